Context: an optimization exercise on an open-source flow, tuned for small area. The choices shown serve that exercise and are no tape-out recipe. At most, simulation tests tie the RTL to the original design; equivalence was not proved. The runs stand in the order in which they began. Some may have run side by side, so a run need not build on the results above it, and the first need not be the original design. Some runs may be left out. An edit can pass the tests and still lose a function that they never use. No functional check of the RTL was part of runs 1, 10, 11 and 14. In runs 14 to 17 the design's own scripts or RTL, not TritonCTS, make the clock network. The flow treats the clock pin as an ideal source. Dropping or thinning the clock tree relies on that and would not hold on a real chip. Power is estimated from default activity; no workload was simulated.

==> design.v <==
`timescale 1ns / 1ps
module Decoder_7_segment(
    input [3:0] in,          
    output reg [6:0] seg         
    );
    always@(in)
    begin
    case(in)
    0:seg=7'b0000001;
    1:seg=7'b1001111;
    2:seg=7'b0010010;
    3:seg=7'b0000110;
    4:seg=7'b1001100;
    5:seg=7'b0100100;
    6:seg=7'b0100000;
    7:seg=7'b0001111;
    8:seg=7'b0000000;
    9:seg=7'b0000100;
    default:seg=7'b1111111;
    endcase
    end
endmodule
`timescale 1ns / 1ps
module binarytoBCD(
    input [11:0] binary,  
    output reg [3:0] thos,   
    output reg [3:0] huns,   
    output reg [3:0] tens,   
    output reg [3:0] ones    
    );
    reg[11:0] bcd_data;
    always@(binary)          
    begin
    bcd_data=binary;     
    thos=bcd_data/1000;  
    bcd_data=bcd_data%1000;  
    huns=bcd_data/100;   
    bcd_data=bcd_data%100;  
    tens=bcd_data/10;    
    ones=bcd_data%10;    
    end
endmodule
`timescale 1ns / 1ps
module D_FF(
    input clk,
    input rst,
    input en,    
    input D,
    output reg Q,
    output reg Qbar
    );
    always@(posedge clk)
    begin
    if(rst)
    begin
    Q<=1'b0;
    Qbar<=1'b1;
    end
    else if(en)
    begin
    Q<=D;
    Qbar<=!Q;
    end
    end
endmodule
`timescale 1ns / 1ps
module Slow_Clock_4Hz(
    input clk_in,
    input rst,
    output reg clk_out,
    output clk_rise      
    );
    reg [25:0] count;     
    assign clk_rise = (count==1_249) && !clk_out;
    always@(posedge clk_in)
    begin
    if(rst)
    begin
    count<=0;
    clk_out<=1'b0;
    end
    else
    begin
    count<=count+1;
    if(count==1_249)
    begin
    count<=0;
    clk_out<=~clk_out;  
    end
    end
    end
endmodule
`timescale 1ns / 1ps
module debounce(
    input clk_in,rst,pb,
    output led 
    );
    wire clk_out, clk_rise;
    wire Q1,Q2,Q2_bar;
    Slow_Clock_4Hz u1(clk_in, rst, clk_out, clk_rise);
    D_FF D1 (clk_in, rst, clk_rise, pb, Q1);
    D_FF D2 (clk_in, rst, clk_rise, Q1, Q2);
    assign Q2_bar = ~Q2;
    assign led= Q1 & Q2_bar;
 endmodule
`timescale 1ns / 1ps
module sevenseg_driver(
    input clk,
    input clr,
    input [3:0] in1,
    input [3:0] in2,
    input [3:0] in3,
    input [3:0] in4,
    output reg [3:0] an,
    output reg [6:0] seg
    );
    wire [6:0] seg1,seg2,seg3,seg4;
    reg [3:0] segclk;  
    localparam LEFT=2'b00, MIDLEFT = 2'b01, MIDRIGHT = 2'b10, RIGHT =2'b11;
    reg [1:0] state;  
    always@(posedge clk)
    if(clr==1)
    segclk<=4'd0;
    else
    segclk<=segclk+1'b1;  
    always@(posedge clk)
    begin 
    if(clr==1)
    begin
    seg<=7'b0000000;  
    an<=4'b0000;
    state<=LEFT;
    end
    else if(segclk==4'b0111)     
    begin                        
    case(state)                  
    LEFT: begin                  
        seg<=seg1;
        an<=4'b0111;                
        state<=MIDLEFT;
        end
    MIDLEFT: begin               
         seg<=seg2;
        an<=4'b1011;
        state<=MIDRIGHT;
        end
    MIDRIGHT: begin
         seg<=seg3;
        an<=4'b1101;
        state<=RIGHT;
        end
    RIGHT: begin
        seg<=seg4;
        an<=4'b1110;
        state<=LEFT;
        end
    endcase 
    end
    end
    Decoder_7_segment disp1(in1,seg1);
    Decoder_7_segment disp2(in2,seg2);
    Decoder_7_segment disp3(in3,seg3);
    Decoder_7_segment disp4(in4,seg4) ;
endmodule
`timescale 1ns / 1ps
module digital_clock(
    input clk,
    input sysrst,  
    input en,
    input rst,
    input hrup,
    input minup,
    output [3:0] s1, 
    output [3:0] s2,
    output [3:0] m1,
    output [3:0] m2,
    output [3:0] h1,
    output [3:0] h2
    );
    reg[5:0] hour, min, sec;  
    integer clkc;     
    localparam onesec=9_999;  
    always@(posedge clk)
    begin
    if(sysrst==1'b1)
     begin
     {hour,min,sec}<=0;
     clkc<=0;
     end
    else if(rst==1'b1)            
     {hour,min,sec}<=0;      
    else if (minup==1'b1)  
    if(min==6'd59)
    min<=0;
    else min<=min+1'd1;
    else if (hrup==1'b1)
    if(hour==23)
    hour<=0;
    else hour<=hour+1'd1;
    else if(en==1'b1)
        if(clkc==onesec)  
            begin
             clkc<=0;
                if(sec==6'd59)
                  begin
                     sec<=0;
                        if (min==6'd59)
                          begin min<=0;
                             if (hour==6'd23)
                                 hour<=0;
                             else
                                hour<=hour+1'd1;
                         end  
                       else
                         min<=min+1'd1;
                  end
                else
                  sec<=sec+1'd1;
             end 
        else    
          clkc<=clkc+1;  
    end
    binarytoBCD secs(.binary(sec), .thos(), .huns(), .tens(s2), .ones(s1));
    binarytoBCD mins(.binary(min), .thos(), .huns(), .tens(m2), .ones(m1));
    binarytoBCD hours(.binary(hour), .thos(), .huns(), .tens(h2), .ones(h1));
endmodule
`timescale 1ns / 1ps
module Top_Module(
    input clk,
    input rst,   
    input sw,    
    input btnC,  
    input btnU,  
    input btnR,  
    output [6:0] seg,
    output [3:0] an,
    output [7:0] led  
    );
    wire [3:0] s1,s2,m1,m2,h1,h2;
    reg hrup, minup;
    wire btnCclr, btnUclr, btnRclr;
    reg btnCclr_prev, btnUclr_prev, btnRclr_prev;  
    debounce dbC (clk,rst,btnC,btnCclr);
    debounce dbU (clk,rst,btnU,btnUclr);     
    debounce dbR (clk,rst,btnR,btnRclr);     
    sevenseg_driver seg7 (clk, rst, h2,h1,m2,m1,an,seg);  
    digital_clock clock(clk,rst,sw,btnCclr,hrup,minup,s1,s2,m1,m2,h1,h2);  
    always@(posedge clk)
    begin
    if (rst)
    begin
    btnUclr_prev <= 1'b0;
    btnRclr_prev <= 1'b0;
    hrup <= 1'b0;
    minup <= 1'b0;
    end
    else
    begin
    btnUclr_prev <= btnUclr;
    btnRclr_prev <= btnRclr;
    if (btnUclr_prev == 1'b0 && btnUclr ==1'b1)
        hrup<=1'b1;
     else hrup<=0;
    if (btnRclr_prev == 1'b0 && btnRclr ==1'b1)
        minup<=1'b1;
     else minup<=0;
    end
    end
    assign led [7:0] = {s2,s1};
endmodule
==> run.sh <==
#!/bin/bash
# synth_recipe.tcl (not shown) runs the flow's synth.tcl, then flattens the netlist and writes it again
# the make line also repeats each setting of config.mk as NAME=value (left out here)
make -C /OpenROAD-flow-scripts/flow DESIGN_CONFIG=/design/flow/config.mk WORK_HOME=/design/flow/orfs CLKGATE_MAP_FILE= SYNTH_SCRIPT=/design/flow/synth_recipe.tcl finish
==> config.mk <==
export PLATFORM = sky130hd
export DESIGN_NAME = Top_Module
export DESIGN_NICKNAME = Top_Module
export VERILOG_FILES = /design/flow/design.v
export SDC_FILE = /design/flow/constraint.sdc
export NUM_CORES = 4
export LEC_CHECK = 0
export CAP_MARGIN = 20
export CORE_MARGIN = 2
export CORE_UTILIZATION = 40
export PLACE_DENSITY = 0.6
export SLEW_MARGIN = 20
==> constraint.sdc <==
create_clock -name core_clock -period 10.0 [get_ports {clk}]
set_input_delay 2.0000 -clock core_clock [delete_from_list [all_inputs] [get_ports {clk}]]
set_output_delay 2.0000 -clock core_clock [all_outputs]
set_load 0.01 [all_outputs]
==> results_dict.tcl, run 1 <==
set metrics [dict create \
    area_added_between_synthesis_and_finish_pct 11.2 \
    routed-via-count 7108 \
    hold_violations 0 \
    place_worst_setup_slack_ns 4.52 \
    grt_first_pass_wirelength_mm 30.5 \
    ys_warn_count 10 \
    cell_family_with_most_cp_delay "compound AO/OA/AOI/OAI gates" \
    routed_wire_length_per_instance_um 12.6 \
    boundaryPins 25 \
    maxClockFrequency_mhz 169 \
    cts_root_buffer "sky130_fd_sc_hd__clkbuf_16" \
    cts_repair_resize_count 0 \
    synth-async-reset-ratio 0 \
    die_width_um 153 \
    rows 54 \
    cp.required_ns 8.00 \
    cp_data_arrival_time_ns 3.92 \
    grt.total_usage 0.152 \
    hold_ws_ns 0.391 \
    rr_worst_depth 15 \
    layout_min_cycle_time_ns 5.92 \
    antenna_violations_before_repair 0 \
    max_stage_delay_ns 0.62 \
    synth_enable_flop_cells 0 \
    ir_drop_v 0.0000971 \
    run_status "finished clean" \
    finalWeightedCongestion 0.795 \
    layout_common_cells "sky130_fd_sc_hd__nor2_1 (174), sky130_fd_sc_hd__dfxtp_1 (158), sky130_fd_sc_hd__nand2_1 (84)" \
    final_util 0.454 \
    power_mw 1.32 \
    antennaDiodeCount 0 \
    crit_fanout 15 \
    yosys.cell_types.count 78 \
    core_area_um2 21800 \
    hpwlAfterDp_mm 12.2 \
    synth-seq-cells 158 \
    clkSlewWorstSetupHoldPaths_ns 0.07 \
    grt_setup_unrepaired "false" \
    ys_top_cells_by_area "sky130_fd_sc_hd__dfxtp_1 (36%), sky130_fd_sc_hd__ha_1 (8.3%), sky130_fd_sc_hd__nor2_1 (7.3%), sky130_fd_sc_hd__xnor2_1 (6.1%), sky130_fd_sc_hd__xor2_1 (4.7%)" \
    slew_viol_final 0 \
    cts_tree "built" \
    grt_overflow 0 \
    cts-buffers-inserted 17 \
    crit_chain "inv_1 > ha_1 > inv_1 > ha_1 > nor4_1 > o21ai_0 > a2111oi_2 > nor2_1 > xnor2_1 > clkdlybuf4s50_1" \
    cts.sinks 158 \
    synth.cell_area_um2 8910 \
    commonest_non_fill_non_tap_cell_in_the_layout "sky130_fd_sc_hd__nor2_1" \
    max_slew_margin 0.338 \
    postSynthAreaPerCell_um2 8.23 \
    detail_route.wirelength_mm 17.3 \
    timing.setup.critical_path_class "reg -> out" \
    worst_setup_path_end_kind "output port" \
    routed-wl-met2_mm 7.67 \
    synthDominantCellAreaShare 0.355 \
    drt.antenna.violating_nets 0 \
    grt_max_degree 36 \
    min_period_over_period 0.592 \
    number_of_buffers_inserted_for_hold_repair_after_clock_tree_synthesis 0 \
    slowest_stage "sky130_fd_sc_hd__a2111oi_2" \
    max_cap_violations 0 \
    synthesis.instances 1083 \
    postLayoutSetupSlackWorst_ns 4.08 \
    leakage_nw 3.55 \
    cts-htree-levels 4 \
    timing_worst_slew_pin_value_ns 0.993 \
    drtIter0Drc 311 \
    firstDrtPassIters 4 \
    dominantRegCellSynth "sky130_fd_sc_hd__dfxtp_1" \
    timing.critical_path.buf_inv 3 \
    postSynthNetCount 1148 \
    route.detailed.drc 0 \
    whs_path_depth 1 \
    maxUsedRoutingLayer "met4" \
    post_cts.repair.setup_buffers 0 \
    drive_above_1_share 0.0591 \
    worstHoldPathType "reg -> reg" \
    clock_latency_ns 0.43 \
    setup-tns-final_ns 0 \
    floorplan.die.height_um 153 \
    buffer_ports.inserted 23 \
    design.die.area_um2 23500 \
    first_global_vias 6605 \
    route.met3.wl_um 471 \
    average_via_count_per_standard_cell 5.15 \
    crit_cells 10 \
    timing.critical_path.from_type "register" \
    finalSetupViolations 0 \
    ctsLongestPathBuffers 2 \
    met1_length_mm 9.03 \
    power.density_nw_per_um2 133 \
    proportion_of_synthesized_chip_area_in_sequential_cells 0.355 \
    floorplan.initialDensity 0.408 \
    num-nets-final 1151 \
    synthDominantAreaCellType "sky130_fd_sc_hd__dfxtp_1" \
    worst_clock_skew_ns 0.0129 \
]
## per-layer routing
layer,vias to the layer above,GRT usage
met5,-,0
met4,0,0.0406
met3,17,0.0295
met2,77,0.244
met1,3280,0.210
li1,3734,-
## Yosys cell counts, drive strengths merged, types with 20 or more instances
cell	instances
ha	59
and3	27
xor2	48
nand4	22
clkbuf	27
dfxtp	158
inv	49
nor4	20
nand3	38
a21oi	43
nand2	84
nor2	175
xnor2	62
or3	22
o21ai	47
nor3	25
## report_power, final
group	leakage, nW	switching [mW]	internal (mW)
logic	1.99	0.0178	0.0106
registers	1.27	0.00556	0.635
clock network	0.282	0.267	0.384
total	3.55	0.291	1.03
## worst register-to-register path, cell delays in order, from the launching register on
cell and delay [ns]:
sky130_fd_sc_hd__dfxtp_1 0.45, sky130_fd_sc_hd__nor2_2 0.29, sky130_fd_sc_hd__inv_1 0.09, sky130_fd_sc_hd__ha_1 0.30, sky130_fd_sc_hd__nand2b_1 0.17, sky130_fd_sc_hd__o21ai_1 0.16, sky130_fd_sc_hd__nand2_1 0.27, sky130_fd_sc_hd__inv_2 0.12
sky130_fd_sc_hd__maj3_1 0.34, sky130_fd_sc_hd__a211oi_1 0.80, sky130_fd_sc_hd__xnor2_1 0.29, sky130_fd_sc_hd__ha_1 0.25, sky130_fd_sc_hd__nand2_1 0.07, sky130_fd_sc_hd__a21boi_1 0.10, sky130_fd_sc_hd__a2111oi_2 0.46, sky130_fd_sc_hd__a2111oi_2 0.13
## per-stage QoR
stage / instances / cell area (µm²)
2_1_floorplan: 1083 / 8910
3_3_place_gp: 1347 / 9320
3_5_place_dp: 1347 / 9320
4_1_cts: 1379 / 9910
5_1_grt: 1379 / 9910
6_report: 1379 / 9910
## state kept, by name (all words and copies together) (netlist names)
| register | cells |
|---|---|
| btnRclr_prev | 1 |
| btnUclr_prev | 1 |
| clock.clkc | 32 |
| clock.hour | 6 |
| clock.min | 6 |
| clock.sec | 6 |
| dbC.D1.Q | 1 |
| dbC.D2.Q | 1 |
| dbC.u1.clk_out | 1 |
| dbC.u1.count | 26 |
| dbR.D1.Q | 1 |
| dbR.D2.Q | 1 |
| dbR.u1.clk_out | 1 |
| dbR.u1.count | 26 |
| dbU.D1.Q | 1 |
| dbU.D2.Q | 1 |
| dbU.u1.clk_out | 1 |
| dbU.u1.count | 26 |
| hrup | 1 |
| minup | 1 |
| seg7.an | 4 |
| seg7.seg | 7 |
| seg7.segclk | 4 |
| seg7.state | 2 |
## logic make-up (layout without fill, tap and decap cells)
logic type                 count (synthesis)  count (layout)  share of synthesized area
adders and majority gates                 61              61                     0.0851
muxes                                     18              18                     0.0209
AOI/OAI and AO/OA                        168             168                      0.128
buffers and inverters                     89             105                     0.0411
xor gates and xnor gates                 110             110                      0.108
and+or+nand+nor                          478             478                      0.261
DFF                                      158             158                      0.355
other                                      1               1                   0.000421
## worst paths after layout
check                                 start  slack, ns                        to
setup / recovery  clock.sec[3]$_SDFFE_PP0P_       4.08                    led[3]
hold / removal      btnUclr_prev$_SDFF_PP0_       0.39           hrup$_SDFF_PP0_
hold reg to reg     btnUclr_prev$_SDFF_PP0_       0.39           hrup$_SDFF_PP0_
setup reg to reg  clock.min[4]$_SDFFE_PP0P_       5.59  seg7.seg[0]$_SDFFE_PP0N_
## area by class of cell
cell class                      count  area, µm²
Fill cell                        2147      11900
Multi-Input combinational cell    836       5380
Sequential cell                   158       3160
Clock buffer                       21        460
Tap cell                          280        350
Timing Repair Buffer               24        238
Inverter                           49        184
Clock inverter                     11        134
==> run 2, diff against run 1 <==
==> design.v (replaced) <==
module Decoder_7_segment(
    input [3:0] in,
    output [6:0] seg
    );
    wire d3 = in[3], d2 = in[2], d1 = in[1], d0 = in[0];
    assign seg[0] = (d2 & d1 & d0) | (~d3 & ~d2 & ~d1);
    assign seg[1] = (~d2 & d1) | (d1 & d0) | (~d3 & ~d2 & d0);
    assign seg[2] = d0 | (d2 & ~d1);
    assign seg[3] = (d2 & ~d1 & ~d0) | (d2 & d1 & d0) | (~d3 & ~d2 & ~d1 & d0);
    assign seg[4] = ~d2 & d1 & ~d0;
    assign seg[5] = (~d3 & d2 & d1 & ~d0) | (d2 & ~d1 & d0);
    assign seg[6] = (d2 & ~d1 & ~d0) | (~d3 & ~d2 & ~d1 & d0);
endmodule
module Top_Module(
    input clk,
    input rst,   
    input sw,    
    input btnC,  
    input btnU,  
    input btnR,  
    output [6:0] seg,
    output [3:0] an,
    output [7:0] led
    );
    reg [5:0] z;
    reg [9:0] y;
    wire y_last  = (y == 10'b0100111101);    
    wire y_first = (y == 10'b0000000001);    
    wire rise = y_last  & (z[1:0] == 2'b01);
    wire pulse = y_first & (z[1:0] == 2'b11);
    always @(posedge clk)
        if (rst) begin
            z <= 6'd56;
            y <= 10'd0;
        end else begin
            z <= z + 1'b1;
            y <= y_last ? 10'd0 : {y[8:0], ~(y[9] ^ y[6])};
        end
    reg qc, dc, qu, du, qr, dr;
    always @(posedge clk)
        if (rst) begin
            {qc, dc, qu, du, qr, dr} <= 6'b0;
        end else if (rise) begin
            qc <= btnC; dc <= btnC & ~qc;
            qu <= btnU; du <= btnU & ~qu;
            qr <= btnR; dr <= btnR & ~qr;
        end
    wire clr   = dc;
    wire minup = pulse & dr;
    wire hrup  = pulse & du;
    reg [13:0] c;
    wire c_last = (c == 14'b00110000100101);    
    wire run  = sw & ~clr & ~minup & ~hrup;
    wire tick = run & c_last;
    always @(posedge clk)
        if (rst)
            c <= 14'd0;
        else if (run)
            c <= c_last ? 14'd0 : {c[12:0], ~(c[13] ^ c[12])};
    reg [3:0] s1, m1, h1;
    reg [2:0] s2, m2;
    reg [1:0] h2;
    wire s1_9 = (s1 == 4'd9);
    wire s59  = s1_9 & (s2 == 3'd5);
    wire m1_9 = (m1 == 4'd9);
    wire m59  = m1_9 & (m2 == 3'd5);
    wire h23  = (h2 == 2'd2) & (h1 == 4'd3);
    wire minc = minup | (tick & s59);
    wire hinc = (hrup & ~minup) | (tick & s59 & m59);
    always @(posedge clk)
        if (rst | clr) begin
            s1 <= 4'd0; s2 <= 3'd0;
            m1 <= 4'd0; m2 <= 3'd0;
            h1 <= 4'd0; h2 <= 2'd0;
        end else begin
            if (tick) begin
                s1 <= s1_9 ? 4'd0 : s1 + 1'b1;
                if (s1_9) s2 <= (s2 == 3'd5) ? 3'd0 : s2 + 1'b1;
            end
            if (minc) begin
                m1 <= m1_9 ? 4'd0 : m1 + 1'b1;
                if (m1_9) m2 <= (m2 == 3'd5) ? 3'd0 : m2 + 1'b1;
            end
            if (hinc) begin
                if (h23) begin
                    h1 <= 4'd0; h2 <= 2'd0;
                end else if (h1 == 4'd9) begin
                    h1 <= 4'd0; h2 <= h2 + 1'b1;
                end else
                    h1 <= h1 + 1'b1;
            end
        end
    assign led = {1'b0, s2, s1};
    reg [3:0] d;
    always @(posedge clk)
        if (rst)
            d <= 4'd14;
        else if (z[3:0] == 4'hf)
            case (z[5:4])
            2'd3: d <= {2'b00, h2};
            2'd0: d <= h1;
            2'd1: d <= {1'b0, m2};
            2'd2: d <= m1;
            endcase
    wire blank = d[3] & d[2];
    assign an = blank ? 4'b0000 : ~(4'b1000 >> z[5:4]);
    Decoder_7_segment dec (.in(d), .seg(seg));
endmodule
--- a/config.mk
+++ b/config.mk
@@ -7,2 +7,3 @@
 export LEC_CHECK = 0
+export ABC_AREA = 1
 export CAP_MARGIN = 20
==> run 2 against run 1 <==
Still clean. Area after synthesis down 67%. Final cell count down 61%. Clock power down 67%. Flip-flop and latch count down 98. Global-route usage up 0.69 points. Combinational power down 8.1%. Count of clock-buffer cells in the layout down 12. Critical path depth down 4. Core utilization up 2.6 points. Critical endpoint is now m2[1]$_SDFFE_PP0P_.
==> results_dict.tcl, run 2 <==
set metrics [dict create \
    run_status "finished clean" \
    die_width_um 89.8 \
    firstDrtPassIters 4 \
    max_slew_margin 0.397 \
    synthesis.instances 403 \
    ys_top_cells_by_area "sky130_fd_sc_hd__dfxtp_1 (41%), sky130_fd_sc_hd__nand2_1 (8.3%), sky130_fd_sc_hd__nor2_1 (7.0%), sky130_fd_sc_hd__inv_1 (6.4%), sky130_fd_sc_hd__a21oi_1 (5.8%)" \
    largest_reg_flops 14 \
    leakage_nw 1.39 \
    average_via_count_per_standard_cell 4.77 \
    routed-via-count 2540 \
    timing.critical_path.from_type "primary input" \
    timing.setup.critical_path_class "in -> reg" \
    timing_worst_slew_pin_value_ns 0.901 \
    max_cap_violations 0 \
    cts.sinks 60 \
    switchingPower_mw 0.122 \
    post_cts.repair.setup_buffers 0 \
    grt_overflow 0 \
    finalSetupViolations 0 \
    synthAdderAreaFrac 0.0127 \
    worstHoldPathType "reg -> reg" \
    synthMostInstantiatedCell "sky130_fd_sc_hd__nand2_1" \
    rows 31 \
    cp_data_arrival_time_ns 4.60 \
    slew_viol_final 0 \
    clkSlewWorstSetupHoldPaths_ns 0.08 \
    maxClockFrequency_mhz 232 \
    first_global_vias 2366 \
    cp.required_ns 10.28 \
    postSynthNetCount 412 \
    worst_clock_skew_ns 0.00923 \
    n_fill_cell 755 \
    hold_violations 0 \
    ir_drop_v 0.0000948 \
    proportion_of_synthesized_chip_area_in_sequential_cells 0.408 \
    clockPowerShare 0.443 \
    synthMuxAreaShare 0 \
    synthTopCellsByCount "sky130_fd_sc_hd__nand2_1 (65), sky130_fd_sc_hd__dfxtp_1 (60), sky130_fd_sc_hd__nor2_1 (55)" \
    antenna_violations_before_repair 0 \
    boundaryPins 25 \
    commonest_non_fill_non_tap_cell_in_the_layout "sky130_fd_sc_hd__nand2_1" \
    cts-buffers-inserted 9 \
    placedInstanceArea_um2 3250 \
    p_sw_frac 0.248 \
    pwr-share-seq 0.504 \
    post_synthesis_xor_xnor_area_fraction 0.00595 \
    routed_wire_length_per_instance_um 11.1 \
    grt_max_degree 19 \
    number_of_buffers_inserted_for_hold_repair_after_clock_tree_synthesis 0 \
    clock_latency_ns 0.34 \
    area_added_between_synthesis_and_finish_pct 17.1 \
    buffer_ports.inserted 23 \
    internal_power_mw 0.370 \
    post-route-cell-area_um2 3450 \
    ctsLongestPathBuffers 2 \
    synth-compound-area-share 0.147 \
    route.detailed.drc 0 \
    cts-htree-levels 3 \
    grt_setup_unrepaired "false" \
    synthDominantAreaCellType "sky130_fd_sc_hd__dfxtp_1" \
    design.die.area_um2 8070 \
    ys_warn_count 1 \
    layout_common_cells "sky130_fd_sc_hd__nand2_1 (65), sky130_fd_sc_hd__dfxtp_1 (60), sky130_fd_sc_hd__nor2_1 (55)" \
    power.combinational.fraction 0.053 \
    synth-seq-cells 60 \
    synth.cell_area_um2 2950 \
    antennaDiodeCount 0 \
    layout_min_cycle_time_ns 4.32 \
    postSynthAreaPerCell_um2 7.31 \
    hold_ws_ns 0.430 \
    drtIter0Drc 103 \
    cts_root_buffer "sky130_fd_sc_hd__clkbuf_8" \
    grt_first_pass_wirelength_mm 10.5 \
    power_mw 0.493 \
    drt.antenna.violating_nets 0 \
    core_area_um2 7180 \
    grt.total_usage 0.159 \
    detail_route.wirelength_mm 5.93 \
    floorplan.die.height_um 89.8 \
    postLayoutSetupSlackWorst_ns 5.68 \
    cts_repair_resize_count 0 \
    synth-async-reset-ratio 0 \
    num-nets-final 438 \
    simple_gate_fraction_of_synth_area 0.333 \
    place_worst_setup_slack_ns 5.29 \
    largest_register "c" \
    setup-tns-final_ns 0 \
    power.density_nw_per_um2 143 \
    yosys.cell_types.count 43 \
    dominantRegCellSynth "sky130_fd_sc_hd__dfxtp_1" \
    drive_above_1_share 0.122 \
    crit_fanout 17 \
    combinational_family_with_the_most_area_after_synthesis "simple AND/OR/NAND/NOR gates" \
    worst_setup_path_end_kind "register" \
    hpwlAfterDp_mm 4.36 \
    synthDominantCellAreaShare 0.408 \
    layout_top_registers "c (14), y (10), z (6)" \
    floorplan.initialDensity 0.410 \
    synth_enable_flop_cells 0 \
    finalWeightedCongestion 0.845 \
    min_period_over_period 0.432 \
    cts_tree "built" \
]
## run 2: worst paths after layout
check / start / end / slack [ns] / depth (start not counted)
worst max-delay path: rst / m2[1]$_SDFFE_PP0P_ / 5.68 / 6
worst min-delay path: y[0]$_SDFF_PP0_ / y[1]$_SDFF_PP0_ / 0.43 / 2
worst max register to register: dc$_SDFFE_PP0P_ / m2[1]$_SDFFE_PP0P_ / 7.89 / 5
worst min register to register: y[0]$_SDFF_PP0_ / y[1]$_SDFF_PP0_ / 0.43 / 2
## run 2: cell families after synthesis
| family | Yosys count |
|---|---|
| other | 1 |
| xor gates and xnor gates | 2 |
| adders and majority gates | 3 |
| and+or+nand+nor | 193 |
| buffers and inverters | 66 |
| AOI/OAI and AO/OA | 78 |
| DFF | 60 |
## run 2: layout make-up
type                            instances  area, µm²  area share
Multi-Input combinational cell        277       1470       0.427
Sequential cell                        60       1200       0.348
Timing Repair Buffer                   23        230      0.0668
Inverter                               58        220      0.0639
Clock buffer                            9        124      0.0359
Tap cell                               99        124      0.0359
Clock inverter                          7       76.3      0.0221
## run 2: metal layers
metal | GRT usage | vias up | routed length (µm)
li1 | - | 1365 | -
met1 | 0.209 | 1118 | 3080
met2 | 0.243 | 45 | 2500
met3 | 0.0310 | 12 | 186
met4 | 0.0936 | 0 | 159
met5 | 0 | - | 0
## run 2: metrics by stage
stage,std cells,util
3_3_place_gp,517,0.453
6_report,533,0.481
4_1_cts,533,0.481
3_5_place_dp,517,0.453
2_1_floorplan,403,-
5_1_grt,533,0.481
## run 2: power by group through the flow
stage | Clock [mW] | Sequential [mW] | Combinational [mW]
floorplan | 0 | 0.253 | 0.0209
global placement | 0 | 0.254 | 0.0258
detailed placement | 0 | 0.254 | 0.0263
CTS | 0.225 | 0.248 | 0.0264
global route | 0.235 | 0.249 | 0.0301
finish | 0.218 | 0.248 | 0.0261
## run 2: critical path, stage by stage
cell	delay, ns
sky130_fd_sc_hd__clkdlybuf4s50_1	0.72
sky130_fd_sc_hd__nor2_1	0.83
sky130_fd_sc_hd__clkinv_1	0.52
sky130_fd_sc_hd__nor4_1	0.38
sky130_fd_sc_hd__nand2_1	0.08
sky130_fd_sc_hd__nand2_1	0.06
==> run 3, diff against run 2 <==
==> flow/run.sh (new file) <==
#!/bin/bash
# Own layout flow: ORFS's standard flow (standard.sh), with
#  - synthesis using a stronger ABC area script (flow/synth.tcl),
#  - port buffers of the smallest buffer cell.
set -euo pipefail
W=$(pwd)
export MY_ABC_SCRIPT=$W/flow/abc_area_strong.script
SYN="SYNTH_SCRIPT=$W/flow/synth.tcl"
bash standard.sh "$SYN" synth > "$W/run_synth.log" 2>&1
bash standard.sh "$SYN" "BUFFER_PORTS_ARGS=-buffer_cell sky130_fd_sc_hd__buf_1" finish > "$W/run_finish.log" 2>&1
==> flow/abc_area_strong.script (new file) <==
strash
balance -l
resub -K 6 -l
rewrite -l
resub -K 6 -N 2 -l
refactor -l
resub -K 8 -l
balance -l
resub -K 8 -N 2 -l
rewrite -l
resub -K 10 -l
rewrite -z -l
resub -K 10 -N 2 -l
balance -l
resub -K 12 -l
refactor -z -l
resub -K 12 -N 2 -l
rewrite -z -l
balance -l
dch -f
map -a
mfs2
strash
balance -l
resub -K 6 -l
rewrite -l
resub -K 6 -N 2 -l
refactor -l
resub -K 8 -l
balance -l
resub -K 8 -N 2 -l
rewrite -l
resub -K 10 -l
rewrite -z -l
resub -K 10 -N 2 -l
balance -l
resub -K 12 -l
refactor -z -l
resub -K 12 -N 2 -l
rewrite -z -l
balance -l
dch -f
map -a
topo
==> flow/synth.tcl (new file) <==
# The standard synthesis script (synth_recipe.tcl), with one change: the
# combinational mapping runs abc_area_strong.script instead of ORFS's abc_area.script.
# Flip-flops are mapped before ABC runs, so the registers are the standard synthesis's.
proc synth {args} { yosys synth -nofsm -noshare {*}$args }
proc abc {args} {
  set i [lsearch -exact $args -script]
  if { $i >= 0 } {
    lset args [expr {$i + 1}] $::env(MY_ABC_SCRIPT)
  }
  yosys abc {*}$args
}
source $::env(SCRIPTS_DIR)/synth.tcl
# left out here: clear keep_hierarchy, flatten, clean up, hide names made inside functions, write 1_2_yosys.v
==> standard.sh (new file) <==
#!/bin/bash
# synth_recipe.tcl (not shown) runs the flow's synth.tcl, then flattens the netlist and writes it again
# the make line also repeats each setting of config.mk as NAME=value (left out here)
make -C /OpenROAD-flow-scripts/flow DESIGN_CONFIG=/design/flow/config.mk WORK_HOME=/design/flow/orfs CLKGATE_MAP_FILE= SYNTH_SCRIPT=/design/flow/synth_recipe.tcl "${@:-finish}"
removed: run.sh
==> run 3 against run 2 <==
Largest power group unchanged. Synthesized cell count down 17%. Die area down 15%. Still clean. Hold slack worse by 0.011 ns. Core utilization down 0.43 points. Largest cell class is now flip-flops and latches. Register-to-register slack worse by 1.4 ns. Flip-flop and latch count unchanged. Non-clock buffer count up 1. Critical path type unchanged. Total power down 7.7%.
==> results_dict.tcl, run 3 <==
set metrics [dict create \
    cts-htree-levels 3 \
    num-nets-final 379 \
    die_width_um 82.8 \
    synth.cell_area_um2 2480 \
    grt_max_degree 25 \
    layout_top_registers "c (14), y (10), z (6)" \
    slew_viol_final 0 \
    cts.sinks 60 \
    max_stage_delay_ns 0.37 \
    clkSlewWorstSetupHoldPaths_ns 0.06 \
    timing.critical_path.from_type "primary input" \
    synthTopCellsByCount "sky130_fd_sc_hd__nor2_1 (62), sky130_fd_sc_hd__clkinv_1 (61), sky130_fd_sc_hd__dfxtp_1 (60)" \
    postSynthAreaPerCell_um2 7.38 \
    placedInstanceArea_um2 2660 \
    design.die.area_um2 6850 \
    floorplan.initialDensity 0.417 \
    commonest_non_fill_non_tap_cell_in_the_layout "sky130_fd_sc_hd__nor2_1" \
    floorplan.die.height_um 82.8 \
    antenna_violations_before_repair 0 \
    grt_first_pass_wirelength_mm 8.42 \
    layout_common_cells "sky130_fd_sc_hd__nor2_1 (62), sky130_fd_sc_hd__clkinv_1 (61), sky130_fd_sc_hd__dfxtp_1 (60)" \
    cp_data_arrival_time_ns 4.48 \
    average_via_count_per_standard_cell 4.93 \
    post-place-cells 434 \
    synth-seq-cells 60 \
    hpwlAfterDp_mm 3.65 \
    cts_root_buffer "sky130_fd_sc_hd__clkbuf_8" \
    grt_setup_unrepaired "false" \
    rows 28 \
    synth_enable_flop_cells 0 \
    place_worst_setup_slack_ns 5.42 \
    timing.setup.critical_path_class "in -> reg" \
    slowest_stage "sky130_fd_sc_hd__nand3_1" \
    post_layout_nonfiller_instances 448 \
    buffer_ports.inserted 23 \
    leakage_nw 0.993 \
    run_status "finished clean" \
    yosys.cell_types.count 25 \
    ir_drop_v 0.0000684 \
    worst_clock_skew_ns 0.00602 \
    route.met3.wl_um 176 \
    n_fill_cell 643 \
    synthesis.instances 336 \
    drt.antenna.violating_nets 0 \
    routed_wire_length_per_instance_um 10.9 \
    clock_latency_ns 0.33 \
    maxUsedRoutingLayer "met4" \
    synth-async-reset-ratio 0 \
    post_cts.repair.setup_buffers 0 \
    core_area_um2 5960 \
    first_global_vias 2034 \
    min_period_over_period 0.423 \
    maxClockFrequency_mhz 236 \
    worstHoldPathType "reg -> reg" \
    pwr-share-seq 0.539 \
    clockPowerShare 0.427 \
    postLayoutSetupSlackWorst_ns 5.77 \
    met1_length_mm 2.47 \
    postSynthNetCount 345 \
    power.density_nw_per_um2 160 \
    ys_top_cells_by_area "sky130_fd_sc_hd__dfxtp_1 (48%), sky130_fd_sc_hd__nor2_1 (9.4%), sky130_fd_sc_hd__clkinv_1 (9.2%), sky130_fd_sc_hd__a21oi_1 (6.1%), sky130_fd_sc_hd__nand2_1 (6.1%)" \
    hold_violations 0 \
    route.detailed.drc 0 \
    detail_route.wirelength_mm 4.87 \
    cts_repair_resize_count 0 \
    cts_tree "built" \
    routed-via-count 2210 \
    crit_chain "buf_1 > nand3_1 > clkinv_1 > nand2_1 > nor2_1 > clkinv_1 > nor2_1 > nand2_1 > nor3_1 > nand4_1 > a21oi_1 > nand2_1 > nor2_1 > nor2_1 > nor3_1" \
    routed-wl-met2_mm 2.10 \
    ys_warn_count 1 \
    final_util 0.476 \
    firstDrtPassIters 4 \
    synthDominantCellAreaShare 0.484 \
    drive_above_1_share 0.0402 \
    grt.total_usage 0.161 \
    dominantRegCellSynth "sky130_fd_sc_hd__dfxtp_1" \
    post-route-cell-area_um2 2840 \
    worst_setup_path_end_kind "register" \
    max_slew_margin 0.280 \
    timing_worst_slew_pin_value_ns 1.07 \
    power.combinational.fraction 0.033 \
    drtIter0Drc 86 \
    finalWeightedCongestion 0.782 \
    proportion_of_synthesized_chip_area_in_sequential_cells 0.484 \
    cell_family_with_most_cp_delay "simple AND/OR/NAND/NOR gates" \
    internal_power_mw 0.354 \
    synthMostInstantiatedCell "sky130_fd_sc_hd__nor2_1" \
    largest_reg_flops 14 \
    cp.required_ns 10.25 \
    boundaryPins 25 \
    cts-buffers-inserted 9 \
    layout_min_cycle_time_ns 4.23 \
    p_sw_frac 0.222 \
    setup-tns-final_ns 0 \
    finalSetupViolations 0 \
    number_of_buffers_inserted_for_hold_repair_after_clock_tree_synthesis 0 \
    area_added_between_synthesis_and_finish_pct 14.3 \
    crit_fanout 14 \
    ctsLongestPathBuffers 2 \
    max_cap_violations 0 \
    timing.critical_path.buf_inv 3 \
    switchingPower_mw 0.101 \
    antennaDiodeCount 0 \
    crit_path_frequent_cell "sky130_fd_sc_hd__nor2_1" \
    synthDominantAreaCellType "sky130_fd_sc_hd__dfxtp_1" \
    largest_register "c" \
    grt_overflow 0 \
]
[run 3: stage by stage]
| stage | hold slack [ns] | total power, mW |
|---|---|---|
| after floorplan | 0.402 | 0.260 |
| after CTS | 0.429 | 0.461 |
| final | 0.419 | 0.455 |
| after global placement | 0.414 | 0.266 |
| after detailed placement | 0.419 | 0.266 |
| after global routing | 0.460 | 0.472 |
[run 3: worst paths after layout]
path,startpoint,end,slack (ns),cells after the start
max,sw,h1[3]$_SDFFE_PP0P_,5.77,15
min,y[1]$_SDFF_PP0_,y[2]$_SDFF_PP0_,0.42,2
max reg2reg,z[0]$_SDFF_PP0_,h1[3]$_SDFFE_PP0P_,6.52,20
min reg2reg,y[1]$_SDFF_PP0_,y[2]$_SDFF_PP0_,0.42,2
[run 3: power groups by stage]
stage | combinational, mW | clock [mW] | sequential (mW)
2_1_floorplan | 0.0104 | 0 | 0.250
3_5_place_dp | 0.0153 | 0 | 0.251
6_report | 0.0152 | 0.194 | 0.245
3_3_place_gp | 0.0151 | 0 | 0.251
4_1_cts | 0.0154 | 0.200 | 0.245
5_1_grt | 0.0178 | 0.209 | 0.246
[run 3: metal layers]
metal,track usage,vias up
met5,0,-
met4,0.0885,0
met3,0.0380,13
met2,0.256,31
met1,0.201,984
li1,-,1182
[run 3: area by class of cell]
| type | count | area (µm²) | share of cell area |
|---|---|---|---|
| timing repair buffer | 24 | 93.8 | 0.0331 |
| sequential | 60 | 1200 | 0.423 |
| clock buffer | 12 | 165 | 0.0582 |
| clock inverter | 2 | 10.0 | 0.00353 |
| inverter | 61 | 229 | 0.0807 |
| multi-input combinational | 214 | 1040 | 0.368 |
| tap | 75 | 93.8 | 0.0331 |
[run 3: logic make-up after synthesis]
family          share of synthesized area
flops                               0.484
compound gates                      0.158
simple gates                        0.243
fa+ha+maj                          0.0151
other cells                       0.00151
xor+xnor                          0.00353
buf+inv                            0.0953
[run 3: tightest hold or removal path: cells and delay by family (launching register included)]
family / cells / cell delay, ns
simple gates: 1 / 0.03
buf+inv: 1 / 0.04
flops: 1 / 0.31
==> run 4, diff against run 3 <==
--- a/config.mk
+++ b/config.mk
@@ -11,2 +11,5 @@
 export CORE_UTILIZATION = 40
+export CTS_BUF_LIST = sky130_fd_sc_hd__clkbuf_8
+export CTS_CLUSTER_DIAMETER = 500
+export CTS_CLUSTER_SIZE = 60
 export PLACE_DENSITY = 0.6
==> run 4 against run 3 <==
Fmax did not move. Sequential share of layout area stayed put. Largest power group unchanged. Global-route usage stayed put. Synthesized cell count did not move. Clock skew stayed put. Still clean on timing, DRC and antenna. Area after synthesis unchanged. Via count unchanged. Critical path depth unchanged.
==> results_dict.tcl, run 4 <==
set metrics [dict create \
    grt_overflow 0 \
    postSynthNetCount 345 \
    internal_power_mw 0.354 \
    switchingPower_mw 0.101 \
    number_of_buffers_inserted_for_hold_repair_after_clock_tree_synthesis 0 \
    worst_setup_path_end_kind "register" \
    rows 28 \
    cts-buffers-inserted 9 \
    met1_length_mm 2.47 \
    routed_wire_length_per_instance_um 10.9 \
    synthDominantAreaCellType "sky130_fd_sc_hd__dfxtp_1" \
    finalSetupViolations 0 \
    hpwlAfterDp_mm 3.65 \
    slowest_stage "sky130_fd_sc_hd__nand3_1" \
    routed-wl-met2_mm 2.10 \
    floorplan.initialDensity 0.417 \
    crit_cells 15 \
    grt_setup_unrepaired "false" \
    routed-via-count 2210 \
    route.met3.wl_um 176 \
    slew_viol_final 0 \
    crit_path_frequent_cell "sky130_fd_sc_hd__nor2_1" \
    ctsLongestPathBuffers 2 \
    firstDrtPassIters 4 \
    crit_fanout 14 \
    timing.critical_path.buf_inv 3 \
    synth-seq-cells 60 \
    timing_worst_slew_pin_value_ns 1.07 \
    floorplan.die.height_um 82.8 \
    largest_register "c" \
    cts_tree "built" \
    synthMostInstantiatedCell "sky130_fd_sc_hd__nor2_1" \
    power.density_nw_per_um2 160 \
    synthDominantCellAreaShare 0.484 \
    synth-async-reset-ratio 0 \
    pwr-share-seq 0.539 \
    hold_ws_ns 0.419 \
    timing.critical_path.from_type "primary input" \
    final_util 0.476 \
    worst_clock_skew_ns 0.00602 \
    core_area_um2 5960 \
    min_period_over_period 0.423 \
    worst_r2r_startpoint "z[0]$_SDFF_PP0_" \
    r2r_setup_slack_ns 6.52 \
    postSynthAreaPerCell_um2 7.38 \
    ys_top_cells_by_area "sky130_fd_sc_hd__dfxtp_1 (48%), sky130_fd_sc_hd__nor2_1 (9.4%), sky130_fd_sc_hd__clkinv_1 (9.2%), sky130_fd_sc_hd__a21oi_1 (6.1%), sky130_fd_sc_hd__nand2_1 (6.1%)" \
    p_sw_frac 0.222 \
    clkSlewWorstSetupHoldPaths_ns 0.06 \
    grt_first_pass_wirelength_mm 8.42 \
    area_added_between_synthesis_and_finish_pct 14.3 \
    cts_root_buffer "sky130_fd_sc_hd__clkbuf_8" \
    layout_top_registers "c (14), y (10), z (6)" \
    timing.setup.critical_path_class "in -> reg" \
    maxClockFrequency_mhz 236 \
    yosys.cell_types.count 25 \
    power_mw 0.455 \
    maxUsedRoutingLayer "met4" \
    clockPowerShare 0.427 \
    route.detailed.drc 0 \
    antennaDiodeCount 0 \
    max_slew_margin 0.280 \
    cts-htree-levels 3 \
    cp.required_ns 10.25 \
    post-place-cells 434 \
    post_cts.repair.setup_buffers 0 \
    layout_common_cells "sky130_fd_sc_hd__nor2_1 (62), sky130_fd_sc_hd__clkinv_1 (61), sky130_fd_sc_hd__dfxtp_1 (60)" \
    timing.hold.worst.start "y[1]$_SDFF_PP0_" \
    drive_above_1_share 0.0402 \
    max_stage_delay_ns 0.37 \
    crit_path_start "sw" \
    design.die.area_um2 6850 \
    die_width_um 82.8 \
    power.combinational.fraction 0.033 \
    proportion_of_synthesized_chip_area_in_sequential_cells 0.484 \
    largest_reg_flops 14 \
    worstHoldPathType "reg -> reg" \
    cts_repair_resize_count 0 \
    regToRegEndpoint "h1[3]$_SDFFE_PP0P_" \
    boundaryPins 25 \
    average_via_count_per_standard_cell 4.93 \
    hold_violations 0 \
    cell_family_with_most_cp_delay "simple AND/OR/NAND/NOR gates" \
    finalWeightedCongestion 0.782 \
    crit_chain "buf_1 > nand3_1 > clkinv_1 > nand2_1 > nor2_1 > clkinv_1 > nor2_1 > nand2_1 > nor3_1 > nand4_1 > a21oi_1 > nand2_1 > nor2_1 > nor2_1 > nor3_1" \
    dominantRegCellSynth "sky130_fd_sc_hd__dfxtp_1" \
    grt.total_usage 0.161 \
    synth_enable_flop_cells 0 \
    synthTopCellsByCount "sky130_fd_sc_hd__nor2_1 (62), sky130_fd_sc_hd__clkinv_1 (61), sky130_fd_sc_hd__dfxtp_1 (60)" \
    first_global_vias 2034 \
    leakage_nw 0.993 \
    grt_max_degree 25 \
    drtIter0Drc 86 \
    buffer_ports.inserted 23 \
    clock_latency_ns 0.33 \
    drt.antenna.violating_nets 0 \
    synthesis.instances 336 \
    crit_end "h1[3]$_SDFFE_PP0P_" \
    ys_warn_count 1 \
    layout_min_cycle_time_ns 4.23 \
    cp_data_arrival_time_ns 4.48 \
    synth.cell_area_um2 2480 \
    commonest_non_fill_non_tap_cell_in_the_layout "sky130_fd_sc_hd__nor2_1" \
    rr_worst_depth 20 \
    run_status "finished clean" \
    detail_route.wirelength_mm 4.87 \
    ir_drop_v 0.0000684 \
    antenna_violations_before_repair 0 \
    max_cap_violations 0 \
    num-nets-final 379 \
    post_layout_nonfiller_instances 448 \
    cts.sinks 60 \
    setup-tns-final_ns 0 \
]
run 4: cell counts in the layout (fill, tap and decap cells not counted):
Identical to the previous run, type by type.
run 4: worst min path at each step:
| stage | slack, ns | end | cells past startpoint |
|---|---|---|---|
| after floorplan | 0.40 | y[8]$_SDFF_PP0_ | 2 |
| after global placement | 0.41 | y[1]$_SDFF_PP0_ | 2 |
| after detailed placement | 0.42 | y[1]$_SDFF_PP0_ | 2 |
| after CTS | 0.43 | y[1]$_SDFF_PP0_ | 2 |
| after global routing | 0.46 | y[1]$_SDFF_PP0_ | 2 |
| final | 0.42 | y[2]$_SDFF_PP0_ | 2 |
run 4: cells by family after synthesis:
| kind of cell | after synthesis | share of synthesized area |
|---|---|---|
| adders and majority gates | 3 | 0.0151 |
| AOI/OAI and AO/OA | 68 | 0.158 |
| and+or+nand+nor | 141 | 0.243 |
| xor gates and xnor gates | 1 | 0.00353 |
| buffers and inverters | 62 | 0.0953 |
| DFF | 60 | 0.484 |
| other | 1 | 0.00151 |
run 4: routing by layer:
layer	up-vias	track usage
li1	1182	-
met1	984	0.201
met2	31	0.256
met3	13	0.0380
met4	0	0.0885
met5	-	0
run 4: metrics by stage:
| stage | instance area, µm² | worst slack (ns) |
|---|---|---|
| CTS | 2840 | 5.76 |
| detailed placement | 2660 | 5.42 |
| floorplan | 2480 | 6.00 |
| global route | 2840 | 5.28 |
| finish | 2840 | 5.77 |
| global placement | 2660 | 5.57 |
run 4: final cells by class:
class                      instances  area (µm²)
clock buffer                      12         165
clock inverter                     2        10.0
fill                             643        3120
inverter                          61         229
multi-input combinational        214        1040
sequential                        60        1200
tap                               75        93.8
timing repair buffer              24        93.8
run 4: power groups by stage:
stage	combinational [mW]	sequential [mW]	clock [mW]
global route	0.0178	0.246	0.209
finish	0.0152	0.245	0.194
CTS	0.0154	0.245	0.200
global placement	0.0151	0.251	0
detailed placement	0.0153	0.251	0
floorplan	0.0104	0.250	0
run 4: worst min-delay path, cell delays in order, from the launching register on:
cell	delay, ns
sky130_fd_sc_hd__dfxtp_1	0.31
sky130_fd_sc_hd__clkinv_1	0.04
sky130_fd_sc_hd__nor2_1	0.03
==> run 5, diff against run 4 <==
--- a/config.mk
+++ b/config.mk
@@ -11,5 +11,5 @@
 export CORE_UTILIZATION = 40
-export CTS_BUF_LIST = sky130_fd_sc_hd__clkbuf_8
+export CTS_BUF_LIST = sky130_fd_sc_hd__clkbuf_4
 export CTS_CLUSTER_DIAMETER = 500
-export CTS_CLUSTER_SIZE = 60
+export CTS_CLUSTER_SIZE = 100
 export PLACE_DENSITY = 0.6
==> run 5 against run 4 <==
Critical endpoint unchanged. Critical path depth did not move. Global-route usage up 0.088 points. Total power shrank 15%. Setup slack improved by 0.062 ns. Hold slack better by 0.0060 ns. First-iteration DRC count is 13% lower. Clock skew rose by 0.0051 ns. Sequential power barely moved. Area after synthesis is the same. Still clean.
==> results_dict.tcl, run 5 <==
set metrics [dict create \
    floorplan.initialDensity 0.417 \
    grt_setup_unrepaired "false" \
    average_via_count_per_standard_cell 4.94 \
    crit_path_frequent_cell "sky130_fd_sc_hd__nor2_1" \
    crit_chain "buf_1 > nand3_1 > clkinv_1 > nand2_1 > nor2_1 > clkinv_1 > nor2_1 > nand2_1 > nor3_1 > nand4_1 > a21oi_1 > nand2_1 > nor2_1 > nor2_1 > nor3_1" \
    clock_latency_ns 0.40 \
    synthDominantCellAreaShare 0.484 \
    timing.critical_path.from_type "primary input" \
    pwr-share-seq 0.633 \
    layout_common_cells "sky130_fd_sc_hd__clkinv_1 (64), sky130_fd_sc_hd__nor2_1 (62), sky130_fd_sc_hd__dfxtp_1 (60)" \
    detail_route.wirelength_mm 4.87 \
    rows 28 \
    finalWeightedCongestion 0.782 \
    leakage_nw 0.952 \
    power.density_nw_per_um2 141 \
    postLayoutSetupSlackWorst_ns 5.83 \
    final_util 0.462 \
    timing_worst_slew_pin_value_ns 1.07 \
    worst_setup_path_end_kind "register" \
    commonest_non_fill_non_tap_cell_in_the_layout "sky130_fd_sc_hd__clkinv_1" \
    antenna_violations_before_repair 0 \
    maxClockFrequency_mhz 240 \
    grt_first_pass_wirelength_mm 8.44 \
    ys_warn_count 1 \
    buffer_ports.inserted 23 \
    setup-tns-final_ns 0 \
    internal_power_mw 0.292 \
    first_global_vias 2026 \
    floorplan.die.height_um 82.8 \
    synth-seq-cells 60 \
    synthTopCellsByCount "sky130_fd_sc_hd__nor2_1 (62), sky130_fd_sc_hd__clkinv_1 (61), sky130_fd_sc_hd__dfxtp_1 (60)" \
    max_stage_delay_ns 0.37 \
    p_sw_frac 0.246 \
    cell_family_with_most_cp_delay "simple AND/OR/NAND/NOR gates" \
    cp.required_ns 10.32 \
    synth.cell_area_um2 2480 \
    worst_clock_skew_ns 0.0111 \
    hold_violations 0 \
    cts-htree-levels 3 \
    cts.sinks 60 \
    cts-buffers-inserted 9 \
    ctsLongestPathBuffers 2 \
    dominantRegCellSynth "sky130_fd_sc_hd__dfxtp_1" \
    timing.setup.critical_path_class "in -> reg" \
    clockPowerShare 0.328 \
    route.detailed.drc 0 \
    grt_overflow 0 \
    proportion_of_synthesized_chip_area_in_sequential_cells 0.484 \
    routed_wire_length_per_instance_um 10.9 \
    worstHoldPathType "reg -> reg" \
    drt.antenna.violating_nets 0 \
    drive_above_1_share 0.0322 \
    min_period_over_period 0.417 \
    drtIter0Drc 75 \
    switchingPower_mw 0.0950 \
    slew_viol_final 0 \
    synth-async-reset-ratio 0 \
    die_width_um 82.8 \
    run_status "finished clean" \
    largest_register "c" \
    max_slew_margin 0.281 \
    cp_data_arrival_time_ns 4.49 \
    cts_root_buffer "sky130_fd_sc_hd__clkbuf_4" \
    grt_max_degree 25 \
    place_worst_setup_slack_ns 5.42 \
    synthesis.instances 336 \
    layout_min_cycle_time_ns 4.17 \
    core_area_um2 5960 \
    cts_repair_resize_count 0 \
    synthMostInstantiatedCell "sky130_fd_sc_hd__nor2_1" \
    boundaryPins 25 \
    ir_drop_v 0.0000661 \
    crit_fanout 14 \
    cts_tree "built" \
    synth_enable_flop_cells 0 \
    grt.total_usage 0.162 \
    firstDrtPassIters 4 \
    num-nets-final 379 \
    slowest_stage "sky130_fd_sc_hd__nand3_1" \
    routed-via-count 2214 \
    postSynthNetCount 345 \
    post_cts.repair.setup_buffers 0 \
    area_added_between_synthesis_and_finish_pct 10.8 \
    design.die.area_um2 6850 \
    hpwlAfterDp_mm 3.65 \
    postSynthAreaPerCell_um2 7.38 \
    antennaDiodeCount 0 \
    synthDominantAreaCellType "sky130_fd_sc_hd__dfxtp_1" \
    finalSetupViolations 0 \
    largest_reg_flops 14 \
    yosys.cell_types.count 25 \
    power.combinational.fraction 0.039 \
    number_of_buffers_inserted_for_hold_repair_after_clock_tree_synthesis 0 \
    max_cap_violations 0 \
    clkSlewWorstSetupHoldPaths_ns 0.09 \
    ys_top_cells_by_area "sky130_fd_sc_hd__dfxtp_1 (48%), sky130_fd_sc_hd__nor2_1 (9.4%), sky130_fd_sc_hd__clkinv_1 (9.2%), sky130_fd_sc_hd__a21oi_1 (6.1%), sky130_fd_sc_hd__nand2_1 (6.1%)" \
    layout_top_registers "c (14), y (10), z (6)" \
    timing.critical_path.buf_inv 3 \
]
-- run 5: cells by family (layout without fill, tap and decap cells) --
kind of cell,Yosys count,in the layout,share of synthesized area
adders and majority gates,3,3,0.0151
buffers and inverters,62,99,0.0953
DFF,60,60,0.484
other,1,1,0.00151
and+or+nand+nor,141,141,0.243
xor gates and xnor gates,1,1,0.00353
AOI/OAI and AO/OA,68,68,0.158
-- run 5: power by group through the flow --
| stage | combinational, mW | sequential (mW) | clock [mW] |
|---|---|---|---|
| floorplan | 0.0104 | 0.250 | 0 |
| finish | 0.0152 | 0.245 | 0.127 |
| detailed placement | 0.0153 | 0.251 | 0 |
| CTS | 0.0154 | 0.245 | 0.134 |
| global route | 0.0178 | 0.246 | 0.143 |
| global placement | 0.0151 | 0.251 | 0 |
-- run 5: final cells by class --
class,instances,area (µm²)
Clock inverter,5,21.3
Timing Repair Buffer,24,93.8
Clock buffer,9,67.6
Sequential cell,60,1200
Fill cell,652,3210
Inverter,61,229
Multi-Input combinational cell,214,1040
Tap cell,75,93.8
-- run 5: worst reg2reg max path: cells and delay by family (launching register included) --
family / cells / cell delay, ns
flip-flops: 1 / 0.36
buffers and inverters: 3 / 0.52
AO/OA/AOI/OAI: 1 / 0.25
AND/OR/NAND/NOR: 15 / 2.04
adder cells (fa/ha/maj): 1 / 0.23
-- run 5: worst paths after layout --
| path | slack (ns) | start | to | cells after the start |
|---|---|---|---|---|
| min reg2reg | 0.42 | y[1]$_SDFF_PP0_ | y[2]$_SDFF_PP0_ | 2 |
| min | 0.42 | y[1]$_SDFF_PP0_ | y[2]$_SDFF_PP0_ | 2 |
| max | 5.83 | sw | h1[3]$_SDFFE_PP0P_ | 15 |
| max reg2reg | 6.52 | z[0]$_SDFF_PP0_ | h1[3]$_SDFFE_PP0P_ | 20 |
-- run 5: metrics by stage --
stage / std cells / area (µm²) / hold slack, ns / power, mW
after detailed placement: 434 / 2660 / 0.419 / 0.266
after global routing: 448 / 2750 / 0.465 / 0.406
after floorplan: 336 / 2480 / 0.402 / 0.260
final: 448 / 2750 / 0.425 / 0.387
after CTS: 448 / 2750 / 0.434 / 0.394
after global placement: 434 / 2660 / 0.414 / 0.266
-- run 5: metal layers --
metal	vias to the layer above	share of wire	global-route usage
li1	1186	-	-
met1	990	0.51	0.204
met2	29	0.43	0.253
met3	9	0.042	0.0576
met4	0	0.019	0.0639
met5	-	0	0
==> run 6, diff against run 5 <==
==> flow/run.sh (replaced) <==
#!/bin/bash
set -euo pipefail
W=$(pwd)
export MY_ABC_SCRIPT=$W/flow/abc_area_strong.script
SYN="SYNTH_SCRIPT=$W/flow/synth.tcl"
bash standard.sh "$SYN" synth > "$W/run_synth.log" 2>&1
bash standard.sh "$SYN" "BUFFER_PORTS_ARGS=-buffer_cell sky130_fd_sc_hd__buf_1" \
  "CTS_ARGS=-buf_list sky130_fd_sc_hd__clkbuf_16 -root_buf sky130_fd_sc_hd__clkbuf_16 -distance_between_buffers 1000 -dont_use_dummy_load -repair_clock_nets" \
  finish > "$W/run_finish.log" 2>&1
--- a/config.mk
+++ b/config.mk
@@ -11,5 +11,2 @@
 export CORE_UTILIZATION = 40
-export CTS_BUF_LIST = sky130_fd_sc_hd__clkbuf_4
-export CTS_CLUSTER_DIAMETER = 500
-export CTS_CLUSTER_SIZE = 100
 export PLACE_DENSITY = 0.6
==> run 6 against run 5 <==
Critical path depth is the same. Core utilization grew 2.3 points. First-iteration DRC count decreased by 16%. Largest cell class unchanged. Sequential share of layout area decreased by 2.1 points. Clock skew decreased by 0.0023 ns. Register-to-register slack barely moved. Non-clock buffer count unchanged. Wire length rose by 0.74%. Still clean. Hold slack lost 0.0042 ns. Area after synthesis is the same. Largest power group unchanged. Final cell count decreased by 1.1%.
==> results_dict.tcl, run 6 <==
set metrics [dict create \
    run_status "finished clean" \
    maxClockFrequency_mhz 236 \
    grt_setup_unrepaired "false" \
    ctsLongestPathBuffers 2 \
    cts_tree "built" \
    synth-seq-cells 60 \
    slew_viol_final 0 \
    crit_path_start "sw" \
    finalSetupViolations 0 \
    worst_r2r_startpoint "z[0]$_SDFF_PP0_" \
    firstDrtPassIters 4 \
    timing_worst_slew_pin_value_ns 0.738 \
    drive_above_1_share 0.0272 \
    cts_repair_resize_count 0 \
    synth.cell_area_um2 2480 \
    r2r_setup_slack_ns 6.53 \
    layout_top_registers "c (14), y (10), z (6)" \
    grt.total_usage 0.163 \
    commonest_non_fill_non_tap_cell_in_the_layout "sky130_fd_sc_hd__nor2_1" \
    detail_route.wirelength_mm 4.90 \
    ys_top_cells_by_area "sky130_fd_sc_hd__dfxtp_1 (48%), sky130_fd_sc_hd__nor2_1 (9.4%), sky130_fd_sc_hd__clkinv_1 (9.2%), sky130_fd_sc_hd__a21oi_1 (6.1%), sky130_fd_sc_hd__nand2_1 (6.1%)" \
    synthAdderAreaFrac 0.0151 \
    crit_end "h1[3]$_SDFFE_PP0P_" \
    num-nets-final 379 \
    layout_min_cycle_time_ns 4.24 \
    route.detailed.drc 0 \
    average_via_count_per_standard_cell 4.96 \
    synthDominantAreaCellType "sky130_fd_sc_hd__dfxtp_1" \
    cts-buffers-inserted 9 \
    buffer_ports.inserted 23 \
    timing.critical_path.from_type "primary input" \
    max_cap_violations 0 \
    largest_register "c" \
    synthesis.instances 336 \
    number_of_buffers_inserted_for_hold_repair_after_clock_tree_synthesis 0 \
    worst_clock_skew_ns 0.00880 \
    core_area_um2 5960 \
    design.die.area_um2 6850 \
    layout_common_cells "sky130_fd_sc_hd__nor2_1 (62), sky130_fd_sc_hd__clkinv_1 (61), sky130_fd_sc_hd__dfxtp_1 (60)" \
    synth-async-reset-ratio 0 \
    switchingPower_mw 0.103 \
    synthDominantCellAreaShare 0.484 \
    post_cts.repair.setup_buffers 0 \
    largest_reg_flops 14 \
    cp_data_arrival_time_ns 4.48 \
    first_global_vias 2036 \
    postSynthAreaPerCell_um2 7.38 \
    cts.sinks 60 \
    power.density_nw_per_um2 176 \
    die_width_um 82.8 \
    ys_warn_count 1 \
    clockPowerShare 0.485 \
    worst_setup_path_end_kind "register" \
    cp.required_ns 10.24 \
    dominantRegCellSynth "sky130_fd_sc_hd__dfxtp_1" \
    synthMuxAreaShare 0 \
    synth-compound-area-share 0.158 \
    finalWeightedCongestion 0.782 \
    yosys.cell_types.count 25 \
    drt.antenna.violating_nets 0 \
    power.combinational.fraction 0.030 \
    proportion_of_synthesized_chip_area_in_sequential_cells 0.484 \
    boundaryPins 25 \
    max_slew_margin 0.506 \
    postSynthNetCount 345 \
    crit_fanout 14 \
    pwr-share-seq 0.485 \
    routed_wire_length_per_instance_um 11.1 \
    combinational_family_with_the_most_area_after_synthesis "simple AND/OR/NAND/NOR gates" \
    rows 28 \
    clkSlewWorstSetupHoldPaths_ns 0.05 \
    drtIter0Drc 63 \
    grt_overflow 0 \
    internal_power_mw 0.404 \
    cts-htree-levels 3 \
    synthMostInstantiatedCell "sky130_fd_sc_hd__nor2_1" \
    hold_violations 0 \
    grt_max_degree 25 \
    antennaDiodeCount 0 \
    antenna_violations_before_repair 0 \
    min_period_over_period 0.424 \
    cts_root_buffer "sky130_fd_sc_hd__clkbuf_16" \
    simple_gate_fraction_of_synth_area 0.243 \
    ir_drop_v 0.000113 \
    regToRegEndpoint "h1[3]$_SDFFE_PP0P_" \
    p_sw_frac 0.203 \
    leakage_nw 1.01 \
    timing.setup.critical_path_class "in -> reg" \
    routed-via-count 2198 \
    area_added_between_synthesis_and_finish_pct 16.3 \
    setup-tns-final_ns 0 \
    post_synthesis_xor_xnor_area_fraction 0.00353 \
    hold_ws_ns 0.421 \
    rr_worst_depth 20 \
    hpwlAfterDp_mm 3.65 \
    clock_latency_ns 0.32 \
    synth_enable_flop_cells 0 \
    floorplan.die.height_um 82.8 \
    grt_first_pass_wirelength_mm 8.45 \
    worstHoldPathType "reg -> reg" \
    synthTopCellsByCount "sky130_fd_sc_hd__nor2_1 (62), sky130_fd_sc_hd__clkinv_1 (61), sky130_fd_sc_hd__dfxtp_1 (60)" \
    floorplan.initialDensity 0.417 \
]
[run 6: cell counts after synthesis]
Identical to the previous run, type by type.
[run 6: critical path: stages]
cell and delay (ns):
sky130_fd_sc_hd__buf_1 0.07, sky130_fd_sc_hd__nand3_1 0.37, sky130_fd_sc_hd__clkinv_1 0.31, sky130_fd_sc_hd__nand2_1 0.10, sky130_fd_sc_hd__nor2_1 0.16, sky130_fd_sc_hd__clkinv_1 0.13
sky130_fd_sc_hd__nor2_1 0.13, sky130_fd_sc_hd__nand2_1 0.10, sky130_fd_sc_hd__nor3_1 0.23, sky130_fd_sc_hd__nand4_1 0.16, sky130_fd_sc_hd__a21oi_1 0.25, sky130_fd_sc_hd__nand2_1 0.13
sky130_fd_sc_hd__nor2_1 0.14, sky130_fd_sc_hd__nor2_1 0.06, sky130_fd_sc_hd__nor3_1 0.12
[run 6: how the worst min path moves through the flow]
stage	start	to	depth (start not counted)
final	y[1]$_SDFF_PP0_	y[2]$_SDFF_PP0_	2
after global routing	y[0]$_SDFF_PP0_	y[1]$_SDFF_PP0_	2
after CTS	y[0]$_SDFF_PP0_	y[1]$_SDFF_PP0_	2
after detailed placement	y[0]$_SDFF_PP0_	y[1]$_SDFF_PP0_	2
after global placement	y[0]$_SDFF_PP0_	y[1]$_SDFF_PP0_	2
after floorplan	y[7]$_SDFF_PP0_	y[8]$_SDFF_PP0_	2
[run 6: stage by stage]
| step | area [µm²] | total power, mW | setup WS (ns) | utilization | instances |
|---|---|---|---|---|---|
| after floorplan | 2480 | 0.260 | 6.00 | - | 336 |
| after global placement | 2660 | 0.266 | 5.57 | 0.447 | 434 |
| after detailed placement | 2660 | 0.266 | 5.42 | 0.447 | 434 |
| after CTS | 2890 | 0.514 | 5.74 | 0.485 | 443 |
| after global routing | 2890 | 0.525 | 5.27 | 0.485 | 443 |
| final | 2890 | 0.507 | 5.76 | 0.485 | 443 |
[run 6: kinds of logic after synthesis]
family | Yosys count
simple gates | 141
compound gates | 68
buf+inv | 62
flops | 60
fa+ha+maj | 3
xor+xnor | 1
other cells | 1
[run 6: routing by layer]
metal  up-vias  routed length (µm)  GRT usage
li1       1186                   -          -
met1       971                2490      0.201
met2        29                2120      0.259
met3        12                 171     0.0413
met4         0                 120     0.0885
met5         -                   0          0
[run 6: power by group through the flow]
stage | logic [mW] | clock network (mW) | registers, mW
floorplan | 0.0104 | 0 | 0.250
detailed placement | 0.0153 | 0 | 0.251
global route | 0.0178 | 0.261 | 0.246
finish | 0.0152 | 0.246 | 0.246
global placement | 0.0151 | 0 | 0.251
CTS | 0.0154 | 0.252 | 0.246
[run 6: final cells by class]
| cell class | count | area, µm² |
|---|---|---|
| inverter | 61 | 229 |
| clock buffer | 9 | 225 |
| multi-input combinational | 214 | 1040 |
| tap | 75 | 93.8 |
| fill | 635 | 3070 |
| sequential | 60 | 1200 |
| timing repair buffer | 24 | 93.8 |
==> run 7, diff against run 6 <==
==> flow/run.sh (replaced) <==
#!/bin/bash
set -euo pipefail
W=$(pwd)
export MY_ABC_SCRIPT=$W/flow/abc_area_strong.script
SYN="SYNTH_SCRIPT=$W/flow/synth.tcl"
bash standard.sh "$SYN" synth > "$W/run_synth.log" 2>&1
bash standard.sh "$SYN" "BUFFER_PORTS_ARGS=-buffer_cell sky130_fd_sc_hd__buf_1" \
  "CTS_ARGS=-sink_clustering_enable -sink_clustering_size 100 -sink_clustering_max_diameter 1000 -sink_clustering_levels 1 -buf_list sky130_fd_sc_hd__clkbuf_8 -root_buf sky130_fd_sc_hd__clkbuf_8 -dont_use_dummy_load -repair_clock_nets" \
  finish > "$W/run_finish.log" 2>&1
==> run 7 against run 6 <==
Still clean on timing, DRC and antenna. Core utilization is 1.7 points lower. Clock power decreased by 35%. Via count is essentially flat. Register-to-register slack about the same. Setup slack improved by 0.0067 ns. Non-clock buffer count unchanged. Clock skew is 0.0050 ns higher. Flip-flop and latch count did not move. Critical path type unchanged. Largest cell class unchanged.
==> results_dict.tcl, run 7 <==
set metrics [dict create \
    grt_setup_unrepaired "false" \
    firstDrtPassIters 4 \
    post-place-cells 434 \
    worst_clock_skew_ns 0.0138 \
    internal_power_mw 0.327 \
    synth-compound-area-share 0.158 \
    design.die.area_um2 6850 \
    timing.setup.critical_path_class "in -> reg" \
    commonest_non_fill_non_tap_cell_in_the_layout "sky130_fd_sc_hd__nor2_1" \
    buffer_ports.inserted 23 \
    route.detailed.drc 0 \
    synth-seq-cells 60 \
    routed_wire_length_per_instance_um 11.0 \
    run_status "finished clean" \
    maxClockFrequency_mhz 236 \
    p_sw_frac 0.220 \
    hpwlAfterDp_mm 3.65 \
    ir_drop_v 0.0000750 \
    die_width_um 82.8 \
    synth.cell_area_um2 2480 \
    grt_overflow 0 \
    detail_route.wirelength_mm 4.87 \
    slowest_stage "sky130_fd_sc_hd__nand3_1" \
    worstHoldPathType "reg -> reg" \
    drt.antenna.violating_nets 0 \
    hold_violations 0 \
    slew_viol_final 0 \
    clkSlewWorstSetupHoldPaths_ns 0.06 \
    power.density_nw_per_um2 151 \
    crit_chain "buf_1 > nand3_1 > clkinv_1 > nand2_1 > nor2_1 > clkinv_1 > nor2_1 > nand2_1 > nor3_1 > nand4_1 > a21oi_1 > nand2_1 > nor2_1 > nor2_1 > nor3_1" \
    layout_min_cycle_time_ns 4.24 \
    synthDominantAreaCellType "sky130_fd_sc_hd__dfxtp_1" \
    postSynthNetCount 345 \
    cts.sinks 60 \
    synthTopCellsByCount "sky130_fd_sc_hd__nor2_1 (62), sky130_fd_sc_hd__clkinv_1 (61), sky130_fd_sc_hd__dfxtp_1 (60)" \
    cp_data_arrival_time_ns 4.48 \
    largest_reg_flops 14 \
    cts_tree "built" \
    antenna_violations_before_repair 0 \
    synth_enable_flop_cells 0 \
    grt_first_pass_wirelength_mm 8.43 \
    cp.required_ns 10.24 \
    switchingPower_mw 0.0923 \
    boundaryPins 25 \
    dominantRegCellSynth "sky130_fd_sc_hd__dfxtp_1" \
    cts-buffers-inserted 9 \
    synthAdderAreaFrac 0.0151 \
    worst_setup_path_end_kind "register" \
    combinational_family_with_the_most_area_after_synthesis "simple AND/OR/NAND/NOR gates" \
    pwr-share-seq 0.585 \
    timing.critical_path.from_type "primary input" \
    max_slew_margin 0.279 \
    min_period_over_period 0.424 \
    core_area_um2 5960 \
    proportion_of_synthesized_chip_area_in_sequential_cells 0.484 \
    layout_top_registers "c (14), y (10), z (6)" \
    postSynthAreaPerCell_um2 7.38 \
    max_cap_violations 0 \
    synthesis.instances 336 \
    post_synthesis_xor_xnor_area_fraction 0.00353 \
    n_fill_cell 648 \
    cts-htree-levels 3 \
    post_cts.repair.setup_buffers 0 \
    finalWeightedCongestion 0.782 \
    floorplan.initialDensity 0.417 \
    floorplan.die.height_um 82.8 \
    max_stage_delay_ns 0.37 \
    grt_max_degree 25 \
    power_mw 0.419 \
    cts_repair_resize_count 0 \
    leakage_nw 0.963 \
    ys_warn_count 1 \
    timing.critical_path.buf_inv 3 \
    synth-async-reset-ratio 0 \
    rows 28 \
    crit_path_frequent_cell "sky130_fd_sc_hd__nor2_1" \
    final_util 0.468 \
    post-route-cell-area_um2 2790 \
    layout_common_cells "sky130_fd_sc_hd__nor2_1 (62), sky130_fd_sc_hd__clkinv_1 (61), sky130_fd_sc_hd__dfxtp_1 (60)" \
    average_via_count_per_standard_cell 4.96 \
    clock_latency_ns 0.33 \
    setup-tns-final_ns 0 \
    drive_above_1_share 0.0272 \
    number_of_buffers_inserted_for_hold_repair_after_clock_tree_synthesis 0 \
    synthMostInstantiatedCell "sky130_fd_sc_hd__nor2_1" \
    cts_root_buffer "sky130_fd_sc_hd__clkbuf_8" \
    synthMuxAreaShare 0 \
    ys_top_cells_by_area "sky130_fd_sc_hd__dfxtp_1 (48%), sky130_fd_sc_hd__nor2_1 (9.4%), sky130_fd_sc_hd__clkinv_1 (9.2%), sky130_fd_sc_hd__a21oi_1 (6.1%), sky130_fd_sc_hd__nand2_1 (6.1%)" \
    power.combinational.fraction 0.036 \
    drtIter0Drc 71 \
    yosys.cell_types.count 25 \
    finalSetupViolations 0 \
    first_global_vias 2034 \
    area_added_between_synthesis_and_finish_pct 12.3 \
    post_layout_nonfiller_instances 443 \
    grt.total_usage 0.162 \
    clockPowerShare 0.379 \
    num-nets-final 379 \
    routed-via-count 2197 \
    synthDominantCellAreaShare 0.484 \
    simple_gate_fraction_of_synth_area 0.243 \
    antennaDiodeCount 0 \
    placedInstanceArea_um2 2660 \
    ctsLongestPathBuffers 2 \
    timing_worst_slew_pin_value_ns 1.07 \
    largest_register "c" \
    crit_fanout 14 \
    cell_family_with_most_cp_delay "simple AND/OR/NAND/NOR gates" \
]
[run 7: cell types whose count changed in the layout (fill, tap and decap cells not counted)]
cell,change
sky130_fd_sc_hd__clkbuf_16,-9
sky130_fd_sc_hd__clkbuf_8,+9
sky130_fd_sc_hd__o21ai_0,+1
sky130_fd_sc_hd__o21ai_1,-1
[run 7: metal layers]
| layer | GRT usage | vias to the layer above | routed length [µm] |
|---|---|---|---|
| li1 | - | 1178 | - |
| met4 | 0.0885 | 0 | 121 |
| met5 | 0 | - | 0 |
| met3 | 0.0413 | 14 | 176 |
| met2 | 0.255 | 27 | 2090 |
| met1 | 0.202 | 978 | 2480 |
[run 7: cell families after synthesis]
group,count (synthesis)
adder cells (fa/ha/maj),3
AND/OR/NAND/NOR,141
flip-flops,60
XOR/XNOR,1
other,1
buffers and inverters,62
AO/OA/AOI/OAI,68
[run 7: power by group through the flow]
stage / Clock [mW] / Sequential, mW / Combinational (mW)
floorplan: 0 / 0.250 / 0.0104
global placement: 0 / 0.251 / 0.0151
detailed placement: 0 / 0.251 / 0.0153
CTS: 0.165 / 0.245 / 0.0154
global route: 0.173 / 0.246 / 0.0178
finish: 0.159 / 0.245 / 0.0152
[run 7: stage by stage]
step | hold slack, ns | worst slack, ns
after global placement | 0.414 | 5.57
after global routing | 0.460 | 5.27
after detailed placement | 0.419 | 5.42
after CTS | 0.429 | 5.75
after floorplan | 0.402 | 6.00
final | 0.418 | 5.76
[run 7: worst reg2reg max path, cell delays in order (launching register included)]
cell	delay (ns)
sky130_fd_sc_hd__dfxtp_1	0.35
sky130_fd_sc_hd__ha_1	0.23
sky130_fd_sc_hd__clkinv_1	0.07
sky130_fd_sc_hd__nor4_1	0.04
sky130_fd_sc_hd__nand3_1	0.11
sky130_fd_sc_hd__nor2_1	0.06
sky130_fd_sc_hd__nor2_1	0.12
sky130_fd_sc_hd__nand3_1	0.37
sky130_fd_sc_hd__clkinv_1	0.32
sky130_fd_sc_hd__nand2_1	0.10
sky130_fd_sc_hd__nor2_1	0.16
sky130_fd_sc_hd__clkinv_1	0.13
sky130_fd_sc_hd__nor2_1	0.13
sky130_fd_sc_hd__nand2_1	0.10
sky130_fd_sc_hd__nor3_1	0.24
sky130_fd_sc_hd__nand4_1	0.16
sky130_fd_sc_hd__a21oi_1	0.25
sky130_fd_sc_hd__nand2_1	0.13
sky130_fd_sc_hd__nor2_1	0.14
sky130_fd_sc_hd__nor2_1	0.06
sky130_fd_sc_hd__nor3_1	0.12
[run 7: worst paths after layout]
check | start | end | slack, ns | depth (start not counted)
max | sw | h1[3]$_SDFFE_PP0P_ | 5.76 | 15
min | y[1]$_SDFF_PP0_ | y[2]$_SDFF_PP0_ | 0.42 | 2
max reg2reg | z[0]$_SDFF_PP0_ | h1[3]$_SDFFE_PP0P_ | 6.52 | 20
min reg2reg | y[1]$_SDFF_PP0_ | y[2]$_SDFF_PP0_ | 0.42 | 2
[run 7: layout make-up]
type	instances	area, µm²	area share
multi-input combinational	214	1040	0.375
tap	75	93.8	0.0337
timing repair buffer	24	93.8	0.0337
sequential	60	1200	0.431
inverter	61	229	0.0822
clock buffer	9	124	0.0445
==> run 8, diff against run 7 <==
==> design.v (replaced) <==
module Decoder_7_segment(
    input [3:0] in,
    output [6:0] seg
    );
    wire d3 = in[3], d2 = in[2], d1 = in[1], d0 = in[0];
    assign seg[0] = (d2 & d1 & d0) | (~d3 & ~d2 & ~d1);
    assign seg[1] = (~d2 & d1) | (d1 & d0) | (~d3 & ~d2 & d0);
    assign seg[2] = d0 | (d2 & ~d1);
    assign seg[3] = (d2 & ~d1 & ~d0) | (d2 & d1 & d0) | (~d3 & ~d2 & ~d1 & d0);
    assign seg[4] = ~d2 & d1 & ~d0;
    assign seg[5] = (~d3 & d2 & d1 & ~d0) | (d2 & ~d1 & d0);
    assign seg[6] = (d2 & ~d1 & ~d0) | (~d3 & ~d2 & ~d1 & d0);
endmodule
module Top_Module(
    input clk,
    input rst,   
    input sw,    
    input btnC,  
    input btnU,  
    input btnR,  
    output [6:0] seg,
    output [3:0] an,
    output [7:0] led
    );
    localparam [5:0]  Z_INV = 6'b000000;
    localparam [9:0]  Y_INV = 10'b0000000000;
    localparam [5:0]  B_INV = 6'b000000;          
    localparam [13:0] C_INV = 14'b00000000000000;
    localparam [19:0] T_INV = 20'b00000000000000000000;  
    localparam [3:0]  D_INV = 4'b0000;
    reg [5:0] z_r;
    reg [9:0] y_r;
    wire [5:0] z = z_r ^ Z_INV;
    wire [9:0] y = y_r ^ Y_INV;
    localparam [9:0] Y_RESET = 10'b0101100000;    
    wire y_last  = (y == 10'b0010110000);         
    wire y_first = (y == 10'b1011000000);         
    wire rise = y_last  & (z[1:0] == 2'b01);
    wire pulse = y_first & (z[1:0] == 2'b11);
    always @(posedge clk)
        if (rst) begin
            z_r <= 6'd56 ^ Z_INV;
            y_r <= Y_RESET ^ Y_INV;
        end else begin
            z_r <= (z + 1'b1) ^ Z_INV;
            y_r <= {y[8:0], ~(y[9] ^ y[6] ^ y_last)} ^ Y_INV;
        end
    reg [5:0] b_r;
    wire [5:0] b = b_r ^ B_INV;
    wire qc = b[5], dc = b[4], qu = b[3], du = b[2], qr = b[1], dr = b[0];
    always @(posedge clk)
        if (rst)
            b_r <= B_INV;
        else if (rise)
            b_r <= {btnC, btnC & ~qc, btnU, btnU & ~qu, btnR, btnR & ~qr} ^ B_INV;
    wire clr   = dc;
    wire minup = pulse & dr;
    wire hrup  = pulse & du;
    reg [13:0] c_r;
    wire [13:0] c = c_r ^ C_INV;
    localparam [13:0] C_RESET = 14'b00010101000000;   
    wire c_last = (c == 14'b00001010100000);          
    wire run  = sw & ~clr & ~minup & ~hrup;
    wire tick = run & c_last;
    always @(posedge clk)
        if (rst)
            c_r <= C_RESET ^ C_INV;
        else if (run)
            c_r <= {c[12:0], ~(c[13] ^ c[12] ^ c_last)} ^ C_INV;
    reg [19:0] t_r;
    wire [19:0] t = t_r ^ T_INV;
    wire [1:0] h2 = t[19:18];
    wire [3:0] h1 = t[17:14];
    wire [2:0] m2 = t[13:11];
    wire [3:0] m1 = t[10:7];
    wire [2:0] s2 = t[6:4];
    wire [3:0] s1 = t[3:0];
    wire s1_9 = (s1 == 4'd9);
    wire s59  = s1_9 & (s2 == 3'd5);
    wire m1_9 = (m1 == 4'd9);
    wire m59  = m1_9 & (m2 == 3'd5);
    wire h23  = (h2 == 2'd2) & (h1 == 4'd3);
    wire minc = minup | (tick & s59);
    wire hinc = (hrup & ~minup) | (tick & s59 & m59);
    reg [3:0] s1_n, m1_n, h1_n;
    reg [2:0] s2_n, m2_n;
    reg [1:0] h2_n;
    always @(*) begin
        s1_n = s1; s2_n = s2; m1_n = m1; m2_n = m2; h1_n = h1; h2_n = h2;
        if (tick) begin
            s1_n = s1_9 ? 4'd0 : s1 + 1'b1;
            if (s1_9) s2_n = (s2 == 3'd5) ? 3'd0 : s2 + 1'b1;
        end
        if (minc) begin
            m1_n = m1_9 ? 4'd0 : m1 + 1'b1;
            if (m1_9) m2_n = (m2 == 3'd5) ? 3'd0 : m2 + 1'b1;
        end
        if (hinc) begin
            if (h23) begin
                h1_n = 4'd0; h2_n = 2'd0;
            end else if (h1 == 4'd9) begin
                h1_n = 4'd0; h2_n = h2 + 1'b1;
            end else
                h1_n = h1 + 1'b1;
        end
    end
    always @(posedge clk)
        if (rst | clr)
            t_r <= T_INV;
        else
            t_r <= {h2_n, h1_n, m2_n, m1_n, s2_n, s1_n} ^ T_INV;
    assign led = {1'b0, s2, s1};
    reg [3:0] d_r;
    wire [3:0] d = d_r ^ D_INV;
    reg [3:0] d_n;
    always @(*)
        case (z[5:4])
        2'd3: d_n = {2'b00, h2};
        2'd0: d_n = h1;
        2'd1: d_n = {1'b0, m2};
        default: d_n = m1;
        endcase
    always @(posedge clk)
        if (rst)
            d_r <= 4'd14 ^ D_INV;
        else if (z[3:0] == 4'hf)
            d_r <= d_n ^ D_INV;
    wire blank = d[3] & d[2];
    assign an = blank ? 4'b0000 : ~(4'b1000 >> z[5:4]);
    Decoder_7_segment dec (.in(d), .seg(seg));
endmodule
==> flow/run.sh (replaced) <==
#!/bin/bash
# Own layout flow: ORFS's standard flow (standard.sh), with
#  - synthesis using a stronger ABC area script (flow/synth.tcl),
#  - port buffers of the smallest buffer cell,
#  - a few clock buffers, each driving a cluster of registers, in place of ORFS's CTS (flow/cts.tcl).
set -euo pipefail
W=$(pwd)
export MY_ABC_SCRIPT=$W/flow/abc_area_strong.script
SYN="SYNTH_SCRIPT=$W/flow/synth.tcl"
PORTS="BUFFER_PORTS_ARGS=-buffer_cell sky130_fd_sc_hd__buf_1"
bash standard.sh "$SYN" synth > "$W/run_synth.log" 2>&1
bash standard.sh "$SYN" "$PORTS" place > "$W/run_place.log" 2>&1
export RES=$W/orfs/results/$FLOW_PLATFORM/Top_Module/base
export CLK_NET=clk CLK_BUF=${CLK_BUF:-sky130_fd_sc_hd__clkbuf_8} CLK_K=${CLK_K:-3}
openroad -no_init -exit "$W/flow/cts.tcl" > "$W/run_cts.log" 2>&1
bash standard.sh "$SYN" "$PORTS" finish > "$W/run_finish.log" 2>&1
==> flow/cts.tcl (new file) <==
# Clock distribution for a small design: the clock port drives CLK_K clock
# buffers directly; each drives one cluster of registers (k-means on the
# placed register positions) and is placed at its cluster's centre.
# Replaces ORFS's CTS step: reads 3_place.odb, writes 4_1_cts.odb and 4_cts.sdc.
set R $::env(RES)
set P $::env(FLOW_HOME)/platforms/$::env(FLOW_PLATFORM)
read_liberty $P/lib/sky130_fd_sc_hd__tt_025C_1v80.lib
read_db $R/3_place.odb
read_sdc $R/3_place.sdc
source $P/setRC.tcl

set block [ord::get_db_block]
set dbu [$block getDbUnitsPerMicron]
set K $::env(CLK_K)
set pins {}
foreach it [[$block findNet $::env(CLK_NET)] getITerms] {
  set inst [$it getInst]
  set bb [$inst getBBox]
  lappend pins [list "[$inst getName]/[[$it getMTerm] getName]" \
    [expr {([$bb xMin] + [$bb xMax]) / 2.0 / $dbu}] \
    [expr {([$bb yMin] + [$bb yMax]) / 2.0 / $dbu}]]
}
set n [llength $pins]
# k-means, seeded with sinks spread along x
set sorted [lsort -real -index 1 $pins]
set cents {}
for {set k 0} {$k < $K} {incr k} {
  set p [lindex $sorted [expr {int(($k + 0.5) * $n / $K)}]]
  lappend cents [list [lindex $p 1] [lindex $p 2]]
}
for {set iter 0} {$iter < 50} {incr iter} {
  set groups {}
  for {set k 0} {$k < $K} {incr k} { lappend groups {} }
  foreach p $pins {
    set best 0; set bd 1e30
    for {set k 0} {$k < $K} {incr k} {
      set c [lindex $cents $k]
      set d [expr {abs([lindex $p 1] - [lindex $c 0]) + abs([lindex $p 2] - [lindex $c 1])}]
      if {$d < $bd} { set bd $d; set best $k }
    }
    lset groups $best [concat [lindex $groups $best] [list $p]]
  }
  set cents {}
  foreach g $groups {
    set sx 0.0; set sy 0.0
    foreach p $g { set sx [expr {$sx + [lindex $p 1]}]; set sy [expr {$sy + [lindex $p 2]}] }
    set m [llength $g]
    if {$m == 0} { set m 1 }
    lappend cents [list [expr {$sx / $m}] [expr {$sy / $m}]]
  }
}
for {set k 0} {$k < $K} {incr k} {
  set g [lindex $groups $k]
  if {[llength $g] == 0} { continue }
  set loads {}
  foreach p $g { lappend loads [get_pins [lindex $p 0]] }
  set c [lindex $cents $k]
  puts "clock buffer $k: [llength $g] sinks at ($c)"
  insert_buffer -buffer_cell $::env(CLK_BUF) -net $::env(CLK_NET) -load_pins $loads \
    -location $c -buffer_name clkbuf_$k -net_name clknet_$k
}
detailed_placement
check_placement -verbose
set_propagated_clock [all_clocks]
estimate_parasitics -placement
report_clock_skew
report_checks -path_delay min
report_checks -path_delay max
write_db $R/4_1_cts.odb
unset_propagated_clock [all_clocks]
write_sdc -no_timestamp $R/4_cts.sdc
==> run 8 against run 7 <==
Largest power group unchanged. Highest routed layer unchanged. Hold slack gained 0.0051 ns. Combinational power grew 38%. Die area shrank 1.5%. Largest cell class unchanged.
==> results_dict.tcl, run 8 <==
set metrics [dict create \
    run_status "finished clean" \
    internal_power_mw 0.282 \
    core_area_um2 5920 \
    power.density_nw_per_um2 133 \
    post_layout_nonfiller_instances 427 \
    postLayoutSetupSlackWorst_ns 5.82 \
    area_added_between_synthesis_and_finish_pct 9.59 \
    drtIter0Drc 67 \
    finalWeightedCongestion 0.761 \
    ys_top_cells_by_area "sky130_fd_sc_hd__dfxtp_1 (49%), sky130_fd_sc_hd__clkinv_1 (9.4%), sky130_fd_sc_hd__nor2_1 (8.6%), sky130_fd_sc_hd__a21oi_1 (7.0%), sky130_fd_sc_hd__o21ai_0 (5.7%)" \
    synthDominantCellAreaShare 0.492 \
    first_global_vias 1833 \
    switchingPower_mw 0.0749 \
    floorplan.initialDensity 0.412 \
    antenna_violations_before_repair 0 \
    clkSlewWorstSetupHoldPaths_ns 0.12 \
    place_worst_setup_slack_ns 5.67 \
    boundaryPins 25 \
    firstDrtPassIters 5 \
    grt.total_usage 0.138 \
    synth.cell_area_um2 2440 \
    synth-async-reset-ratio 0 \
    layout_top_registers "t_r (20), c_r (14), y_r (10)" \
    postSynthAreaPerCell_um2 7.51 \
    synthesis.instances 325 \
    num-nets-final 363 \
    synthMostInstantiatedCell "sky130_fd_sc_hd__clkinv_1" \
    floorplan.die.height_um 82.1 \
    average_via_count_per_standard_cell 4.92 \
    layout_common_cells "sky130_fd_sc_hd__clkinv_1 (61), sky130_fd_sc_hd__dfxtp_1 (60), sky130_fd_sc_hd__nor2_1 (56)" \
    buffer_ports.inserted 23 \
    grt_setup_unrepaired "false" \
    worst_clock_skew_ns 0.0167 \
    final_util 0.452 \
    ys_warn_count 1 \
    post-route-cell-area_um2 2680 \
    clock_latency_ns 0.17 \
    drive_above_1_share 0.0227 \
    max_slew_margin 0.495 \
    ir_drop_v 0.0000931 \
    route.detailed.drc 0 \
    p_sw_frac 0.210 \
    cp.required_ns 10.09 \
    synthTopCellsByCount "sky130_fd_sc_hd__clkinv_1 (61), sky130_fd_sc_hd__dfxtp_1 (60), sky130_fd_sc_hd__nor2_1 (56)" \
    routed_wire_length_per_instance_um 10.6 \
    leakage_nw 0.954 \
    crit_fanout 29 \
    maxClockFrequency_mhz 239 \
    timing.setup.critical_path_class "in -> reg" \
    proportion_of_synthesized_chip_area_in_sequential_cells 0.492 \
    placedInstanceArea_um2 2630 \
    detail_route.wirelength_mm 4.51 \
    pwr-share-seq 0.702 \
    timing.critical_path.from_type "primary input" \
    largest_reg_flops 20 \
    setup-tns-final_ns 0 \
    max_cap_violations 0 \
    slew_viol_final 0 \
    layout_min_cycle_time_ns 4.18 \
    finalSetupViolations 0 \
    hpwlAfterDp_mm 3.34 \
    hold_violations 0 \
    power.combinational.fraction 0.059 \
    synthDominantAreaCellType "sky130_fd_sc_hd__dfxtp_1" \
    dominantRegCellSynth "sky130_fd_sc_hd__dfxtp_1" \
    timing_worst_slew_pin_value_ns 0.755 \
    cp_data_arrival_time_ns 4.27 \
    commonest_non_fill_non_tap_cell_in_the_layout "sky130_fd_sc_hd__clkinv_1" \
    grt_first_pass_wirelength_mm 7.81 \
    post-place-cells 424 \
    synth-seq-cells 60 \
    min_period_over_period 0.418 \
    postSynthNetCount 334 \
    antennaDiodeCount 0 \
    design.die.area_um2 6740 \
    worst_setup_path_end_kind "register" \
    rows 28 \
    die_width_um 82.1 \
    drt.antenna.violating_nets 0 \
    largest_register "t_r" \
    grt_overflow 0 \
    routed-via-count 2099 \
    yosys.cell_types.count 29 \
    grt_max_degree 30 \
    synth_enable_flop_cells 0 \
    clockPowerShare 0.239 \
    worstHoldPathType "reg -> reg" \
]
[run 8: cell types whose count changed after synthesis, sizes merged, moves of 2 or more]
cell and change:
a22oi -7, nor2 -6, nor4 -2, a21oi +4, nor3 -6, o21ai +10
o22ai +2, nand2 -11
[run 8: layer usage]
layer	track usage	vias to the layer above	part of all wire
li1	-	1122	-
met5	0	-	0
met2	0.241	44	0.44
met3	0.0109	5	0.040
met4	0.0133	0	0.010
met1	0.194	928	0.51
[run 8: worst max-delay path, cell delays in order]
cell                       delay (ns)
sky130_fd_sc_hd__buf_1           0.06
sky130_fd_sc_hd__nor3b_2         0.14
sky130_fd_sc_hd__buf_4           0.27
sky130_fd_sc_hd__nand2_1         0.11
sky130_fd_sc_hd__nor2_1          0.16
sky130_fd_sc_hd__clkinv_1        0.14
sky130_fd_sc_hd__nor2_1          0.16
sky130_fd_sc_hd__nand2_1         0.12
sky130_fd_sc_hd__o31ai_1         0.27
sky130_fd_sc_hd__clkinv_1        0.13
sky130_fd_sc_hd__nor2_1          0.15
sky130_fd_sc_hd__clkinv_1        0.10
sky130_fd_sc_hd__nor2_1          0.20
sky130_fd_sc_hd__nand2_1         0.10
sky130_fd_sc_hd__a22oi_1         0.15
[run 8: cell type report]
| cell class | count | area, µm² |
|---|---|---|
| Fill cell | 598 | 3250 |
| Inverter | 61 | 229 |
| Sequential cell | 60 | 1200 |
| Tap cell | 75 | 93.8 |
| Clock buffer | 3 | 41.3 |
| Multi-Input combinational cell | 203 | 1010 |
| Timing Repair Buffer | 25 | 101 |
[run 8: logic make-up after synthesis]
group	synth area share
flops	0.492
buf+inv	0.0969
simple gates	0.205
compound gates	0.186
fa+ha+maj	0.0154
xor+xnor	0.00359
other cells	0.00154
[run 8: path summary, 6_finish.rpt]
kind	from	endpoint	slack, ns	depth (start not counted)
hold / removal	y_r[0]$_SDFF_PP0_	y_r[1]$_SDFF_PP0_	0.42	2
setup reg to reg	z_r[0]$_SDFF_PP0_	t_r[13]$_SDFFE_PP0P_	6.76	19
setup / recovery	sw	t_r[13]$_SDFFE_PP0P_	5.82	15
hold reg to reg	y_r[0]$_SDFF_PP0_	y_r[1]$_SDFF_PP0_	0.42	2
[run 8: power by group through the flow]
stage	clock network, mW	logic, mW	registers (mW)
after floorplan	0	0.0151	0.255
after global placement	0	0.0209	0.256
after detailed placement	0	0.0214	0.256
after global routing	0.0979	0.0251	0.251
final	0.0851	0.0210	0.250
[run 8: per-stage QoR]
step           total power, mW  hold WS, ns
2_1_floorplan            0.270        0.397
3_5_place_dp             0.277        0.408
6_report                 0.357        0.423
5_1_grt                  0.374        0.442
3_3_place_gp             0.277        0.403
==> run 9, diff against run 8 <==
--- a/flow/run.sh
+++ b/flow/run.sh
@@ -13,3 +13,3 @@
 export RES=$W/orfs/results/$FLOW_PLATFORM/Top_Module/base
-export CLK_NET=clk CLK_BUF=${CLK_BUF:-sky130_fd_sc_hd__clkbuf_8} CLK_K=${CLK_K:-3}
+export CLK_NET=clk CLK_BUF=${CLK_BUF:-sky130_fd_sc_hd__clkbuf_16} CLK_K=${CLK_K:-2}
 openroad -no_init -exit "$W/flow/cts.tcl" > "$W/run_cts.log" 2>&1
==> run 9 against run 8 <==
Via count shrank 1.4%. Final cell count down 0.23%. First-iteration DRC count decreased by 1.5%. Clock skew down 0.0082 ns. Largest cell class unchanged.
==> results_dict.tcl, run 9 <==
set metrics [dict create \
    worst_clock_skew_ns 0.00853 \
    routed-via-count 2070 \
    largest_register "t_r" \
    post-place-cells 424 \
    cp.required_ns 10.08 \
    hpwlAfterDp_mm 3.34 \
    max_stage_delay_ns 0.27 \
    detail_route.wirelength_mm 4.52 \
    layout_top_registers "t_r (20), c_r (14), y_r (10)" \
    ir_drop_v 0.0000882 \
    die_width_um 82.1 \
    grt_first_pass_wirelength_mm 7.78 \
    proportion_of_synthesized_chip_area_in_sequential_cells 0.492 \
    area_added_between_synthesis_and_finish_pct 9.94 \
    ys_warn_count 1 \
    multiInputGateArea_um2 1010 \
    synthesis.instances 325 \
    crit_path_start "sw" \
    core_area_um2 5920 \
    timing.setup.critical_path_class "in -> reg" \
    synthDominantCellAreaShare 0.492 \
    post_layout_nonfiller_instances 426 \
    floorplan.initialDensity 0.412 \
    crit_fanout 29 \
    slew_viol_final 0 \
    post-route-cell-area_um2 2680 \
    synthMostInstantiatedCell "sky130_fd_sc_hd__clkinv_1" \
    largest_reg_flops 20 \
    power.combinational.fraction 0.058 \
    final_util 0.453 \
    postSynthAreaPerCell_um2 7.51 \
    grt_use_met2 0.248 \
    use_met1 0.190 \
    switchingPower_mw 0.0754 \
    firstDrtPassIters 5 \
    rows 28 \
    max_cap_violations 0 \
    grt_busiest_layer "met2" \
    power.density_nw_per_um2 136 \
    crit_path_frequent_cell "sky130_fd_sc_hd__nor2_1" \
    p_sw_frac 0.206 \
    timing.critical_path.buf_inv 5 \
    grt_max_degree 32 \
    grt_overflow 0 \
    crit_cells 16 \
    layout_common_cells "sky130_fd_sc_hd__clkinv_1 (61), sky130_fd_sc_hd__dfxtp_1 (60), sky130_fd_sc_hd__nor2_1 (56)" \
    regArea_um2 1200 \
    finalSetupViolations 0 \
    grt.total_usage 0.138 \
    synthTopCellsByCount "sky130_fd_sc_hd__clkinv_1 (61), sky130_fd_sc_hd__dfxtp_1 (60), sky130_fd_sc_hd__nor2_1 (56)" \
    drt.antenna.violating_nets 0 \
    ys_top_cells_by_area "sky130_fd_sc_hd__dfxtp_1 (49%), sky130_fd_sc_hd__clkinv_1 (9.4%), sky130_fd_sc_hd__nor2_1 (8.6%), sky130_fd_sc_hd__a21oi_1 (7.0%), sky130_fd_sc_hd__o21ai_0 (5.7%)" \
    worst_setup_path_end_kind "register" \
    boundaryPins 25 \
    worst_r2r_startpoint "z_r[0]$_SDFF_PP0_" \
    max_slew_margin 0.512 \
    cell_family_with_most_cp_delay "simple AND/OR/NAND/NOR gates" \
    synthDominantAreaCellType "sky130_fd_sc_hd__dfxtp_1" \
    maxClockFrequency_mhz 241 \
    commonest_non_fill_non_tap_cell_in_the_layout "sky130_fd_sc_hd__clkinv_1" \
    internal_power_mw 0.291 \
    antenna_violations_before_repair 0 \
    clock_latency_ns 0.17 \
    clkSlewWorstSetupHoldPaths_ns 0.11 \
    routed_wire_length_per_instance_um 10.6 \
    global_route.usage.met3 0.00761 \
    yosys.cell_types.count 29 \
    hold_violations 0 \
    r2r_setup_slack_ns 6.81 \
    run_status "finished clean" \
    cp_data_arrival_time_ns 4.22 \
    synth_enable_flop_cells 0 \
    rr_worst_depth 20 \
    antennaDiodeCount 0 \
    finalWeightedCongestion 0.761 \
    synth.cell_area_um2 2440 \
    regToRegEndpoint "t_r[12]$_SDFFE_PP0P_" \
    synth-seq-cells 60 \
    clockPowerShare 0.258 \
    grt_setup_unrepaired "false" \
    n_fill_cell 592 \
    postSynthNetCount 334 \
    dominantRegCellSynth "sky130_fd_sc_hd__dfxtp_1" \
    leakage_nw 0.957 \
    design.die.area_um2 6740 \
    slowest_stage "sky130_fd_sc_hd__buf_4" \
    first_global_vias 1822 \
    min_period_over_period 0.414 \
    average_via_count_per_standard_cell 4.86 \
    drtIter0Drc 66 \
    num-nets-final 362 \
    synth-async-reset-ratio 0 \
    floorplan.die.height_um 82.1 \
    placedInstanceArea_um2 2630 \
    power_mw 0.366 \
    pwr-share-seq 0.684 \
    worstHoldPathType "reg -> reg" \
    buffer_ports.inserted 23 \
    timing_worst_slew_pin_value_ns 0.729 \
    crit_chain "buf_1 > nor3b_2 > buf_4 > nand2_1 > nor2_1 > clkinv_1 > nor2_1 > nand2_1 > o31ai_1 > clkinv_1 > nor2_1 > clkinv_1 > nor2_1 > nand2_1 > nand2_1 > nor2_1" \
    route.detailed.drc 0 \
    drive_above_1_share 0.0199 \
    layout_min_cycle_time_ns 4.14 \
    setup-tns-final_ns 0 \
    timing.critical_path.from_type "primary input" \
    crit_end "t_r[12]$_SDFFE_PP0P_" \
]
[run 9: layout make-up]
class | count | area share
Sequential cell | 60 | 0.448
Timing Repair Buffer | 25 | 0.0378
Tap cell | 75 | 0.0350
Clock buffer | 2 | 0.0186
Multi-Input combinational cell | 203 | 0.376
Inverter | 61 | 0.0853
[run 9: power groups by stage]
stage          registers (mW)  logic [mW]  clock network, mW
3_5_place_dp            0.256      0.0214                  0
5_1_grt                 0.251      0.0252              0.107
6_report                0.250      0.0211             0.0945
3_3_place_gp            0.256      0.0209                  0
2_1_floorplan           0.255      0.0151                  0
[run 9: per-layer routing]
metal / up-vias / share of wire
li1: 1120 / -
met1: 915 / 0.51
met2: 31 / 0.45
met3: 4 / 0.032
met4: 0 / 0.010
met5: - / 0
[run 9: worst min path at each step]
stage | startpoint | to | slack, ns | cells past startpoint
floorplan | y_r[2]$_SDFF_PP0_ | y_r[3]$_SDFF_PP0_ | 0.40 | 2
global placement | y_r[1]$_SDFF_PP0_ | y_r[2]$_SDFF_PP0_ | 0.40 | 2
detailed placement | y_r[2]$_SDFF_PP0_ | y_r[3]$_SDFF_PP0_ | 0.41 | 2
global route | y_r[2]$_SDFF_PP0_ | y_r[3]$_SDFF_PP0_ | 0.44 | 2
finish | y_r[0]$_SDFF_PP0_ | y_r[1]$_SDFF_PP0_ | 0.42 | 2
[run 9: logic make-up (layout without fill, tap and decap cells)]
family | Yosys count | in the layout | share of synthesized area
simple gates | 117 | 117 | 0.205
compound gates | 81 | 81 | 0.186
buf+inv | 62 | 88 | 0.0969
flops | 60 | 60 | 0.492
fa+ha+maj | 3 | 3 | 0.0154
other cells | 1 | 1 | 0.00154
xor+xnor | 1 | 1 | 0.00359
[run 9: worst min-delay path, stage by stage (launching register included)]
cell and delay [ns]:
sky130_fd_sc_hd__dfxtp_1 0.32, sky130_fd_sc_hd__clkinv_1 0.05, sky130_fd_sc_hd__nor2_1 0.03
[run 9: stage by stage]
step / hold WS, ns / setup slack [ns]
final: 0.421 / 5.86
after detailed placement: 0.408 / 5.67
after global routing: 0.440 / 5.49
after floorplan: 0.397 / 4.90
after global placement: 0.403 / 5.81
==> run 10, diff against run 9 <==
--- a/design.v
+++ b/design.v
@@ -77,31 +77,26 @@
     wire [3:0] s1 = t[3:0];
-    wire s1_9 = (s1 == 4'd9);
-    wire s59  = s1_9 & (s2 == 3'd5);
-    wire m1_9 = (m1 == 4'd9);
-    wire m59  = m1_9 & (m2 == 3'd5);
-    wire h23  = (h2 == 2'd2) & (h1 == 4'd3);
+    wire s1_9 = s1[3] & s1[0];
+    wire s59  = s1_9 & s2[2] & s2[0];
+    wire m1_9 = m1[3] & m1[0];
+    wire m59  = m1_9 & m2[2] & m2[0];
+    wire h1_9 = h1[3] & h1[0];
+    wire h23  = h2[1] & h1[1] & h1[0];
     wire minc = minup | (tick & s59);
     wire hinc = (hrup & ~minup) | (tick & s59 & m59);
-    reg [3:0] s1_n, m1_n, h1_n;
-    reg [2:0] s2_n, m2_n;
-    reg [1:0] h2_n;
-    always @(*) begin
-        s1_n = s1; s2_n = s2; m1_n = m1; m2_n = m2; h1_n = h1; h2_n = h2;
-        if (tick) begin
-            s1_n = s1_9 ? 4'd0 : s1 + 1'b1;
-            if (s1_9) s2_n = (s2 == 3'd5) ? 3'd0 : s2 + 1'b1;
-        end
-        if (minc) begin
-            m1_n = m1_9 ? 4'd0 : m1 + 1'b1;
-            if (m1_9) m2_n = (m2 == 3'd5) ? 3'd0 : m2 + 1'b1;
-        end
-        if (hinc) begin
-            if (h23) begin
-                h1_n = 4'd0; h2_n = 2'd0;
-            end else if (h1 == 4'd9) begin
-                h1_n = 4'd0; h2_n = h2 + 1'b1;
-            end else
-                h1_n = h1 + 1'b1;
-        end
-    end
+    function [3:0] bcd10_t(input [3:0] q);
+        bcd10_t = {q[0] & (q[3] | (q[2] & q[1])), q[0] & q[1], q[0] & ~q[3], 1'b1};
+    endfunction
+    function [2:0] bcd6_t(input [2:0] q);
+        bcd6_t = {q[0] & (q[1] | q[2]), q[0] & ~q[2], 1'b1};
+    endfunction
+    wire e_s2 = tick & s1_9;
+    wire e_m2 = minc & m1_9;
+    wire [3:0] s1_n = s1 ^ ({4{tick}} & bcd10_t(s1));
+    wire [2:0] s2_n = s2 ^ ({3{e_s2}} & bcd6_t(s2));
+    wire [3:0] m1_n = m1 ^ ({4{minc}} & bcd10_t(m1));
+    wire [2:0] m2_n = m2 ^ ({3{e_m2}} & bcd6_t(m2));
+    wire [3:0] h1_t = bcd10_t(h1) & {2'b11, ~h2[1], 1'b1};
+    wire [3:0] h1_n = h1 ^ ({4{hinc}} & h1_t);
+    wire [1:0] h2_n = {(h2[1] & ~(hinc & h23)) | (hinc & h1_9 & h2[0]),
+                       h2[0] ^ (hinc & h1_9)};
     always @(posedge clk)
--- a/flow/run.sh
+++ b/flow/run.sh
@@ -2,8 +2,9 @@
 # Own layout flow: ORFS's standard flow (standard.sh), with
-#  - synthesis using a stronger ABC area script (flow/synth.tcl),
+#  - synthesis keeping the smallest of several ABC area mappings (flow/synth.tcl),
 #  - port buffers of the smallest buffer cell,
-#  - a few clock buffers, each driving a cluster of registers, in place of ORFS's CTS (flow/cts.tcl).
+#  - a few clock buffers, each driving a cluster of registers, in place of
+#    ORFS's CTS (flow/cts.tcl).
 set -euo pipefail
 W=$(pwd)
-export MY_ABC_SCRIPT=$W/flow/abc_area_strong.script
+export MY_ABC_DIR=$W/flow
 SYN="SYNTH_SCRIPT=$W/flow/synth.tcl"
==> flow/abc07.script (new file) <==
strash
&get -n
&st
&synch2
&if -m -a -K 6
&mfs
&st
&dch
&nf -R 1000
&put
topo
==> flow/abc09.script (new file) <==
strash
balance -l
resub -K 6 -l
rewrite -l
resub -K 6 -N 2 -l
refactor -l
resub -K 8 -l
balance -l
resub -K 8 -N 2 -l
rewrite -l
resub -K 10 -l
rewrite -z -l
resub -K 10 -N 2 -l
balance -l
resub -K 12 -l
refactor -z -l
resub -K 12 -N 2 -l
rewrite -z -l
balance -l
balance -l
resub -K 6 -l
rewrite -l
resub -K 6 -N 2 -l
refactor -l
resub -K 8 -l
balance -l
resub -K 8 -N 2 -l
rewrite -l
resub -K 10 -l
rewrite -z -l
resub -K 10 -N 2 -l
balance -l
resub -K 12 -l
refactor -z -l
resub -K 12 -N 2 -l
rewrite -z -l
balance -l
dch -f
amap
mfs2
strash
dch -f
map -a
mfs2
strash
dch -f
amap
topo
==> flow/abc1.script (new file) <==
strash
&get -n
&fraig -x
&put
dch -f
map -a
mfs2
strash
dch -f
map -a
topo
==> flow/abc10.script (new file) <==
strash
dc2
dch -f
map -a
mfs2
strash
dc2
dch -f
map -a
topo
==> flow/abc11.script (new file) <==
strash
&get -n
&st
&dc2
&dch -f
&put
map -a
mfs2 -a
strash
dch -f
map -a
topo
==> flow/abc12.script (new file) <==
strash
balance
rewrite
refactor
balance
rewrite
rewrite -z
balance
refactor -z
rewrite -z
balance
balance -l
resub -K 6 -l
rewrite -l
resub -K 6 -N 2 -l
refactor -l
resub -K 8 -l
balance -l
resub -K 8 -N 2 -l
rewrite -l
resub -K 10 -l
rewrite -z -l
resub -K 10 -N 2 -l
balance -l
resub -K 12 -l
refactor -z -l
resub -K 12 -N 2 -l
rewrite -z -l
balance -l
dch -f
map -a
strash
balance -l
resub -K 6 -l
rewrite -l
resub -K 6 -N 2 -l
refactor -l
resub -K 8 -l
balance -l
resub -K 8 -N 2 -l
rewrite -l
resub -K 10 -l
rewrite -z -l
resub -K 10 -N 2 -l
balance -l
resub -K 12 -l
refactor -z -l
resub -K 12 -N 2 -l
rewrite -z -l
balance -l
dch -f
map -a
mfs2
strash
dch -f
map -a
topo
==> flow/abc13.script (new file) <==
strash
ifraig
balance -l
resub -K 6 -l
rewrite -l
resub -K 6 -N 2 -l
refactor -l
resub -K 8 -l
balance -l
resub -K 8 -N 2 -l
rewrite -l
resub -K 10 -l
rewrite -z -l
resub -K 10 -N 2 -l
balance -l
resub -K 12 -l
refactor -z -l
resub -K 12 -N 2 -l
rewrite -z -l
balance -l
dch -f
map -a
mfs2
strash
balance -l
resub -K 6 -l
rewrite -l
resub -K 6 -N 2 -l
refactor -l
resub -K 8 -l
balance -l
resub -K 8 -N 2 -l
rewrite -l
resub -K 10 -l
rewrite -z -l
resub -K 10 -N 2 -l
balance -l
resub -K 12 -l
refactor -z -l
resub -K 12 -N 2 -l
rewrite -z -l
balance -l
dch -f
map -a
topo
==> flow/abc14.script (new file) <==
strash
&get -n
&st
&syn2
&dch
&put
amap
mfs2
strash
&get -n
&st
&syn3
&dch -f
&put
map -a
topo
==> flow/abc15.script (new file) <==
strash
&get -n
&st
&dch
&nf -p -a
&put
mfs2
strash
dch -f
map -a
topo
==> flow/abc16.script (new file) <==
strash
balance
rewrite
refactor
balance
rewrite
rewrite -z
balance
refactor -z
rewrite -z
balance
balance
rewrite
refactor
balance
rewrite
rewrite -z
balance
refactor -z
rewrite -z
balance
dch -f
map -a
mfs2
strash
dch -f
map -a
mfs2
strash
dch -f
map -a
topo
==> flow/abc2.script (new file) <==
strash
balance
rewrite
refactor
balance
rewrite
rewrite -z
balance
refactor -z
rewrite -z
balance
dch -f
map -a
mfs2
strash
dch -f
map -a
topo
==> flow/abc3.script (new file) <==
strash
balance -l
resub -K 6 -l
rewrite -l
resub -K 6 -N 2 -l
refactor -l
resub -K 8 -l
balance -l
resub -K 8 -N 2 -l
rewrite -l
resub -K 10 -l
rewrite -z -l
resub -K 10 -N 2 -l
balance -l
resub -K 12 -l
refactor -z -l
resub -K 12 -N 2 -l
rewrite -z -l
balance -l
dch -f
map -a
mfs2
strash
balance -l
resub -K 6 -l
rewrite -l
resub -K 6 -N 2 -l
refactor -l
resub -K 8 -l
balance -l
resub -K 8 -N 2 -l
rewrite -l
resub -K 10 -l
rewrite -z -l
resub -K 10 -N 2 -l
balance -l
resub -K 12 -l
refactor -z -l
resub -K 12 -N 2 -l
rewrite -z -l
balance -l
dch -f
map -a
topo
==> flow/abc4.script (new file) <==
strash
&get -n
&fraig -x
&put
balance -l
resub -K 6 -l
rewrite -l
resub -K 6 -N 2 -l
refactor -l
resub -K 8 -l
balance -l
resub -K 8 -N 2 -l
rewrite -l
resub -K 10 -l
rewrite -z -l
resub -K 10 -N 2 -l
balance -l
resub -K 12 -l
refactor -z -l
resub -K 12 -N 2 -l
rewrite -z -l
balance -l
balance -l
resub -K 6 -l
rewrite -l
resub -K 6 -N 2 -l
refactor -l
resub -K 8 -l
balance -l
resub -K 8 -N 2 -l
rewrite -l
resub -K 10 -l
rewrite -z -l
resub -K 10 -N 2 -l
balance -l
resub -K 12 -l
refactor -z -l
resub -K 12 -N 2 -l
rewrite -z -l
balance -l
dch -f
map -a
mfs2
strash
dch -f
map -a
mfs2
strash
dch -f
map -a
topo
==> flow/abc5.script (new file) <==
strash
balance -l
resub -K 6 -l
rewrite -l
resub -K 6 -N 2 -l
refactor -l
resub -K 8 -l
balance -l
resub -K 8 -N 2 -l
rewrite -l
resub -K 10 -l
rewrite -z -l
resub -K 10 -N 2 -l
balance -l
resub -K 12 -l
refactor -z -l
resub -K 12 -N 2 -l
rewrite -z -l
balance -l
dch -f
amap
mfs2
strash
dch -f
map -a
topo
==> flow/abc6.script (new file) <==
strash
dch -f
amap
topo
==> flow/synth.tcl (replaced) <==
# The standard synthesis script (synth_recipe.tcl), with one change: the
# combinational mapping (ABC) runs each of the area scripts flow/abc*.script
# and keeps the smallest result. Flip-flops are mapped before ABC runs, so the
# registers are the standard synthesis's.
proc synth {args} { yosys synth -nofsm -noshare {*}$args }
proc design_area {lib_args} {
  set s [tee -q -s result.string stat {*}$lib_args]
  if {[regexp {Chip area for module '[^']*': ([0-9.]+)} $s -> a]} { return $a }
  return 1e30
}
proc abc {args} {
  set i [lsearch -exact $args -script]
  if { $i < 0 } { yosys abc {*}$args; return }
  set lib_args {}
  foreach {k v} $args { if {$k eq "-liberty"} { lappend lib_args -liberty $v } }
  set scripts [lsort [glob $::env(MY_ABC_DIR)/abc*.script]]
  design -save before_abc
  set best ""; set best_area 1e30
  foreach s $scripts {
    design -load before_abc
    lset args [expr {$i + 1}] $s
    yosys abc {*}$args
    yosys opt_clean
    # a result with unmapped cells is not usable
    set unmapped [tee -q -s result.string select -count t:\$*]
    if {[regexp {([0-9]+) objects} $unmapped -> nu] && $nu > 0} {
      puts "ABC script $s: $nu unmapped cells, skipped"
      continue
    }
    set a [design_area $lib_args]
    puts "ABC script $s: area $a"
    if {$a < $best_area} { set best_area $a; set best $s }
  }
  puts "ABC: using $best (area $best_area)"
  design -load before_abc
  lset args [expr {$i + 1}] $best
  yosys abc {*}$args
}
source $::env(SCRIPTS_DIR)/synth.tcl
# left out here: clear keep_hierarchy, flatten, clean up, hide names made inside functions, write 1_2_yosys.v
removed: flow/abc_area_strong.script
==> run 10 against run 9 <==
Sequential share of layout area increased by 2.3 points. Total power is 0.60% lower. Synthesized cell count is 15% lower. Sequential power about the same. Non-clock buffer count is 1 lower. Core utilization increased by 0.42 points. Flip-flop and latch count is the same.
==> results_dict.tcl, run 10 <==
set metrics [dict create \
    cp_data_arrival_time_ns 5.07 \
    detail_route.wirelength_mm 4.22 \
    hpwlAfterDp_mm 3.13 \
    rows 27 \
    area_added_between_synthesis_and_finish_pct 9.75 \
    r2r_setup_slack_ns 5.95 \
    slew_viol_final 0 \
    layout_top_registers "t_r (20), c_r (14), y_r (10)" \
    worstHoldPathType "reg -> reg" \
    multiInputGateArea_um2 972 \
    final_util 0.457 \
    setup-tns-final_ns 0 \
    layout_min_cycle_time_ns 5.00 \
    grt_first_pass_wirelength_mm 7.18 \
    rr_worst_depth 19 \
    timing.critical_path.from_type "primary input" \
    maxClockFrequency_mhz 200 \
    timing.setup.critical_path_class "in -> reg" \
    routed_wire_length_per_instance_um 11.3 \
    postLayoutSetupSlackWorst_ns 5.00 \
    synth_enable_flop_cells 0 \
    ir_drop_v 0.0000914 \
    power_mw 0.364 \
    timing.hold.worst.start "y_r[2]$_SDFF_PP0_" \
    worst_clock_skew_ns 0.00572 \
    worst_setup_path_end_kind "register" \
    synthMostInstantiatedCell "sky130_fd_sc_hd__dfxtp_1" \
    crit_path_frequent_cell "sky130_fd_sc_hd__nand2_1" \
    ys_warn_count 1 \
    clock_latency_ns 0.17 \
    buffer_ports.inserted 23 \
    power.density_nw_per_um2 143 \
    synthDominantCellAreaShare 0.517 \
    boundaryPins 25 \
    commonest_non_fill_non_tap_cell_in_the_layout "sky130_fd_sc_hd__dfxtp_1" \
    timing.hold.worst_endpoint "y_r[3]$_SDFF_PP0_" \
    grt_max_degree 32 \
    proportion_of_synthesized_chip_area_in_sequential_cells 0.517 \
    placedInstanceArea_um2 2500 \
    n_fill_cell 562 \
    first_global_vias 1610 \
    average_via_count_per_standard_cell 5.10 \
    hold_violations 0 \
    core_area_um2 5570 \
    synth-async-reset-ratio 0 \
    postSynthNetCount 287 \
    post-place-cells 372 \
    drive_above_1_share 0.00993 \
    grt_overflow 0 \
    post-route-cell-area_um2 2550 \
    ys_top_cells_by_area "sky130_fd_sc_hd__dfxtp_1 (52%), sky130_fd_sc_hd__nor2_1 (8.2%), sky130_fd_sc_hd__clkinv_1 (6.1%), sky130_fd_sc_hd__nor3_1 (4.3%), sky130_fd_sc_hd__a21oi_1 (3.4%)" \
    postSynthAreaPerCell_um2 8.39 \
    drtIter0Drc 63 \
    grt.total_usage 0.131 \
    synth.cell_area_um2 2320 \
    crit_chain "buf_1 > nand3_1 > nor2_1 > nand2_1 > nor2b_1 > nand2_1 > clkinv_1 > nand2_1 > nand2_1 > nand2_1 > nor2_1 > clkinv_1 > o41ai_1 > and3_1 > ha_1 > and3_1" \
    synthDominantAreaCellType "sky130_fd_sc_hd__dfxtp_1" \
    floorplan.initialDensity 0.417 \
    min_period_over_period 0.500 \
    antenna_violations_before_repair 0 \
    run_status "finished clean" \
    layout_common_cells "sky130_fd_sc_hd__dfxtp_1 (60), sky130_fd_sc_hd__nor2_1 (51), sky130_fd_sc_hd__clkinv_1 (38)" \
    synthTopCellsByCount "sky130_fd_sc_hd__dfxtp_1 (60), sky130_fd_sc_hd__nor2_1 (51), sky130_fd_sc_hd__clkinv_1 (38)" \
    timing_worst_slew_pin_value_ns 0.781 \
    worst_r2r_startpoint "z_r[0]$_SDFF_PP0_" \
    max_cap_violations 0 \
    hold_ws_ns 0.424 \
    whs_path_depth 2 \
    finalSetupViolations 0 \
    slowest_stage "sky130_fd_sc_hd__o41ai_1" \
    place_worst_setup_slack_ns 4.81 \
    leakage_nw 0.924 \
    num-nets-final 314 \
    clkSlewWorstSetupHoldPaths_ns 0.11 \
    firstDrtPassIters 4 \
    dominantRegCellSynth "sky130_fd_sc_hd__dfxtp_1" \
    route.detailed.drc 0 \
    die_width_um 80.2 \
    regToRegEndpoint "t_r[18]$_SDFF_PP0_" \
    synthesis.instances 277 \
    largest_register "t_r" \
    drt.antenna.violating_nets 0 \
    largest_reg_flops 20 \
    routed-via-count 1907 \
    synth-seq-cells 60 \
    finalWeightedCongestion 0.813 \
    antennaDiodeCount 0 \
    design.die.area_um2 6430 \
    post_layout_nonfiller_instances 374 \
    grt_setup_unrepaired "false" \
    regArea_um2 1200 \
    crit_fanout 17 \
    yosys.cell_types.count 31 \
    floorplan.die.height_um 80.2 \
    cp.required_ns 10.07 \
    max_stage_delay_ns 0.65 \
    max_slew_margin 0.472 \
]
==> run 10: cell count changes after synthesis, moves of 7 or more <==
cell,change
sky130_fd_sc_hd__nor3_1,+7
sky130_fd_sc_hd__a21oi_1,-18
sky130_fd_sc_hd__a22oi_1,+9
sky130_fd_sc_hd__clkinv_1,-23
sky130_fd_sc_hd__nand2_1,-15
sky130_fd_sc_hd__and3_1,+7
sky130_fd_sc_hd__o21ai_0,-20
==> run 10: layout make-up <==
type | instances | share of cell area
flip-flops and latches | 60 | 0.471
multi-input cells | 178 | 0.381
well taps | 72 | 0.0353
inverters | 38 | 0.0559
clock buffers | 2 | 0.0196
repair buffers | 24 | 0.0368
==> run 10: logic make-up after synthesis <==
family          count (synthesis)  synth area share
fa+ha+maj                       4            0.0215
simple gates                  111             0.215
flops                          60             0.517
buf+inv                        39            0.0646
other cells                     1           0.00161
compound gates                 61             0.176
xor+xnor                        1           0.00377
==> run 10: how the worst max path moves through the flow <==
stage,start,endpoint,slack (ns)
3_3_place_gp,sw,t_r[18]$_SDFF_PP0_,4.88
6_report,sw,t_r[18]$_SDFF_PP0_,5.00
5_1_grt,sw,t_r[18]$_SDFF_PP0_,4.62
3_5_place_dp,sw,t_r[18]$_SDFF_PP0_,4.81
2_1_floorplan,sw,t_r[18]$_SDFF_PP0_,5.35
==> run 10: per-layer routing <==
metal  up-vias  track usage  wire length (µm)
li1       1023            -                 -
met4         0      0.00847                30
met5         -            0                 0
met2        29        0.232              1990
met3         2      0.00787               128
met1       853        0.183              2070
==> run 10: power breakdown <==
group | internal (mW) | switching [mW]
sequential | 0.245 | 0.00407
combinational | 0.00676 | 0.0121
clock | 0.0372 | 0.0584
==> run 10: worst max-delay path, delay by kind of cell <==
family | cells | cell delay [ns]
simple gates | 11 | 1.91
fa+ha+maj | 1 | 0.22
compound gates | 1 | 0.65
buf+inv | 3 | 0.27
==> run 11, diff against run 10 <==
--- a/config.mk
+++ b/config.mk
@@ -8,6 +8,6 @@
 export ABC_AREA = 1
-export CAP_MARGIN = 20
+export CAP_MARGIN = 0
 export CORE_MARGIN = 2
-export CORE_UTILIZATION = 40
-export PLACE_DENSITY = 0.6
-export SLEW_MARGIN = 20
+export CORE_UTILIZATION = 65
+export PLACE_DENSITY = 0.75
+export SLEW_MARGIN = 0
==> run 11 against run 10 <==
Still clean on timing, DRC and antenna. Core utilization rose by 29 points. Final cell count shrank 7.0%. Fmax fell by 1.1%. Critical path depth unchanged. Sequential share of layout area up 0.61 points. Non-clock buffer count unchanged. Count of clock-buffer cells in the layout stayed put. Total power fell by 0.69%. Critical endpoint unchanged. Largest cell class unchanged.
==> results_dict.tcl, run 11 <==
set metrics [dict create \
    finalSetupViolations 0 \
    hold_violations 0 \
    layout_top_registers "t_r (20), c_r (14), y_r (10)" \
    worst_setup_path_end_kind "register" \
    routed-via-count 1915 \
    grt_setup_unrepaired "false" \
    slew_viol_final 0 \
    worst_r2r_startpoint "z_r[0]$_SDFF_PP0_" \
    power.density_nw_per_um2 144 \
    proportion_of_synthesized_chip_area_in_sequential_cells 0.517 \
    timing_worst_slew_pin_value_ns 0.777 \
    grt_first_pass_wirelength_mm 7.38 \
    buffer_ports.inserted 23 \
    rows 21 \
    slowest_stage "sky130_fd_sc_hd__o41ai_1" \
    routed_wire_length_per_instance_um 11.7 \
    postLayoutSetupSlackWorst_ns 4.94 \
    boundaryPins 25 \
    ir_drop_v 0.000176 \
    largest_reg_flops 20 \
    cell_family_with_most_cp_delay "simple AND/OR/NAND/NOR gates" \
    detail_route.wirelength_mm 4.06 \
    regArea_um2 1200 \
    design.die.area_um2 4070 \
    setup-tns-final_ns 0 \
    timing.critical_path.buf_inv 3 \
    place_worst_setup_slack_ns 4.75 \
    drive_above_1_share 0.00993 \
    n_fill_cell 257 \
    run_status "finished clean" \
    synth.cell_area_um2 2320 \
    postSynthNetCount 287 \
    finalWeightedCongestion 0.798 \
    dominantRegCellSynth "sky130_fd_sc_hd__dfxtp_1" \
    maxUsedRoutingLayer "met4" \
    synthDominantCellAreaShare 0.517 \
    layout_min_cycle_time_ns 5.06 \
    firstDrtPassIters 4 \
    rr_worst_depth 19 \
    min_period_over_period 0.506 \
    postSynthAreaPerCell_um2 8.39 \
    regToRegEndpoint "t_r[18]$_SDFF_PP0_" \
    clkSlewWorstSetupHoldPaths_ns 0.10 \
    synth-seq-cells 60 \
    grt_overflow 0 \
    average_via_count_per_standard_cell 5.50 \
    num-nets-final 314 \
    max_cap_violations 0 \
    cp.required_ns 10.07 \
    drtIter0Drc 117 \
    synthMostInstantiatedCell "sky130_fd_sc_hd__dfxtp_1" \
    floorplan.initialDensity 0.685 \
    ys_warn_count 1 \
    synthTopCellsByCount "sky130_fd_sc_hd__dfxtp_1 (60), sky130_fd_sc_hd__nor2_1 (51), sky130_fd_sc_hd__clkinv_1 (38)" \
    max_stage_delay_ns 0.64 \
    synth_enable_flop_cells 0 \
    antennaDiodeCount 0 \
    die_width_um 63.8 \
    largest_register "t_r" \
    ys_top_cells_by_area "sky130_fd_sc_hd__dfxtp_1 (52%), sky130_fd_sc_hd__nor2_1 (8.2%), sky130_fd_sc_hd__clkinv_1 (6.1%), sky130_fd_sc_hd__nor3_1 (4.3%), sky130_fd_sc_hd__a21oi_1 (3.4%)" \
    routed-wl-met2_mm 1.89 \
    commonest_non_fill_non_tap_cell_in_the_layout "sky130_fd_sc_hd__dfxtp_1" \
    met1_length_mm 2.01 \
    crit_path_frequent_cell "sky130_fd_sc_hd__nand2_1" \
    max_slew_margin 0.475 \
    multiInputGateArea_um2 972 \
    timing.setup.critical_path_class "in -> reg" \
    hpwlAfterDp_mm 3.03 \
    first_global_vias 1765 \
    drt.antenna.violating_nets 0 \
    leakage_nw 0.924 \
    worst_clock_skew_ns 0.00481 \
    r2r_setup_slack_ns 5.95 \
    post-route-cell-area_um2 2520 \
    layout_common_cells "sky130_fd_sc_hd__dfxtp_1 (60), sky130_fd_sc_hd__nor2_1 (51), sky130_fd_sc_hd__clkinv_1 (38)" \
    crit_fanout 17 \
    worstHoldPathType "reg -> reg" \
    synthDominantAreaCellType "sky130_fd_sc_hd__dfxtp_1" \
    area_added_between_synthesis_and_finish_pct 8.35 \
    placedInstanceArea_um2 2470 \
    timing.critical_path.from_type "primary input" \
    timing.hold.worst_endpoint "y_r[4]$_SDFF_PP0_" \
    core_area_um2 3390 \
    maxClockFrequency_mhz 198 \
    clock_latency_ns 0.16 \
    timing.hold.worst.start "y_r[3]$_SDFF_PP0_" \
    synth-async-reset-ratio 0 \
    floorplan.die.height_um 63.8 \
    synthesis.instances 277 \
    crit_chain "buf_1 > nand3_1 > nor2_1 > nand2_1 > nor2b_1 > nand2_1 > clkinv_1 > nand2_1 > nand2_1 > nand2_1 > nor2_1 > clkinv_1 > o41ai_1 > and3_1 > ha_1 > and3_1" \
    route.met3.wl_um 134 \
    grt.total_usage 0.213 \
    route.detailed.drc 0 \
    whs_path_depth 2 \
    cp_data_arrival_time_ns 5.13 \
    yosys.cell_types.count 31 \
    antenna_violations_before_repair 0 \
    grt_max_degree 32 \
]
[run 11: cell counts after synthesis]
No cell type changed its count.
[run 11: final cells by class]
type                            instances  share of cell area
Sequential cell                        60               0.477
Multi-Input combinational cell        178               0.386
Inverter                               38              0.0567
Timing Repair Buffer                   24              0.0373
Tap cell                               46              0.0229
Clock buffer                            2              0.0199
[run 11: cell families (layout without fill, tap and decap cells)]
family                   Yosys count  in the layout  synth area share
AND/OR/NAND/NOR                  111            111             0.215
adder cells (fa/ha/maj)            4              4            0.0215
flip-flops                        60             60             0.517
AO/OA/AOI/OAI                     61             61             0.176
buffers and inverters             39             64            0.0646
XOR/XNOR                           1              1           0.00377
other                              1              1           0.00161
[run 11: per-stage QoR]
stage,util,hold WS [ns],power [mW],std cells
3_5_place_dp,0.728,0.418,0.274,346
2_1_floorplan,-,0.400,0.267,277
6_report,0.743,0.432,0.361,348
3_3_place_gp,0.728,0.409,0.273,346
5_1_grt,0.743,0.457,0.375,348
[run 11: report_power, final]
group | switching [mW] | total (mW) | internal, mW
sequential | 0.00415 | 0.249 | 0.245
clock | 0.0557 | 0.0928 | 0.0371
combinational | 0.0123 | 0.0191 | 0.00686
[run 11: how the worst max path moves through the flow]
stage | startpoint | to | slack, ns | cells past startpoint
5_1_grt | sw | t_r[15]$_SDFF_PP0_ | 4.46 | 17
2_1_floorplan | sw | t_r[18]$_SDFF_PP0_ | 5.35 | 15
6_report | sw | t_r[18]$_SDFF_PP0_ | 4.94 | 16
3_3_place_gp | sw | t_r[18]$_SDFF_PP0_ | 4.92 | 16
3_5_place_dp | sw | t_r[18]$_SDFF_PP0_ | 4.75 | 16
[run 11: worst min-delay path, stage by stage (launching register included)]
cell and delay (ns):
sky130_fd_sc_hd__dfxtp_1 0.32, sky130_fd_sc_hd__clkinv_1 0.05, sky130_fd_sc_hd__nor2_1 0.04
[run 11: metal layers]
metal,global-route usage,vias to the layer above
li1,-,1018
met4,0.0163,0
met1,0.292,863
met5,0,-
met3,0.0106,2
met2,0.387,32
==> run 12, diff against run 11 <==
--- a/design.v
+++ b/design.v
@@ -97,3 +97,3 @@
     wire [2:0] m2_n = m2 ^ ({3{e_m2}} & bcd6_t(m2));
-    wire [3:0] h1_t = bcd10_t(h1) & {2'b11, ~h2[1], 1'b1};
+    wire [3:0] h1_t = bcd10_t(h1) & {1'b1, ~h2[1], 2'b11};
     wire [3:0] h1_n = h1 ^ ({4{hinc}} & h1_t);
--- a/config.mk
+++ b/config.mk
@@ -8,6 +8,6 @@
 export ABC_AREA = 1
-export CAP_MARGIN = 0
+export CAP_MARGIN = 20
 export CORE_MARGIN = 2
-export CORE_UTILIZATION = 65
-export PLACE_DENSITY = 0.75
-export SLEW_MARGIN = 0
+export CORE_UTILIZATION = 40
+export PLACE_DENSITY = 0.6
+export SLEW_MARGIN = 20
==> run 12 against run 11 <==
Critical path type unchanged. Setup slack improved by 1.2 ns. First-iteration DRC count fell by 41%. Final area rose by 4.0%. Highest routed layer unchanged.
==> results_dict.tcl, run 12 <==
set metrics [dict create \
    routed_wire_length_per_instance_um 11.6 \
    timing.critical_path.from_type "primary input" \
    postLayoutSetupSlackWorst_ns 6.10 \
    min_period_over_period 0.390 \
    largest_register "t_r" \
    worstHoldPathType "reg -> reg" \
    synthMostInstantiatedCell "sky130_fd_sc_hd__dfxtp_1" \
    layout_common_cells "sky130_fd_sc_hd__dfxtp_1 (60), sky130_fd_sc_hd__nor2_1 (51), sky130_fd_sc_hd__a21oi_1 (29)" \
    ir_drop_v 0.0000853 \
    route.detailed.drc 0 \
    timing_worst_slew_pin_value_ns 0.770 \
    floorplan.die.height_um 81.1 \
    crit_fanout 16 \
    internal_power_mw 0.292 \
    synthDominantAreaCellType "sky130_fd_sc_hd__dfxtp_1" \
    power.density_nw_per_um2 141 \
    commonest_non_fill_non_tap_cell_in_the_layout "sky130_fd_sc_hd__dfxtp_1" \
    drive_above_1_share 0.0130 \
    max_slew_margin 0.479 \
    maxClockFrequency_mhz 256 \
    power_mw 0.369 \
    finalWeightedCongestion 0.771 \
    clkSlewWorstSetupHoldPaths_ns 0.11 \
    antenna_violations_before_repair 0 \
    firstDrtPassIters 4 \
    ys_warn_count 1 \
    floorplan.initialDensity 0.407 \
    timing.hold.worst_endpoint "y_r[8]$_SDFF_PP1_" \
    power.combinational.fraction 0.056 \
    detail_route.wirelength_mm 4.43 \
    design.die.area_um2 6580 \
    clock_latency_ns 0.17 \
    antennaDiodeCount 0 \
    hold_violations 0 \
    synthesis.instances 281 \
    postSynthAreaPerCell_um2 8.47 \
    grt_first_pass_wirelength_mm 7.58 \
    num-nets-final 319 \
    n_fill_cell 604 \
    buffer_ports.inserted 23 \
    area_added_between_synthesis_and_finish_pct 9.99 \
    pwr-share-seq 0.683 \
    dominantRegCellSynth "sky130_fd_sc_hd__dfxtp_1" \
    leakage_nw 0.923 \
    proportion_of_synthesized_chip_area_in_sequential_cells 0.505 \
    switchingPower_mw 0.0769 \
    grt_setup_unrepaired "false" \
    max_cap_violations 0 \
    clockPowerShare 0.261 \
    hpwlAfterDp_mm 3.12 \
    run_status "finished clean" \
    synth.cell_area_um2 2380 \
    worst_r2r_startpoint "y_r[1]$_SDFF_PP0_" \
    layout_min_cycle_time_ns 3.90 \
    setup-tns-final_ns 0 \
    synth_enable_flop_cells 0 \
    multiInputGateArea_um2 1150 \
    largest_reg_flops 20 \
    final_util 0.447 \
    core_area_um2 5850 \
    cp_data_arrival_time_ns 3.99 \
    first_global_vias 1723 \
    timing.hold.worst.start "y_r[7]$_SDFF_PP0_" \
    synthDominantCellAreaShare 0.505 \
    r2r_setup_slack_ns 7.15 \
    drt.antenna.violating_nets 0 \
    boundaryPins 25 \
    postSynthNetCount 291 \
    synthTopCellsByCount "sky130_fd_sc_hd__dfxtp_1 (60), sky130_fd_sc_hd__nor2_1 (51), sky130_fd_sc_hd__a21oi_1 (29)" \
    yosys.cell_types.count 34 \
    regToRegEndpoint "t_r[18]$_SDFF_PP0_" \
    worst_clock_skew_ns 0.00653 \
    p_sw_frac 0.208 \
    timing.setup.critical_path_class "in -> reg" \
    routed-via-count 1969 \
    average_via_count_per_standard_cell 5.15 \
    cp.required_ns 10.09 \
    slew_viol_final 0 \
    drtIter0Drc 69 \
    synth-async-reset-ratio 0 \
    place_worst_setup_slack_ns 5.90 \
    regArea_um2 1200 \
    rr_worst_depth 11 \
    grt_overflow 0 \
    whs_path_depth 1 \
    worst_setup_path_end_kind "register" \
    die_width_um 81.1 \
    grt_max_degree 42 \
    ys_top_cells_by_area "sky130_fd_sc_hd__dfxtp_1 (50%), sky130_fd_sc_hd__nor2_1 (8.0%), sky130_fd_sc_hd__a21oi_1 (6.1%), sky130_fd_sc_hd__nor3_1 (4.2%), sky130_fd_sc_hd__nand2_1 (4.1%)" \
    layout_top_registers "t_r (20), c_r (14), y_r (10)" \
    rows 28 \
    grt.total_usage 0.136 \
    synth-seq-cells 60 \
    finalSetupViolations 0 \
]
## run 12: worst max-delay path by stage
stage | start | end | cells after the start | slack (ns)
floorplan | sw | t_r[18]$_SDFF_PP0_ | 9 | 6.28
global placement | sw | t_r[18]$_SDFF_PP0_ | 10 | 5.97
detailed placement | sw | t_r[8]$_SDFF_PP0_ | 9 | 5.90
global route | sw | t_r[8]$_SDFF_PP0_ | 9 | 5.80
finish | sw | t_r[10]$_SDFF_PP0_ | 9 | 6.10
## run 12: critical path, stage by stage
cell and delay, ns:
sky130_fd_sc_hd__buf_1 0.06, sky130_fd_sc_hd__nor2b_1 0.15, sky130_fd_sc_hd__o21a_1 0.46, sky130_fd_sc_hd__nand3_1 0.21, sky130_fd_sc_hd__o21ai_0 0.34, sky130_fd_sc_hd__and2_0 0.32, sky130_fd_sc_hd__and3_1 0.22, sky130_fd_sc_hd__nor2_1 0.04
sky130_fd_sc_hd__nor3b_1 0.18
## run 12: cell families (layout without fill, tap and decap cells)
logic type	Yosys count	after routing	share of synthesized area
AO/OA/AOI/OAI	57	57	0.140
AND/OR/NAND/NOR	147	147	0.301
XOR/XNOR	4	4	0.0147
buffers and inverters	7	33	0.0126
flip-flops	60	60	0.505
other	1	1	0.00158
multiplexers	1	1	0.00421
adder cells (fa/ha/maj)	4	4	0.0210
## run 12: routing by layer
| layer | global-route usage | vias up | wire length, µm |
|---|---|---|---|
| li1 | - | 1035 | - |
| met1 | 0.193 | 910 | 2260 |
| met2 | 0.240 | 21 | 2020 |
| met3 | 0.00778 | 3 | 111 |
| met4 | 0.00847 | 0 | 32 |
| met5 | 0 | - | 0 |
## run 12: area by class of cell
type,instances,share of cell area
flip-flops and latches,60,0.459
multi-input cells,214,0.439
well taps,75,0.0359
clock buffers,2,0.0191
repair buffers,25,0.0387
inverters,6,0.00860
## run 12: through the flow
step | cells | area (µm²) | hold WS [ns]
2_1_floorplan | 281 | 2380 | 0.409
3_3_place_gp | 380 | 2570 | 0.426
3_5_place_dp | 380 | 2570 | 0.430
5_1_grt | 382 | 2620 | 0.476
6_report | 382 | 2620 | 0.452
## run 12: power groups by stage
stage / combinational, mW / clock [mW] / sequential (mW)
6_report: 0.0208 / 0.0962 / 0.252
3_3_place_gp: 0.0207 / 0 / 0.257
5_1_grt: 0.0244 / 0.109 / 0.253
2_1_floorplan: 0.0147 / 0 / 0.256
3_5_place_dp: 0.0211 / 0 / 0.257
==> run 13, diff against run 12 <==
--- a/flow/run.sh
+++ b/flow/run.sh
@@ -14,3 +14,3 @@
 export RES=$W/orfs/results/$FLOW_PLATFORM/Top_Module/base
-export CLK_NET=clk CLK_BUF=${CLK_BUF:-sky130_fd_sc_hd__clkbuf_16} CLK_K=${CLK_K:-2}
+export CLK_NET=clk CLK_BUF=${CLK_BUF:-sky130_fd_sc_hd__clkbuf_8} CLK_K=${CLK_K:-3}
 openroad -no_init -exit "$W/flow/cts.tcl" > "$W/run_cts.log" 2>&1
--- a/config.mk
+++ b/config.mk
@@ -10,4 +10,4 @@
 export CORE_MARGIN = 2
-export CORE_UTILIZATION = 40
-export PLACE_DENSITY = 0.6
+export CORE_UTILIZATION = 65
+export PLACE_DENSITY = 0.75
 export SLEW_MARGIN = 20
==> run 13 against run 12 <==
Final area is 1.7% lower. Combinational power hardly changed. Synthesized cell count did not move. Still clean. Non-clock buffer count unchanged. Clock power is 12% lower. Final cell count fell by 7.3%. Critical path depth unchanged. Sequential share of layout area grew 0.80 points. Global-route usage is 7.4 points higher. Critical endpoint unchanged. Area after synthesis stayed put. Setup slack improved by 0.024 ns. Flip-flop and latch count unchanged. Highest routed layer unchanged.
==> results_dict.tcl, run 13 <==
set metrics [dict create \
    r2r_setup_slack_ns 7.14 \
    buffer_ports.inserted 23 \
    finalWeightedCongestion 0.786 \
    grt_busiest_layer "met2" \
    clock_latency_ns 0.17 \
    firstDrtPassIters 4 \
    average_via_count_per_standard_cell 5.51 \
    maxClockFrequency_mhz 258 \
    die_width_um 64.5 \
    synthDominantCellAreaShare 0.505 \
    core_area_um2 3420 \
    postSynthNetCount 291 \
    slew_viol_final 0 \
    design.die.area_um2 4160 \
    ir_drop_v 0.000143 \
    ys_top_cells_by_area "sky130_fd_sc_hd__dfxtp_1 (50%), sky130_fd_sc_hd__nor2_1 (8.0%), sky130_fd_sc_hd__a21oi_1 (6.1%), sky130_fd_sc_hd__nor3_1 (4.2%), sky130_fd_sc_hd__nand2_1 (4.1%)" \
    proportion_of_synthesized_chip_area_in_sequential_cells 0.505 \
    global_route.usage.met3 0.0139 \
    worst_r2r_startpoint "y_r[1]$_SDFF_PP0_" \
    largest_reg_flops 20 \
    synth-async-reset-ratio 0 \
    grt_setup_unrepaired "false" \
    dominantRegCellSynth "sky130_fd_sc_hd__dfxtp_1" \
    synth.cell_area_um2 2380 \
    finalSetupViolations 0 \
    largest_register "t_r" \
    antenna_violations_before_repair 0 \
    postSynthAreaPerCell_um2 8.47 \
    timing_worst_slew_pin_value_ns 0.773 \
    min_period_over_period 0.388 \
    cp_data_arrival_time_ns 3.96 \
    layout_common_cells "sky130_fd_sc_hd__dfxtp_1 (60), sky130_fd_sc_hd__nor2_1 (51), sky130_fd_sc_hd__a21oi_1 (29)" \
    grt.total_usage 0.210 \
    run_status "finished clean" \
    place_worst_setup_slack_ns 5.91 \
    detail_route.wirelength_mm 4.04 \
    max_cap_violations 0 \
    floorplan.die.height_um 64.5 \
    crit_fanout 16 \
    route.detailed.drc 0 \
    first_global_vias 1776 \
    area_added_between_synthesis_and_finish_pct 8.10 \
    rows 21 \
    boundaryPins 25 \
    drtIter0Drc 116 \
    regArea_um2 1200 \
    setup-tns-final_ns 0 \
    power.density_nw_per_um2 139 \
    synthDominantAreaCellType "sky130_fd_sc_hd__dfxtp_1" \
    use_met1 0.289 \
    synthAdderAreaFrac 0.0210 \
    layout_min_cycle_time_ns 3.88 \
    cp.required_ns 10.08 \
    max_slew_margin 0.477 \
    grt_use_met2 0.382 \
    hpwlAfterDp_mm 2.85 \
    drive_above_1_share 0.0162 \
    worstHoldPathType "reg -> reg" \
    synthesis.instances 281 \
    crit_path_start "sw" \
    worst_setup_path_end_kind "register" \
    routed_wire_length_per_instance_um 11.4 \
    drt.antenna.violating_nets 0 \
    combinational_family_with_the_most_area_after_synthesis "simple AND/OR/NAND/NOR gates" \
    synth-seq-cells 60 \
    clkSlewWorstSetupHoldPaths_ns 0.11 \
    rr_worst_depth 11 \
    synth_enable_flop_cells 0 \
    grt_first_pass_wirelength_mm 7.48 \
    n_fill_cell 272 \
    layout_top_registers "t_r (20), c_r (14), y_r (10)" \
    yosys.cell_types.count 34 \
    ys_warn_count 1 \
    leakage_nw 0.920 \
    grt_max_degree 42 \
    regToRegEndpoint "t_r[18]$_SDFF_PP0_" \
    hold_violations 0 \
    num-nets-final 320 \
    grt_overflow 0 \
    synthMuxAreaShare 0.00421 \
    simple_gate_fraction_of_synth_area 0.301 \
    commonest_non_fill_non_tap_cell_in_the_layout "sky130_fd_sc_hd__dfxtp_1" \
    floorplan.initialDensity 0.697 \
    post_synthesis_xor_xnor_area_fraction 0.0147 \
    synth-compound-area-share 0.140 \
    antennaDiodeCount 0 \
    power_mw 0.357 \
    synthTopCellsByCount "sky130_fd_sc_hd__dfxtp_1 (60), sky130_fd_sc_hd__nor2_1 (51), sky130_fd_sc_hd__a21oi_1 (29)" \
    postLayoutSetupSlackWorst_ns 6.12 \
    timing.critical_path.from_type "primary input" \
    synthMostInstantiatedCell "sky130_fd_sc_hd__dfxtp_1" \
    crit_end "t_r[10]$_SDFF_PP0_" \
    multiInputGateArea_um2 1150 \
    timing.setup.critical_path_class "in -> reg" \
    routed-via-count 1949 \
    worst_clock_skew_ns 0.0210 \
]
-- run 13: cell counts after synthesis --
No cell type changed its count.
-- run 13: kinds of logic (layout without fill, tap and decap cells) --
group | count (synthesis) | after routing
buf+inv | 7 | 34
xor+xnor | 4 | 4
compound gates | 57 | 57
fa+ha+maj | 4 | 4
flops | 60 | 60
other cells | 1 | 1
simple gates | 147 | 147
mux | 1 | 1
-- run 13: through the flow --
step	hold WS, ns	instances	util	area [µm²]
floorplan	0.409	281	-	2380
global placement	0.420	351	0.741	2530
detailed placement	0.438	351	0.741	2530
global route	0.481	354	0.753	2570
finish	0.455	354	0.753	2570
-- run 13: routing by layer --
metal | wire length [µm] | vias up
met2 | 1810 | 33
met1 | 2060 | 873
met4 | 37 | 0
met3 | 135 | 4
li1 | - | 1039
met5 | 0 | -
-- run 13: power by group --
| group | leakage (nW) | internal, mW | switching [mW] |
|---|---|---|---|
| sequential | 0.490 | 0.246 | 0.00531 |
| combinational | 0.408 | 0.00849 | 0.0123 |
| clock | 0.0216 | 0.0281 | 0.0565 |
| total | 0.920 | 0.283 | 0.0741 |
-- run 13: worst max-delay path: stages --
cell,delay (ns)
sky130_fd_sc_hd__buf_1,0.06
sky130_fd_sc_hd__nor2b_1,0.14
sky130_fd_sc_hd__o21a_1,0.47
sky130_fd_sc_hd__nand3_1,0.21
sky130_fd_sc_hd__o21ai_0,0.31
sky130_fd_sc_hd__and2_0,0.31
sky130_fd_sc_hd__and3_1,0.21
sky130_fd_sc_hd__nor2_1,0.05
sky130_fd_sc_hd__nor3b_1,0.19
-- run 13: area by class of cell --
cell class                      instances  share of cell area
Tap cell                               46              0.0224
Sequential cell                        60               0.467
Multi-Input combinational cell        214               0.446
Timing Repair Buffer                   25              0.0394
Clock buffer                            3              0.0161
Inverter                                6             0.00875
-- run 13: worst min-delay path by stage --
stage / start / end / slack, ns / cells past startpoint
floorplan: y_r[7]$_SDFF_PP0_ / y_r[8]$_SDFF_PP1_ / 0.41 / 1
global route: y_r[1]$_SDFF_PP0_ / y_r[2]$_SDFF_PP0_ / 0.48 / 1
global placement: y_r[7]$_SDFF_PP0_ / y_r[8]$_SDFF_PP1_ / 0.42 / 1
finish: c_r[8]$_SDFFE_PP1P_ / c_r[8]$_SDFFE_PP1P_ / 0.46 / 2
detailed placement: y_r[7]$_SDFF_PP0_ / y_r[8]$_SDFF_PP1_ / 0.44 / 1
==> run 14, diff against run 13 <==
--- a/design.v
+++ b/design.v
@@ -44,3 +44,4 @@
         end else begin
-            z_r <= (z + 1'b1) ^ Z_INV;
+            z_r <= {z[5] ^ (&z[4:0]), z[4] ^ (&z[3:0]), z[3] ^ (&z[2:0]),
+                    z[2] ^ (&z[1:0]), z[1] ^ z[0], ~z[0]} ^ Z_INV;
             y_r <= {y[8:0], ~(y[9] ^ y[6] ^ y_last)} ^ Y_INV;
--- a/flow/run.sh
+++ b/flow/run.sh
@@ -4,3 +4,3 @@
 #  - port buffers of the smallest buffer cell,
-#  - a few clock buffers, each driving a cluster of registers, in place of
+#  - a two-stage inverter clock tree, the second stage driving clusters of registers, in place of
 #    ORFS's CTS (flow/cts.tcl).
@@ -14,3 +14,3 @@
 export RES=$W/orfs/results/$FLOW_PLATFORM/Top_Module/base
-export CLK_NET=clk CLK_BUF=${CLK_BUF:-sky130_fd_sc_hd__clkbuf_8} CLK_K=${CLK_K:-3}
+export CLK_NET=clk CLK_ROOT=${CLK_ROOT:-sky130_fd_sc_hd__inv_2} CLK_BUF=${CLK_BUF:-sky130_fd_sc_hd__inv_12} CLK_K=${CLK_K:-2}
 openroad -no_init -exit "$W/flow/cts.tcl" > "$W/run_cts.log" 2>&1
--- a/flow/cts.tcl
+++ b/flow/cts.tcl
@@ -1,4 +1,5 @@
-# Clock distribution for a small design: the clock port drives CLK_K clock
-# buffers directly; each drives one cluster of registers (k-means on the
-# placed register positions) and is placed at its cluster's centre.
+# Clock distribution for a small design: the clock port drives one inverter
+# (CLK_ROOT), which drives CLK_K inverters (CLK_BUF); each of those drives one
+# cluster of registers (k-means on the placed register positions) and is
+# placed at its cluster's centre.
 # Replaces ORFS's CTS step: reads 3_place.odb, writes 4_1_cts.odb and 4_cts.sdc.
@@ -51,2 +52,15 @@
 }
+# two inverting stages: the port drives one small inverter, which drives one
+# larger inverter per cluster; the registers see the clock's own polarity.
+set db [ord::get_db]
+set clk_net [$block findNet $::env(CLK_NET)]
+set cx 0.0; set cy 0.0
+foreach c $cents { set cx [expr {$cx + [lindex $c 0] / $K}]; set cy [expr {$cy + [lindex $c 1] / $K}] }
+set root [odb::dbInst_create $block [$db findMaster $::env(CLK_ROOT)] clkinv_root]
+set root_net [odb::dbNet_create $block clknet_root]
+$root_net setSigType CLOCK
+[$root findITerm A] connect $clk_net
+[$root findITerm Y] connect $root_net
+$root setLocation [expr {int($cx * $dbu)}] [expr {int($cy * $dbu)}]
+$root setPlacementStatus PLACED
 for {set k 0} {$k < $K} {incr k} {
@@ -54,8 +68,16 @@
   if {[llength $g] == 0} { continue }
-  set loads {}
-  foreach p $g { lappend loads [get_pins [lindex $p 0]] }
   set c [lindex $cents $k]
-  puts "clock buffer $k: [llength $g] sinks at ($c)"
-  insert_buffer -buffer_cell $::env(CLK_BUF) -net $::env(CLK_NET) -load_pins $loads \
-    -location $c -buffer_name clkbuf_$k -net_name clknet_$k
+  set inv [odb::dbInst_create $block [$db findMaster $::env(CLK_BUF)] clkinv_$k]
+  set net [odb::dbNet_create $block clknet_$k]
+  $net setSigType CLOCK
+  [$inv findITerm A] connect $root_net
+  [$inv findITerm Y] connect $net
+  $inv setLocation [expr {int([lindex $c 0] * $dbu)}] [expr {int([lindex $c 1] * $dbu)}]
+  $inv setPlacementStatus PLACED
+  foreach p $g {
+    set it [$block findITerm [lindex $p 0]]
+    $it disconnect
+    $it connect $net
+  }
+  puts "clock inverter $k: [llength $g] sinks at ($c)"
 }
--- a/config.mk
+++ b/config.mk
@@ -10,4 +10,4 @@
 export CORE_MARGIN = 2
-export CORE_UTILIZATION = 65
-export PLACE_DENSITY = 0.75
+export CORE_UTILIZATION = 40
+export PLACE_DENSITY = 0.6
 export SLEW_MARGIN = 20
==> run 14 against run 13 <==
Critical path type unchanged. Via count decreased by 3.1%. Critical endpoint unchanged. Sequential power about the same. Fmax increased by 4.6%. Still clean on timing, DRC and antenna.
==> results_dict.tcl, run 14 <==
set metrics [dict create \
    core_area_um2 5850 \
    layout_common_cells "sky130_fd_sc_hd__dfxtp_1 (60), sky130_fd_sc_hd__nor2_1 (45), sky130_fd_sc_hd__a21oi_1 (29)" \
    routed-via-count 1888 \
    finalWeightedCongestion 0.724 \
    slew_viol_final 0 \
    cp_data_arrival_time_ns 3.87 \
    regToRegEndpoint "t_r[15]$_SDFF_PP0_" \
    worstHoldPathType "reg -> reg" \
    rows 28 \
    yosys.cell_types.count 35 \
    clkSlewWorstSetupHoldPaths_ns 0.11 \
    antennaDiodeCount 0 \
    worst_r2r_startpoint "y_r[1]$_SDFF_PP0_" \
    grt_setup_unrepaired "false" \
    layout_top_registers "t_r (20), c_r (14), y_r (10)" \
    synthDominantAreaCellType "sky130_fd_sc_hd__dfxtp_1" \
    synthTopCellsByCount "sky130_fd_sc_hd__dfxtp_1 (60), sky130_fd_sc_hd__nor2_1 (45), sky130_fd_sc_hd__a21oi_1 (29)" \
    synthMostInstantiatedCell "sky130_fd_sc_hd__dfxtp_1" \
    area_added_between_synthesis_and_finish_pct 9.04 \
    buffer_ports.inserted 23 \
    internal_power_mw 0.265 \
    synthesis.instances 275 \
    crit_path_start "sw" \
    synthDominantCellAreaShare 0.502 \
    floorplan.die.height_um 81.4 \
    worst_setup_path_end_kind "register" \
    max_slew_margin 0.542 \
    drive_above_1_share 0.0199 \
    largest_register "t_r" \
    cp.required_ns 10.16 \
    hold_violations 0 \
    whs_path_depth 2 \
    grt.total_usage 0.130 \
    power.density_nw_per_um2 138 \
    switchingPower_mw 0.0942 \
    drtIter0Drc 77 \
    rr_worst_depth 11 \
    grt_first_pass_wirelength_mm 7.21 \
    run_status "finished clean" \
    num-nets-final 315 \
    ys_warn_count 1 \
    worst_clock_skew_ns 0.00920 \
    timing.setup.critical_path_class "in -> reg" \
    min_period_over_period 0.370 \
    detail_route.wirelength_mm 4.26 \
    hold_ws_ns 0.456 \
    r2r_setup_slack_ns 6.71 \
    first_global_vias 1655 \
    clock_latency_ns 0.24 \
    placedInstanceArea_um2 2570 \
    grt_max_degree 42 \
    synth-async-reset-ratio 0 \
    synth.cell_area_um2 2390 \
    ys_top_cells_by_area "sky130_fd_sc_hd__dfxtp_1 (50%), sky130_fd_sc_hd__nor2_1 (7.1%), sky130_fd_sc_hd__a21oi_1 (6.1%), sky130_fd_sc_hd__nand2_1 (4.4%), sky130_fd_sc_hd__nor3_1 (3.6%)" \
    proportion_of_synthesized_chip_area_in_sequential_cells 0.502 \
    firstDrtPassIters 5 \
    timing.hold.worst.start "c_r[10]$_SDFFE_PP1P_" \
    hpwlAfterDp_mm 3.04 \
    maxClockFrequency_mhz 270 \
    die_width_um 81.4 \
    grt_overflow 0 \
    power_mw 0.360 \
    average_via_count_per_standard_cell 5.02 \
    timing.hold.worst_endpoint "c_r[10]$_SDFFE_PP1P_" \
    route.detailed.drc 0 \
    finalSetupViolations 0 \
    routed_wire_length_per_instance_um 11.3 \
    setup-tns-final_ns 0 \
    largest_reg_flops 20 \
    timing_worst_slew_pin_value_ns 0.687 \
    commonest_non_fill_non_tap_cell_in_the_layout "sky130_fd_sc_hd__dfxtp_1" \
    pwr-share-seq 0.700 \
    antenna_violations_before_repair 0 \
    layout_min_cycle_time_ns 3.70 \
    crit_fanout 15 \
    leakage_nw 0.943 \
    synth-seq-cells 60 \
    postSynthAreaPerCell_um2 8.71 \
    dominantRegCellSynth "sky130_fd_sc_hd__dfxtp_1" \
    synth_enable_flop_cells 0 \
    post-route-cell-area_um2 2610 \
    ir_drop_v 0.0000882 \
    design.die.area_um2 6620 \
    postSynthNetCount 287 \
    clockPowerShare 0.246 \
    place_worst_setup_slack_ns 6.01 \
    drt.antenna.violating_nets 0 \
    boundaryPins 25 \
    floorplan.initialDensity 0.409 \
    max_cap_violations 0 \
    postLayoutSetupSlackWorst_ns 6.30 \
    timing.critical_path.from_type "primary input" \
    p_sw_frac 0.262 \
    power.combinational.fraction 0.054 \
]
[run 14: cell types whose count changed in the layout (fill, tap and decap cells not counted), moves of 3 or more]
cell,previous run,this run
sky130_fd_sc_hd__nor2_1,51,45
sky130_fd_sc_hd__nand3_1,9,4
sky130_fd_sc_hd__nand3b_1,0,4
sky130_fd_sc_hd__clkbuf_8,3,0
sky130_fd_sc_hd__clkinv_1,6,9
sky130_fd_sc_hd__nor3_1,20,17
sky130_fd_sc_hd__nor4b_1,3,0
[run 14: cell type report]
class / instances / area (µm²)
Sequential cell: 60 / 1200
Multi-Input combinational cell: 205 / 1150
Tap cell: 75 / 93.8
Inverter: 12 / 70.1
Fill cell: 625 / 3240
Timing Repair Buffer: 24 / 93.8
[run 14: kinds of logic after synthesis]
kind of cell	share of synthesized area
and+or+nand+nor	0.288
DFF	0.502
AOI/OAI and AO/OA	0.119
buffers and inverters	0.0172
adders and majority gates	0.0313
xor gates and xnor gates	0.0183
muxes	0.0230
other	0.00157
[run 14: layer usage]
metal / GRT usage / part of all wire / up-vias
li1: - / - / 1011
met1: 0.177 / 0.51 / 854
met2: 0.231 / 0.45 / 21
met3: 0.0122 / 0.031 / 2
met4: 0.0102 / 0.0059 / 0
met5: 0 / 0 / -
[run 14: power by group through the flow]
stage / registers [mW] / logic, mW / clock network, mW
after floorplan: 0.256 / 0.0138 / 0
after global placement: 0.257 / 0.0196 / 0
after detailed placement: 0.257 / 0.0199 / 0
after global routing: 0.253 / 0.0232 / 0.102
final: 0.252 / 0.0196 / 0.0883
[run 14: worst max-delay path: stages]
cell                      delay (ns)
sky130_fd_sc_hd__buf_1          0.08
sky130_fd_sc_hd__and3b_1        0.48
sky130_fd_sc_hd__and3_1         0.41
sky130_fd_sc_hd__nand4_1        0.13
sky130_fd_sc_hd__nand2_1        0.11
sky130_fd_sc_hd__and2_0         0.22
sky130_fd_sc_hd__and3_1         0.20
sky130_fd_sc_hd__nor2_1         0.04
sky130_fd_sc_hd__nor3b_1        0.18
[run 14: stage by stage]
step	util	std cells
after detailed placement	0.440	373
after floorplan	-	275
after global routing	0.446	376
after global placement	0.440	373
final	0.446	376
[run 14: worst max-delay path by stage]
stage	slack, ns	depth (start not counted)	endpoint
after floorplan	6.41	7	t_r[15]$_SDFF_PP0_
after global placement	6.07	8	t_r[15]$_SDFF_PP0_
after detailed placement	6.01	8	t_r[15]$_SDFF_PP0_
after global routing	6.06	8	t_r[15]$_SDFF_PP0_
final	6.30	9	t_r[10]$_SDFF_PP0_
==> run 15, diff against run 14 <==
--- a/design.v
+++ b/design.v
@@ -24,3 +24,3 @@
     );
-    localparam [5:0]  Z_INV = 6'b000000;
+    localparam [5:0]  Z_INV = 6'b000010;
     localparam [9:0]  Y_INV = 10'b0000000000;
@@ -29,3 +29,4 @@
     localparam [19:0] T_INV = 20'b00000000000000000000;  
-    localparam [3:0]  D_INV = 4'b0000;
+    localparam [3:0]  D_INV = 4'b0001;
+    localparam [1:0]  PARTIAL = 2'b11;             
     reg [5:0] z_r;
@@ -35,4 +36,6 @@
     localparam [9:0] Y_RESET = 10'b0101100000;    
-    wire y_last  = (y == 10'b0010110000);         
-    wire y_first = (y == 10'b1011000000);         
+    wire y_last  = PARTIAL[0] ? ({y[8:6], y[4:0]} == 8'b01010000)   
+                              : (y == 10'b0010110000);
+    wire y_first = PARTIAL[0] ? (y[8:0] == 9'b011000000)            
+                              : (y == 10'b1011000000);
     wire rise = y_last  & (z[1:0] == 2'b01);
@@ -44,4 +47,3 @@
         end else begin
-            z_r <= {z[5] ^ (&z[4:0]), z[4] ^ (&z[3:0]), z[3] ^ (&z[2:0]),
-                    z[2] ^ (&z[1:0]), z[1] ^ z[0], ~z[0]} ^ Z_INV;
+            z_r <= (z + 1'b1) ^ Z_INV;
             y_r <= {y[8:0], ~(y[9] ^ y[6] ^ y_last)} ^ Y_INV;
@@ -62,3 +64,4 @@
     localparam [13:0] C_RESET = 14'b00010101000000;   
-    wire c_last = (c == 14'b00001010100000);          
+    wire c_last = PARTIAL[1] ? ({c[12:11], c[9:0]} == 12'b001010100000)
+                             : (c == 14'b00001010100000);
     wire run  = sw & ~clr & ~minup & ~hrup;
--- a/flow/run.sh
+++ b/flow/run.sh
@@ -8,3 +8,4 @@
 W=$(pwd)
-export MY_ABC_DIR=$W/flow
+export MY_ABC_LIST=$W/flow/abc_scripts.txt MY_ABC_TMP=$W/abc_tmp
+mkdir -p "$MY_ABC_TMP"
 SYN="SYNTH_SCRIPT=$W/flow/synth.tcl"
==> flow/abc_scripts.txt (new file) <==
strash;&get -n;&st;&synch2;&if -m -a -K 6;&mfs;&st;&dch;&nf -R 1000;&put;topo
strash;balance -l;resub -K 6 -l;rewrite -l;resub -K 6 -N 2 -l;refactor -l;resub -K 8 -l;balance -l;resub -K 8 -N 2 -l;rewrite -l;resub -K 10 -l;rewrite -z -l;resub -K 10 -N 2 -l;balance -l;resub -K 12 -l;refactor -z -l;resub -K 12 -N 2 -l;rewrite -z -l;balance -l;balance -l;resub -K 6 -l;rewrite -l;resub -K 6 -N 2 -l;refactor -l;resub -K 8 -l;balance -l;resub -K 8 -N 2 -l;rewrite -l;resub -K 10 -l;rewrite -z -l;resub -K 10 -N 2 -l;balance -l;resub -K 12 -l;refactor -z -l;resub -K 12 -N 2 -l;rewrite -z -l;balance -l;dch -f;amap;mfs2;strash;dch -f;map -a;mfs2;strash;dch -f;amap;topo
strash;&get -n;&fraig -x;&put;dch -f;map -a;mfs2;strash;dch -f;map -a;topo
strash;dc2;dch -f;map -a;mfs2;strash;dc2;dch -f;map -a;topo
strash;&get -n;&st;&dc2;&dch -f;&put;map -a;mfs2 -a;strash;dch -f;map -a;topo
strash;balance;rewrite;refactor;balance;rewrite;rewrite -z;balance;refactor -z;rewrite -z;balance;balance -l;resub -K 6 -l;rewrite -l;resub -K 6 -N 2 -l;refactor -l;resub -K 8 -l;balance -l;resub -K 8 -N 2 -l;rewrite -l;resub -K 10 -l;rewrite -z -l;resub -K 10 -N 2 -l;balance -l;resub -K 12 -l;refactor -z -l;resub -K 12 -N 2 -l;rewrite -z -l;balance -l;dch -f;map -a;strash;balance -l;resub -K 6 -l;rewrite -l;resub -K 6 -N 2 -l;refactor -l;resub -K 8 -l;balance -l;resub -K 8 -N 2 -l;rewrite -l;resub -K 10 -l;rewrite -z -l;resub -K 10 -N 2 -l;balance -l;resub -K 12 -l;refactor -z -l;resub -K 12 -N 2 -l;rewrite -z -l;balance -l;dch -f;map -a;mfs2;strash;dch -f;map -a;topo
strash;ifraig;balance -l;resub -K 6 -l;rewrite -l;resub -K 6 -N 2 -l;refactor -l;resub -K 8 -l;balance -l;resub -K 8 -N 2 -l;rewrite -l;resub -K 10 -l;rewrite -z -l;resub -K 10 -N 2 -l;balance -l;resub -K 12 -l;refactor -z -l;resub -K 12 -N 2 -l;rewrite -z -l;balance -l;dch -f;map -a;mfs2;strash;balance -l;resub -K 6 -l;rewrite -l;resub -K 6 -N 2 -l;refactor -l;resub -K 8 -l;balance -l;resub -K 8 -N 2 -l;rewrite -l;resub -K 10 -l;rewrite -z -l;resub -K 10 -N 2 -l;balance -l;resub -K 12 -l;refactor -z -l;resub -K 12 -N 2 -l;rewrite -z -l;balance -l;dch -f;map -a;topo
strash;&get -n;&st;&syn2;&dch;&put;amap;mfs2;strash;&get -n;&st;&syn3;&dch -f;&put;map -a;topo
strash;&get -n;&st;&dch;&nf -p -a;&put;mfs2;strash;dch -f;map -a;topo
strash;balance;rewrite;refactor;balance;rewrite;rewrite -z;balance;refactor -z;rewrite -z;balance;balance;rewrite;refactor;balance;rewrite;rewrite -z;balance;refactor -z;rewrite -z;balance;dch -f;map -a;mfs2;strash;dch -f;map -a;mfs2;strash;dch -f;map -a;topo
strash;balance;rewrite;refactor;balance;rewrite;rewrite -z;balance;refactor -z;rewrite -z;balance;dch -f;map -a;mfs2;strash;dch -f;map -a;topo
strash;balance -l;resub -K 6 -l;rewrite -l;resub -K 6 -N 2 -l;refactor -l;resub -K 8 -l;balance -l;resub -K 8 -N 2 -l;rewrite -l;resub -K 10 -l;rewrite -z -l;resub -K 10 -N 2 -l;balance -l;resub -K 12 -l;refactor -z -l;resub -K 12 -N 2 -l;rewrite -z -l;balance -l;dch -f;map -a;mfs2;strash;balance -l;resub -K 6 -l;rewrite -l;resub -K 6 -N 2 -l;refactor -l;resub -K 8 -l;balance -l;resub -K 8 -N 2 -l;rewrite -l;resub -K 10 -l;rewrite -z -l;resub -K 10 -N 2 -l;balance -l;resub -K 12 -l;refactor -z -l;resub -K 12 -N 2 -l;rewrite -z -l;balance -l;dch -f;map -a;topo
strash;&get -n;&fraig -x;&put;balance -l;resub -K 6 -l;rewrite -l;resub -K 6 -N 2 -l;refactor -l;resub -K 8 -l;balance -l;resub -K 8 -N 2 -l;rewrite -l;resub -K 10 -l;rewrite -z -l;resub -K 10 -N 2 -l;balance -l;resub -K 12 -l;refactor -z -l;resub -K 12 -N 2 -l;rewrite -z -l;balance -l;balance -l;resub -K 6 -l;rewrite -l;resub -K 6 -N 2 -l;refactor -l;resub -K 8 -l;balance -l;resub -K 8 -N 2 -l;rewrite -l;resub -K 10 -l;rewrite -z -l;resub -K 10 -N 2 -l;balance -l;resub -K 12 -l;refactor -z -l;resub -K 12 -N 2 -l;rewrite -z -l;balance -l;dch -f;map -a;mfs2;strash;dch -f;map -a;mfs2;strash;dch -f;map -a;topo
strash;balance -l;resub -K 6 -l;rewrite -l;resub -K 6 -N 2 -l;refactor -l;resub -K 8 -l;balance -l;resub -K 8 -N 2 -l;rewrite -l;resub -K 10 -l;rewrite -z -l;resub -K 10 -N 2 -l;balance -l;resub -K 12 -l;refactor -z -l;resub -K 12 -N 2 -l;rewrite -z -l;balance -l;dch -f;amap;mfs2;strash;dch -f;map -a;topo
strash;dch -f;amap;topo
strash;balance -l;resub -K 6 -l;rewrite -l;resub -K 6 -N 2 -l;refactor -l;resub -K 8 -l;balance -l;resub -K 8 -N 2 -l;rewrite -l;resub -K 10 -l;rewrite -z -l;resub -K 10 -N 2 -l;balance -l;resub -K 12 -l;refactor -z -l;resub -K 12 -N 2 -l;rewrite -z -l;balance -l;dch -f;amap;mfs2;strash;dch -f;map -a;mfs2;strash;dch -f;amap;mfs2;strash;dch -f;amap;topo
strash;balance -l;resub -K 6 -l;rewrite -l;resub -K 6 -N 2 -l;refactor -l;resub -K 8 -l;balance -l;resub -K 8 -N 2 -l;rewrite -l;resub -K 10 -l;rewrite -z -l;resub -K 10 -N 2 -l;balance -l;resub -K 12 -l;refactor -z -l;resub -K 12 -N 2 -l;rewrite -z -l;balance -l;dch -f;amap;mfs2;strash;dch -f;amap;mfs2;strash;dch -f;map -a;mfs2;strash;dch -f;amap;topo
strash;balance -l;resub -K 6 -l;rewrite -l;resub -K 6 -N 2 -l;refactor -l;resub -K 8 -l;balance -l;resub -K 8 -N 2 -l;rewrite -l;resub -K 10 -l;rewrite -z -l;resub -K 10 -N 2 -l;balance -l;resub -K 12 -l;refactor -z -l;resub -K 12 -N 2 -l;rewrite -z -l;balance -l;dch -f;amap;mfs2;strash;dch -f;map -a;mfs2;strash;dch -f;amap;mfs2;strash;dch -f;map -a;mfs2;strash;dch -f;amap;topo
strash;ifraig;balance -l;resub -K 6 -l;rewrite -l;resub -K 6 -N 2 -l;refactor -l;resub -K 8 -l;balance -l;resub -K 8 -N 2 -l;rewrite -l;resub -K 10 -l;rewrite -z -l;resub -K 10 -N 2 -l;balance -l;resub -K 12 -l;refactor -z -l;resub -K 12 -N 2 -l;rewrite -z -l;balance -l;balance -l;resub -K 6 -l;rewrite -l;resub -K 6 -N 2 -l;refactor -l;resub -K 8 -l;balance -l;resub -K 8 -N 2 -l;rewrite -l;resub -K 10 -l;rewrite -z -l;resub -K 10 -N 2 -l;balance -l;resub -K 12 -l;refactor -z -l;resub -K 12 -N 2 -l;rewrite -z -l;balance -l;dch -f;amap;mfs2;strash;dch -f;map -a;mfs2;strash;dch -f;amap;mfs2;strash;dch -f;map -a;mfs2;strash;dch -f;amap;topo
strash;ifraig;balance -l;resub -K 6 -l;rewrite -l;resub -K 6 -N 2 -l;refactor -l;resub -K 8 -l;balance -l;resub -K 8 -N 2 -l;rewrite -l;resub -K 10 -l;rewrite -z -l;resub -K 10 -N 2 -l;balance -l;resub -K 12 -l;refactor -z -l;resub -K 12 -N 2 -l;rewrite -z -l;balance -l;balance -l;resub -K 6 -l;rewrite -l;resub -K 6 -N 2 -l;refactor -l;resub -K 8 -l;balance -l;resub -K 8 -N 2 -l;rewrite -l;resub -K 10 -l;rewrite -z -l;resub -K 10 -N 2 -l;balance -l;resub -K 12 -l;refactor -z -l;resub -K 12 -N 2 -l;rewrite -z -l;balance -l;dch -f;amap;mfs2;strash;dch -f;map -a;mfs2;strash;dch -f;amap;topo
strash;&get -n;&st;&syn2;&put;balance -l;resub -K 6 -l;rewrite -l;resub -K 6 -N 2 -l;refactor -l;resub -K 8 -l;balance -l;resub -K 8 -N 2 -l;rewrite -l;resub -K 10 -l;rewrite -z -l;resub -K 10 -N 2 -l;balance -l;resub -K 12 -l;refactor -z -l;resub -K 12 -N 2 -l;rewrite -z -l;balance -l;dch -f;amap;mfs2;strash;dch -f;map -a;mfs2;strash;dch -f;amap;topo
strash;balance;rewrite;refactor;balance;rewrite;rewrite -z;balance;refactor -z;rewrite -z;balance;balance -l;resub -K 6 -l;rewrite -l;resub -K 6 -N 2 -l;refactor -l;resub -K 8 -l;balance -l;resub -K 8 -N 2 -l;rewrite -l;resub -K 10 -l;rewrite -z -l;resub -K 10 -N 2 -l;balance -l;resub -K 12 -l;refactor -z -l;resub -K 12 -N 2 -l;rewrite -z -l;balance -l;dch -f;amap;mfs2;strash;dch -f;map -a;mfs2;strash;dch -f;amap;topo
strash;balance;rewrite;refactor;balance;rewrite;rewrite -z;balance;refactor -z;rewrite -z;balance;balance -l;resub -K 6 -l;rewrite -l;resub -K 6 -N 2 -l;refactor -l;resub -K 8 -l;balance -l;resub -K 8 -N 2 -l;rewrite -l;resub -K 10 -l;rewrite -z -l;resub -K 10 -N 2 -l;balance -l;resub -K 12 -l;refactor -z -l;resub -K 12 -N 2 -l;rewrite -z -l;balance -l;dch -f;amap;mfs2;strash;dch -f;map -a;mfs2;strash;dch -f;amap;mfs2;strash;dch -f;amap;topo
strash;&get -n;&st;&syn2;&put;balance -l;resub -K 6 -l;rewrite -l;resub -K 6 -N 2 -l;refactor -l;resub -K 8 -l;balance -l;resub -K 8 -N 2 -l;rewrite -l;resub -K 10 -l;rewrite -z -l;resub -K 10 -N 2 -l;balance -l;resub -K 12 -l;refactor -z -l;resub -K 12 -N 2 -l;rewrite -z -l;balance -l;dch -f;amap;mfs2;strash;dch -f;map -a;mfs2;strash;dch -f;amap;mfs2;strash;dch -f;amap;topo
strash;ifraig;balance -l;resub -K 6 -l;rewrite -l;resub -K 6 -N 2 -l;refactor -l;resub -K 8 -l;balance -l;resub -K 8 -N 2 -l;rewrite -l;resub -K 10 -l;rewrite -z -l;resub -K 10 -N 2 -l;balance -l;resub -K 12 -l;refactor -z -l;resub -K 12 -N 2 -l;rewrite -z -l;balance -l;balance -l;resub -K 6 -l;rewrite -l;resub -K 6 -N 2 -l;refactor -l;resub -K 8 -l;balance -l;resub -K 8 -N 2 -l;rewrite -l;resub -K 10 -l;rewrite -z -l;resub -K 10 -N 2 -l;balance -l;resub -K 12 -l;refactor -z -l;resub -K 12 -N 2 -l;rewrite -z -l;balance -l;dch -f;amap;mfs2;strash;dch -f;map -a;mfs2;strash;dch -f;amap;mfs2;strash;dch -f;amap;topo
--- a/flow/synth.tcl
+++ b/flow/synth.tcl
@@ -1,4 +1,5 @@
 # The standard synthesis script (synth_recipe.tcl), with one change: the
-# combinational mapping (ABC) runs each of the area scripts flow/abc*.script
-# and keeps the smallest result. Flip-flops are mapped before ABC runs, so the
+# combinational mapping (ABC) runs each of the area scripts listed in
+# flow/abc_scripts.txt (one per line, commands separated by ';') and keeps the
+# smallest fully mapped result. Flip-flops are mapped before ABC runs, so the
 # registers are the standard synthesis's.
@@ -15,3 +16,15 @@
   foreach {k v} $args { if {$k eq "-liberty"} { lappend lib_args -liberty $v } }
-  set scripts [lsort [glob $::env(MY_ABC_DIR)/abc*.script]]
+  set scripts {}
+  set f [open $::env(MY_ABC_LIST) r]
+  set n 0
+  while {[gets $f line] >= 0} {
+    set line [string trim $line]
+    if {$line eq ""} { continue }
+    set path [file join $::env(MY_ABC_TMP) abc_[incr n].script]
+    set o [open $path w]
+    foreach c [split $line ";"] { puts $o [string trim $c] }
+    close $o
+    lappend scripts $path
+  }
+  close $f
   design -save before_abc
removed: flow/abc07.script
removed: flow/abc09.script
removed: flow/abc1.script
removed: flow/abc10.script
removed: flow/abc11.script
removed: flow/abc12.script
removed: flow/abc13.script
removed: flow/abc14.script
removed: flow/abc15.script
removed: flow/abc16.script
removed: flow/abc2.script
removed: flow/abc3.script
removed: flow/abc4.script
removed: flow/abc5.script
removed: flow/abc6.script
==> run 15 against run 14 <==
Clock power rose by 2.8%. Via count rose by 1.8%. Clock skew decreased by 0.00080 ns. First-iteration DRC count is 7.8% higher. Die area fell by 3.4%. Fmax down 5.2%. Final cell count fell by 0.53%. Flip-flop and latch count unchanged. Global-route usage rose by 1.7 points. Register-to-register slack gained 0.18 ns. Combinational power is about 10% lower. Total power shrank 0.60%. Largest cell class unchanged.
==> results_dict.tcl, run 15 <==
set metrics [dict create \
    route.detailed.drc 0 \
    maxClockFrequency_mhz 256 \
    synth.cell_area_um2 2310 \
    clock_latency_ns 0.24 \
    postLayoutSetupSlackWorst_ns 6.09 \
    synthDominantCellAreaShare 0.520 \
    simple_gate_fraction_of_synth_area 0.251 \
    drive_above_1_share 0.0166 \
    place_worst_setup_slack_ns 5.84 \
    slew_viol_final 0 \
    synthMostInstantiatedCell "sky130_fd_sc_hd__dfxtp_1" \
    dominantRegCellSynth "sky130_fd_sc_hd__dfxtp_1" \
    hpwlAfterDp_mm 3.31 \
    ys_top_cells_by_area "sky130_fd_sc_hd__dfxtp_1 (52%), sky130_fd_sc_hd__nor2_1 (8.6%), sky130_fd_sc_hd__a21oi_1 (4.8%), sky130_fd_sc_hd__nor3_1 (4.8%), sky130_fd_sc_hd__clkinv_1 (4.1%)" \
    area_added_between_synthesis_and_finish_pct 9.54 \
    ys_warn_count 1 \
    synth-compound-area-share 0.163 \
    synthMuxAreaShare 0 \
    grt_first_pass_wirelength_mm 7.96 \
    layout_top_registers "t_r (20), c_r (14), y_r (10)" \
    layout_min_cycle_time_ns 3.91 \
    synthAdderAreaFrac 0.0163 \
    leakage_nw 0.898 \
    ir_drop_v 0.000130 \
    crit_path_start "sw" \
    first_global_vias 1746 \
    power.density_nw_per_um2 141 \
    core_area_um2 5540 \
    floorplan.initialDensity 0.417 \
    commonest_non_fill_non_tap_cell_in_the_layout "sky130_fd_sc_hd__dfxtp_1" \
    finalWeightedCongestion 0.790 \
    drtIter0Drc 83 \
    num-nets-final 313 \
    average_via_count_per_standard_cell 5.14 \
    largest_reg_flops 20 \
    rows 27 \
    die_width_um 80.0 \
    largest_register "t_r" \
    cp.required_ns 10.14 \
    crit_fanout 18 \
    postSynthNetCount 284 \
    max_cap_violations 0 \
    timing.critical_path.from_type "primary input" \
    synthTopCellsByCount "sky130_fd_sc_hd__dfxtp_1 (60), sky130_fd_sc_hd__nor2_1 (53), sky130_fd_sc_hd__clkinv_1 (25)" \
    hold_violations 0 \
    detail_route.wirelength_mm 4.57 \
    synth_enable_flop_cells 0 \
    cp_data_arrival_time_ns 4.05 \
    floorplan.die.height_um 80.0 \
    buffer_ports.inserted 23 \
    antennaDiodeCount 0 \
    timing.hold.worst.start "y_r[1]$_SDFF_PP0_" \
    grt_overflow 0 \
    worst_clock_skew_ns 0.00841 \
    finalSetupViolations 0 \
    grt.total_usage 0.147 \
    post_synthesis_xor_xnor_area_fraction 0.00379 \
    max_slew_margin 0.600 \
    yosys.cell_types.count 30 \
    worst_r2r_startpoint "z_r[0]$_SDFF_PP0_" \
    timing_worst_slew_pin_value_ns 0.598 \
    clkSlewWorstSetupHoldPaths_ns 0.11 \
    worst_setup_path_end_kind "register" \
    proportion_of_synthesized_chip_area_in_sequential_cells 0.520 \
    routed_wire_length_per_instance_um 12.2 \
    synthesis.instances 275 \
    min_period_over_period 0.391 \
    drt.antenna.violating_nets 0 \
    power_mw 0.357 \
    n_fill_cell 576 \
    synth-seq-cells 60 \
    antenna_violations_before_repair 0 \
    boundaryPins 25 \
    rr_worst_depth 15 \
    layout_common_cells "sky130_fd_sc_hd__dfxtp_1 (60), sky130_fd_sc_hd__nor2_1 (53), sky130_fd_sc_hd__clkinv_1 (25)" \
    r2r_setup_slack_ns 6.89 \
    grt_max_degree 32 \
    regToRegEndpoint "t_r[18]$_SDFF_PP0_" \
    combinational_family_with_the_most_area_after_synthesis "simple AND/OR/NAND/NOR gates" \
    grt_setup_unrepaired "false" \
    design.die.area_um2 6400 \
    run_status "finished clean" \
    timing.setup.critical_path_class "in -> reg" \
    synthDominantAreaCellType "sky130_fd_sc_hd__dfxtp_1" \
    postSynthAreaPerCell_um2 8.39 \
    setup-tns-final_ns 0 \
    firstDrtPassIters 4 \
    crit_end "t_r[18]$_SDFF_PP0_" \
    synth-async-reset-ratio 0 \
    routed-via-count 1922 \
    worstHoldPathType "reg -> reg" \
]
## run 15: cell count changes in the layout (fill, tap and decap cells not counted), moves of 5 or more
cell / delta
sky130_fd_sc_hd__a21oi_1: -7
sky130_fd_sc_hd__a22oi_1: +8
sky130_fd_sc_hd__clkinv_1: +16
sky130_fd_sc_hd__nand2_1: -10
sky130_fd_sc_hd__nor2_1: +8
sky130_fd_sc_hd__nor3_1: +5
sky130_fd_sc_hd__o221ai_1: +5
## run 15: cell families after synthesis
| group | count (synthesis) |
|---|---|
| AND/OR/NAND/NOR | 126 |
| flip-flops | 60 |
| AO/OA/AOI/OAI | 58 |
| buffers and inverters | 26 |
| adder cells (fa/ha/maj) | 3 |
| XOR/XNOR | 1 |
| other | 1 |
## run 15: area by class of cell
| cell class | count | area, µm² | share of cell area |
|---|---|---|---|
| inverters | 28 | 130 | 0.0515 |
| multi-input cells | 189 | 1010 | 0.398 |
| flip-flops and latches | 60 | 1200 | 0.475 |
| well taps | 72 | 90.1 | 0.0356 |
| repair buffers | 25 | 101 | 0.0401 |
## run 15: how the worst min path moves through the flow
| stage | cells after the start | slack (ns) | to |
|---|---|---|---|
| finish | 2 | 0.42 | y_r[2]$_SDFF_PP0_ |
| global route | 2 | 0.45 | y_r[2]$_SDFF_PP0_ |
| detailed placement | 2 | 0.41 | y_r[2]$_SDFF_PP0_ |
| global placement | 2 | 0.41 | y_r[2]$_SDFF_PP0_ |
| floorplan | 2 | 0.40 | y_r[1]$_SDFF_PP0_ |
## run 15: per-layer routing
layer  GRT usage  wire length, µm  vias up
met5           0                0        -
met4      0.0136               25        0
met3      0.0124              172        2
met2       0.258             2080       30
met1       0.204             2290      871
li1            -                -     1019
## run 15: power by group
| part | total [mW] | switching, mW | internal, mW |
|---|---|---|---|
| Clock | 0.0908 | 0.0798 | 0.0111 |
| Combinational | 0.0176 | 0.0112 | 0.00644 |
| Sequential | 0.249 | 0.00395 | 0.245 |
| Total | 0.357 | 0.0949 | 0.263 |
## run 15: per-stage QoR
step | instance area [µm²] | instances | hold WS, ns | utilization
floorplan | 2310 | 275 | 0.401 | -
global placement | 2490 | 371 | 0.411 | 0.450
detailed placement | 2490 | 371 | 0.411 | 0.450
global route | 2530 | 374 | 0.446 | 0.456
finish | 2530 | 374 | 0.424 | 0.456
## run 15: worst max-delay path, cell delays in order
cell and delay, ns:
sky130_fd_sc_hd__buf_1 0.07, sky130_fd_sc_hd__nand2_1 0.05, sky130_fd_sc_hd__nor2_1 0.07, sky130_fd_sc_hd__o21ai_0 0.07, sky130_fd_sc_hd__buf_4 0.20, sky130_fd_sc_hd__nor2_1 0.20
sky130_fd_sc_hd__nand4_1 0.20, sky130_fd_sc_hd__nor3_1 0.21, sky130_fd_sc_hd__a21oi_1 0.07, sky130_fd_sc_hd__nor2b_1 0.25, sky130_fd_sc_hd__nor2b_1 0.23, sky130_fd_sc_hd__ha_1 0.25
sky130_fd_sc_hd__and3_1 0.17
==> run 16, diff against run 15 <==
--- a/config.mk
+++ b/config.mk
@@ -8,6 +8,7 @@
 export ABC_AREA = 1
-export CAP_MARGIN = 20
+export CAP_MARGIN = 0
 export CORE_MARGIN = 2
 export CORE_UTILIZATION = 40
+export GPL_TIMING_DRIVEN = 0
 export PLACE_DENSITY = 0.6
-export SLEW_MARGIN = 20
+export SLEW_MARGIN = 0
==> run 16 against run 15 <==
Still clean. Clock skew is 0.0056 ns higher. Setup slack lost 0.51 ns. Fmax is 12% lower. Total power is 0.41% lower. Wire length decreased by 5.8%. Hold slack improved by 0.0020 ns. Combinational power barely moved. Final cell count unchanged. Flip-flop and latch count did not move. Core utilization did not move. Largest cell class unchanged.
==> results_dict.tcl, run 16 <==
set metrics [dict create \
    run_status "finished clean" \
    die_width_um 80.0 \
    floorplan.die.height_um 80.0 \
    boundaryPins 25 \
    grt_use_met2 0.240 \
    first_global_vias 1720 \
    rows 27 \
    hold_violations 0 \
    grt_max_degree 32 \
    synthDominantCellAreaShare 0.520 \
    clkSlewWorstSetupHoldPaths_ns 0.11 \
    r2r_setup_slack_ns 6.98 \
    routed_wire_length_per_instance_um 11.5 \
    min_period_over_period 0.442 \
    cp_data_arrival_time_ns 4.54 \
    max_cap_violations 0 \
    ir_drop_v 0.0000844 \
    grt.total_usage 0.139 \
    floorplan.initialDensity 0.417 \
    placedInstanceArea_um2 2490 \
    worst_clock_skew_ns 0.0140 \
    crit_chain "buf_1 > clkinv_1 > nand2_1 > o22ai_1" \
    global_route.usage.met3 0.0124 \
    drtIter0Drc 76 \
    leakage_nw 0.898 \
    largest_register "t_r" \
    cp.required_ns 10.12 \
    post-route-cell-area_um2 2530 \
    n_fill_cell 614 \
    final_util 0.456 \
    yosys.cell_types.count 30 \
    slew_viol_final 0 \
    ys_top_cells_by_area "sky130_fd_sc_hd__dfxtp_1 (52%), sky130_fd_sc_hd__nor2_1 (8.6%), sky130_fd_sc_hd__a21oi_1 (4.8%), sky130_fd_sc_hd__nor3_1 (4.8%), sky130_fd_sc_hd__clkinv_1 (4.1%)" \
    post_layout_nonfiller_instances 374 \
    route.detailed.drc 0 \
    layout_common_cells "sky130_fd_sc_hd__dfxtp_1 (60), sky130_fd_sc_hd__nor2_1 (53), sky130_fd_sc_hd__clkinv_1 (25)" \
    timing.critical_path.from_type "primary input" \
    power.density_nw_per_um2 141 \
    routed-via-count 1911 \
    timing_worst_slew_pin_value_ns 1.19 \
    synthTopCellsByCount "sky130_fd_sc_hd__dfxtp_1 (60), sky130_fd_sc_hd__nor2_1 (53), sky130_fd_sc_hd__clkinv_1 (25)" \
    synth_enable_flop_cells 0 \
    setup-tns-final_ns 0 \
    slowest_stage "sky130_fd_sc_hd__buf_1" \
    maxClockFrequency_mhz 226 \
    antenna_violations_before_repair 0 \
    hpwlAfterDp_mm 3.12 \
    drive_above_1_share 0.0166 \
    grt_busiest_layer "met2" \
    max_stage_delay_ns 0.85 \
    switchingPower_mw 0.0934 \
    worst_setup_path_end_kind "register" \
    design.die.area_um2 6400 \
    commonest_non_fill_non_tap_cell_in_the_layout "sky130_fd_sc_hd__dfxtp_1" \
    postLayoutSetupSlackWorst_ns 5.58 \
    largest_reg_flops 20 \
    dominantRegCellSynth "sky130_fd_sc_hd__dfxtp_1" \
    area_added_between_synthesis_and_finish_pct 9.54 \
    pwr-share-seq 0.700 \
    clockPowerShare 0.251 \
    place_worst_setup_slack_ns 5.26 \
    grt_first_pass_wirelength_mm 7.52 \
    grt_overflow 0 \
    p_sw_frac 0.263 \
    buffer_ports.inserted 23 \
    proportion_of_synthesized_chip_area_in_sequential_cells 0.520 \
    crit_fanout 28 \
    timing.hold.worst_endpoint "y_r[2]$_SDFF_PP0_" \
    hold_ws_ns 0.426 \
    whs_path_depth 2 \
    firstDrtPassIters 5 \
    timing.setup.critical_path_class "in -> reg" \
    synthesis.instances 275 \
    layout_min_cycle_time_ns 4.42 \
    antennaDiodeCount 0 \
    synth-async-reset-ratio 0 \
    use_met1 0.195 \
    postSynthNetCount 284 \
    finalSetupViolations 0 \
    detail_route.wirelength_mm 4.30 \
    multiInputGateArea_um2 1010 \
    power_mw 0.356 \
    ys_warn_count 1 \
    synth.cell_area_um2 2310 \
    worstHoldPathType "reg -> reg" \
    worst_r2r_startpoint "z_r[0]$_SDFF_PP0_" \
    core_area_um2 5540 \
    internal_power_mw 0.262 \
    clock_latency_ns 0.25 \
    regToRegEndpoint "t_r[18]$_SDFF_PP0_" \
    timing.hold.worst.start "y_r[1]$_SDFF_PP0_" \
    finalWeightedCongestion 0.758 \
    synthMostInstantiatedCell "sky130_fd_sc_hd__dfxtp_1" \
    num-nets-final 313 \
    layout_top_registers "t_r (20), c_r (14), y_r (10)" \
    postSynthAreaPerCell_um2 8.39 \
    power.combinational.fraction 0.049 \
    post-place-cells 371 \
    rr_worst_depth 14 \
    drt.antenna.violating_nets 0 \
    max_slew_margin 0.209 \
    synth-seq-cells 60 \
    average_via_count_per_standard_cell 5.11 \
    regArea_um2 1200 \
    synthDominantAreaCellType "sky130_fd_sc_hd__dfxtp_1" \
    grt_setup_unrepaired "false" \
]
run 16: final cells by class:
cell class,instances,area share
buffer,1,0.00297
inverter,28,0.0515
multi-input combinational,189,0.398
sequential,60,0.475
tap,72,0.0356
timing repair buffer,24,0.0371
run 16: worst max path at each step:
| stage | from | end |
|---|---|---|
| after floorplan | sw | t_r[18]$_SDFF_PP0_ |
| after global placement | sw | t_r[18]$_SDFF_PP0_ |
| after detailed placement | rst | t_r[6]$_SDFF_PP0_ |
| after global routing | rst | t_r[6]$_SDFF_PP0_ |
| final | rst | t_r[6]$_SDFF_PP0_ |
run 16: critical path: cells and delay by family:
kind                   cells  cell delay (ns)
AOI/OAI and AO/OA          1             0.18
buffers and inverters      2             1.65
and+or+nand+nor            1             0.69
run 16: power groups by stage:
stage / clock network (mW) / logic [mW] / registers (mW)
after floorplan: 0 / 0.0121 / 0.253
after global placement: 0 / 0.0173 / 0.254
after detailed placement: 0 / 0.0178 / 0.254
after global routing: 0.102 / 0.0205 / 0.250
final: 0.0894 / 0.0175 / 0.249
run 16: cell families after synthesis:
logic type,share of synthesized area
compound gates,0.163
xor+xnor,0.00379
fa+ha+maj,0.0163
buf+inv,0.0439
flops,0.520
other cells,0.00162
simple gates,0.251
run 16: per-layer routing:
metal / vias up / part of all wire
met5: - / 0
met4: 0 / 0.0053
met3: 2 / 0.029
met2: 22 / 0.47
met1: 872 / 0.49
li1: 1015 / -
==> run 17, diff against run 16 <==
--- a/design.v
+++ b/design.v
@@ -24,9 +24,9 @@
     );
-    localparam [5:0]  Z_INV = 6'b000010;
-    localparam [9:0]  Y_INV = 10'b0000000000;
-    localparam [5:0]  B_INV = 6'b000000;          
+    localparam [5:0] Z_INV = 6'b100011;
+    localparam [9:0] Y_INV = 10'b0000000000;
+    localparam [5:0] B_INV = 6'b000000;          
     localparam [13:0] C_INV = 14'b00000000000000;
     localparam [19:0] T_INV = 20'b00000000000000000000;  
-    localparam [3:0]  D_INV = 4'b0001;
-    localparam [1:0]  PARTIAL = 2'b11;             
+    localparam [3:0] D_INV = 4'b0001;
+    localparam [1:0] PARTIAL = 2'b00;             
     reg [5:0] z_r;
--- a/flow/run.sh
+++ b/flow/run.sh
@@ -3,3 +3,3 @@
 #  - synthesis keeping the smallest of several ABC area mappings (flow/synth.tcl),
-#  - port buffers of the smallest buffer cell,
+#  - port buffers of the smallest buffer cell (one size up for a high-fanout input, flow/ports.tcl),
 #  - a two-stage inverter clock tree, the second stage driving clusters of registers, in place of
@@ -11,5 +11,9 @@
 SYN="SYNTH_SCRIPT=$W/flow/synth.tcl"
+# a constant output gets the smallest buffer
+MINBUF="MIN_BUF_CELL_AND_PORTS=sky130_fd_sc_hd__buf_1 A X"
 PORTS="BUFFER_PORTS_ARGS=-buffer_cell sky130_fd_sc_hd__buf_1"
-bash standard.sh "$SYN" synth > "$W/run_synth.log" 2>&1
-bash standard.sh "$SYN" "$PORTS" place > "$W/run_place.log" 2>&1
+HOOK="PRE_RESIZE_TCL=$W/flow/ports.tcl"
+export MAX_FANOUT_BUF1=16 MAX_FANOUT_X0=10
+bash standard.sh "$SYN" "$MINBUF" synth > "$W/run_synth.log" 2>&1
+bash standard.sh "$SYN" "$MINBUF" "$PORTS" "$HOOK" place > "$W/run_place.log" 2>&1
 export RES=$W/orfs/results/$FLOW_PLATFORM/Top_Module/base
@@ -17,2 +21,2 @@
 openroad -no_init -exit "$W/flow/cts.tcl" > "$W/run_cts.log" 2>&1
-bash standard.sh "$SYN" "$PORTS" finish > "$W/run_finish.log" 2>&1
+bash standard.sh "$SYN" "$MINBUF" "$PORTS" "$HOOK" finish > "$W/run_finish.log" 2>&1
--- a/flow/cts.tcl
+++ b/flow/cts.tcl
@@ -2,3 +2,3 @@
 # (CLK_ROOT), which drives CLK_K inverters (CLK_BUF); each of those drives one
-# cluster of registers (k-means on the placed register positions) and is
+# cluster of registers (equal-size slices of the placed registers) and is
 # placed at its cluster's centre.
@@ -24,29 +24,18 @@
 set n [llength $pins]
-# k-means, seeded with sinks spread along x
-set sorted [lsort -real -index 1 $pins]
-set cents {}
+# equal-size clusters: the sinks are cut into K slices of (nearly) equal
+# count along the axis in which they spread the most
+set xs {}; set ys {}
+foreach p $pins { lappend xs [lindex $p 1]; lappend ys [lindex $p 2] }
+set xs [lsort -real $xs]; set ys [lsort -real $ys]
+set axis [expr {([lindex $xs end] - [lindex $xs 0]) >= ([lindex $ys end] - [lindex $ys 0]) ? 1 : 2}]
+set sorted [lsort -real -index $axis $pins]
+set groups {}; set cents {}
 for {set k 0} {$k < $K} {incr k} {
-  set p [lindex $sorted [expr {int(($k + 0.5) * $n / $K)}]]
-  lappend cents [list [lindex $p 1] [lindex $p 2]]
-}
-for {set iter 0} {$iter < 50} {incr iter} {
-  set groups {}
-  for {set k 0} {$k < $K} {incr k} { lappend groups {} }
-  foreach p $pins {
-    set best 0; set bd 1e30
-    for {set k 0} {$k < $K} {incr k} {
-      set c [lindex $cents $k]
-      set d [expr {abs([lindex $p 1] - [lindex $c 0]) + abs([lindex $p 2] - [lindex $c 1])}]
-      if {$d < $bd} { set bd $d; set best $k }
-    }
-    lset groups $best [concat [lindex $groups $best] [list $p]]
-  }
-  set cents {}
-  foreach g $groups {
-    set sx 0.0; set sy 0.0
-    foreach p $g { set sx [expr {$sx + [lindex $p 1]}]; set sy [expr {$sy + [lindex $p 2]}] }
-    set m [llength $g]
-    if {$m == 0} { set m 1 }
-    lappend cents [list [expr {$sx / $m}] [expr {$sy / $m}]]
-  }
+  set lo [expr {($k * $n) / $K}]
+  set hi [expr {(($k + 1) * $n) / $K - 1}]
+  set g [lrange $sorted $lo $hi]
+  set sx 0.0; set sy 0.0
+  foreach p $g { set sx [expr {$sx + [lindex $p 1]}]; set sy [expr {$sy + [lindex $p 2]}] }
+  lappend groups $g
+  lappend cents [list [expr {$sx / [llength $g]}] [expr {$sy / [llength $g]}]]
 }
==> flow/ports.tcl (new file) <==
set block [ord::get_db_block]
set db [ord::get_db]
set bigger [$db findMaster sky130_fd_sc_hd__buf_2]
foreach bterm [$block getBTerms] {
  if {[$bterm getIoType] ne "INPUT"} { continue }
  set net [$bterm getNet]
  if {$net eq "NULL" || [$net getSigType] eq "CLOCK"} { continue }
  foreach it [$net getITerms] {
    set inst [$it getInst]
    if {[[$inst getMaster] getName] ne "sky130_fd_sc_hd__buf_1"} { continue }
    set onet [[$inst findITerm X] getNet]
    if {$onet eq "NULL"} { continue }
    set fanout [llength [$onet getITerms]]
    if {$fanout > 1 + $::env(MAX_FANOUT_BUF1)} {
      puts "port [$bterm getName]: buffer [$inst getName] drives [expr {$fanout - 1}] pins, now buf_2"
      $inst swapMaster $bigger
    }
  }
}
foreach inst [$block getInsts] {
  set m [[$inst getMaster] getName]
  if {![regexp {^(.*)_0$} $m -> base]} { continue }
  set m1 [$db findMaster ${base}_1]
  if {$m1 eq "NULL"} { continue }
  foreach it [$inst getITerms] {
    if {![$it isOutputSignal]} { continue }
    set n [$it getNet]
    if {$n eq "NULL"} { continue }
    set fanout [expr {[llength [$n getITerms]] - 1 + [llength [$n getBTerms]]}]
    if {$fanout > $::env(MAX_FANOUT_X0)} {
      puts "cell [$inst getName] ($m) drives $fanout pins, now ${base}_1"
      $inst swapMaster $m1
    }
  }
}
--- a/config.mk
+++ b/config.mk
@@ -8,3 +8,3 @@
 export ABC_AREA = 1
-export CAP_MARGIN = 0
+export CAP_MARGIN = 20
 export CORE_MARGIN = 2
@@ -13,2 +13,2 @@
 export PLACE_DENSITY = 0.6
-export SLEW_MARGIN = 0
+export SLEW_MARGIN = 20
==> run 17 against run 16 <==
Highest routed layer unchanged. Combinational power grew 18%. Fmax up 4.4%. Setup slack improved by 0.19 ns. Wire length fell by 3.5%. Critical path depth grew 9.
==> results_dict.tcl, run 17 <==
set metrics [dict create \
    timing_worst_slew_pin_value_ns 0.669 \
    power.density_nw_per_um2 144 \
    route.detailed.drc 0 \
    drtIter0Drc 67 \
    slowest_stage "sky130_fd_sc_hd__nand3_1" \
    floorplan.initialDensity 0.415 \
    synth.cell_area_um2 2280 \
    average_via_count_per_standard_cell 5.05 \
    crit_fanout 17 \
    cp_data_arrival_time_ns 4.38 \
    die_width_um 79.6 \
    n_fill_cell 594 \
    max_slew_margin 0.553 \
    timing.critical_path.from_type "primary input" \
    power_mw 0.360 \
    core_area_um2 5510 \
    synthMostInstantiatedCell "sky130_fd_sc_hd__dfxtp_1" \
    grt_overflow 0 \
    rows 27 \
    synthesis.instances 275 \
    clock_latency_ns 0.25 \
    grt.total_usage 0.139 \
    finalWeightedCongestion 0.745 \
    num-nets-final 313 \
    synthDominantCellAreaShare 0.526 \
    worst_setup_path_end_kind "register" \
    crit_chain "buf_1 > nand3_1 > nor2_1 > nand2_1 > nor2b_1 > nand2_1 > clkinv_1 > nand2_1 > o32ai_1 > nand2_1 > nor2_1 > ha_1 > and3_1" \
    dominantRegCellSynth "sky130_fd_sc_hd__dfxtp_1" \
    drive_above_1_share 0.0133 \
    max_stage_delay_ns 0.44 \
    synthDominantAreaCellType "sky130_fd_sc_hd__dfxtp_1" \
    crit_path_frequent_cell "sky130_fd_sc_hd__nand2_1" \
    antennaDiodeCount 0 \
    design.die.area_um2 6330 \
    antenna_violations_before_repair 0 \
    firstDrtPassIters 4 \
    routed_wire_length_per_instance_um 11.1 \
    postSynthNetCount 285 \
    post-place-cells 370 \
    post-route-cell-area_um2 2500 \
    grt_max_degree 31 \
    placedInstanceArea_um2 2460 \
    run_status "finished clean" \
    r2r_setup_slack_ns 6.49 \
    worstHoldPathType "reg -> reg" \
    hold_violations 0 \
    hpwlAfterDp_mm 3.02 \
    commonest_non_fill_non_tap_cell_in_the_layout "sky130_fd_sc_hd__dfxtp_1" \
    ys_warn_count 1 \
    buffer_ports.inserted 23 \
    largest_reg_flops 20 \
    timing.setup.critical_path_class "in -> reg" \
    boundaryPins 25 \
    synth-seq-cells 60 \
    synthTopCellsByCount "sky130_fd_sc_hd__dfxtp_1 (60), sky130_fd_sc_hd__nor2_1 (52), sky130_fd_sc_hd__clkinv_1 (33)" \
    setup-tns-final_ns 0 \
    floorplan.die.height_um 79.6 \
    layout_common_cells "sky130_fd_sc_hd__dfxtp_1 (60), sky130_fd_sc_hd__nor2_1 (52), sky130_fd_sc_hd__clkinv_1 (33)" \
    post_layout_nonfiller_instances 373 \
    cp.required_ns 10.15 \
    area_added_between_synthesis_and_finish_pct 9.36 \
    postLayoutSetupSlackWorst_ns 5.77 \
    leakage_nw 0.899 \
    postSynthAreaPerCell_um2 8.31 \
    min_period_over_period 0.423 \
    drt.antenna.violating_nets 0 \
    timing.critical_path.buf_inv 2 \
    worst_clock_skew_ns 0.00611 \
    slew_viol_final 0 \
    routed-via-count 1885 \
    ir_drop_v 0.0000796 \
    cell_family_with_most_cp_delay "simple AND/OR/NAND/NOR gates" \
    layout_min_cycle_time_ns 4.23 \
    synth-async-reset-ratio 0 \
    clkSlewWorstSetupHoldPaths_ns 0.11 \
    max_cap_violations 0 \
    maxClockFrequency_mhz 236 \
    synth_enable_flop_cells 0 \
    place_worst_setup_slack_ns 5.49 \
    layout_top_registers "t_r (20), c_r (14), y_r (10)" \
    proportion_of_synthesized_chip_area_in_sequential_cells 0.526 \
    largest_register "t_r" \
    grt_setup_unrepaired "false" \
    grt_first_pass_wirelength_mm 7.56 \
    detail_route.wirelength_mm 4.15 \
    first_global_vias 1711 \
    yosys.cell_types.count 27 \
    ys_top_cells_by_area "sky130_fd_sc_hd__dfxtp_1 (53%), sky130_fd_sc_hd__nor2_1 (8.5%), sky130_fd_sc_hd__clkinv_1 (5.4%), sky130_fd_sc_hd__nor3_1 (4.2%), sky130_fd_sc_hd__nand2_1 (4.1%)" \
    finalSetupViolations 0 \
]
[run 17: cell count changes after synthesis, sizes merged, moves of 5 or more]
cell / before / now
clkinv: 25 / 33
nor2b: 11 / 5
nand2: 18 / 25
o22ai: 4 / 15
a21oi: 22 / 12
a22oi: 10 / 5
[run 17: area by class of cell]
type | instances | area (µm²) | share of cell area
well taps | 72 | 90.1 | 0.0361
plain buffers | 1 | 3.75 | 0.00150
flip-flops and latches | 60 | 1200 | 0.481
inverters | 36 | 160 | 0.0641
multi-input cells | 181 | 956 | 0.383
repair buffers | 23 | 87.6 | 0.0351
[run 17: path summary, 6_finish.rpt]
path | from | to | cells past startpoint
worst max-delay path | sw | t_r[18]$_SDFF_PP0_ | 13
worst min-delay path | z_r[0]$_SDFF_PP1_ | z_r[0]$_SDFF_PP1_ | 1
worst max register to register | z_r[0]$_SDFF_PP1_ | t_r[18]$_SDFF_PP0_ | 17
worst min register to register | z_r[0]$_SDFF_PP1_ | z_r[0]$_SDFF_PP1_ | 1
[run 17: through the flow]
| step | hold slack [ns] | utilization |
|---|---|---|
| floorplan | 0.362 | - |
| global placement | 0.370 | 0.447 |
| detailed placement | 0.381 | 0.447 |
| global route | 0.418 | 0.454 |
| finish | 0.408 | 0.454 |
[run 17: cell families after synthesis]
group	Yosys count	synth area share
compound gates	57	0.165
xor+xnor	1	0.00383
fa+ha+maj	4	0.0219
buf+inv	34	0.0559
flops	60	0.526
other cells	1	0.00164
simple gates	118	0.226
[run 17: power breakdown]
part	switching (mW)	internal [mW]	total, mW	leakage [nW]
registers	0.00423	0.246	0.250	0.490
logic	0.0131	0.00758	0.0207	0.390
clock network	0.0779	0.0110	0.0889	0.0188
total	0.0952	0.265	0.360	0.899
[run 17: worst reg2reg max path, stage by stage, from the launching register on]
cell and delay, ns:
sky130_fd_sc_hd__dfxtp_1 0.36, sky130_fd_sc_hd__clkinv_1 0.11, sky130_fd_sc_hd__ha_1 0.25, sky130_fd_sc_hd__nand3_1 0.09
sky130_fd_sc_hd__nor4_1 0.06, sky130_fd_sc_hd__o21ai_0 0.16, sky130_fd_sc_hd__nand3_1 0.53, sky130_fd_sc_hd__nor2_1 0.30
sky130_fd_sc_hd__nand2_1 0.12, sky130_fd_sc_hd__nor2b_1 0.21, sky130_fd_sc_hd__nand2_1 0.12, sky130_fd_sc_hd__clkinv_1 0.07
sky130_fd_sc_hd__nand2_1 0.07, sky130_fd_sc_hd__o32ai_1 0.29, sky130_fd_sc_hd__nand2_1 0.12, sky130_fd_sc_hd__nor2_1 0.14
sky130_fd_sc_hd__ha_1 0.24, sky130_fd_sc_hd__and3_1 0.17
[run 17: routing by layer]
layer / wire length (µm) / track usage
met3: 123 / 0.00679
met2: 1840 / 0.241
met1: 2130 / 0.196
met5: 0 / 0
met4: 65 / 0.0207

## afterwards: timing with drivers on the ports
No port has a modelled driver above. Below, the same layouts with a new extraction and two added sets of constraints.
Step 1 assumes that a clkbuf_16 drives the clock port and a buf_2 every other input.
Step 2, shift: input delay + t, output delay - t, t = (earliest + latest rising clock arrival at the registers) / 2. This alone moves slack from input paths to output paths.
a / b / c = ideal / step 1 / step 2; a / b = the first two.
run | t (ns) | setup slack, ns | clock arrival spread, ns | slew at the worst register clock pin (ns) | worst data-port slew with drivers (ns)
run 1 | 0.470 | 4.082 / 4.036 / 4.505 | 0.016 / 0.015 | 0.07 / 0.07 | 0.06
run 2 | 0.362 | 5.683 / 5.690 / 5.328 | 0.010 / 0.009 | 0.08 / 0.08 | 0.03
run 3 | 0.359 | 5.769 / 5.776 / 5.417 | 0.006 / 0.006 | 0.06 / 0.06 | 0.03
run 4 | 0.359 | 5.769 / 5.776 / 5.417 | 0.006 / 0.006 | 0.06 / 0.06 | 0.03
run 5 | 0.419 | 5.831 / 5.836 / 5.417 | 0.012 / 0.012 | 0.10 / 0.10 | 0.03
run 6 | 0.349 | 5.755 / 5.766 / 5.417 | 0.009 / 0.009 | 0.05 / 0.05 | 0.03
run 7 | 0.355 | 5.762 / 5.768 / 5.413 | 0.014 / 0.014 | 0.06 / 0.06 | 0.03
run 8 | 0.215 | 5.820 / 5.842 / 5.627 | 0.017 / 0.016 | 0.12 / 0.12 | 0.03
run 9 | 0.213 | 5.855 / 5.878 / 5.665 | 0.009 / 0.008 | 0.11 / 0.11 | 0.03
run 10 | 0.210 | 4.998 / 5.018 / 4.808 | 0.007 / 0.007 | 0.11 / 0.11 | 0.03
run 11 | 0.207 | 4.942 / 4.960 / 4.753 | 0.005 / 0.005 | 0.10 / 0.10 | 0.03
run 12 | 0.211 | 6.101 / 6.126 / 5.915 | 0.007 / 0.006 | 0.11 / 0.11 | 0.03
run 13 | 0.210 | 6.124 / 6.148 / 5.938 | 0.022 / 0.022 | 0.12 / 0.12 | 0.03
run 14 | 0.270 | 6.296 / 6.303 / 6.034 | 0.009 / 0.009 | 0.11 / 0.11 | 0.03
run 15 | 0.269 | 6.092 / 6.098 / 5.829 | 0.008 / 0.008 | 0.11 / 0.11 | 0.03
run 16 | 0.269 | 5.584 / 5.583 / 5.314 | 0.014 / 0.014 | 0.11 / 0.11 | 0.03
run 17 | 0.275 | 5.771 / 5.770 / 5.496 | 0.006 / 0.007 | 0.11 / 0.11 | 0.03
After both steps setup and hold are still met in every run listed. For run 5, which loses most, drivers alone change the setup slack by +0.005 ns; drivers and shift together by -0.414 ns.
